Background: an optimization exercise with open tools, aiming at small area. Do not read the settings as production practice. Only simulation tests tie the RTL to the original design; equivalence was not proved. Runs are listed by start time; runs that overlapped did not see each other's results, and the first one shown may already differ from the original design. Not every run is shown, and edits may drop behaviour that the tests do not exercise. Power figures rest on the tool's default switching activity, not on a simulated workload.

[design.v]
module Registrador (
    input  wire        Clk,
    input  wire        Reset,
    input  wire        Load,
    input  wire [31:0] Entrada,
    output reg  [31:0] Saida
);
    always @(posedge Clk) begin
        if (Reset)
            Saida <= 32'b0;
        else if (Load)
            Saida <= Entrada;
    end
endmodule
module Instr_Reg (
    input  wire        Clk,
    input  wire        Reset,
    input  wire        Load_ir,
    input  wire [31:0] Entrada,
    output reg  [5:0]  Instr31_26,
    output reg  [4:0]  Instr25_21,
    output reg  [4:0]  Instr20_16,
    output reg  [15:0] Instr15_0
);
    always @(posedge Clk) begin
        if (Reset) begin
            Instr31_26 <= 6'b0;
            Instr25_21 <= 5'b0;
            Instr20_16 <= 5'b0;
            Instr15_0  <= 16'b0;
        end
        else if (Load_ir) begin
            Instr31_26 <= Entrada[31:26];
            Instr25_21 <= Entrada[25:21];
            Instr20_16 <= Entrada[20:16];
            Instr15_0  <= Entrada[15:0];
        end
    end
endmodule
module Banco_reg (
    input  wire        Clk,
    input  wire        Reset,
    input  wire        RegWrite,
    input  wire [4:0]  ReadReg1,
    input  wire [4:0]  ReadReg2,
    input  wire [4:0]  WriteReg,
    input  wire [31:0] WriteData,
    output wire [31:0] ReadData1,
    output wire [31:0] ReadData2
);
    reg [31:0] Cluster [0:31];
    integer i;
    assign ReadData1 = Cluster[ReadReg1];
    assign ReadData2 = Cluster[ReadReg2];
    always @(posedge Clk) begin
        if (Reset) begin
            for (i = 0; i < 32; i = i + 1)
                Cluster[i] <= 32'b0;
        end
        else if (RegWrite) begin
            Cluster[WriteReg] <= WriteData;
        end
    end
endmodule
module RegDesloc (
    input  wire        Clk,
    input  wire        Reset,
    input  wire [2:0]  Shift,
    input  wire [4:0]  N,
    input  wire [31:0] Entrada,
    output wire [31:0] Saida
);
    reg [31:0] temp;
    reg [4:0]  n_shift;
    assign Saida = temp;
    always @(posedge Clk) begin
        if (Reset) begin
            temp    <= 32'b0;
            n_shift <= 5'b0;
        end
        else begin
            case (Shift)
                3'b001: begin
                    temp    <= Entrada;
                    n_shift <= N;
                end
                3'b010: temp <= temp << n_shift;
                3'b011: temp <= temp >> n_shift;
                3'b100: temp <= $signed(temp) >>> n_shift;
                3'b101: temp <= (temp >> n_shift) | (temp << (6'd32 - {1'b0, n_shift}));
                3'b110: temp <= (temp << n_shift) | (temp >> (6'd32 - {1'b0, n_shift}));
                default: temp <= temp;
            endcase
        end
    end
endmodule
module Ula32 (
    input  wire [31:0] A,
    input  wire [31:0] B,
    input  wire [2:0]  Seletor,
    output wire [31:0] S,
    output wire        Overflow,
    output wire        Negativo,
    output wire        z,
    output wire        Igual,
    output wire        Maior,
    output wire        Menor
);
    reg  [31:0] s_temp;
    wire [31:0] soma_temp;
    wire [31:0] carry_temp;
    wire [31:0] novo_B;
    wire        igual_temp;
    wire        overflow_temp;
    always @(*) begin
        case (Seletor)
            3'b000: s_temp = A;
            3'b001: s_temp = soma_temp;
            3'b010: s_temp = soma_temp;
            3'b011: s_temp = A & B;
            3'b110: s_temp = A ^ B;
            3'b101: s_temp = ~A;
            3'b100: s_temp = soma_temp;
            default: s_temp = 32'b0;
        endcase
    end
    assign S = s_temp;
    assign Negativo = s_temp[31];
    assign z = (s_temp == 32'b0);
    assign novo_B = (Seletor == 3'b001) ? B :
                    (Seletor == 3'b100) ? 32'd1 : ~B;
    assign soma_temp[0]  = A[0] ^ novo_B[0] ^ Seletor[1];
    assign carry_temp[0] = (Seletor[1] & (A[0] | novo_B[0])) | (A[0] & novo_B[0]);
    genvar k;
    generate
        for (k = 1; k < 32; k = k + 1) begin : rca
            assign soma_temp[k]  = A[k] ^ novo_B[k] ^ carry_temp[k-1];
            assign carry_temp[k] = (carry_temp[k-1] & (A[k] | novo_B[k])) | (A[k] & novo_B[k]);
        end
    endgenerate
    assign overflow_temp = carry_temp[31] ^ carry_temp[30];
    assign Overflow = overflow_temp;
    assign igual_temp = (soma_temp == 32'b0) ? ~overflow_temp : 1'b0;
    assign Igual = igual_temp;
    assign Maior = ((~soma_temp[31] & ~overflow_temp) | (overflow_temp & ~A[31])) & ~igual_temp;
    assign Menor = (soma_temp[31] & ~overflow_temp) | (overflow_temp & A[31]);
endmodule
module Control_Unit (
    input wire Clock,
    input wire Reset,
    input wire GT,
    input wire LT,
    input wire EQ,
    input wire Z,
    input wire [5:0] OP_Code,
    input wire [5:0] Funct,
    input wire Exception_Signal,
    output reg Reset_Signal,
    output reg Div_Control,
    output reg Mult_Control,
    output reg [2:0] Shift_Control,
    output reg [1:0] LS_Control,
    output reg [1:0] SS_Control,
    output reg [2:0] PC_Src,
    output reg [1:0] IorD,
    output reg [2:0] Reg_Dst,
    output reg [3:0] MemToReg,
    output reg ALU_SrcA,
    output reg [1:0] ALU_SrcB,
    output reg HI_Src,
    output reg LO_Src,
    output reg Shift_Src,
    output reg [1:0] Shift_Amt,
    output reg PC_Write,
    output reg PC_Write_Cond,
    output reg Mem_WR,
    output reg MDR_Write,
    output reg IR_Write,
    output reg Reg_Write,
    output reg A_Write,
    output reg B_Write,
    output reg HI_Write,
    output reg LO_Write,
    output reg ALUOut_Write,
    output reg EPC_Write,
    output reg [2:0] ALU_Op,
    output reg AllowException,
    output reg OPCode_Error
);
reg [5:0] State;
reg [5:0] Counter;
parameter State_Common = 6'b000000;
parameter State_Reset  = 6'b111111;
parameter State_Exception = 6'b111110;
parameter State_Add    = 6'b000001;
parameter State_And    = 6'b000010;
parameter State_Div    = 6'b000011;
parameter State_Mult   = 6'b000100;
parameter State_Jr     = 6'b000101;
parameter State_Mfhi   = 6'b000110;
parameter State_Mflo   = 6'b000111;
parameter State_Sll    = 6'b001000;
parameter State_Sllv   = 6'b001001;
parameter State_Slt    = 6'b001010;
parameter State_Sra    = 6'b001011;
parameter State_Srav   = 6'b001100;
parameter State_Srl    = 6'b001101;
parameter State_Sub    = 6'b001110;
parameter State_Break  = 6'b001111;
parameter State_Rte    = 6'b010000;
parameter State_Xchg   = 6'b010001;
parameter State_Addi   = 6'b010010;
parameter State_Addiu  = 6'b010011;
parameter State_Beq    = 6'b010100;
parameter State_Bne    = 6'b010101;
parameter State_Ble    = 6'b010110;
parameter State_Bgt    = 6'b010111;
parameter State_Sram   = 6'b011000;
parameter State_Lb     = 6'b011001;
parameter State_Lh     = 6'b011010;
parameter State_Lui    = 6'b011011;
parameter State_Lw     = 6'b011100;
parameter State_Sb     = 6'b011101;
parameter State_Sh     = 6'b011110;
parameter State_Slti   = 6'b011111;
parameter State_Sw     = 6'b100000;
parameter State_J      = 6'b100001;
parameter State_Jal    = 6'b100010;
parameter OPCode_R     = 6'b000000;
parameter R_Add        = 6'b100000;
parameter R_And        = 6'b100100;
parameter R_Div        = 6'b011010;
parameter R_Mult       = 6'b011000;
parameter R_Jr         = 6'b001000;
parameter R_Mfhi       = 6'b010000;
parameter R_Mflo       = 6'b010010;
parameter R_Sll        = 6'b000000;
parameter R_Sllv       = 6'b000100;
parameter R_Slt        = 6'b101010;
parameter R_Sra        = 6'b000011;
parameter R_Srav       = 6'b000111;
parameter R_Srl        = 6'b000010;
parameter R_Sub        = 6'b100010;
parameter R_Break      = 6'b001101;
parameter R_Rte        = 6'b010011;
parameter R_Xchg       = 6'b000101;
parameter OPCode_Addi  = 6'b001000;
parameter OPCode_Addiu = 6'b001001;
parameter OPCode_Beq   = 6'b000100;
parameter OPCode_Bne   = 6'b000101;
parameter OPCode_Ble   = 6'b000110;
parameter OPCode_Bgt   = 6'b000111;
parameter OPCode_Sram  = 6'b000001;
parameter OPCode_Lb    = 6'b100000;
parameter OPCode_Lh    = 6'b100001;
parameter OPCode_Lui   = 6'b001111;
parameter OPCode_Lw    = 6'b100011;
parameter OPCode_Sb    = 6'b101000;
parameter OPCode_Sh    = 6'b101001;
parameter OPCode_Slti  = 6'b001010;
parameter OPCode_Sw    = 6'b101011;
parameter OPCode_J     = 6'b000010;
parameter OPCode_Jal   = 6'b000011;
always @(posedge Clock) begin
    if (Reset) begin
        if (1'b1) begin   
            State <= State_Reset;
            Reset_Signal <= 1'b1;
            Counter <= 6'b0;
            Div_Control <= 1'b0;
            Mult_Control <= 1'b0;
            MDR_Write <= 1'b0;
            LS_Control <= 2'b0;
            SS_Control <= 2'b0;
            Shift_Control <= 3'b0;
            PC_Src <= 3'b001;
            IorD <= 2'b0;
            Reg_Dst <= 3'b0;
            MemToReg <= 4'b0;
            ALU_SrcA <= 1'b0;
            ALU_SrcB <= 2'b0;
            HI_Src <= 1'b0;
            LO_Src <= 1'b0;
            Shift_Src <= 1'b0;
            Shift_Amt <= 2'b0;
            PC_Write <= 1'b0;
            PC_Write_Cond <= 1'b0;
            Mem_WR <= 1'b0;
            IR_Write <= 1'b0;
            Reg_Write <= 1'b0;
            A_Write <= 1'b0;
            B_Write <= 1'b0;
            HI_Write <= 1'b0;
            LO_Write <= 1'b0;
            ALUOut_Write <= 1'b0;
            EPC_Write <= 1'b0;
            ALU_Op <= 3'b0;
            AllowException <= 1'b0;
            OPCode_Error <= 1'b0;
        end
        else begin
            State <= State_Common;
            Reset_Signal <= 1'b0;
            Counter <= 6'b0;
            Div_Control <= 1'b0;
            Mult_Control <= 1'b0;
            MDR_Write <= 1'b0;
            LS_Control <= 2'b0;
            SS_Control <= 2'b0;
            Shift_Control <= 3'b0;
            PC_Src <= 3'b001;
            IorD <= 2'b0;
            Reg_Dst <= 3'b0;
            MemToReg <= 4'b0;
            ALU_SrcA <= 1'b0;
            ALU_SrcB <= 2'b0;
            HI_Src <= 1'b0;
            LO_Src <= 1'b0;
            Shift_Src <= 1'b0;
            Shift_Amt <= 2'b0;
            PC_Write <= 1'b0;
            PC_Write_Cond <= 1'b0;
            Mem_WR <= 1'b0;
            IR_Write <= 1'b0;
            Reg_Write <= 1'b0;
            A_Write <= 1'b0;
            B_Write <= 1'b0;
            HI_Write <= 1'b0;
            LO_Write <= 1'b0;
            ALUOut_Write <= 1'b0;
            EPC_Write <= 1'b0;
            ALU_Op <= 3'b0;
            AllowException <= 1'b0;
            OPCode_Error <= 1'b0;
        end
    end
    else begin
        case (State)
            State_Common: begin
                if (Counter == 6'b000000 || Counter == 6'b000001) begin
                    State <= State_Common;
                    MemToReg <= 4'b0;
                    ALU_SrcA <= 1'b0;
                    ALU_SrcB <= 2'b01;
                    ALU_Op <= 3'b001;
                    Reg_Write <= 1'b0;
                    Mem_WR <= 1'b0;
                    IorD <= 2'b00;
                    MDR_Write <= 1'b0;
                    PC_Src <= 3'b000;
                    PC_Write <= 1'b0;
                    AllowException <= 1'b0;
                    Counter <= Counter + 1;
                end
                else if (Counter == 6'b000010) begin
                    State <= State_Common;
                    MemToReg <= 4'b0;        
                    ALU_SrcA <= 1'b0;        
                    ALU_SrcB <= 2'b01;       
                    PC_Write <= 1'b1;         
                    Mem_WR <= 1'b0;          
                    IR_Write <= 1'b1;         
                    ALU_Op <= 3'b001;        
                    Counter <= Counter + 1;
                end
                else if (Counter == 6'b000011) begin
                    State <= State_Common;
                    MemToReg <= 4'b0;        
                    ALU_SrcA <= 1'b0;        
                    ALU_SrcB <= 2'b00;        
                    PC_Write <= 1'b0;         
                    Mem_WR <= 1'b0;          
                    IR_Write <= 1'b0;         
                    Reg_Write <= 1'b0;
                    A_Write <= 1'b1;          
                    B_Write <= 1'b1;          
                    ALU_Op <= 3'b000;        
                    AllowException <= 1'b0;
                    OPCode_Error <= 1'b0;
                    Counter <= Counter + 1;
                end
                else if (Counter == 6'b000100) begin
                    case (OP_Code)
                        OPCode_R:  begin
                            case (Funct)
                                R_Add: begin
                                    State <= State_Add;
                                    OPCode_Error <= 1'b0;
                                end
                                R_And: begin
                                    State <= State_And;
                                    OPCode_Error <= 1'b0;
                                end
                                R_Div: begin
                                    State <= State_Div;
                                    OPCode_Error <= 1'b0;
                                end
                                R_Mult: begin
                                    State <= State_Mult;
                                    OPCode_Error <= 1'b0;
                                end
                                R_Jr: begin
                                    State <= State_Jr;
                                    OPCode_Error <= 1'b0;
                                end
                                R_Mfhi: begin
                                    State <= State_Mfhi;
                                    OPCode_Error <= 1'b0;
                                end
                                R_Mflo: begin
                                    State <= State_Mflo;
                                    OPCode_Error <= 1'b0;
                                end
                                R_Sll: begin
                                    State <= State_Sll;
                                    OPCode_Error <= 1'b0;
                                end
                                R_Sllv: begin
                                    State <= State_Sllv;
                                    OPCode_Error <= 1'b0;
                                end
                                R_Slt: begin
                                    State <= State_Slt;
                                    OPCode_Error <= 1'b0;
                                end
                                R_Sra: begin
                                    State <= State_Sra;
                                    OPCode_Error <= 1'b0;
                                end
                                R_Srav: begin
                                    State <= State_Srav;
                                    OPCode_Error <= 1'b0;
                                end
                                R_Srl: begin
                                    State <= State_Srl;
                                    OPCode_Error <= 1'b0;
                                end
                                R_Sub: begin
                                    State <= State_Sub;
                                    OPCode_Error <= 1'b0;
                                end
                                R_Break: begin
                                    State <= State_Break;
                                    OPCode_Error <= 1'b0;
                                end
                                R_Rte: begin
                                    State <= State_Rte;
                                    OPCode_Error <= 1'b0;
                                end
                                R_Xchg: begin
                                    State <= State_Xchg;
                                    OPCode_Error <= 1'b0;
                                end
                                default: begin
                                    State <= State_Exception;
                                    OPCode_Error <= 1'b1;
                                    Counter <=  6'b000000;
                                end
                            endcase
                        end
                        OPCode_Addi: begin
                            State <= State_Addi;
                            OPCode_Error <= 1'b0;
                        end
                        OPCode_Addiu: begin
                            State <= State_Addiu;
                            OPCode_Error <= 1'b0;
                        end
                        OPCode_Beq: begin
                            State <= State_Beq;
                            OPCode_Error <= 1'b0;
                        end
                        OPCode_Bne: begin
                            State <= State_Bne;
                            OPCode_Error <= 1'b0;
                        end
                        OPCode_Ble: begin
                            State <= State_Ble;
                            OPCode_Error <= 1'b0;
                        end
                        OPCode_Bgt: begin
                            State <= State_Bgt;
                            OPCode_Error <= 1'b0;
                        end
                        OPCode_Sram: begin
                            State <= State_Sram;
                            OPCode_Error <= 1'b0;
                        end
                        OPCode_Lb: begin
                            State <= State_Lb;
                            OPCode_Error <= 1'b0;
                        end
                        OPCode_Lh: begin
                            State <= State_Lh;
                            OPCode_Error <= 1'b0;
                        end
                        OPCode_Lui: begin
                            State <= State_Lui;
                            OPCode_Error <= 1'b0;
                        end
                        OPCode_Lw: begin
                            State <= State_Lw;
                            OPCode_Error <= 1'b0;
                        end
                        OPCode_Sb: begin
                            State <= State_Sb;
                            OPCode_Error <= 1'b0;
                        end
                        OPCode_Sh: begin
                            State <= State_Sh;
                            OPCode_Error <= 1'b0;
                        end
                        OPCode_Slti: begin
                            State <= State_Slti;
                            OPCode_Error <= 1'b0;
                        end
                        OPCode_Sw: begin
                            State <= State_Sw;
                            OPCode_Error <= 1'b0;
                        end
                        OPCode_J: begin
                            State <= State_J;
                            OPCode_Error <= 1'b0;
                        end
                        OPCode_Jal: begin
                            State <= State_Jal;
                            OPCode_Error <= 1'b0;
                        end
                        default: begin
                            State <= State_Exception;
                            OPCode_Error <= 1'b1;
                            Counter <=  6'b000000;
                        end
                    endcase
                    Reset_Signal <= 1'b0;
                    Shift_Control <= 2'b0;
                    LS_Control <= 2'b0;
                    SS_Control <= 2'b0;
                    PC_Src <= 3'b000;
                    IorD <= 2'b0;
                    Reg_Dst <= 3'b0;
                    MemToReg <= 4'b0;        
                    ALU_SrcA <= 1'b0;        
                    ALU_SrcB <= 2'b01;        
                    HI_Src <= 1'b0;
                    LO_Src <= 1'b0;
                    Shift_Src <= 2'b0;
                    Shift_Amt <= 3'b0;
                    PC_Write <= 1'b0;
                    PC_Write_Cond <= 1'b0;
                    Mem_WR <= 1'b0;
                    IR_Write <= 1'b0;
                    Reg_Write <= 1'b0;
                    A_Write <= 1'b0;          
                    B_Write <= 1'b0;          
                    HI_Write <= 1'b0;
                    LO_Write <= 1'b0;
                    ALUOut_Write <= 1'b0;
                    EPC_Write <= 1'b0;
                    ALU_Op <= 3'b001;         
                    Counter <=  6'b000000;
                end
            end
            State_Reset: begin
                State <= State_Common;
                Reset_Signal <= 1'b1;
                Counter <= 6'b0;
                Shift_Control <= 3'b0;
                PC_Src <= 3'b000;
                IorD <= 2'b0;
                Reg_Dst <= 3'b010;
                MemToReg <= 4'b0101;
                ALU_SrcA <= 1'b0;
                ALU_SrcB <= 2'b0;
                HI_Src <= 1'b0;
                LO_Src <= 1'b0;
                Shift_Src <= 2'b0;
                Shift_Amt <= 3'b0;
                PC_Write <= 1'b0;
                PC_Write_Cond <= 1'b0;
                Mem_WR <= 1'b0;
                IR_Write <= 1'b0;
                Reg_Write <= 1'b1;
                A_Write <= 1'b0;
                B_Write <= 1'b0;
                HI_Write <= 1'b0;
                LO_Write <= 1'b0;
                ALUOut_Write <= 1'b0;
                EPC_Write <= 1'b0;
                ALU_Op <= 3'b0;
                AllowException <= 1'b0;
                OPCode_Error <= 1'b0;
            end
            State_Add: begin
                if (Counter == 6'b000000) begin
                    State <= State_Add;
                    Reg_Dst <= 3'b100;       
                    MemToReg <= 4'b0000;     
                    ALU_SrcA <= 1'b1;         
                    ALU_SrcB <= 2'b00;        
                    Reg_Write <= 1'b0;       
                    ALUOut_Write <= 1'b1;    
                    ALU_Op <= 3'b001;         
                    AllowException <= 1'b0;
                    Counter <= Counter + 1;
                end
                else if (Counter == 6'b000001) begin
                    ALU_SrcA <= 1'b0;        
                    ALU_SrcB <= 2'b00;       
                    ALUOut_Write <= 1'b0;    
                    ALU_Op <= 3'b001;        
                    AllowException <= 1'b0;
                    if (Exception_Signal) begin
                        State <= State_Exception;
                        Reg_Write <= 1'b0;        
                    end
                    else begin
                        State <= State_Common;
                        Reg_Write <= 1'b1;        
                    end
                    Counter <= 6'b000000;
                end
            end
            State_And: begin
                if (Counter == 6'b000000) begin
                    State <= State_And;
                    Reg_Dst <= 3'b100;       
                    MemToReg <= 4'b0000;     
                    ALU_SrcA <= 1'b1;         
                    ALU_SrcB <= 2'b00;        
                    Reg_Write <= 1'b0;       
                    ALUOut_Write <= 1'b1;    
                    ALU_Op <= 3'b011;         
                    AllowException <= 1'b0;
                    Counter <= Counter + 1;
                end
                else if (Counter == 6'b000001) begin
                    State <= State_Common;
                    ALU_SrcA <= 1'b0;        
                    ALU_SrcB <= 2'b00;       
                    Reg_Write <= 1'b1;        
                    ALUOut_Write <= 1'b0;    
                    ALU_Op <= 3'b011;        
                    AllowException <= 1'b0;
                    Counter <= 6'b000000;
                end
            end
            State_Div: begin
                if (Counter <= 6'b100001) begin
                    AllowException <= 1'b0;
                    if (Exception_Signal) begin
                        State <= State_Exception;
                        Div_Control <= 1'b0;
                        Counter <= 6'b000000;
                    end
                    else begin
                        State <= State_Div;
                        Div_Control <= 1'b1;
                        Counter <= Counter + 1;
                    end
                end
                else if (Counter == 6'b100010) begin
                    State <= State_Common;
                    Div_Control <= 1'b0;
                    HI_Src <= 1'b1;
                    LO_Src <= 1'b1;
                    HI_Write <= 1'b1;
                    LO_Write <= 1'b1;
                    AllowException <= 1'b0;
                    Counter <= 6'b000000;
                end
            end
            State_Mult: begin
                if (Counter <= 6'b100000) begin
                    State <= State_Mult;
                    Mult_Control <= 1'b1;
                    AllowException <= 1'b0;
                    Counter <= Counter + 1;
                end
                else if (Counter == 6'b100001) begin
                    State <= State_Common;
                    Mult_Control <= 1'b0;
                    HI_Src <= 1'b0;
                    LO_Src <= 1'b0;
                    HI_Write <= 1'b1;
                    LO_Write <= 1'b1;
                    AllowException <= 1'b0;
                    Counter <= 6'b000000;
                end
            end
            State_Jr: begin
                if (Counter == 6'b000000) begin
                    State <= State_Jr;
                    ALU_SrcA <= 1'b1;
                    ALU_Op <= 3'b000;
                    PC_Src <= 3'b000;
                    PC_Write <= 1'b1;
                    AllowException <= 1'b0;
                    Counter <= Counter + 1;
                end
                else if (Counter == 6'b000001) begin
                    State <= State_Common;
                    ALU_SrcA <= 1'b0;       
                    ALU_Op <= 3'b000;     
                    PC_Src <= 3'b000;       
                    PC_Write <= 1'b0;
                    AllowException <= 1'b0;
                    Counter <= 6'b000000;
                end
            end
            State_Mfhi: begin
                if (Counter == 6'b000000) begin
                    State <= State_Mfhi;
                    Reg_Dst <= 3'b100;       
                    MemToReg <= 4'b0011;     
                    Reg_Write <= 1'b1;       
                    AllowException <= 1'b0;
                    Counter <= Counter + 1;
                end
                else if (Counter == 6'b000001) begin
                    State <= State_Common;
                    Reg_Dst <= 3'b100;       
                    MemToReg <= 4'b0011;     
                    Reg_Write <= 1'b0;       
                    AllowException <= 1'b0;
                    Counter <= 6'b000000;
                end
            end
            State_Mflo: begin
                if (Counter == 6'b000000) begin
                    State <= State_Mflo;
                    Reg_Dst <= 3'b100;       
                    MemToReg <= 4'b0100;     
                    Reg_Write <= 1'b1;       
                    AllowException <= 1'b0;
                    Counter <= Counter + 1;
                end
                else if (Counter == 6'b000001) begin
                    State <= State_Common;
                    Reg_Dst <= 3'b100;       
                    MemToReg <= 4'b0100;     
                    Reg_Write <= 1'b0;       
                    AllowException <= 1'b0;
                    Counter <= 6'b000000;
                end
            end
            State_Sll: begin
                 if (Counter == 6'b000000) begin
                    State <= State_Sll;
                    Shift_Control  <= 3'b001;
                    Shift_Src <= 2'b00;
                    Shift_Amt <= 3'b000;
                    AllowException <= 1'b0;
                    Counter <= Counter + 1;
                end
                else if (Counter == 6'b000001) begin
                    State <= State_Sll;
                    Shift_Src <= 2'b00;
                    Shift_Amt <= 3'b000;
                    Shift_Control <= 3'b010;
                    MemToReg <= 4'b0111;
                    Reg_Dst <= 3'b100;
                    Reg_Write <= 1'b0;
                    AllowException <= 1'b0;
                    Counter <= Counter + 1;
                end
                else if (Counter == 6'b000010) begin
                    State <= State_Sll;
                    Shift_Amt <= 3'b000;
                    Shift_Control <= 3'b010;
                    MemToReg <= 4'b0111;
                    Reg_Dst <= 3'b100;
                    Reg_Write <= 1'b1;
                    AllowException <= 1'b0;
                     Counter <= Counter + 1;
                end
                else if (Counter == 6'b000011) begin
                    State <= State_Common;
                    Reg_Write <= 1'b0;
                    AllowException <= 1'b0;
                    Counter <= 6'b000000;
                end
            end
            State_Sllv: begin
                if (Counter == 6'b000000) begin
                    State <= State_Sllv;
                    Shift_Control  <= 3'b001;
                    Shift_Src <= 2'b01;
                    Shift_Amt <= 3'b010;
                    AllowException <= 1'b0;
                    Counter <= Counter + 1;
                end
                else if (Counter == 6'b000001) begin
                    State <= State_Sllv;
                    Shift_Src <= 2'b01;
                    Shift_Amt <= 3'b010;
                    Shift_Control <= 3'b110;
                    MemToReg <= 4'b0111;
                    Reg_Dst <= 3'b100;
                    Reg_Write <= 1'b0;
                    AllowException <= 1'b0;
                    Counter <= Counter + 1;
                end
                else if (Counter == 6'b000010) begin
                    State <= State_Sllv;
                    Shift_Amt <= 3'b010;
                    Shift_Control <= 3'b110;
                    MemToReg <= 4'b0111;
                    Reg_Dst <= 3'b100;
                    Reg_Write <= 1'b1;
                    AllowException <= 1'b0;
                    Counter <= Counter + 1;
                end
                else if (Counter == 6'b000011) begin
                    State <= State_Common;
                    Reg_Write <= 1'b0;
                    AllowException <= 1'b0;
                    Counter <= 6'b000000;
                end
            end
            State_Slt: begin
                if (Counter == 6'b000000) begin
                    State <= State_Slt;
                    ALU_SrcA  <= 1'b1;
                    ALU_SrcB <= 2'b00;
                    ALU_Op <= 3'b111;
                    MemToReg <= 4'b1010;
                    Reg_Dst <= 3'b100;
                    Reg_Write <= 1'b1;
                    AllowException <= 1'b0;
                    Counter <= Counter + 1;
                end
                else if (Counter == 6'b000001) begin
                    State <= State_Common;
                    Reg_Write <= 1'b0;
                    AllowException <= 1'b0;
                    Counter <= 6'b000000;
                end
            end
            State_Sra: begin
                if (Counter == 6'b000000) begin
                    State <= State_Sra;
                    Shift_Control  <= 3'b001;
                    Shift_Src <= 2'b00;
                    Shift_Amt <= 3'b000;
                    AllowException <= 1'b0;
                    Counter <= Counter + 1;
                end
                else if (Counter == 6'b000001) begin
                    State <= State_Sra;
                    Shift_Src <= 2'b00;
                    Shift_Amt <= 3'b000;
                    Shift_Control <= 3'b100;
                    MemToReg <= 4'b0111;
                    Reg_Dst <= 3'b100;
                    Reg_Write <= 1'b0;
                    AllowException <= 1'b0;
                    Counter <= Counter + 1;
                end
                else if (Counter == 6'b000010) begin
                    State <= State_Sra;
                    Shift_Amt <= 3'b000;
                    Shift_Control <= 3'b100;
                    MemToReg <= 4'b0111;
                    Reg_Dst <= 3'b100;
                    Reg_Write <= 1'b1;
                    AllowException <= 1'b0;
                    Counter <= Counter + 1;
                end
                else if (Counter == 6'b000011) begin
                    State <= State_Common;
                    Reg_Write <= 1'b0;
                    AllowException <= 1'b0;
                    Counter <= 6'b000000;
                end
            end
            State_Srav: begin
                if (Counter == 6'b000000) begin
                    State <= State_Srav;
                    Shift_Control  <= 3'b001;
                    Shift_Src <= 2'b01;
                    Shift_Amt <= 3'b010;
                    AllowException <= 1'b0;
                    Counter <= Counter + 1;
                end
                else if (Counter == 6'b000001) begin
                    State <= State_Srav;
                    Shift_Src <= 2'b01;
                    Shift_Amt <= 3'b010;
                    Shift_Control <= 3'b100;
                    MemToReg <= 4'b0111;
                    Reg_Dst <= 3'b100;
                    Reg_Write <= 1'b0;
                    AllowException <= 1'b0;
                    Counter <= Counter + 1;
                end
                else if (Counter == 6'b000010) begin
                    State <= State_Srav;
                    Shift_Amt <= 3'b010;
                    Shift_Control <= 3'b100;
                    MemToReg <= 4'b0111;
                    Reg_Dst <= 3'b100;
                    Reg_Write <= 1'b1;
                    AllowException <= 1'b0;
                    Counter <= Counter + 1;
                end
                else if (Counter == 6'b000011) begin
                    State <= State_Common;
                    Reg_Write <= 1'b0;
                    AllowException <= 1'b0;
                    Counter <= 6'b000000;
                end
            end
            State_Srl: begin
                if (Counter == 6'b000000) begin
                    State <= State_Srl;
                    Shift_Control  <= 3'b001;
                    Shift_Src <= 2'b00;
                    Shift_Amt <= 3'b000;
                    AllowException <= 1'b0;
                    Counter <= Counter + 1;
                end
                else if (Counter == 6'b000001) begin
                    State <= State_Srl;
                    Shift_Src <= 2'b00;
                    Shift_Amt <= 3'b000;
                    Shift_Control <= 3'b011;
                    MemToReg <= 4'b0111;
                    Reg_Dst <= 3'b100;
                    Reg_Write <= 1'b0;
                    AllowException <= 1'b0;
                    Counter <= Counter + 1;
                end
                else if (Counter == 6'b000010) begin
                    State <= State_Srl;
                    Shift_Amt <= 3'b000;
                    Shift_Control <= 3'b011;
                    MemToReg <= 4'b0111;
                    Reg_Dst <= 3'b100;
                    Reg_Write <= 1'b1;
                    AllowException <= 1'b0;
                    Counter <= Counter + 1;
                end
                else if (Counter == 6'b000011) begin
                    State <= State_Common;
                    Reg_Write <= 1'b0;
                    AllowException <= 1'b0;
                    Counter <= 6'b000000;
                end
            end
            State_Sub: begin
                if (Counter == 6'b000000) begin
                    State <= State_Sub;
                    Reg_Dst <= 3'b100;       
                    MemToReg <= 4'b0000;     
                    ALU_SrcA <= 1'b1;         
                    ALU_SrcB <= 2'b00;        
                    Reg_Write <= 1'b0;       
                    ALUOut_Write <= 1'b1;    
                    ALU_Op <= 3'b010;         
                    AllowException <= 1'b0;
                    Counter <= Counter + 1;
                end
                else if (Counter == 6'b000001) begin
                    ALU_SrcA <= 1'b0;        
                    ALU_SrcB <= 2'b00;       
                    ALUOut_Write <= 1'b0;    
                    ALU_Op <= 3'b010;        
                    AllowException <= 1'b0;
                    if (Exception_Signal) begin
                        State <= State_Exception;
                        Reg_Write <= 1'b0;        
                    end
                    else begin
                        State <= State_Common;
                        Reg_Write <= 1'b1;        
                    end
                    Counter <= 6'b000000;
                end
            end
            State_Break: begin
                if (Counter == 6'b000000) begin
                    State <= State_Break;
                    ALU_SrcA <= 1'b0;         
                    ALU_SrcB <= 2'b01;        
                    ALU_Op <= 3'b010;         
                    PC_Src <= 3'b000;         
                    PC_Write <= 1'b1;
                    AllowException <= 1'b0;
                    Counter <= Counter + 1;
                end
                else if (Counter == 6'b000001) begin
                    State <= State_Common;
                    ALU_SrcA <= 1'b0;         
                    ALU_SrcB <= 2'b01;        
                    ALU_Op <= 3'b010;         
                    PC_Src <= 3'b000;         
                    PC_Write <= 1'b0;
                    AllowException <= 1'b0;
                    Counter <= 6'b000000;
                end
            end
            State_Rte: begin
                if (Counter == 6'b000000) begin
                    State <= State_Rte;
                    EPC_Write <= 1'b0;
                    PC_Src <= 3'b011;
                    PC_Write <= 1'b1;
                    AllowException <= 1'b0;
                    Counter <= Counter + 1;
                end
                else if (Counter == 6'b000001) begin
                    State <= State_Common;
                    EPC_Write <= 1'b0;      
                    PC_Src <= 3'b000;       
                    PC_Write <= 1'b0;       
                    AllowException <= 1'b0;
                    Counter <= 6'b000000;
                end 
            end
            State_Xchg: begin
                if (Counter == 6'b000000) begin
                    State <= State_Xchg;
                    Reg_Dst <= 3'b000;
                    MemToReg <= 4'b1001;
                    Reg_Write <= 1'b1;
                    AllowException <= 1'b0;
                    Counter <= Counter + 1;
                end
                else if (Counter == 6'b000001) begin
                    State <= State_Xchg;
                    Reg_Dst <= 3'b001;
                    MemToReg <= 4'b1000;
                    Reg_Write <= 1'b1;
                    AllowException <= 1'b0;
                    Counter <= Counter + 1;
                end
                else if (Counter == 6'b000010) begin
                    State <= State_Common;
                    Reg_Write <= 1'b0;
                    AllowException <= 1'b0;
                    Counter <= 6'b000000;
                end
            end
            State_Addi: begin
                if (Counter == 6'b000000) begin
                    State <= State_Addi;
                    Reg_Dst <= 3'b000;       
                    MemToReg <= 4'b0000;     
                    ALU_SrcA <= 1'b1;         
                    ALU_SrcB <= 2'b10;        
                    Reg_Write <= 1'b0;       
                    ALUOut_Write <= 1'b1;    
                    ALU_Op <= 3'b001;         
                    AllowException <= 1'b0;
                    Counter <= Counter + 1;
                end
                else if (Counter == 6'b000001) begin
                    ALU_SrcA <= 1'b0;        
                    ALU_SrcB <= 2'b00;       
                    ALUOut_Write <= 1'b0;    
                    ALU_Op <= 3'b001;        
                    AllowException <= 1'b0;
                    if (Exception_Signal) begin
                        State <= State_Exception;
                        Reg_Write <= 1'b0;        
                    end
                    else begin
                        Reg_Write <= 1'b1;        
                        State <= State_Common;
                    end
                    Counter <= 6'b000000;
                end
            end
            State_Addiu: begin
                if (Counter == 6'b000000) begin
                    State <= State_Addiu;
                    Reg_Dst <= 3'b000;       
                    MemToReg <= 4'b0000;     
                    ALU_SrcA <= 1'b1;         
                    ALU_SrcB <= 2'b10;        
                    Reg_Write <= 1'b0;       
                    ALUOut_Write <= 1'b1;    
                    ALU_Op <= 3'b001;         
                    AllowException <= 1'b1;
                    Counter <= Counter + 1;
                end
                else if (Counter == 6'b000001) begin
                    State <= State_Common;
                    ALU_SrcA <= 1'b0;        
                    ALU_SrcB <= 2'b00;       
                    Reg_Write <= 1'b1;        
                    ALUOut_Write <= 1'b0;    
                    ALU_Op <= 3'b001;        
                    AllowException <= 1'b1;
                    Counter <= 6'b000000;
                end
            end
            State_Beq: begin
                if (Counter == 6'b000000) begin
                    State <= State_Beq;
                    ALU_SrcA <= 1'b0;
                    ALU_SrcB <= 2'b11;
                    ALU_Op <= 3'b001;
                    ALUOut_Write <= 1'b1;
                    AllowException <= 1'b0;
                    Counter <= Counter + 1;
                end
                else if (Counter == 6'b000001) begin
                    State <= State_Beq;
                    ALU_SrcA <= 1'b1;
                    ALU_SrcB <= 2'b00;
                    ALU_Op <= 3'b111;
                    AllowException <= 1'b0;
                    ALUOut_Write <= 1'b0;
                    Counter <= Counter + 1;
                end
                else if (Counter == 6'b000010) begin
                    if (EQ) begin
                        PC_Src <= 3'b001;
                        PC_Write <= 1'b1;
                    end
                    else begin
                        PC_Src <= 3'b000;
                        PC_Write <= 1'b0;
                    end
                    Counter <= Counter + 1;
                end
                else if (Counter == 6'b000011) begin
                    State <= State_Common;
                    ALU_SrcA <= 1'b0;
                    ALU_SrcB <= 2'b00;
                    ALU_Op <= 3'b000;
                    PC_Src <= 3'b000;
                    PC_Write <= 1'b0;
                    AllowException <= 1'b0;
                    Counter <= 6'b000000;
                end
            end
            State_Bne: begin
                if (Counter == 6'b000000) begin
                    State <= State_Bne;
                    ALU_SrcA <= 1'b0;
                    ALU_SrcB <= 2'b11;
                    ALU_Op <= 3'b001;
                    ALUOut_Write <= 1'b1;
                    AllowException <= 1'b0;
                    Counter <= Counter + 1;
                end
                else if (Counter == 6'b000001) begin
                    State <= State_Bne;
                    ALU_SrcA <= 1'b1;
                    ALU_SrcB <= 2'b00;
                    ALU_Op <= 3'b111;
                    AllowException <= 1'b0;
                    ALUOut_Write <= 1'b0;
                    Counter <= Counter + 1;
                end
                else if (Counter == 6'b000010) begin
                    if (!EQ) begin
                        PC_Src <= 3'b001;
                        PC_Write <= 1'b1;
                    end
                    else begin
                        PC_Src <= 3'b000;
                        PC_Write <= 1'b0;
                    end
                    Counter <= Counter + 1;
                end
                else if (Counter == 6'b000011) begin
                    State <= State_Common;
                    ALU_SrcA <= 1'b0;
                    ALU_SrcB <= 2'b00;
                    ALU_Op <= 3'b000;
                    PC_Src <= 3'b000;
                    PC_Write <= 1'b0;
                    AllowException <= 1'b0;
                    Counter <= 6'b000000;
                end
            end
            State_Ble: begin
                if (Counter == 6'b000000) begin
                    State <= State_Ble;
                    ALU_SrcA <= 1'b0;
                    ALU_SrcB <= 2'b11;
                    ALU_Op <= 3'b001;
                    ALUOut_Write <= 1'b1;
                    AllowException <= 1'b0;
                    Counter <= Counter + 1;
                end
                else if (Counter == 6'b000001) begin
                    State <= State_Ble;
                    ALU_SrcA <= 1'b1;
                    ALU_SrcB <= 2'b00;
                    ALU_Op <= 3'b111;
                    AllowException <= 1'b0;
                    ALUOut_Write <= 1'b0;
                    Counter <= Counter + 1;
                end
                else if (Counter == 6'b000010) begin
                    if (!GT) begin
                        PC_Src <= 3'b001;
                        PC_Write <= 1'b1;
                    end
                    else begin
                        PC_Src <= 3'b000;
                        PC_Write <= 1'b0;
                    end
                    Counter <= Counter + 1;
                end
                else if (Counter == 6'b000011) begin
                    State <= State_Common;
                    ALU_SrcA <= 1'b0;
                    ALU_SrcB <= 2'b00;
                    ALU_Op <= 3'b000;
                    PC_Src <= 3'b000;
                    PC_Write <= 1'b0;
                    AllowException <= 1'b0;
                    Counter <= 6'b000000;
                end
            end
            State_Bgt: begin
                if (Counter == 6'b000000) begin
                    State <= State_Bgt;
                    ALU_SrcA <= 1'b0;
                    ALU_SrcB <= 2'b11;
                    ALU_Op <= 3'b001;
                    ALUOut_Write <= 1'b1;
                    AllowException <= 1'b0;
                    Counter <= Counter + 1;
                end
                else if (Counter == 6'b000001) begin
                    State <= State_Bgt;
                    ALU_SrcA <= 1'b1;
                    ALU_SrcB <= 2'b00;
                    ALU_Op <= 3'b111;
                    ALUOut_Write <= 1'b0;
                    AllowException <= 1'b0;
                    Counter <= Counter + 1;
                end
                else if (Counter == 6'b000010) begin
                    if (GT) begin
                        PC_Src <= 3'b001;
                        PC_Write <= 1'b1;
                    end
                    else begin
                        PC_Src <= 3'b000;
                        PC_Write <= 1'b0;
                    end
                    Counter <= Counter + 1;
                end
                else if (Counter == 6'b000011) begin
                    State <= State_Common;
                    ALU_SrcA <= 1'b0;
                    ALU_SrcB <= 2'b00;
                    ALU_Op <= 3'b000;
                    PC_Src <= 3'b000;
                    PC_Write <= 1'b0;
                    AllowException <= 1'b0;
                    Counter <= 6'b000000;
                end
            end
            State_Sram: begin
                if (Counter == 6'b000000 || Counter == 6'b000001) begin
                    State <= State_Sram;
                    ALU_SrcA <= 1'b1;
                    ALU_SrcB <= 2'b10;
                    ALU_Op <= 3'b001;
                    IorD <= 2'b10;
                    Mem_WR <= 1'b0;
                    MDR_Write <= 1'b0;
                    AllowException <= 1'b0;
                    Counter <= Counter + 1;
                end
                else if (Counter == 6'b000010) begin
                    State <= State_Sram;
                    Mem_WR <= 1'b0;
                    MDR_Write <= 1'b1;
                    LS_Control <= 2'b00;
                    Counter <= Counter + 1;
                end
                else if (Counter == 6'b000011) begin
                    State <= State_Sram;
                    LS_Control <= 2'b00;
                    MDR_Write <= 1'b0;
                    Shift_Src <= 2'b00;
                    Shift_Amt <= 2'b01;
                    Shift_Control <= 3'b001;
                    Reg_Dst <= 3'b000;
                    MemToReg <= 4'b0111;
                    Reg_Write <= 1'b0;
                    AllowException <= 1'b0;
                    Counter <= Counter + 1;
                end
                else if (Counter == 6'b000100) begin
                    State <= State_Sram;
                    LS_Control <= 2'b00;
                    MDR_Write <= 1'b0;
                    Shift_Amt <= 2'b01;
                    Shift_Control <= 3'b100;
                    Reg_Dst <= 3'b000;
                    MemToReg <= 4'b0111;
                    Reg_Write <= 1'b0;
                    AllowException <= 1'b0;
                    Counter <= Counter + 1;
                end
                else if (Counter == 6'b000101) begin
                    State <= State_Common;
                    LS_Control <= 2'b00;
                    MDR_Write <= 1'b0;
                    Shift_Amt <= 2'b01;
                    Shift_Control <= 3'b100;
                    Reg_Dst <= 3'b000;
                    MemToReg <= 4'b0111;
                    Reg_Write <= 1'b1;
                    AllowException <= 1'b0;
                    Counter <= 6'b000000;
                end
            end
            State_Lb: begin
                if (Counter == 6'b000000 || Counter == 6'b000001) begin
                    State <= State_Lb;
                    ALU_SrcA <= 1'b1;
                    ALU_SrcB <= 2'b10;
                    ALU_Op <= 3'b001;
                    MDR_Write <= 1'b0;
                    IorD <= 2'b10;
                    Mem_WR <= 1'b0;
                    AllowException <= 1'b0;
                    Counter <= Counter + 1;
                end
                else if (Counter == 6'b000010) begin
                    State <= State_Lb;
                    Mem_WR <= 1'b0;
                    MDR_Write <= 1'b1;
                    LS_Control <= 2'b10;
                    Counter <= Counter + 1;
                end
                else if (Counter == 6'b000011) begin
                    State <= State_Common;
                    LS_Control <= 2'b10;
                    MDR_Write <= 1'b1;
                    Reg_Dst <= 3'b000;
                    MemToReg <= 4'b0001;
                    Reg_Write <= 1'b1;
                    AllowException <= 1'b0;
                    Counter <= 6'b000000;
                end
            end
            State_Lh: begin
                if (Counter == 6'b000000 || Counter == 6'b000001) begin
                    State <= State_Lh;
                    ALU_SrcA <= 1'b1;
                    ALU_SrcB <= 2'b10;
                    ALU_Op <= 3'b001;
                    MDR_Write <= 1'b0;
                    IorD <= 2'b10;
                    Mem_WR <= 1'b0;
                    AllowException <= 1'b0;
                    Counter <= Counter + 1;
                end
                else if (Counter == 6'b000010) begin
                    State <= State_Lh;
                    Mem_WR <= 1'b0;
                    MDR_Write <= 1'b1;
                    LS_Control <= 2'b01;
                    Counter <= Counter + 1;
                end
                else if (Counter == 6'b000011) begin
                    State <= State_Common;
                    LS_Control <= 2'b01;
                    MDR_Write <= 1'b1;
                    Reg_Dst <= 3'b000;
                    MemToReg <= 4'b0001;
                    Reg_Write <= 1'b1;
                    AllowException <= 1'b0;
                    Counter <= 6'b000000;
                end
            end
            State_Lui: begin
                if (Counter == 6'b000000) begin
                    State <= State_Lui;
                    Reg_Dst <= 3'b000;
                    MemToReg <= 4'b0010;
                    Reg_Write <= 1'b1;
                    AllowException <= 1'b0;
                    Counter <= Counter + 1;
                end
                else if (Counter == 6'b000001) begin
                    State <= State_Common;
                    Reg_Dst <= 3'b000;
                    MemToReg <= 4'b0000;
                    Reg_Write <= 1'b0;
                    AllowException <= 1'b0;
                    Counter <= 6'b000000;
                end
            end
            State_Lw: begin
                if (Counter == 6'b000000 || Counter == 6'b000001) begin
                    State <= State_Lw;
                    ALU_SrcA <= 1'b1;
                    ALU_SrcB <= 2'b10;
                    ALU_Op <= 3'b001;
                    MDR_Write <= 1'b0;
                    IorD <= 2'b10;
                    Mem_WR <= 1'b0;
                    AllowException <= 1'b0;
                    Counter <= Counter + 1;
                end
                else if (Counter == 6'b000010) begin
                    State <= State_Lw;
                    Mem_WR <= 1'b0;
                    MDR_Write <= 1'b1;
                    LS_Control <= 2'b00;
                    Counter <= Counter + 1;
                end
                else if (Counter == 6'b000011) begin
                    State <= State_Common;
                    LS_Control <= 2'b00;
                    MDR_Write <= 1'b1;
                    Reg_Dst <= 3'b000;
                    MemToReg <= 4'b0001;
                    Reg_Write <= 1'b1;
                    AllowException <= 1'b0;
                    Counter <= 6'b000000;
                end
            end
            State_Sb: begin
                  if (Counter == 6'b000000) begin
                    State <= State_Sb;
                    ALU_SrcA <= 1'b1;
                    ALU_SrcB <= 2'b10;
                    ALU_Op <= 3'b001;
                    MDR_Write <= 1'b0;
                    IorD <= 2'b10;
                    Mem_WR <= 1'b0;
                    AllowException <= 1'b0;
                    Counter <= Counter + 1;
                end
                else if (Counter == 6'b000001 || Counter == 6'b000010) begin
                    State <= State_Sb;
                    MDR_Write <= 1'b1;
                    SS_Control <= 2'b10;
                    Counter <= Counter + 1;
                end
                else if (Counter == 6'b000011) begin
                    State <= State_Common;
                    SS_Control <= 2'b10;
                    Mem_WR <= 1'b1;
                    MDR_Write <= 1'b0;
                    AllowException <= 1'b0;
                    Counter <= 6'b000000;
                end
            end
            State_Sh: begin
                  if (Counter == 6'b000000) begin
                    State <= State_Sh;
                    ALU_SrcA <= 1'b1;
                    ALU_SrcB <= 2'b10;
                    ALU_Op <= 3'b001;
                    MDR_Write <= 1'b0;
                    IorD <= 2'b10;
                    Mem_WR <= 1'b0;
                    AllowException <= 1'b0;
                    Counter <= Counter + 1;
                end
                else if (Counter == 6'b000001 || Counter == 6'b000010) begin
                    State <= State_Sh;
                    MDR_Write <= 1'b1;
                    SS_Control <= 2'b01;
                    Counter <= Counter + 1;
                end
                else if (Counter == 6'b000011) begin
                    State <= State_Common;
                    SS_Control <= 2'b01;
                    Mem_WR <= 1'b1;
                    MDR_Write <= 1'b0;
                    AllowException <= 1'b0;
                    Counter <= 6'b000000;
                end
            end
            State_Slti: begin
                if (Counter == 6'b000000) begin
                    State <= State_Slti;
                    ALU_SrcA <= 1'b1;
                    ALU_SrcB <= 2'b10;
                    ALU_Op <= 3'b111;
                    MemToReg <= 4'b1010;
                    Reg_Dst <= 3'b000;
                    Reg_Write <= 1'b1;
                    AllowException <= 1'b0;
                    Counter <= Counter + 1;
                end
                else if (Counter == 6'b000001) begin
                    State <= State_Common;
                    Reg_Write <= 1'b0;
                    AllowException <= 1'b0;
                    Counter <= 6'b000000;
                end
            end
            State_Sw: begin
                 if (Counter == 6'b000000) begin
                    State <= State_Sw;
                    ALU_SrcA <= 1'b1;
                    ALU_SrcB <= 2'b10;
                    ALU_Op <= 3'b001;
                    MDR_Write <= 1'b0;
                    AllowException <= 1'b0;
                    Counter <= Counter + 1;
                end
                else if (Counter == 6'b000001) begin
                    State <= State_Sw;
                    IorD <= 2'b10;
                    Mem_WR <= 1'b0;
                    MDR_Write <= 1'b1;
                    SS_Control <= 2'b00;
                    Counter <= Counter + 1;
                end
                else if (Counter == 6'b000010) begin
                    State <= State_Common;
                    SS_Control <= 2'b00;
                    Mem_WR <= 1'b1;
                    MDR_Write <= 1'b0;
                    AllowException <= 1'b0;
                    Counter <= 6'b000000;
                end
            end
            State_J: begin
                if (Counter == 6'b000000) begin
                    State <= State_J;
                    PC_Src <= 3'b010;
                    PC_Write <= 1'b1;
                    ALU_SrcA <= 1'b0;
                    ALU_SrcB <= 2'b01;
                    ALU_Op <= 3'b001;
                    AllowException <= 1'b0;
                    Counter <= Counter + 1;
                end
                else if (Counter == 6'b000001) begin
                    State <= State_Common;
                    PC_Src <= 3'b010;
                    PC_Write <= 1'b0;
                    AllowException <= 1'b0;
                    Counter <= 6'b000000;
                end
            end
            State_Jal: begin
                 if (Counter == 6'b000000) begin
                    State <= State_Jal;
                    ALU_SrcA <= 1'b0;
                    ALU_SrcB <= 2'b01;
                    ALU_Op <= 3'b000;
                    Reg_Dst <= 3'b011;
                    ALUOut_Write <= 1'b1;
                    PC_Src <= 3'b010;
                    PC_Write <= 1'b1;
                    AllowException <= 1'b0;
                    Counter <= Counter + 1;
                end
                else if (Counter == 6'b000001) begin
                    State <= State_Common;
                    PC_Src <= 3'b000;
                    PC_Write <= 1'b0;
                    Reg_Write <= 1'b1;
                    Reg_Dst <= 3'b011;
                    MemToReg <= 4'b0000;
                    Counter <= 6'b000000;
                end
            end
            State_Exception: begin
                if (Counter == 6'b000000) begin
                    State <= State_Exception;
                    IorD <= 2'b11;
                    Mem_WR <= 1'b0;
                    ALU_SrcA <= 1'b0;
                    ALU_SrcB <= 2'b01;
                    ALU_Op <= 3'b010;
                    EPC_Write <= 1'b1;
                    Counter <= Counter + 1;
                end
                else if (Counter == 6'b000001 || Counter == 6'b000010) begin
                    State <= State_Exception;
                    IorD <= 2'b11;
                    Mem_WR <= 1'b0;
                    MDR_Write <= 1'b1;
                    LS_Control <= 2'b10;
                    PC_Src <= 3'b100;
                    EPC_Write <= 1'b0;
                    Counter <= Counter + 1;
                end
                else if (Counter == 6'b000011) begin
                    State <= State_Common;
                    IorD <= 2'b11;
                    Mem_WR <= 1'b0;
                    MDR_Write <= 1'b0;
                    LS_Control <= 2'b10;
                    PC_Src <= 3'b100;
                    PC_Write <= 1'b1;
                    OPCode_Error <= 1'b0;
                    Counter <= 6'b000000;
                end
            end
        endcase
    end
    Reset_Signal <= Reset;
end
endmodule
module Div (
    input wire Clock,
    input wire Reset,
    input wire Div_Control,
    input wire [31:0] A,
    input wire [31:0] B,
    output wire Div_Zero,
    output reg [31:0] HI_Out,
    output reg [31:0] LO_Out
);
reg Controle;
reg Div_Zero_Reg;
reg [1:0] Signal_Combination;
reg [31:0] Quociente;
reg [63:0] Divisor;
reg [63:0] Resto;
reg [5:0] Contador;
reg [31:0] HI_Out_t;
reg [31:0] LO_Out_t;
reg Div_Zero_Reg_t;
always @(posedge Clock) begin
    HI_Out_t = HI_Out;
    LO_Out_t = LO_Out;
    Div_Zero_Reg_t = Div_Zero_Reg;
    if (Reset) begin
        Signal_Combination = 2'b00;
        Divisor = 64'b00000000000000000000000000000000;
        Resto = 64'b00000000000000000000000000000000;
        Quociente = 32'b00000000000000000000000000000000;
        Contador = 6'b000000;
        Controle = 1'b0;
        Div_Zero_Reg_t = 1'b0;
        HI_Out_t = 32'b00000000000000000000000000000000;
        LO_Out_t = 32'b00000000000000000000000000000000;
    end
    else begin
        if (Div_Zero_Reg_t) begin
            Div_Zero_Reg_t = 1'b0;
        end
        if (Controle) begin
            if (A == 32'b0000000 || B == 32'b0000000) begin
                Div_Zero_Reg_t = 1'b1;
                Controle = 1'b0;
            end
            Resto = Resto - Divisor;
            if (Resto[63]) begin
                Resto = Resto + Divisor;
                Quociente[31:1] = Quociente[30:0];
                Quociente[0] = 1'b0;
            end
            else begin
                Quociente[31:1] = Quociente[30:0];
                Quociente[0] = 1'b1;
            end
            Divisor = Divisor >> 1;
            Contador = Contador + 1;
            if (Contador == 6'b100001) begin     
                if (Signal_Combination[1] != Signal_Combination[0]) begin
                    LO_Out_t = ~Quociente + 1;
                    HI_Out_t = Signal_Combination[1] ? ~Resto[31:0] : Resto[31:0];
                end
                else begin
                    LO_Out_t = Quociente;
                    HI_Out_t = Resto[31:0];
                end
                Controle = 1'b0;
                Contador = 6'b000000;
            end
        end
        if ((Div_Control != Controle) && (!Div_Zero_Reg_t)) begin
            Controle = Div_Control;
            if (Controle) begin
                Signal_Combination[1] = A[31];
                Signal_Combination[0] = B[31];
                Divisor[63:32] = B[31] ? ~B + 1 : B;
                Divisor[31:0] = 32'b00000000000000000000000000000000;
                Resto[31:0] = A[31] ? ~A + 1 : A;
                Resto[63:32] = 32'b00000000000000000000000000000000;
                Contador = 6'b000000;
                Quociente = 32'b00000000000000000000000000000000;
            end
        end
    end
    HI_Out <= HI_Out_t;
    LO_Out <= LO_Out_t;
    Div_Zero_Reg <= Div_Zero_Reg_t;
end
assign Div_Zero = Div_Zero_Reg;
endmodule
module Mult (
    input wire Clock,
    input wire Reset,
    input wire Mult_Control,
    input wire [31:0] A,
    input wire [31:0] B,
    output reg [31:0] HI_Out,
    output reg [31:0] LO_Out
);
reg Controle;
reg [1:0] Signal_Combination;
reg [31:0] Multiplicador;
reg [63:0] Multiplicando;
reg [63:0] Produto;
reg [5:0] Contador;
reg [31:0] HI_Out_t;
reg [31:0] LO_Out_t;
always @(posedge Clock) begin
    HI_Out_t = HI_Out;
    LO_Out_t = LO_Out;
    if (Reset) begin
        Signal_Combination = 2'b00;
        Multiplicando = 64'b00000;
        Multiplicador = 32'b00000;
        Produto = 64'b00000;
        Contador = 6'b000000;
        Controle = 1'b0;
        HI_Out_t = 32'b000;
        LO_Out_t = 32'b000;
    end
    else begin
        if (Controle) begin
            if (Multiplicador[0]) begin
                Produto = Produto + Multiplicando;
            end
            Multiplicando = Multiplicando <<< 1;
            Multiplicador = Multiplicador >>> 1;
            Contador = Contador + 1;
            if (Contador == 6'b100000) begin     
                HI_Out_t = Produto[63:32];
                LO_Out_t = Produto[31:0];
                Produto = 64'b00000;
                Controle = 1'b0;
                Contador = 6'b000000;
            end
        end
        if (Mult_Control != Controle) begin
            Controle = Mult_Control;
            if (Controle) begin
                Signal_Combination[1] = A[31];
                Signal_Combination[0] = B[31];
                Multiplicando[31:0] = A;
                Multiplicando[63:32] = 32'b00000000000;
                Multiplicador = B;
                Contador = 6'b000000;
            end
        end
    end
    HI_Out <= HI_Out_t;
    LO_Out <= LO_Out_t;
end
endmodule
module Exception_Control(
    input  wire AllowException,
    input  wire OPCodeError,
    input  wire OverflowError,
    input  wire DivisionByZeroError,
    output wire Exception_Signal,
    output wire [31:0] MemPosition
);
    assign MemPosition = (OPCodeError) ? 32'b00000000000000000000000011111101 : 
                         (OverflowError) ? 32'b00000000000000000000000011111110 : 
                         (DivisionByZeroError) ? 32'b00000000000000000000000011111111 : 
                         32'b00000000000000000000000000000000;
    assign Exception_Signal = (!AllowException && (OPCodeError || OverflowError || DivisionByZeroError));
endmodule
module load_size_control(
    input wire [1:0] LS_control,
    input wire [31:0] mdr_input,
    output wire [31:0] LS_out
);
    wire [31:0] LWH;
    assign LWH = (LS_control[0]) ? {{16'd0}, mdr_input[15:0]} : mdr_input;
    assign LS_out = (LS_control[1]) ? {{24'd0}, mdr_input[7:0]} : LWH;
endmodule
module store_size_control(
    input wire [1:0] SS_control,
    input wire [31:0] B,
    input wire [31:0] mdr_input,
    output wire [31:0] SS_out
);
    wire [31:0] SWH;
    assign SWH = (SS_control[0]) ? {mdr_input[31:16], B[15:0]} : B;
    assign SS_out = (SS_control[1]) ? {mdr_input[31:8], B[7:0]} : SWH;
endmodule
module mux_01_32b (
    input  wire        signal,
    input  wire [31:0] data_1,
    input  wire [31:0] data_2,
    output wire [31:0] data_out
);
    assign data_out = (signal) ? data_2 : data_1;
endmodule
module mux_ALUSrcB (
    input  wire [1:0]  ALUSrcB,
    input  wire [31:0] B,
    input  wire [31:0] Immediate,
    input  wire [31:0] ImmShifted,
    output wire [31:0] ALUSrcB_Out
);
    wire [31:0] aux1;
    wire [31:0] aux2;
    assign aux1 = (ALUSrcB[0]) ? 32'b00000000000000000000000000000100 : B;
    assign aux2 = (ALUSrcB[0]) ? ImmShifted : Immediate;
    assign ALUSrcB_Out = (ALUSrcB[1]) ? aux2 : aux1;
endmodule
module mux_IorD (
    input  wire [1:0]  IorD,
    input  wire [31:0] PC,
    input  wire [31:0] ALUOut,
    input  wire [31:0] ALU_Result,
    input  wire [31:0] Excpt_Out,
    output wire [31:0] IorD_Out
);
    wire [31:0] aux1;
    wire [31:0] aux2;
    assign aux1 = (IorD[0]) ? ALUOut : PC;
    assign aux2 = (IorD[0]) ? Excpt_Out : ALU_Result;
    assign IorD_Out = (IorD[1]) ? aux2 : aux1;
endmodule
module mux_MemToReg (
    input  wire [3:0]  MemToReg,
    input  wire [31:0] ALUOut,
    input  wire [31:0] LSControl_Out,
    input  wire [31:0] Imm_SL16,
    input  wire [31:0] HI_Out,
    input  wire [31:0] LO_Out,
    input  wire [31:0] Imm_SignExt,
    input  wire [31:0] ShiftReg_Out,
    input  wire [31:0] B_Out,
    input  wire [31:0] A_Out,
    input  wire [31:0] LT_extended,
    output wire [31:0] MemToReg_Out
);
    wire [31:0] w1xxx;
    wire [31:0] w0xxx;
    wire [31:0] w100x;
    wire [31:0] w01xx;
    wire [31:0] w00xx;
    wire [31:0] w011x;
    wire [31:0] w010x;
    wire [31:0] w001x;
    wire [31:0] w000x;
    assign w000x = (MemToReg[0]) ? LSControl_Out : ALUOut;
    assign w001x = (MemToReg[0]) ? HI_Out : Imm_SL16;
    assign w00xx = (MemToReg[1]) ? w001x : w000x;
    assign w010x = (MemToReg[0]) ? 32'b00000000000000000000000011100011 : LO_Out;
    assign w011x = (MemToReg[0]) ? ShiftReg_Out : Imm_SignExt;
    assign w01xx = (MemToReg[1]) ? w011x : w010x;
    assign w0xxx = (MemToReg[2]) ? w01xx : w00xx;
    assign w100x = (MemToReg[0]) ? A_Out : B_Out;
    assign w1xxx = (MemToReg[1]) ? LT_extended : w100x;
    assign MemToReg_Out = (MemToReg[3]) ? w1xxx : w0xxx;
endmodule
module mux_PCSrc (
    input  wire [2:0]  PCSource,
    input  wire [31:0] ALU_Result,
    input  wire [31:0] ALUOut,
    input  wire [31:0] Shift_28,
    input  wire [31:0] EPC_Out,
    input  wire [31:0] Sign_8_32,
    output wire [31:0] PCSource_Out
);
    wire [31:0] aux1;
    wire [31:0] aux2;
    wire [31:0] aux3;
    assign aux1 = (PCSource[0]) ? ALUOut : ALU_Result;
    assign aux2 = (PCSource[0]) ? EPC_Out : Shift_28;
    assign aux3 = (PCSource[1]) ? aux2 : aux1;
    assign PCSource_Out = (PCSource[2]) ? Sign_8_32 : aux3;
endmodule
module mux_RegDest (
    input  wire [2:0] RegDest,
    input  wire [4:0] rt,
    input  wire [4:0] rs,
    input  wire [4:0] rd,
    output wire [4:0] RegDest_Out
);
    wire [4:0] aux1;
    wire [4:0] aux2;
    wire [4:0] aux3;
    assign aux1 = (RegDest[0]) ? rs : rt;
    assign aux2 = (RegDest[0]) ? 5'b11111 : 5'b11101;
    assign aux3 = (RegDest[1]) ? aux2 : aux1;
    assign RegDest_Out = (RegDest[2]) ? rd : aux3;
endmodule
module mux_ShiftAmt (
    input wire [1:0] ShiftAmt,
    input wire [4:0] Shamt,
    input wire [4:0] MDR_Out,
    input wire [4:0] B_Out,
    output wire [4:0] ShiftAMt_Out
);
    wire [4:0] aux1;
    assign aux1 = (ShiftAmt[0]) ? MDR_Out : Shamt;
    assign ShiftAMt_Out = (ShiftAmt[1]) ? B_Out : aux1;
endmodule
module extend_1_32(
    input wire extend_in,
    output wire [31:0] extend_out
);
    assign extend_out = {{31{1'b0}},extend_in};
endmodule
module extend_28_32(
    input wire [31:0] pc,
    input wire [27:0] extend_26_28,
    output wire [31:0] extend_28_32_out
);
    assign extend_28_32_out = {pc[31:28], extend_26_28};
endmodule
module shift_left_16(
    input wire [15:0] sign_in,
    output wire [31:0] sign_out 
);
    wire [31:0] aux = {16'b0, sign_in};
    assign sign_out = aux << 16;
endmodule
module shift_left_2(
    input wire [31:0] sign_in,
    output wire [31:0] sign_out 
);
    assign sign_out = sign_in << 2;
endmodule
module shift_left_26_28(
    input wire [4:0] rs,
    input wire [4:0] rt,
    input wire [15:0] immediate,
    output wire [27:0] shift_left_26_28_out
);
    assign shift_left_26_28_out = {rs, rt, immediate, 2'b00};
endmodule
module extend_16_32(
    input wire [15:0] immediate,
    output wire [31:0] extend_out
);
    assign extend_out = (immediate[15]) ? {{16{1'b1}}, immediate} : {{16{1'b0}}, immediate};
endmodule
module cpu (
    input wire Clock,
    input wire Reset,
    output wire [31:0] mem_addr,
    output wire        mem_wr,
    output wire [31:0] mem_wdata,
    input  wire [31:0] mem_rdata
);
    wire [5:0] Instr_31_26;
    wire [4:0] Instr_25_21;
    wire [4:0] Instr_20_16;
    wire [15:0] Instr_15_0;
    wire Reset_Signal;
    wire Div_Control;
    wire Mult_Control;
    wire [2:0] Shift_Control;
    wire [1:0] LS_Control;
    wire [1:0] SS_Control;
    wire [2:0] PC_Src;
    wire [1:0] IorD;
    wire [2:0] Reg_Dst;
    wire [3:0] MemToReg;
    wire ALU_SrcA;
    wire [1:0] ALU_SrcB;
    wire HI_Src;
    wire LO_Src;
    wire Shift_Src;
    wire [1:0] Shift_Amt;
    wire PC_Write;
    wire PC_Write_Cond;
    wire Mem_WR;
    wire MDR_Write;
    wire IR_Write;
    wire Reg_Write;
    wire A_Write;
    wire B_Write;
    wire HI_Write;
    wire LO_Write;
    wire ALUOut_Write;
    wire EPC_Write;
    wire [2:0] ALU_Op;
    wire AllowException;
    wire Neg;
    wire Zero;
    wire Eq;
    wire Gt;
    wire Lt;
    wire [31:0] ALU_A;
    wire [31:0] ALU_B;
    wire [31:0] ALU_Result;
    wire OPCode_Error;
    wire Overflow;
    wire Div_Zero;
    wire Exception_Signal;
    wire [31:0] Exception_MemPosition;
    wire [4:0] ShiftReg_Amt;
    wire [31:0] ShiftReg_In;
    wire [31:0] ShiftReg_Out;
    wire [31:0] PC_In;               
    wire [31:0] PC_Out;              
    wire [31:0] A_In;                
    wire [31:0] A_Out;               
    wire [31:0] B_In;                
    wire [31:0] B_Out;               
    wire [31:0] ALUOut_Result;       
    wire [31:0] HI_In;               
    wire [31:0] HI_Out;              
    wire [31:0] LO_In;               
    wire [31:0] LO_Out;              
    wire [31:0] EPC_Out;             
    wire [31:0] ETR_Out;             
    wire [31:0] Mem_Address;         
    wire [31:0] Mem_Data;            
    wire [31:0] MDR_Out;             
    wire [31:0] SSControl_Out;       
    wire [31:0] LSControl_Out;       
    wire [4:0] Reg_WriteIn;          
    wire [31:0] Reg_WriteData;       
    wire [31:0] Div_HIOut;           
    wire [31:0] Div_LOOut;           
    wire [31:0] Mult_HIOut;          
    wire [31:0] Mult_LOOut;          
    wire [31:0] Imm_SL16;            
    wire [31:0] Imm_SignExt;         
    wire [31:0] Imm_SignExtSL2;      
    wire [31:0] SignExt_1_32_Out;
    wire [27:0] ShiftL_26_28_Out;    
    wire [31:0] Jump_Address;        
    Control_Unit Control_Unit(
        Clock,
        Reset,
        Gt,
        Lt,
        Eq,
        Zero,
        Instr_31_26,
        Instr_15_0[5:0],
        Exception_Signal,
        Reset_Signal,
        Div_Control,
        Mult_Control,
        Shift_Control,
        LS_Control,
        SS_Control,
        PC_Src,
        IorD,
        Reg_Dst,
        MemToReg,
        ALU_SrcA,
        ALU_SrcB,
        HI_Src,
        LO_Src,
        Shift_Src,
        Shift_Amt,
        PC_Write,
        PC_Write_Cond,
        Mem_WR,
        MDR_Write,
        IR_Write,
        Reg_Write,
        A_Write,
        B_Write,
        HI_Write,
        LO_Write,
        ALUOut_Write,
        EPC_Write,
        ALU_Op,
        AllowException,
        OPCode_Error
    );
    Ula32 ALU(
        ALU_A,
        ALU_B,
        ALU_Op,
        ALU_Result,
        Overflow,
        Neg,
        Zero,
        Eq,
        Gt,
        Lt
    );
    assign mem_addr  = Mem_Address;
    assign mem_wr    = Mem_WR;
    assign mem_wdata = SSControl_Out;
    assign Mem_Data  = mem_rdata;
    Div Div(
        Clock,
        Reset_Signal,
        Div_Control,
        A_Out,
        B_Out,
        Div_Zero,
        Div_HIOut,
        Div_LOOut
    );
    Mult Mult(
        Clock,
        Reset_Signal,
        Mult_Control,
        A_Out,
        B_Out,
        Mult_HIOut,
        Mult_LOOut
    );
    Instr_Reg IR(
        Clock,
        Reset_Signal,
        IR_Write,
        Mem_Data,
        Instr_31_26,
        Instr_25_21,
        Instr_20_16,
        Instr_15_0
    );
    Banco_reg Regs(
        Clock,
        Reset_Signal,
        Reg_Write,
        Instr_25_21,
        Instr_20_16,
        Reg_WriteIn,
        Reg_WriteData,
        A_In,
        B_In
    );
    RegDesloc ShiftReg(
        Clock,
        Reset_Signal,
        Shift_Control,
        ShiftReg_Amt,
        ShiftReg_In,
        ShiftReg_Out
    );
    Registrador PC(
        Clock,
        Reset_Signal,
        PC_Write || PC_Write_Cond,
        PC_In,
        PC_Out
    );
    Registrador A(
        Clock,
        Reset_Signal,
        A_Write,
        A_In,
        A_Out
    );
    Registrador B(
        Clock,
        Reset_Signal,
        B_Write,
        B_In,
        B_Out
    );
    Registrador ALUOut(
        Clock,
        Reset_Signal,
        ALUOut_Write,
        ALU_Result,
        ALUOut_Result
    );
    Registrador HI(
        Clock,
        Reset_Signal,
        HI_Write,
        HI_In,
        HI_Out
    );
    Registrador LO(
        Clock,
        Reset_Signal,
        LO_Write,
        LO_In,
        LO_Out
    );
    Registrador EPC(
        Clock,
        Reset_Signal,
        EPC_Write,
        ALU_Result,
        EPC_Out
    );
    Registrador ETR(
        Clock,
        Reset_Signal,
        Exception_Signal,
        Exception_MemPosition,
        ETR_Out
    );
    Registrador MDR(
        Clock,
        Reset_Signal,
        MDR_Write,
        Mem_Data,
        MDR_Out
    );
    load_size_control LSControl(
        LS_Control,
        MDR_Out,
        LSControl_Out
    );
    store_size_control SSControl(
        SS_Control,
        B_Out,
        MDR_Out,
        SSControl_Out
    );
    Exception_Control Exception_Control(
        AllowException,
        OPCode_Error,
        Overflow,
        Div_Zero,
        Exception_Signal,
        Exception_MemPosition
    );
    mux_PCSrc Mux_PCSrc(
        PC_Src,
        ALU_Result,
        ALUOut_Result,
        Jump_Address,
        EPC_Out,
        LSControl_Out,
        PC_In
    );
    mux_IorD Mux_IorD(
        IorD,
        PC_Out,
        ALUOut_Result,
        ALU_Result,
        ETR_Out,
        Mem_Address
    );
    mux_RegDest Mux_Reg_Dst(
        Reg_Dst,
        Instr_20_16,
        Instr_25_21,
        Instr_15_0[15:11],
        Reg_WriteIn
    );
    mux_MemToReg Mux_MemToReg(
        MemToReg,
        ALUOut_Result,
        LSControl_Out,
        Imm_SL16,
        HI_Out,
        LO_Out,
        Imm_SignExt,
        ShiftReg_Out,
        B_Out,
        A_Out,
        SignExt_1_32_Out,
        Reg_WriteData
    );
    mux_01_32b Mux_ALUSrcA(
        ALU_SrcA,
        PC_Out,
        A_Out,
        ALU_A
    );
    mux_ALUSrcB Mux_ALUSrcB(
        ALU_SrcB,
        B_Out,
        Imm_SignExt,
        Imm_SignExtSL2,
        ALU_B
    );
    mux_01_32b Mux_HI(
        HI_Src,
        Mult_HIOut,
        Div_HIOut,
        HI_In
    );
    mux_01_32b Mux_LO(
        LO_Src,
        Mult_LOOut,
        Div_LOOut,
        LO_In
    );
    mux_01_32b Mux_Shift_Src(
        Shift_Src,
        B_Out,
        A_Out,
        ShiftReg_In
    );
    mux_ShiftAmt Mux_Shift_Amt(
        Shift_Amt,
        Instr_15_0[10:6],
        MDR_Out[4:0],
        B_Out[4:0],
        ShiftReg_Amt
    );
    shift_left_2 ShiftL_2(
        Imm_SignExt,
        Imm_SignExtSL2
    );
    shift_left_16 ShiftL_16(
        Instr_15_0,
        Imm_SL16
    );
    shift_left_26_28 ShiftL_26_28(
        Instr_25_21,
        Instr_20_16,
        Instr_15_0,
        ShiftL_26_28_Out
    );
    extend_1_32 SignExt_1_32(
        Lt,
        SignExt_1_32_Out
    );
    extend_16_32 SignExt_16_32(
        Instr_15_0,
        Imm_SignExt
    );
    extend_28_32 SignExt_28_32(
        PC_Out,
        ShiftL_26_28_Out,
        Jump_Address
    );
endmodule
[constraint.sdc]
create_clock -name core_clock -period 25.0 [get_ports {Clock}]
set_input_delay 5.0000 -clock core_clock [delete_from_list [all_inputs] [get_ports {Clock}]]
set_output_delay 5.0000 -clock core_clock [all_outputs]
set_load 0.01 [all_outputs]
[config.mk]
export PLATFORM = sky130hd
export DESIGN_NAME = cpu
export DESIGN_NICKNAME = cpu
export VERILOG_FILES = /design/flow/design.v
export SDC_FILE = /design/flow/constraint.sdc
export NUM_CORES = 4
export LEC_CHECK = 0
export CAP_MARGIN = 20
export CORE_MARGIN = 2
export CORE_UTILIZATION = 40
export MAX_ROUTING_LAYER = met4
export PLACE_DENSITY = 0.6
export SLEW_MARGIN = 20
[run.sh]
#!/bin/bash
# synth_recipe.tcl (not shown) runs the flow's synth.tcl, then flattens the netlist and writes it again
# the make line also repeats each setting of config.mk as NAME=value (left out here)
make -C /OpenROAD-flow-scripts/flow DESIGN_CONFIG=/design/flow/config.mk WORK_HOME=/design/flow/orfs CLKGATE_MAP_FILE= SYNTH_SCRIPT=/design/flow/synth_recipe.tcl finish
==> impl_summary.txt, run 1 <==
----------------------------------------------------
[Pwr]
  Part of the total power dissipated in sequential elements ... 34.1%
  Power share of the combinational group ... 35.1%
  Lkg Pwr ... 43.50 nW
  Clock share of power ... 30.7%
  Internal power ... 6.701 mW
  Worst VDD drop ... 63.68 uV
  Net load switching power ... 4.116 mW
  Total power per unit cell area ... 83.95 nW/um^2
  Switching part of the total power ... 38.05%

[Yosys]
  Most frequent cells after synthesis ... 2288 x sky130_fd_sc_hd__nor2_1, 1024 x sky130_fd_sc_hd__edfxtp_1, 886 x sky130_fd_sc_hd__clkbuf_1
  Dominant register cell in the synthesized netlist ... sky130_fd_sc_hd__edfxtp_1
  Cell with the most instances after synthesis ... sky130_fd_sc_hd__nor2_1
  Cell count after synthesis ... 11780
  Distinct cell type count after synthesis ... 92
  Sequential-to-total area share from yosys stat ... 41.00%
  Yosys top cell by area ... sky130_fd_sc_hd__edfxtp_1
  Post-synthesis net count ... 12090
  Area fraction of the dominant cell type after synthesis ... 26.36%
  Netlist Area Pre-Place ... 116600 um^2
  Yosys synthesis warning count ... 8
  Average size of a mapped cell ... 9.906 um^2
  Largest cells by area after synthesis ... sky130_fd_sc_hd__edfxtp_1 26%, sky130_fd_sc_hd__dfxtp_1 15%, sky130_fd_sc_hd__mux4_2 14%
  Number of synthesized flops with an enable pin ... 1024
  Async set or reset register ratio after synthesis ... 0%
  Number of register bits inferred by synthesis ... 1877

[CTS]
  CTS Sinks ... 1877
  Quantity of hold-fixing buffers added after cts ... 0
  CTS Root Buffer Type ... sky130_fd_sc_hd__clkbuf_16
  TritonCTS buffer count ... 214
  CTS Buffer Depth ... 4
  CTS resizes ... 0
  Clock-pin slew of the registers on the worst-case setup and hold paths ... 60 ps
  Clock insertion delay at the later pin of the skew report ... 960 ps
  CTS tree ... yes
  Setup fix buffers added after clock tree synthesis ... 0
  H-tree levels ... 4

[Worst setup path]
  Top cell family by delay on the critical path ... adder cells
  Slowest Stage Delay on Critical Path ... 770 ps
  Most frequent cell on the critical path ... sky130_fd_sc_hd__fa_1
  End of the worst register-to-register path ... Control_Unit.State[4]
  Crit path depth ... 47
  Required arrival time at the worst endpoint ... 20000 ps
  Number of cells on the worst reg-to-reg path ... 48
  CP Max Fanout ... 64
  Worst Setup Start Kind ... flip-flop
  Register-to-Register Setup Slack ... 8080 ps
  Sum of buffers and inverters on the critical path ... 6
  WS Path Type ... reg -> out
  Arrival time at the worst endpoint ... 17780 ps
  Worst Setup End Kind ... primary output
  Cell with the largest stage delay on the worst path ... sky130_fd_sc_hd__clkinv_1
  FF-to-FF Start ... Control_Unit.ALU_Op[0]

[Placement]
  Port Buffers ... 98
  Pre-CTS setup slack ... 3250 ps
  Area post-placement ... 121500 um^2
  Gpl congestion ... 1.026
  Placed insts ... 15020
  Placed wire-length estimate ... 345100 um

[Finish]
  Util after Layout ... 44.34%
  Design area ... 128900 um^2
  Seq. cell area ... 47930 um^2
  Number of nets in the final layout ... 11650
  Fraction of layout cells with a size suffix above 1 ... 15.11%
  Area occupied by multi-input gates ... 64350 um^2
  Area Growth Syn to Fin ... 10.48%
  Final instance count without filler cells ... 15440
  Layout fillers ... 27310

[GRT]
  Total overflow reported by the global router ... 0
  Largest net degree at the start of global routing ... 189
  Global-route usage over all layers ... 33.54%
  First-pass GRT wire length ... 700400 um
  Antenna violations before repair ... 32
  Via count of the first global-routing pass ... 95210

[Min path]
  Sink of the worst hold path ... Div.HI_Out[4]
  Number of cells on the worst hold path ... 2
  Type of the worst min-delay path ... reg -> reg
  Critical hold path startpoint ... Div.HI_Out[4]

[Die]
  Number of cell rows ... 198
  Initial Utilization ... 40.14%
  Full die area ... 295900 um^2
  Placeable core region ... 290600 um^2
  I/O pin count ... 99
  Horizontal die dimension ... 544.0 um
  Die Height ... 544.0 um

[Drt]
  Overall via count from detail_route ... 99220
  First-pass detailed-route iteration total ... 7
  Routed length per instance ... 32.03 um
  DRC violations left ... 0
  Routed vias/inst ... 6.426
  Total Wirelength ... 494500 um
  Antenna-violating nets left ... 0
  1st-iter DRT viols ... 13470

[Timing]
  Actual slew at the worst max-slew pin ... 1340 ps
  Number of max-slew violations in the final report ... 0
  Setup repair after global routing missed its margin ... no
  Final Hold Viols ... 0
  Share of the clock period used by the worst path after layout ... 91.12%
  Final setup violation count ... 0
  Setup tns final ... 0 ps
  Achievable Freq ... 43.90 MHz
  Setup skew after layout ... 139.1 ps
  Tmin final ... 22780 ps
  Relative max-transition margin ... 10.67%
  Final critical-path setup slack ... 2219 ps

[Flow run]
  Max_cap viols ... 0

[Outcome]
  Outcome ... complete, no violations

----------------------------------------------------
## how the worst max path moves through the flow
stage / end / slack, ps / from
6_report: mem_addr[31] / 2220 / Control_Unit.ALU_Op[0]
3_5_place_dp: mem_addr[31] / 3250 / Control_Unit.ALU_Op[0]
5_1_grt: mem_addr[31] / 1550 / Control_Unit.ALU_Op[0]
4_1_cts: mem_addr[31] / 2290 / Control_Unit.ALU_Op[0]
2_1_floorplan: mem_addr[31] / 5520 / Control_Unit.ALU_Op[2]
3_3_place_gp: mem_addr[31] / 3020 / Control_Unit.ALU_Op[0]
## worst min-delay path: cells and delay by family, from the launching register on
family           cells  cell delay, ps
flip-flops           1             310
AND/OR/NAND/NOR      1              50
AO/OA/AOI/OAI        1              50
## area by class of cell
class                           count  area share (%)
Sequential cell                  1877           37.19
Clock inverter                    105          0.9933
Antenna cell                       29         0.05631
Multi-Input combinational cell   8604           49.94
Clock buffer                      283           4.660
Timing Repair Buffer              434           2.766
Inverter                          208          0.6078
Tap cell                         3900           3.787
## metrics by stage
stage | hold WS [ps] | total power [mW]
final | 453.0 | 10.82
after global routing | 479.3 | 11.17
after CTS | 454.4 | 10.74
after detailed placement | 446.5 | 7.438
after global placement | 441.8 | 7.406
after floorplan | 431.5 | 6.103
## metal layers
layer	routed length (um)	part of all wire (%)	up-vias	GRT usage [%]
met5	0	0	-	-
met4	32960	6.7	0	19.49
met3	51120	10	1259	6.841
met2	220900	45	5895	50.32
met1	189500	38	49350	41.99
li1	-	-	42720	-
## power by group through the flow
| stage | sequential [mW] | clock [mW] | combinational [mW] |
|---|---|---|---|
| after global routing | 3.70 | 3.46 | 4.00 |
| after CTS | 3.68 | 3.35 | 3.70 |
| final | 3.69 | 3.33 | 3.80 |
| after floorplan | 3.56 | 0 | 2.54 |
| after detailed placement | 3.75 | 0 | 3.69 |
| after global placement | 3.74 | 0 | 3.67 |
## layout by cell type, fill, tap and decap left out, drive strengths merged, types with 36 or more instances in the layout
cell,n
and3,47
a221oi,58
clkinv,74
a211oi,465
o22ai,62
a31oi,95
inv,209
xnor2,193
and2,36
o211ai,59
a21oi,736
o21bai,50
ha,241
mux2,128
nor2,2289
edfxtp,1024
nor2b,70
nor4,39
o21ai,548
or3,36
nand4,71
clkbuf,283
fa,36
dfxtp,853
o31ai,47
nand2b,60
buf,337
clkdlybuf4s50,97
nand2,852
mux4,707
nor3,129
xor2,111
mux2i,740
a22oi,85
a21o,141
nand3,100
## cells by family after synthesis
| group | synth area share [%] |
|---|---|
| multiplexers | 21.24 |
| XOR/XNOR | 2.283 |
| flip-flops | 41.00 |
| adder cells (fa/ha/maj) | 3.203 |
| buffers and inverters | 4.255 |
| AND/OR/NAND/NOR | 13.59 |
| AO/OA/AOI/OAI | 14.43 |
## registers in the layout, summed over array words and instances (netlist names), 64 cells and up, named ones only
| register | flops |
|---|---|
| Div.Resto | 64 |
| Mult.Multiplicando | 64 |
| Div.Divisor | 64 |
| Mult.Produto | 64 |
| Regs.Cluster | 1024 |
==> inputs of run 2 (changes only) <==
--- a/design.v
+++ b/design.v
@@ -186,8 +186,12 @@
     output reg [2:0] ALU_Op,
     output reg AllowException,
-    output reg OPCode_Error
+    output reg OPCode_Error,
+    output wire [5:0] State_o,
+    output wire [5:0] Counter_o
 );
 reg [5:0] State;
 reg [5:0] Counter;
+assign State_o = State;
+assign Counter_o = Counter;
 parameter State_Common = 6'b000000;
 parameter State_Reset  = 6'b111111;
@@ -1950,14 +1954,8 @@
     input  wire [31:0] mem_rdata
 );
-    wire [5:0] Instr_31_26;
-    wire [4:0] Instr_25_21;
-    wire [4:0] Instr_20_16;
-    wire [15:0] Instr_15_0;
     wire Reset_Signal;
-    wire Div_Control;
-    wire Mult_Control;
+    wire Div_Control, Mult_Control;
     wire [2:0] Shift_Control;
-    wire [1:0] LS_Control;
-    wire [1:0] SS_Control;
+    wire [1:0] LS_Control, SS_Control;
     wire [2:0] PC_Src;
     wire [1:0] IorD;
@@ -1966,358 +1964,177 @@
     wire ALU_SrcA;
     wire [1:0] ALU_SrcB;
-    wire HI_Src;
-    wire LO_Src;
-    wire Shift_Src;
+    wire HI_Src, LO_Src, Shift_Src;
     wire [1:0] Shift_Amt;
-    wire PC_Write;
-    wire PC_Write_Cond;
-    wire Mem_WR;
-    wire MDR_Write;
-    wire IR_Write;
-    wire Reg_Write;
-    wire A_Write;
-    wire B_Write;
-    wire HI_Write;
-    wire LO_Write;
-    wire ALUOut_Write;
-    wire EPC_Write;
+    wire PC_Write, PC_Write_Cond, Mem_WR, MDR_Write, IR_Write, Reg_Write;
+    wire A_Write, B_Write, HI_Write, LO_Write, ALUOut_Write, EPC_Write;
     wire [2:0] ALU_Op;
-    wire AllowException;
-    wire Neg;
-    wire Zero;
-    wire Eq;
-    wire Gt;
-    wire Lt;
-    wire [31:0] ALU_A;
-    wire [31:0] ALU_B;
-    wire [31:0] ALU_Result;
-    wire OPCode_Error;
-    wire Overflow;
-    wire Div_Zero;
+    wire AllowException, OPCode_Error;
+    wire [5:0] State, Counter;
+    wire Neg, Zero, Eq, Gt, Lt, Overflow;
     wire Exception_Signal;
-    wire [31:0] Exception_MemPosition;
-    wire [4:0] ShiftReg_Amt;
-    wire [31:0] ShiftReg_In;
-    wire [31:0] ShiftReg_Out;
-    wire [31:0] PC_In;               
-    wire [31:0] PC_Out;              
-    wire [31:0] A_In;                
-    wire [31:0] A_Out;               
-    wire [31:0] B_In;                
-    wire [31:0] B_Out;               
-    wire [31:0] ALUOut_Result;       
-    wire [31:0] HI_In;               
-    wire [31:0] HI_Out;              
-    wire [31:0] LO_In;               
-    wire [31:0] LO_Out;              
-    wire [31:0] EPC_Out;             
-    wire [31:0] ETR_Out;             
-    wire [31:0] Mem_Address;         
-    wire [31:0] Mem_Data;            
-    wire [31:0] MDR_Out;             
-    wire [31:0] SSControl_Out;       
-    wire [31:0] LSControl_Out;       
-    wire [4:0] Reg_WriteIn;          
-    wire [31:0] Reg_WriteData;       
-    wire [31:0] Div_HIOut;           
-    wire [31:0] Div_LOOut;           
-    wire [31:0] Mult_HIOut;          
-    wire [31:0] Mult_LOOut;          
-    wire [31:0] Imm_SL16;            
-    wire [31:0] Imm_SignExt;         
-    wire [31:0] Imm_SignExtSL2;      
-    wire [31:0] SignExt_1_32_Out;
-    wire [27:0] ShiftL_26_28_Out;    
-    wire [31:0] Jump_Address;        
+    reg [5:0]  IR_op;
+    reg [4:0]  IR_rs, IR_rt;
+    reg [15:0] IR_imm;
     Control_Unit Control_Unit(
-        Clock,
-        Reset,
-        Gt,
-        Lt,
-        Eq,
-        Zero,
-        Instr_31_26,
-        Instr_15_0[5:0],
-        Exception_Signal,
-        Reset_Signal,
-        Div_Control,
-        Mult_Control,
-        Shift_Control,
-        LS_Control,
-        SS_Control,
-        PC_Src,
-        IorD,
-        Reg_Dst,
-        MemToReg,
-        ALU_SrcA,
-        ALU_SrcB,
-        HI_Src,
-        LO_Src,
-        Shift_Src,
-        Shift_Amt,
-        PC_Write,
-        PC_Write_Cond,
-        Mem_WR,
-        MDR_Write,
-        IR_Write,
-        Reg_Write,
-        A_Write,
-        B_Write,
-        HI_Write,
-        LO_Write,
-        ALUOut_Write,
-        EPC_Write,
-        ALU_Op,
-        AllowException,
-        OPCode_Error
-    );
-    Ula32 ALU(
-        ALU_A,
-        ALU_B,
-        ALU_Op,
-        ALU_Result,
-        Overflow,
-        Neg,
-        Zero,
-        Eq,
-        Gt,
-        Lt
-    );
+        Clock, Reset, Gt, Lt, Eq, Zero, IR_op, IR_imm[5:0], Exception_Signal,
+        Reset_Signal, Div_Control, Mult_Control, Shift_Control, LS_Control, SS_Control,
+        PC_Src, IorD, Reg_Dst, MemToReg, ALU_SrcA, ALU_SrcB, HI_Src, LO_Src,
+        Shift_Src, Shift_Amt, PC_Write, PC_Write_Cond, Mem_WR, MDR_Write, IR_Write,
+        Reg_Write, A_Write, B_Write, HI_Write, LO_Write, ALUOut_Write, EPC_Write,
+        ALU_Op, AllowException, OPCode_Error, State, Counter
+    );
+    reg [31:0] PC, A, B, ALUOut, EPC, MDR, HI, LO, P0;
+    reg [1:0]  ETR;       
+    wire [31:0] ALU_A, ALU_B, ALU_Result;
+    wire [31:0] Imm_SignExt = {{16{IR_imm[15]}}, IR_imm};
+    reg [31:0] rf [0:31];
+    reg [31:0] rf_valid;
+    wire [4:0]  rd_addr = IR_Write ? mem_rdata[25:21] : IR_rt;
+    wire [31:0] rd_data = rf_valid[rd_addr] ? rf[rd_addr] : 32'b0;
+    wire [4:0]  Reg_WriteIn = Reg_Dst[2] ? IR_imm[15:11] :
+                              Reg_Dst[1] ? (Reg_Dst[0] ? 5'd31 : 5'd29) :
+                              (Reg_Dst[0] ? IR_rs : IR_rt);
+    wire [31:0] Reg_WriteData;
+    always @(posedge Clock) begin
+        if (Reg_Write)
+            rf[Reg_WriteIn] <= Reg_WriteData;
+    end
+    always @(posedge Clock) begin
+        if (Reset_Signal)
+            rf_valid <= 32'b0;
+        else if (Reg_Write)
+            rf_valid[Reg_WriteIn] <= 1'b1;
+    end
+    always @(posedge Clock) begin
+        if (Reset_Signal) begin
+            IR_op <= 6'b0; IR_rs <= 5'b0; IR_rt <= 5'b0; IR_imm <= 16'b0;
+        end else if (IR_Write) begin
+            IR_op <= mem_rdata[31:26]; IR_rs <= mem_rdata[25:21];
+            IR_rt <= mem_rdata[20:16]; IR_imm <= mem_rdata[15:0];
+        end
+    end
+    always @(posedge Clock) begin
+        if (Reset_Signal) A <= 32'b0;
+        else if (IR_Write) A <= rd_data;
+    end
+    always @(posedge Clock) begin
+        if (Reset_Signal) B <= 32'b0;
+        else if (A_Write) B <= rd_data;
+    end
+    assign ALU_A = ALU_SrcA ? A : PC;
+    assign ALU_B = ALU_SrcB[1] ? (ALU_SrcB[0] ? {Imm_SignExt[29:0], 2'b00} : Imm_SignExt)
+                               : (ALU_SrcB[0] ? 32'd4 : B);
+    Ula32 ALU(ALU_A, ALU_B, ALU_Op, ALU_Result, Overflow, Neg, Zero, Eq, Gt, Lt);
+    reg dz1;
+    wire Div_Zero = dz1;
+    assign Exception_Signal = !AllowException && (OPCode_Error || Overflow || Div_Zero);
+    wire [1:0] exc_code = OPCode_Error ? 2'd1 : Overflow ? 2'd2 : 2'd3;
+    always @(posedge Clock) begin
+        if (Reset_Signal) ETR <= 2'b0;
+        else if (Exception_Signal) ETR <= exc_code;
+    end
+    wire [31:0] ETR_Out = {24'b0, {6{ETR != 2'b0}}, ETR};
+    always @(posedge Clock) begin
+        if (Reset_Signal) MDR <= 32'b0;
+        else if (MDR_Write) MDR <= mem_rdata;
+    end
+    wire [31:0] LSControl_Out = LS_Control[1] ? {24'b0, MDR[7:0]} :
+                                LS_Control[0] ? {16'b0, MDR[15:0]} : MDR;
+    wire [31:0] SSControl_Out = SS_Control[1] ? {MDR[31:8], B[7:0]} :
+                                SS_Control[0] ? {MDR[31:16], B[15:0]} : B;
+    wire [31:0] Jump_Address = {PC[31:28], IR_rs, IR_rt, IR_imm, 2'b00};
+    wire [31:0] PC_In = PC_Src[2] ? LSControl_Out :
+                        PC_Src[1] ? (PC_Src[0] ? EPC : Jump_Address) :
+                                    (PC_Src[0] ? ALUOut : ALU_Result);
+    always @(posedge Clock) begin
+        if (Reset_Signal) PC <= 32'b0;
+        else if (PC_Write || PC_Write_Cond) PC <= PC_In;
+    end
+    always @(posedge Clock) begin
+        if (Reset_Signal) ALUOut <= 32'b0;
+        else if (ALUOut_Write) ALUOut <= ALU_Result;
+    end
+    always @(posedge Clock) begin
+        if (Reset_Signal) EPC <= 32'b0;
+        else if (EPC_Write) EPC <= ALU_Result;
+    end
+    wire [31:0] Mem_Address = IorD[1] ? (IorD[0] ? ETR_Out : ALU_Result)
+                                      : (IorD[0] ? ALUOut : PC);
     assign mem_addr  = Mem_Address;
     assign mem_wr    = Mem_WR;
     assign mem_wdata = SSControl_Out;
-    assign Mem_Data  = mem_rdata;
-    Div Div(
-        Clock,
-        Reset_Signal,
-        Div_Control,
-        A_Out,
-        B_Out,
-        Div_Zero,
-        Div_HIOut,
-        Div_LOOut
-    );
-    Mult Mult(
-        Clock,
-        Reset_Signal,
-        Mult_Control,
-        A_Out,
-        B_Out,
-        Mult_HIOut,
-        Mult_LOOut
-    );
-    Instr_Reg IR(
-        Clock,
-        Reset_Signal,
-        IR_Write,
-        Mem_Data,
-        Instr_31_26,
-        Instr_25_21,
-        Instr_20_16,
-        Instr_15_0
-    );
-    Banco_reg Regs(
-        Clock,
-        Reset_Signal,
-        Reg_Write,
-        Instr_25_21,
-        Instr_20_16,
-        Reg_WriteIn,
-        Reg_WriteData,
-        A_In,
-        B_In
-    );
-    RegDesloc ShiftReg(
-        Clock,
-        Reset_Signal,
-        Shift_Control,
-        ShiftReg_Amt,
-        ShiftReg_In,
-        ShiftReg_Out
-    );
-    Registrador PC(
-        Clock,
-        Reset_Signal,
-        PC_Write || PC_Write_Cond,
-        PC_In,
-        PC_Out
-    );
-    Registrador A(
-        Clock,
-        Reset_Signal,
-        A_Write,
-        A_In,
-        A_Out
-    );
-    Registrador B(
-        Clock,
-        Reset_Signal,
-        B_Write,
-        B_In,
-        B_Out
-    );
-    Registrador ALUOut(
-        Clock,
-        Reset_Signal,
-        ALUOut_Write,
-        ALU_Result,
-        ALUOut_Result
-    );
-    Registrador HI(
-        Clock,
-        Reset_Signal,
-        HI_Write,
-        HI_In,
-        HI_Out
-    );
-    Registrador LO(
-        Clock,
-        Reset_Signal,
-        LO_Write,
-        LO_In,
-        LO_Out
-    );
-    Registrador EPC(
-        Clock,
-        Reset_Signal,
-        EPC_Write,
-        ALU_Result,
-        EPC_Out
-    );
-    Registrador ETR(
-        Clock,
-        Reset_Signal,
-        Exception_Signal,
-        Exception_MemPosition,
-        ETR_Out
-    );
-    Registrador MDR(
-        Clock,
-        Reset_Signal,
-        MDR_Write,
-        Mem_Data,
-        MDR_Out
-    );
-    load_size_control LSControl(
-        LS_Control,
-        MDR_Out,
-        LSControl_Out
-    );
-    store_size_control SSControl(
-        SS_Control,
-        B_Out,
-        MDR_Out,
-        SSControl_Out
-    );
-    Exception_Control Exception_Control(
-        AllowException,
-        OPCode_Error,
-        Overflow,
-        Div_Zero,
-        Exception_Signal,
-        Exception_MemPosition
-    );
-    mux_PCSrc Mux_PCSrc(
-        PC_Src,
-        ALU_Result,
-        ALUOut_Result,
-        Jump_Address,
-        EPC_Out,
-        LSControl_Out,
-        PC_In
-    );
-    mux_IorD Mux_IorD(
-        IorD,
-        PC_Out,
-        ALUOut_Result,
-        ALU_Result,
-        ETR_Out,
-        Mem_Address
-    );
-    mux_RegDest Mux_Reg_Dst(
-        Reg_Dst,
-        Instr_20_16,
-        Instr_25_21,
-        Instr_15_0[15:11],
-        Reg_WriteIn
-    );
-    mux_MemToReg Mux_MemToReg(
-        MemToReg,
-        ALUOut_Result,
-        LSControl_Out,
-        Imm_SL16,
-        HI_Out,
-        LO_Out,
-        Imm_SignExt,
-        ShiftReg_Out,
-        B_Out,
-        A_Out,
-        SignExt_1_32_Out,
-        Reg_WriteData
-    );
-    mux_01_32b Mux_ALUSrcA(
-        ALU_SrcA,
-        PC_Out,
-        A_Out,
-        ALU_A
-    );
-    mux_ALUSrcB Mux_ALUSrcB(
-        ALU_SrcB,
-        B_Out,
-        Imm_SignExt,
-        Imm_SignExtSL2,
-        ALU_B
-    );
-    mux_01_32b Mux_HI(
-        HI_Src,
-        Mult_HIOut,
-        Div_HIOut,
-        HI_In
-    );
-    mux_01_32b Mux_LO(
-        LO_Src,
-        Mult_LOOut,
-        Div_LOOut,
-        LO_In
-    );
-    mux_01_32b Mux_Shift_Src(
-        Shift_Src,
-        B_Out,
-        A_Out,
-        ShiftReg_In
-    );
-    mux_ShiftAmt Mux_Shift_Amt(
-        Shift_Amt,
-        Instr_15_0[10:6],
-        MDR_Out[4:0],
-        B_Out[4:0],
-        ShiftReg_Amt
-    );
-    shift_left_2 ShiftL_2(
-        Imm_SignExt,
-        Imm_SignExtSL2
-    );
-    shift_left_16 ShiftL_16(
-        Instr_15_0,
-        Imm_SL16
-    );
-    shift_left_26_28 ShiftL_26_28(
-        Instr_25_21,
-        Instr_20_16,
-        Instr_15_0,
-        ShiftL_26_28_Out
-    );
-    extend_1_32 SignExt_1_32(
-        Lt,
-        SignExt_1_32_Out
-    );
-    extend_16_32 SignExt_16_32(
-        Instr_15_0,
-        Imm_SignExt
-    );
-    extend_28_32 SignExt_28_32(
-        PC_Out,
-        ShiftL_26_28_Out,
-        Jump_Address
-    );
+    wire [31:0] sh_src = Shift_Src ? A : B;
+    wire [4:0]  sh_n   = Shift_Amt[1] ? B[4:0] : (Shift_Amt[0] ? MDR[4:0] : IR_imm[10:6]);
+    reg  [31:0] ShiftReg_Out;
+    always @(*) begin
+        case (Shift_Control)
+            3'b010:  ShiftReg_Out = sh_src << sh_n;
+            3'b011:  ShiftReg_Out = sh_src >> sh_n;
+            3'b100:  ShiftReg_Out = $signed(sh_src) >>> sh_n;
+            default: ShiftReg_Out = (sh_src << sh_n) | (sh_src >> (6'd32 - {1'b0, sh_n}));
+        endcase
+    end
+    wire st_mult = (State == 6'b000100);
+    wire st_div  = (State == 6'b000011);
+    wire m_start = st_mult && (Counter == 6'd1);
+    wire m_step  = st_mult && (Counter >= 6'd2) && (Counter <= 6'd33);
+    wire m_end   = st_mult && (Counter == 6'd33);
+    wire dv_ok   = (A != 32'b0) && (B != 32'b0);
+    wire d_load  = st_div && (Counter == 6'd0) && dv_ok && !Exception_Signal;
+    wire d_abs   = st_div && (Counter == 6'd1) && dv_ok;
+    wire d_step  = st_div && (Counter >= 6'd2) && (Counter <= 6'd33) && dv_ok;
+    wire d_fix   = st_div && (Counter == 6'd34) && dv_ok;
+    wire [31:0] add_x  = st_mult ? HI : {HI[30:0], LO[31]};
+    wire [31:0] add_y  = st_mult ? A : (B[31] ? B : ~B);
+    wire        add_ci = !st_mult && !B[31];
+    wire [32:0] add_s  = {1'b0, add_x} + {1'b0, add_y} + {32'b0, add_ci};
+    wire [32:0] m_t    = LO[0] ? add_s : {1'b0, HI};
+    wire [31:0] lo_neg = ~LO + 32'd1;
+    always @(posedge Clock) begin
+        if (Reset_Signal) begin
+            HI <= 32'b0;
+            LO <= 32'b0;
+        end else if (m_start) begin
+            HI <= P0;
+            LO <= B;
+        end else if (m_step) begin
+            HI <= m_t[32:1];
+            LO <= {m_t[0], LO[31:1]};
+        end else if (d_load) begin
+            HI <= 32'b0;
+            LO <= A;
+        end else if (d_abs) begin
+            if (LO[31]) LO <= lo_neg;
+        end else if (d_step) begin
+            if (add_s[32]) begin
+                HI <= add_s[31:0];
+                LO <= {LO[30:0], 1'b1};
+            end else begin
+                HI <= {HI[30:0], LO[31]};
+                LO <= {LO[30:0], 1'b0};
+            end
+        end else if (d_fix) begin
+            if (A[31] ^ B[31]) LO <= lo_neg;
+            if (A[31] && !B[31]) HI <= ~HI;
+        end
+    end
+    always @(posedge Clock) begin
+        if (Reset_Signal) P0 <= 32'b0;
+        else if (m_end) P0 <= B[0] ? A : 32'b0;
+    end
+    always @(posedge Clock) begin
+        if (Reset_Signal) dz1 <= 1'b0;
+        else dz1 <= st_div && (Counter == 6'd2) && !dv_ok;
+    end
+    wire [31:0] Imm_SL16 = {IR_imm, 16'b0};
+    wire [31:0] w000x = MemToReg[0] ? LSControl_Out : ALUOut;
+    wire [31:0] w001x = MemToReg[0] ? HI : Imm_SL16;
+    wire [31:0] w00xx = MemToReg[1] ? w001x : w000x;
+    wire [31:0] w010x = MemToReg[0] ? 32'd227 : LO;
+    wire [31:0] w011x = MemToReg[0] ? ShiftReg_Out : Imm_SignExt;
+    wire [31:0] w01xx = MemToReg[1] ? w011x : w010x;
+    wire [31:0] w0xxx = MemToReg[2] ? w01xx : w00xx;
+    wire [31:0] w100x = MemToReg[0] ? A : B;
+    wire [31:0] w1xxx = MemToReg[1] ? {31'b0, Lt} : w100x;
+    assign Reg_WriteData = MemToReg[3] ? w1xxx : w0xxx;
 endmodule
==> impl_summary.txt, run 2 <==
----------------------------------------------------
[Yosys]
  Number of synthesized flops with an enable pin ... 1024
  Yosys synthesis warning count ... 3
  Cell count after synthesis ... 7435
  Area fraction of the dominant cell type after synthesis ... 38.53%
  Arithmetic-cell share of the synthesized area counting full adders, half adders and majority gates ... 2.195%
  Average size of a mapped cell ... 10.73 um^2
  Most frequent cells after synthesis ... 1024 x sky130_fd_sc_hd__edfxtp_1, 843 x sky130_fd_sc_hd__nand2_1, 745 x sky130_fd_sc_hd__nor2_1
  Fraction of the mapped netlist area in compound gates ... 14.66%
  Sequential-to-total area share from yosys stat ... 48.87%
  Post-Synth XOR/XNOR Area ... 1.021%
  Dominant register cell in the synthesized netlist ... sky130_fd_sc_hd__edfxtp_1
  Fraction of the mapped netlist area in simple logic gates ... 12.55%
  Async set or reset register ratio after synthesis ... 0%
  Mux contribution to synthesized area ... 16.86%
  Netlist Area Pre-Place ... 79800 um^2
  Number of register bits inferred by synthesis ... 1436
  Cell with the most instances after synthesis ... sky130_fd_sc_hd__edfxtp_1
  Largest cells by area after synthesis ... sky130_fd_sc_hd__edfxtp_1 39%, sky130_fd_sc_hd__dfxtp_1 10%, sky130_fd_sc_hd__mux4_2 9.5%
  Yosys top cell by area ... sky130_fd_sc_hd__edfxtp_1
  Post-synthesis net count ... 7588
  Distinct cell type count after synthesis ... 95
  Main combinational cell family by area after synthesis ... multiplexers

[CTS]
  Setup fix buffers added after clock tree synthesis ... 0
  TritonCTS buffer count ... 158
  H-tree levels ... 4
  CTS Sinks ... 1436
  Clock-pin slew of the registers on the worst-case setup and hold paths ... 60 ps
  Quantity of hold-fixing buffers added after cts ... 0
  CTS Root Buffer Type ... sky130_fd_sc_hd__clkbuf_16
  CTS Buffer Depth ... 3
  CTS tree ... yes
  CTS resizes ... 0
  Clock insertion delay at the later pin of the skew report ... 850 ps

[Drt]
  Routed length per instance ... 34.24 um
  Total Wirelength ... 345500 um
  1st-iter DRT viols ... 9652
  Overall via count from detail_route ... 66250
  DRC violations left ... 0
  First-pass detailed-route iteration total ... 13
  Antenna-violating nets left ... 0
  Routed vias/inst ... 6.565

[GRT]
  Largest net degree at the start of global routing ... 125
  Antenna violations before repair ... 24
  Global-route usage over all layers ... 34.18%
  Total overflow reported by the global router ... 0
  First-pass GRT wire length ... 483100 um
  Via count of the first global-routing pass ... 62100

[Pwr]
  Total power per unit cell area ... 87.97 nW/um^2
  Worst VDD drop ... 72.90 uV
  Lkg Pwr ... 30.83 nW
  Power consumption ... 7.890 mW

[Timing]
  Actual slew at the worst max-slew pin ... 1192 ps
  Setup skew after layout ... 73.86 ps
  Final Hold Viols ... 0
  Relative max-transition margin ... 20.03%
  Share of the clock period used by the worst path after layout ... 88.32%
  Final setup violation count ... 0
  Tmin final ... 22080 ps
  Setup tns final ... 0 ps
  Number of max-slew violations in the final report ... 0
  Setup repair after global routing missed its margin ... no
  Achievable Freq ... 45.29 MHz
  Final worst hold slack ... 455.8 ps

[Finish]
  Final instance count without filler cells ... 10090
  Area Growth Syn to Fin ... 12.39%
  Register with the most flip-flops ... rf
  Number of flip-flops in the largest register ... 1024
  Layout fillers ... 18410
  Number of nets in the final layout ... 7448
  Top library cells by usage in the layout, fill and taps aside ... 1024 x sky130_fd_sc_hd__edfxtp_1, 839 x sky130_fd_sc_hd__nand2_1, 704 x sky130_fd_sc_hd__nor2_1
  Leading cell type in the layout, fill and taps excluded ... sky130_fd_sc_hd__edfxtp_1
  Fraction of layout cells with a size suffix above 1 ... 15.82%

[Die]
  Initial Utilization ... 40.34%
  Placeable core region ... 197800 um^2
  Die Height ... 450.6 um
  Number of cell rows ... 163
  Full die area ... 203100 um^2
  Horizontal die dimension ... 450.6 um
  I/O pin count ... 99

[Worst setup path]
  Slowest Stage Delay on Critical Path ... 730 ps
  Worst Setup End Kind ... primary output
  Most frequent cell on the critical path ... sky130_fd_sc_hd__fa_1
  Worst Setup Start Kind ... flip-flop
  Number of cells on the worst reg-to-reg path ... 52
  CP Max Fanout ... 50
  Arrival time at the worst endpoint ... 17080 ps
  WS Path Type ... reg -> out
  Cell with the largest stage delay on the worst path ... sky130_fd_sc_hd__clkdlybuf4s50_1
  Register-to-Register Setup Slack ... 7470 ps
  End of the worst register-to-register path ... HI[14]
  FF-to-FF Start ... Control_Unit.ALU_Op[0]
  Required arrival time at the worst endpoint ... 20000 ps

[Min path]
  Type of the worst min-delay path ... reg -> reg
  Critical hold path startpoint ... P0[30]
  Number of cells on the worst hold path ... 2
  Sink of the worst hold path ... P0[30]

[Placement]
  Port Buffers ... 98
  Placed wire-length estimate ... 233500 um
  Placed insts ... 9775
  Gpl congestion ... 1.080

[Flow run]
  Max_cap viols ... 0

[Outcome]
  Outcome ... complete, no violations

----------------------------------------------------
[run 2: cell count changes after synthesis, moves of 211 or more]
cell / delta
sky130_fd_sc_hd__a211oi_1: -349
sky130_fd_sc_hd__nor2_1: -1543
sky130_fd_sc_hd__clkbuf_1: -391
sky130_fd_sc_hd__nand3_1: +211
sky130_fd_sc_hd__mux2i_1: -308
sky130_fd_sc_hd__mux4_2: -369
sky130_fd_sc_hd__dfxtp_1: -441
[run 2: layout make-up]
cell class	count	area, um^2	area share [%]
Antenna cell	29	72.57	0.08091
Clock buffer	189	4183	4.664
Clock inverter	98	1231	1.373
Inverter	93	349.1	0.3892
Multi-Input combinational cell	5233	38440	42.86
Sequential cell	1436	39040	43.53
Tap cell	2640	3303	3.683
Timing Repair Buffer	373	3065	3.418
[run 2: how the worst max path moves through the flow]
stage	startpoint	end	slack, ps
after floorplan	Control_Unit.ALU_Op[2]	mem_addr[31]	5660
after global placement	Control_Unit.ALU_Op[0]	mem_addr[31]	3970
after detailed placement	Control_Unit.ALU_Op[0]	mem_addr[31]	3980
after CTS	Control_Unit.ALU_Op[0]	mem_addr[31]	2970
after global routing	Control_Unit.ALU_Op[0]	mem_addr[31]	2310
final	Control_Unit.ALU_Op[0]	mem_addr[31]	2920
[run 2: per-stage QoR]
step / utilization, % / setup WS [ps] / cell area (um^2)
global route: 45.32 / 2312 / 89660
CTS: 45.27 / 2974 / 89550
floorplan: - / 5658 / 79800
finish: 45.34 / 2920 / 89690
global placement: 42.52 / 3972 / 84120
detailed placement: 42.53 / 3977 / 84140
[run 2: per-layer routing]
layer,global-route usage (%),vias to the layer above,share of wire (%)
li1,-,27890,-
met1,42.32,33230,38
met2,50.99,4155,45
met3,6.876,973,9.4
met4,22.01,0,7.8
met5,-,-,0
[run 2: cell families (layout without fill, tap and decap cells)]
family / after synthesis / in the layout
buffers and inverters: 766 / 753
AO/OA/AOI/OAI: 1819 / 1819
other: 0 / 29
XOR/XNOR: 93 / 93
AND/OR/NAND/NOR: 2298 / 2298
multiplexers: 904 / 904
flip-flops: 1436 / 1436
adder cells (fa/ha/maj): 119 / 119
[run 2: worst max-delay path: cells and delay by family, from the launching register on]
kind | cells | cell delay, ps
adders and majority gates | 32 | 12280
buffers and inverters | 7 | 1670
DFF | 1 | 650
muxes | 1 | 320
AOI/OAI and AO/OA | 5 | 890
and+or+nand+nor | 3 | 420
[run 2: power by group]
group	total, mW	internal, mW	switching (mW)
logic	2.44	0.725	1.72
clock network	2.44	1.41	1.03
registers	3.01	2.90	0.116
total	7.89	5.03	2.86
==> inputs of run 3 (changes only) <==
--- a/design.v
+++ b/design.v
@@ -105,5 +105,6 @@
     output wire        Igual,
     output wire        Maior,
-    output wire        Menor
+    output wire        Menor,
+    output wire        Carry
 );
     reg  [31:0] s_temp;
@@ -141,4 +142,5 @@
     assign overflow_temp = carry_temp[31] ^ carry_temp[30];
     assign Overflow = overflow_temp;
+    assign Carry = carry_temp[31];
     assign igual_temp = (soma_temp == 32'b0) ? ~overflow_temp : 1'b0;
     assign Igual = igual_temp;
@@ -1991,5 +1993,12 @@
     reg [31:0] rf_valid;
     wire [4:0]  rd_addr = IR_Write ? mem_rdata[25:21] : IR_rt;
-    wire [31:0] rd_data = rf_valid[rd_addr] ? rf[rd_addr] : 32'b0;
+    wire [31:0] rd_sel = rf_valid & (32'b1 << rd_addr);
+    reg  [31:0] rd_data;
+    integer ri;
+    always @(*) begin
+        rd_data = 32'b0;
+        for (ri = 0; ri < 32; ri = ri + 1)
+            rd_data = rd_data | (rf[ri] & {32{rd_sel[ri]}});
+    end
     wire [4:0]  Reg_WriteIn = Reg_Dst[2] ? IR_imm[15:11] :
                               Reg_Dst[1] ? (Reg_Dst[0] ? 5'd31 : 5'd29) :
@@ -2007,7 +2016,5 @@
     end
     always @(posedge Clock) begin
-        if (Reset_Signal) begin
-            IR_op <= 6'b0; IR_rs <= 5'b0; IR_rt <= 5'b0; IR_imm <= 16'b0;
-        end else if (IR_Write) begin
+        if (IR_Write) begin
             IR_op <= mem_rdata[31:26]; IR_rs <= mem_rdata[25:21];
             IR_rt <= mem_rdata[20:16]; IR_imm <= mem_rdata[15:0];
@@ -2015,27 +2022,36 @@
     end
     always @(posedge Clock) begin
-        if (Reset_Signal) A <= 32'b0;
-        else if (IR_Write) A <= rd_data;
+        if (IR_Write) A <= rd_data;
     end
     always @(posedge Clock) begin
-        if (Reset_Signal) B <= 32'b0;
-        else if (A_Write) B <= rd_data;
+        if (A_Write) B <= rd_data;
     end
-    assign ALU_A = ALU_SrcA ? A : PC;
-    assign ALU_B = ALU_SrcB[1] ? (ALU_SrcB[0] ? {Imm_SignExt[29:0], 2'b00} : Imm_SignExt)
-                               : (ALU_SrcB[0] ? 32'd4 : B);
-    Ula32 ALU(ALU_A, ALU_B, ALU_Op, ALU_Result, Overflow, Neg, Zero, Eq, Gt, Lt);
+    wire st_mult = (State == 6'b000100);
+    wire st_div  = (State == 6'b000011);
+    wire md_busy = st_mult || (st_div && (Counter != 6'd0));
+    wire md_inc  = st_div && ((Counter == 6'd1) || (Counter == 6'd34));    
+    wire [31:0] ALU_A_std = ALU_SrcA ? A : PC;
+    wire [31:0] ALU_B_std = ALU_SrcB[1] ? (ALU_SrcB[0] ? {Imm_SignExt[29:0], 2'b00} : Imm_SignExt)
+                                        : (ALU_SrcB[0] ? 32'd4 : B);
+    assign ALU_A = !md_busy ? ALU_A_std :
+                   st_mult  ? A :
+                   md_inc   ? ~LO : {HI[30:0], LO[31]};
+    assign ALU_B = !md_busy ? ALU_B_std : (st_mult ? HI : B);
+    wire [2:0] ALU_Sel = !md_busy ? ALU_Op :
+                         md_inc   ? 3'b100 :
+                         (st_mult || B[31]) ? 3'b001 : 3'b010;
+    wire ALU_Carry;
+    Ula32 ALU(ALU_A, ALU_B, ALU_Sel, ALU_Result, Overflow, Neg, Zero, Eq, Gt, Lt, ALU_Carry);
     reg dz1;
     wire Div_Zero = dz1;
-    assign Exception_Signal = !AllowException && (OPCode_Error || Overflow || Div_Zero);
-    wire [1:0] exc_code = OPCode_Error ? 2'd1 : Overflow ? 2'd2 : 2'd3;
+    wire Ovf_Eff = Overflow && !md_busy;
+    assign Exception_Signal = !AllowException && (OPCode_Error || Ovf_Eff || Div_Zero);
+    wire [1:0] exc_code = OPCode_Error ? 2'd1 : Ovf_Eff ? 2'd2 : 2'd3;
     always @(posedge Clock) begin
-        if (Reset_Signal) ETR <= 2'b0;
-        else if (Exception_Signal) ETR <= exc_code;
+        if (Exception_Signal) ETR <= exc_code;
     end
     wire [31:0] ETR_Out = {24'b0, {6{ETR != 2'b0}}, ETR};
     always @(posedge Clock) begin
-        if (Reset_Signal) MDR <= 32'b0;
-        else if (MDR_Write) MDR <= mem_rdata;
+        if (MDR_Write) MDR <= mem_rdata;
     end
     wire [31:0] LSControl_Out = LS_Control[1] ? {24'b0, MDR[7:0]} :
@@ -2052,6 +2068,5 @@
     end
     always @(posedge Clock) begin
-        if (Reset_Signal) ALUOut <= 32'b0;
-        else if (ALUOut_Write) ALUOut <= ALU_Result;
+        if (ALUOut_Write) ALUOut <= ALU_Result;
     end
     always @(posedge Clock) begin
@@ -2066,15 +2081,24 @@
     wire [31:0] sh_src = Shift_Src ? A : B;
     wire [4:0]  sh_n   = Shift_Amt[1] ? B[4:0] : (Shift_Amt[0] ? MDR[4:0] : IR_imm[10:6]);
-    reg  [31:0] ShiftReg_Out;
-    always @(*) begin
-        case (Shift_Control)
-            3'b010:  ShiftReg_Out = sh_src << sh_n;
-            3'b011:  ShiftReg_Out = sh_src >> sh_n;
-            3'b100:  ShiftReg_Out = $signed(sh_src) >>> sh_n;
-            default: ShiftReg_Out = (sh_src << sh_n) | (sh_src >> (6'd32 - {1'b0, sh_n}));
-        endcase
-    end
-    wire st_mult = (State == 6'b000100);
-    wire st_div  = (State == 6'b000011);
+    wire        sh_left  = Shift_Control[1] && !Shift_Control[0];       
+    wire        sh_rot   = Shift_Control[2] && Shift_Control[1];        
+    wire        sh_arith = Shift_Control[2] && !Shift_Control[1];       
+    wire [4:0]  sh_r   = sh_left ? sh_n : (5'd0 - sh_n);
+    wire [31:0] rot1 = sh_r[0] ? {sh_src[30:0], sh_src[31]}    : sh_src;
+    wire [31:0] rot2 = sh_r[1] ? {rot1[29:0],   rot1[31:30]}   : rot1;
+    wire [31:0] rot4 = sh_r[2] ? {rot2[27:0],   rot2[31:28]}   : rot2;
+    wire [31:0] rot8 = sh_r[3] ? {rot4[23:0],   rot4[31:24]}   : rot4;
+    wire [31:0] rot  = sh_r[4] ? {rot8[15:0],   rot8[31:16]}   : rot8;
+    wire [31:0] low_mask = ~(32'hffffffff << sh_n);
+    wire [31:0] high_mask;
+    genvar gi;
+    generate
+        for (gi = 0; gi < 32; gi = gi + 1) begin : g_hm
+            assign high_mask[gi] = low_mask[31 - gi];
+        end
+    endgenerate
+    wire [31:0] sh_mask = sh_rot ? 32'b0 : (sh_left ? low_mask : high_mask);
+    wire        sh_fill = sh_arith && sh_src[31];
+    wire [31:0] ShiftReg_Out = (rot & ~sh_mask) | ({32{sh_fill}} & sh_mask);
     wire m_start = st_mult && (Counter == 6'd1);
     wire m_step  = st_mult && (Counter >= 6'd2) && (Counter <= 6'd33);
@@ -2085,10 +2109,7 @@
     wire d_step  = st_div && (Counter >= 6'd2) && (Counter <= 6'd33) && dv_ok;
     wire d_fix   = st_div && (Counter == 6'd34) && dv_ok;
-    wire [31:0] add_x  = st_mult ? HI : {HI[30:0], LO[31]};
-    wire [31:0] add_y  = st_mult ? A : (B[31] ? B : ~B);
-    wire        add_ci = !st_mult && !B[31];
-    wire [32:0] add_s  = {1'b0, add_x} + {1'b0, add_y} + {32'b0, add_ci};
+    wire [32:0] add_s  = {ALU_Carry, ALU_Result};
     wire [32:0] m_t    = LO[0] ? add_s : {1'b0, HI};
-    wire [31:0] lo_neg = ~LO + 32'd1;
+    wire [31:0] lo_neg = ALU_Result;
     always @(posedge Clock) begin
         if (Reset_Signal) begin
@@ -2124,6 +2145,5 @@
     end
     always @(posedge Clock) begin
-        if (Reset_Signal) dz1 <= 1'b0;
-        else dz1 <= st_div && (Counter == 6'd2) && !dv_ok;
+        dz1 <= st_div && (Counter == 6'd2) && !dv_ok;
     end
     wire [31:0] Imm_SL16 = {IR_imm, 16'b0};
==> impl_summary.txt, run 3 <==
----------------------------------------------------
[GRT]
  Via count of the first global-routing pass ... 54040
  Antenna violations before repair ... 15
  Global-route usage over all layers ... 37.03%
  First-pass GRT wire length ... 454400 um
  Largest net degree at the start of global routing ... 79
  Total overflow reported by the global router ... 0

[Drt]
  Top layer in use ... met4
  Total Wirelength ... 335600 um
  Routed length per instance ... 39.42 um
  Overall via count from detail_route ... 59730
  Total length of routed met3 wires ... 36970 um
  First-pass detailed-route iteration total ... 9
  1st-iter DRT viols ... 10100
  Detail Route met2 WL ... 148300 um
  Wl on met1 ... 124300 um
  DRC violations left ... 0
  Routed vias/inst ... 7.016
  Antenna-violating nets left ... 0

[Finish]
  Seq. cell area ... 40650 um^2
  Fraction of layout cells with a size suffix above 1 ... 13.58%
  Layout fillers ... 16000
  Area occupied by multi-input gates ... 28140 um^2
  Final instance count without filler cells ... 8514
  Register with the most flip-flops ... rf
  Number of flip-flops in the largest register ... 1024
  Leading cell type in the layout, fill and taps excluded ... sky130_fd_sc_hd__edfxtp_1
  Area Growth Syn to Fin ... 12.96%
  Number of nets in the final layout ... 6164
  Top library cells by usage in the layout, fill and taps aside ... 1186 x sky130_fd_sc_hd__edfxtp_1, 456 x sky130_fd_sc_hd__nor2_1, 383 x sky130_fd_sc_hd__nand2_1

[Timing]
  Setup skew after layout ... 55.07 ps
  Number of max-slew violations in the final report ... 0
  Setup tns final ... 0 ps
  Final setup violation count ... 0
  Achievable Freq ... 43.81 MHz
  Actual slew at the worst max-slew pin ... 1292 ps
  Setup repair after global routing missed its margin ... no
  Relative max-transition margin ... 13.88%
  Share of the clock period used by the worst path after layout ... 91.30%
  Final Hold Viols ... 0
  Tmin final ... 22830 ps

[Worst setup path]
  Arrival time at the worst endpoint ... 17830 ps
  Required arrival time at the worst endpoint ... 20000 ps
  WS Path Type ... reg -> out
  Worst Setup End Kind ... primary output
  Slowest Stage Delay on Critical Path ... 740 ps
  Worst Setup Start Kind ... flip-flop
  Most frequent cell on the critical path ... sky130_fd_sc_hd__fa_1
  Cell with the largest stage delay on the worst path ... sky130_fd_sc_hd__a211oi_4
  CP Max Fanout ... 20

[Die]
  I/O pin count ... 99
  Die Height ... 425.1 um
  Full die area ... 180700 um^2
  Horizontal die dimension ... 425.1 um
  Number of cell rows ... 154
  Placeable core region ... 176100 um^2
  Initial Utilization ... 40.28%

[Yosys]
  Distinct cell type count after synthesis ... 115
  Yosys synthesis warning count ... 3
  Average size of a mapped cell ... 11.66 um^2
  Post-synthesis net count ... 6205
  Number of register bits inferred by synthesis ... 1436
  Async set or reset register ratio after synthesis ... 0%
  Largest cells by area after synthesis ... sky130_fd_sc_hd__edfxtp_1 50%, sky130_fd_sc_hd__dfxtp_1 7.1%, sky130_fd_sc_hd__a22oi_1 3.8%
  Yosys top cell by area ... sky130_fd_sc_hd__edfxtp_1
  Number of synthesized flops with an enable pin ... 1186
  Netlist Area Pre-Place ... 70940 um^2
  Dominant register cell in the synthesized netlist ... sky130_fd_sc_hd__edfxtp_1
  Area fraction of the dominant cell type after synthesis ... 50.20%
  Cell count after synthesis ... 6085
  Most frequent cells after synthesis ... 1186 x sky130_fd_sc_hd__edfxtp_1, 492 x sky130_fd_sc_hd__nor2_1, 395 x sky130_fd_sc_hd__clkbuf_1
  Cell with the most instances after synthesis ... sky130_fd_sc_hd__edfxtp_1
  Sequential-to-total area share from yosys stat ... 57.26%

[Pwr]
  Lkg Pwr ... 26.40 nW
  Power share of the combinational group ... 33.6%
  Internal power ... 5.043 mW
  Part of the total power dissipated in sequential elements ... 38.3%
  Clock share of power ... 28.1%
  Total power per unit cell area ... 101.6 nW/um^2
  Net load switching power ... 3.098 mW
  Switching part of the total power ... 38.05%
  Worst VDD drop ... 70.95 uV

[CTS]
  CTS Root Buffer Type ... sky130_fd_sc_hd__clkbuf_16
  Clock-pin slew of the registers on the worst-case setup and hold paths ... 60 ps
  CTS tree ... yes
  TritonCTS buffer count ... 151
  Setup fix buffers added after clock tree synthesis ... 0
  Clock insertion delay at the later pin of the skew report ... 820 ps
  CTS Sinks ... 1436
  Quantity of hold-fixing buffers added after cts ... 0
  H-tree levels ... 4
  CTS resizes ... 0
  CTS Buffer Depth ... 3

[Placement]
  Gpl congestion ... 1.053
  Placed insts ... 8228
  Placed wire-length estimate ... 212100 um
  Port Buffers ... 98

[Flow run]
  Max_cap viols ... 0

[Outcome]
  Outcome ... complete, no violations

[Min path]
  Type of the worst min-delay path ... reg -> reg

----------------------------------------------------
run 3: cell count changes after synthesis, sizes merged, moves of 165 or more:
| cell | previous run | this run |
|---|---|---|
| nand3 | 311 | 140 |
| a22oi | 60 | 360 |
| a21oi | 572 | 298 |
| nand2 | 843 | 386 |
| mux4 | 338 | 27 |
| nor2 | 746 | 494 |
| mux2i | 433 | 268 |
run 3: through the flow:
| stage | area (um^2) | util (%) | setup WS, ps | hold WS, ps | power, mW |
|---|---|---|---|---|---|
| 2_1_floorplan | 70940 | - | 5368 | 428.6 | 4.792 |
| 3_3_place_gp | 74980 | 42.58 | 3324 | 438.6 | 5.769 |
| 3_5_place_dp | 75020 | 42.60 | 3320 | 446.6 | 5.764 |
| 4_1_cts | 80010 | 45.43 | 2387 | 454.2 | 8.023 |
| 5_1_grt | 80120 | 45.49 | 1640 | 474.7 | 8.332 |
| 6_report | 80130 | 45.50 | 2174 | 452.1 | 8.141 |
run 3: logic make-up after synthesis:
group / Yosys count / share of synthesized area, %
compound gates: 1895 / 19.51
fa+ha+maj: 87 / 1.880
mux: 421 / 6.678
xor+xnor: 29 / 0.3792
buf+inv: 664 / 3.861
simple gates: 1553 / 10.43
flops: 1436 / 57.26
run 3: final timing paths:
kind / cells after the start / slack, ps / endpoint / from
worst max-delay path: 48 / 2170 / mem_addr[31] / Control_Unit.Counter[0]
worst min-delay path: 2 / 450 / P0[10] / P0[10]
worst max register to register: 48 / 6520 / LO[15] / Control_Unit.Counter[0]
worst min register to register: 2 / 450 / P0[10] / P0[10]
run 3: area by class of cell:
type	instances	share of cell area, %
Antenna cell	18	0.05621
Clock buffer	191	5.020
Clock inverter	74	1.209
Inverter	115	0.5387
Multi-Input combinational cell	3985	35.12
Sequential cell	1436	50.73
Tap cell	2340	3.654
Timing Repair Buffer	355	3.679
run 3: metal layers:
layer  track usage, %  vias to the layer above
met1            46.65                    30120
met3            7.020                     1092
met4            22.56                        0
li1                 -                    23940
met2            55.29                     4581
met5                -                        -
run 3: power by group through the flow:
stage | Clock, mW | Sequential [mW] | Combinational [mW]
6_report | 2.29 | 3.12 | 2.74
5_1_grt | 2.38 | 3.12 | 2.83
4_1_cts | 2.30 | 3.11 | 2.61
3_5_place_dp | 0 | 3.16 | 2.60
3_3_place_gp | 0 | 3.16 | 2.61
2_1_floorplan | 0 | 3.09 | 1.70
run 3: critical path, delay by kind of cell (launching register included):
kind                     cells  cell delay (ps)
buffers and inverters        6             1250
AND/OR/NAND/NOR              3              680
multiplexers                 1              230
adder cells (fa/ha/maj)     32            12650
flip-flops                   1              450
AO/OA/AOI/OAI                6             1760
==> inputs of run 4 (changes only) <==
--- a/design.v
+++ b/design.v
@@ -120,6 +120,4 @@
             3'b010: s_temp = soma_temp;
             3'b011: s_temp = A & B;
-            3'b110: s_temp = A ^ B;
-            3'b101: s_temp = ~A;
             3'b100: s_temp = soma_temp;
             default: s_temp = 32'b0;
@@ -1975,9 +1973,8 @@
     wire Neg, Zero, Eq, Gt, Lt, Overflow;
     wire Exception_Signal;
-    reg [5:0]  IR_op;
     reg [4:0]  IR_rs, IR_rt;
     reg [15:0] IR_imm;
     Control_Unit Control_Unit(
-        Clock, Reset, Gt, Lt, Eq, Zero, IR_op, IR_imm[5:0], Exception_Signal,
+        Clock, Reset, Gt, Lt, Eq, Zero, mem_rdata[31:26], IR_imm[5:0], Exception_Signal,
         Reset_Signal, Div_Control, Mult_Control, Shift_Control, LS_Control, SS_Control,
         PC_Src, IorD, Reg_Dst, MemToReg, ALU_SrcA, ALU_SrcB, HI_Src, LO_Src,
@@ -1986,11 +1983,17 @@
         ALU_Op, AllowException, OPCode_Error, State, Counter
     );
-    reg [31:0] PC, A, B, ALUOut, EPC, MDR, HI, LO, P0;
+    reg [31:0] PC, A, ALUOut, EPC, HI, LO, P0;
+    wire [31:0] B;
+    reg [7:0]  MDR_lo;
     reg [1:0]  ETR;       
     wire [31:0] ALU_A, ALU_B, ALU_Result;
+    wire xchg0 = (State == 6'b010001) && (Counter == 6'd0);
     wire [31:0] Imm_SignExt = {{16{IR_imm[15]}}, IR_imm};
     reg [31:0] rf [0:31];
     reg [31:0] rf_valid;
-    wire [4:0]  rd_addr = IR_Write ? mem_rdata[25:21] : IR_rt;
+    reg  [4:0]  rd_addr;
+    always @(posedge Clock) begin
+        rd_addr <= IR_Write ? mem_rdata[25:21] : IR_rt;
+    end
     wire [31:0] rd_sel = rf_valid & (32'b1 << rd_addr);
     reg  [31:0] rd_data;
@@ -2017,14 +2020,12 @@
     always @(posedge Clock) begin
         if (IR_Write) begin
-            IR_op <= mem_rdata[31:26]; IR_rs <= mem_rdata[25:21];
+            IR_rs <= mem_rdata[25:21];
             IR_rt <= mem_rdata[20:16]; IR_imm <= mem_rdata[15:0];
         end
     end
     always @(posedge Clock) begin
-        if (IR_Write) A <= rd_data;
-    end
-    always @(posedge Clock) begin
-        if (A_Write) B <= rd_data;
+        if (A_Write) A <= rd_data;
     end
+    assign B = rd_data;
     wire st_mult = (State == 6'b000100);
     wire st_div  = (State == 6'b000011);
@@ -2035,5 +2036,5 @@
                                         : (ALU_SrcB[0] ? 32'd4 : B);
     assign ALU_A = !md_busy ? ALU_A_std :
-                   st_mult  ? A :
+                   st_mult  ? (A & {32{LO[0]}}) :
                    md_inc   ? ~LO : {HI[30:0], LO[31]};
     assign ALU_B = !md_busy ? ALU_B_std : (st_mult ? HI : B);
@@ -2053,6 +2054,7 @@
     wire [31:0] ETR_Out = {24'b0, {6{ETR != 2'b0}}, ETR};
     always @(posedge Clock) begin
-        if (MDR_Write) MDR <= mem_rdata;
+        if (MDR_Write) MDR_lo <= mem_rdata[7:0];
     end
+    wire [31:0] MDR = {mem_rdata[31:8], MDR_lo};
     wire [31:0] LSControl_Out = LS_Control[1] ? {24'b0, MDR[7:0]} :
                                 LS_Control[0] ? {16'b0, MDR[15:0]} : MDR;
@@ -2069,4 +2071,5 @@
     always @(posedge Clock) begin
         if (ALUOut_Write) ALUOut <= ALU_Result;
+        else if (xchg0) ALUOut <= rd_data;
     end
     always @(posedge Clock) begin
@@ -2110,5 +2113,4 @@
     wire d_fix   = st_div && (Counter == 6'd34) && dv_ok;
     wire [32:0] add_s  = {ALU_Carry, ALU_Result};
-    wire [32:0] m_t    = LO[0] ? add_s : {1'b0, HI};
     wire [31:0] lo_neg = ALU_Result;
     always @(posedge Clock) begin
@@ -2120,6 +2122,6 @@
             LO <= B;
         end else if (m_step) begin
-            HI <= m_t[32:1];
-            LO <= {m_t[0], LO[31:1]};
+            HI <= add_s[32:1];
+            LO <= {add_s[0], LO[31:1]};
         end else if (d_load) begin
             HI <= 32'b0;
@@ -2155,5 +2157,5 @@
     wire [31:0] w01xx = MemToReg[1] ? w011x : w010x;
     wire [31:0] w0xxx = MemToReg[2] ? w01xx : w00xx;
-    wire [31:0] w100x = MemToReg[0] ? A : B;
+    wire [31:0] w100x = MemToReg[0] ? A : ALUOut;    
     wire [31:0] w1xxx = MemToReg[1] ? {31'b0, Lt} : w100x;
     assign Reg_WriteData = MemToReg[3] ? w1xxx : w0xxx;
--- a/config.mk
+++ b/config.mk
@@ -8,6 +8,8 @@
 export CAP_MARGIN = 20
 export CORE_MARGIN = 2
-export CORE_UTILIZATION = 40
+export CORE_UTILIZATION = 45
+export CTS_CLUSTER_DIAMETER = 120
+export CTS_CLUSTER_SIZE = 20
 export MAX_ROUTING_LAYER = met4
-export PLACE_DENSITY = 0.6
+export PLACE_DENSITY = 0.65
 export SLEW_MARGIN = 20
==> impl_summary.txt, run 4 <==
----------------------------------------------------
[Yosys]
  Async set or reset register ratio after synthesis ... 0%
  Cell with the most instances after synthesis ... sky130_fd_sc_hd__edfxtp_1
  Distinct cell type count after synthesis ... 104
  Netlist Area Pre-Place ... 69860 um^2
  Largest cells by area after synthesis ... sky130_fd_sc_hd__edfxtp_1 48%, sky130_fd_sc_hd__dfxtp_1 7.3%, sky130_fd_sc_hd__nand3_1 6.8%
  Post-Synth XOR/XNOR Area ... 0.1863%
  Mux contribution to synthesized area ... 5.067%
  Arithmetic-cell share of the synthesized area counting full adders, half adders and majority gates ... 1.322%
  Number of register bits inferred by synthesis ... 1379
  Fraction of the mapped netlist area in compound gates ... 14.75%
  Post-synthesis net count ... 6796
  Yosys synthesis warning count ... 3
  Sequential-to-total area share from yosys stat ... 55.63%
  Fraction of the mapped netlist area in simple logic gates ... 19.07%
  Most frequent cells after synthesis ... 1124 x sky130_fd_sc_hd__edfxtp_1, 949 x sky130_fd_sc_hd__nand3_1, 574 x sky130_fd_sc_hd__nor2_1
  Main combinational cell family by area after synthesis ... simple AND/OR/NAND/NOR gates
  Average size of a mapped cell ... 10.41 um^2
  Cell count after synthesis ... 6708
  Dominant register cell in the synthesized netlist ... sky130_fd_sc_hd__edfxtp_1
  Yosys top cell by area ... sky130_fd_sc_hd__edfxtp_1
  Number of synthesized flops with an enable pin ... 1124
  Area fraction of the dominant cell type after synthesis ... 48.32%

[Drt]
  Routed vias/inst ... 7.383
  Routed length per instance ... 40.34 um
  1st-iter DRT viols ... 12130
  DRC violations left ... 0
  Overall via count from detail_route ... 64630
  First-pass detailed-route iteration total ... 12
  Antenna-violating nets left ... 0
  Total Wirelength ... 353100 um

[GRT]
  Largest net degree at the start of global routing ... 87
  First-pass GRT wire length ... 483200 um
  Total overflow reported by the global router ... 0
  Global-route usage over all layers ... 44.83%
  Via count of the first global-routing pass ... 59110
  Antenna violations before repair ... 38

[Pwr]
  Switching part of the total power ... 41.40%
  Net load switching power ... 3.036 mW
  Power consumption ... 7.333 mW
  Power share of the combinational group ... 40.4%
  Total power per unit cell area ... 95.55 nW/um^2
  Part of the total power dissipated in sequential elements ... 39.7%
  Internal power ... 4.298 mW
  Worst VDD drop ... 101.1 uV
  Lkg Pwr ... 25.71 nW
  Clock share of power ... 19.9%

[Timing]
  Setup skew after layout ... 59.16 ps
  Share of the clock period used by the worst path after layout ... 97.31%
  Actual slew at the worst max-slew pin ... 1298 ps
  Final setup violation count ... 0
  Setup tns final ... 0 ps
  Final worst hold slack ... 457.5 ps
  Achievable Freq ... 41.10 MHz
  Setup repair after global routing missed its margin ... no
  Number of max-slew violations in the final report ... 0
  Tmin final ... 24330 ps
  Final Hold Viols ... 0
  Relative max-transition margin ... 13.44%

[Die]
  I/O pin count ... 99
  Initial Utilization ... 45.35%
  Full die area ... 158400 um^2
  Placeable core region ... 154000 um^2
  Number of cell rows ... 144
  Die Height ... 398 um
  Horizontal die dimension ... 398 um

[Worst setup path]
  Slowest Stage Delay on Critical Path ... 910 ps
  WS Path Type ... reg -> out
  Most frequent cell on the critical path ... sky130_fd_sc_hd__fa_1
  Required arrival time at the worst endpoint ... 20000 ps
  Arrival time at the worst endpoint ... 19330 ps
  Register-to-Register Setup Slack ... 4190 ps
  Cell with the largest stage delay on the worst path ... sky130_fd_sc_hd__a2111oi_0
  Worst Setup End Kind ... primary output
  Number of cells on the worst reg-to-reg path ... 51
  End of the worst register-to-register path ... HI[17]
  FF-to-FF Start ... rd_addr[2]
  CP Max Fanout ... 19
  Worst Setup Start Kind ... flip-flop

[Placement]
  Placed wire-length estimate ... 231800 um
  Gpl congestion ... 1.116
  Area post-placement ... 74180 um^2
  Port Buffers ... 98
  Placed insts ... 8594

[CTS]
  CTS Buffer Depth ... 3
  H-tree levels ... 3
  CTS resizes ... 0
  CTS Root Buffer Type ... sky130_fd_sc_hd__clkbuf_16
  CTS Sinks ... 1379
  Setup fix buffers added after clock tree synthesis ... 0
  Clock insertion delay at the later pin of the skew report ... 780 ps
  CTS tree ... yes
  Clock-pin slew of the registers on the worst-case setup and hold paths ... 90 ps
  TritonCTS buffer count ... 82
  Quantity of hold-fixing buffers added after cts ... 0

[Finish]
  Leading cell type in the layout, fill and taps excluded ... sky130_fd_sc_hd__edfxtp_1
  Number of flip-flops in the largest register ... 1024
  Number of nets in the final layout ... 6723
  Final instance count without filler cells ... 8753
  Design area ... 76750 um^2
  Register with the most flip-flops ... rf
  Seq. cell area ... 38880 um^2
  Top library cells by usage in the layout, fill and taps aside ... 1124 x sky130_fd_sc_hd__edfxtp_1, 946 x sky130_fd_sc_hd__nand3_1, 538 x sky130_fd_sc_hd__nor2_1
  Fraction of layout cells with a size suffix above 1 ... 10.49%
  Area Growth Syn to Fin ... 9.866%
  Layout fillers ... 13920
  Area occupied by multi-input gates ... 28970 um^2

[Min path]
  Sink of the worst hold path ... P0[6]
  Number of cells on the worst hold path ... 2
  Critical hold path startpoint ... P0[6]
  Type of the worst min-delay path ... reg -> reg

[Flow run]
  Max_cap viols ... 0

[Outcome]
  Outcome ... complete, no violations

----------------------------------------------------
## run 4: worst max path at each step
| stage | startpoint | end | slack (ps) | cells after the start |
|---|---|---|---|---|
| floorplan | Control_Unit.Counter[2] | mem_addr[31] | 4540 | 50 |
| global placement | rd_addr[2] | mem_addr[31] | 2190 | 47 |
| detailed placement | rd_addr[2] | mem_addr[31] | 2030 | 47 |
| CTS | rd_addr[2] | mem_addr[31] | 1100 | 47 |
| global route | rd_addr[2] | mem_addr[31] | 500 | 47 |
| finish | rd_addr[2] | mem_addr[31] | 670 | 47 |
## run 4: final cells by class
| type | instances | share of cell area (%) |
|---|---|---|
| diodes | 36 | 0.1174 |
| clock buffers | 107 | 2.824 |
| clock inverters | 15 | 0.3587 |
| inverters | 95 | 0.4712 |
| multi-input cells | 4658 | 37.75 |
| flip-flops and latches | 1379 | 50.65 |
| well taps | 2044 | 3.332 |
| repair buffers | 419 | 4.493 |
## run 4: stage by stage
| step | setup slack (ps) | utilization [%] |
|---|---|---|
| floorplan | 4539 | - |
| global route | 501.0 | 49.81 |
| detailed placement | 2029 | 48.15 |
| CTS | 1103 | 49.74 |
| global placement | 2187 | 48.15 |
| finish | 671.9 | 49.82 |
## run 4: kinds of logic after synthesis
group / count (synthesis)
AOI/OAI and AO/OA: 1569
xor gates and xnor gates: 14
adders and majority gates: 54
buffers and inverters: 671
DFF: 1379
muxes: 311
and+or+nand+nor: 2710
## run 4: power groups by stage
stage                     Combinational (mW)  Sequential [mW]  Clock [mW]
after global routing                    3.06             2.92        1.52
after detailed placement                2.81             2.96           0
final                                   2.97             2.91        1.46
after floorplan                         1.66             2.91           0
after global placement                  2.81             2.95           0
after CTS                               2.82             2.90        1.45
## run 4: per-layer routing
metal,up-vias,track usage (%),part of all wire [%]
met2,6055,62.15,41
met5,-,-,0
met1,31380,54.95,35
met3,1584,14.84,15
li1,25610,-,-
met4,0,31.20,8.8
## run 4: worst max-delay path, delay by kind of cell (launching register included)
| kind | cells | cell delay [ps] |
|---|---|---|
| mux | 1 | 240 |
| fa+ha+maj | 31 | 12250 |
| simple gates | 4 | 1180 |
| buf+inv | 7 | 1690 |
| flops | 1 | 810 |
| compound gates | 4 | 2330 |
==> inputs of run 5 (changes only) <==
==> flow/run.sh (new file) <==
#!/bin/bash
# Layout flow: the standard layout (standard.sh) with two changes to
# how the layout is made:
#  - the port buffers use the smallest buffer cell (buf_1) instead of
#    buffer_ports' default choice;
#  - after global routing, power recovery (RECOVER_POWER=100) downsizes
#    gates on paths that keep positive slack.
# Synthesis is the standard one, run unchanged. Each step's full output is
# in synth.log and layout.log here, and ORFS's per-step logs in orfs/logs.
set -euo pipefail
bash standard.sh synth > synth.log 2>&1
bash standard.sh "BUFFER_PORTS_ARGS=-buffer_cell sky130_fd_sc_hd__buf_1" RECOVER_POWER=100 finish > layout.log 2>&1
==> standard.sh (new file) <==
#!/bin/bash
# synth_recipe.tcl (not shown) runs the flow's synth.tcl, then flattens the netlist and writes it again
# the make line also repeats each setting of config.mk as NAME=value (left out here)
make -C /OpenROAD-flow-scripts/flow DESIGN_CONFIG=/design/flow/config.mk WORK_HOME=/design/flow/orfs CLKGATE_MAP_FILE= SYNTH_SCRIPT=/design/flow/synth_recipe.tcl "${@:-finish}"
removed: run.sh
==> impl_summary.txt, run 5 <==
----------------------------------------------------
[Outcome]
  Outcome ... finished with violations
  Layout violations ..... max-capacitance violations, max-slew violations

[CTS]
  CTS Sinks ... 1379
  Clock insertion delay at the later pin of the skew report ... 770 ps
  CTS resizes ... 0
  CTS tree ... yes
  Clock-pin slew of the registers on the worst-case setup and hold paths ... 100 ps
  TritonCTS buffer count ... 82
  Setup fix buffers added after clock tree synthesis ... 0
  Quantity of hold-fixing buffers added after cts ... 0
  CTS Buffer Depth ... 3
  H-tree levels ... 3
  CTS Root Buffer Type ... sky130_fd_sc_hd__clkbuf_16

[Timing]
  Setup skew after layout ... 51.64 ps
  Relative max-transition margin ... -222.9%
  Number of max-slew violations in the final report ... 2431
  Share of the clock period used by the worst path after layout ... 95.62%
  Setup repair after global routing missed its margin ... no
  Final Hold Viols ... 0
  Actual slew at the worst max-slew pin ... 4792 ps
  Tmin final ... 23910 ps
  Final critical-path setup slack ... 1095 ps
  Achievable Freq ... 41.83 MHz
  Final setup violation count ... 0
  Setup tns final ... 0 ps

[Finish]
  Layout fillers ... 14190
  Fraction of layout cells with a size suffix above 1 ... 8.497%
  Register with the most flip-flops ... rf
  Leading cell type in the layout, fill and taps excluded ... sky130_fd_sc_hd__edfxtp_1
  Number of nets in the final layout ... 6734
  Top library cells by usage in the layout, fill and taps aside ... 1124 x sky130_fd_sc_hd__edfxtp_1, 947 x sky130_fd_sc_hd__nand3_1, 537 x sky130_fd_sc_hd__nor2_1
  Area Growth Syn to Fin ... 8.252%
  Number of flip-flops in the largest register ... 1024
  Design area ... 75620 um^2

[Yosys]
  Cell count after synthesis ... 6708
  Dominant register cell in the synthesized netlist ... sky130_fd_sc_hd__edfxtp_1
  Distinct cell type count after synthesis ... 104
  Number of register bits inferred by synthesis ... 1379
  Sequential-to-total area share from yosys stat ... 55.63%
  Yosys synthesis warning count ... 3
  Number of synthesized flops with an enable pin ... 1124
  Netlist Area Pre-Place ... 69860 um^2
  Area fraction of the dominant cell type after synthesis ... 48.32%
  Largest cells by area after synthesis ... sky130_fd_sc_hd__edfxtp_1 48%, sky130_fd_sc_hd__dfxtp_1 7.3%, sky130_fd_sc_hd__nand3_1 6.8%
  Most frequent cells after synthesis ... 1124 x sky130_fd_sc_hd__edfxtp_1, 949 x sky130_fd_sc_hd__nand3_1, 574 x sky130_fd_sc_hd__nor2_1
  Yosys top cell by area ... sky130_fd_sc_hd__edfxtp_1
  Post-synthesis net count ... 6796
  Cell with the most instances after synthesis ... sky130_fd_sc_hd__edfxtp_1
  Average size of a mapped cell ... 10.41 um^2
  Async set or reset register ratio after synthesis ... 0%

[Drt]
  First-pass detailed-route iteration total ... 10
  DRC violations left ... 0
  Total Wirelength ... 374800 um
  1st-iter DRT viols ... 11490
  Overall via count from detail_route ... 64830
  Routed vias/inst ... 7.402
  Routed length per instance ... 42.79 um
  Antenna-violating nets left ... 0

[Placement]
  Area post-placement ... 73680 um^2
  Placed wire-length estimate ... 246100 um
  Pre-CTS setup slack ... 2789 ps
  Port Buffers ... 98
  Gpl congestion ... 1.094

[Die]
  Placeable core region ... 154000 um^2
  Horizontal die dimension ... 398 um
  Number of cell rows ... 144
  Full die area ... 158400 um^2
  I/O pin count ... 99
  Initial Utilization ... 45.35%
  Die Height ... 398 um

[Flow run]
  Max_cap viols ... 79

[Worst setup path]
  Slowest Stage Delay on Critical Path ... 890 ps
  Worst Setup End Kind ... primary output
  FF-to-FF Start ... rd_addr[3]
  WS Path Type ... reg -> out
  Most frequent cell on the critical path ... sky130_fd_sc_hd__fa_1
  Cell with the largest stage delay on the worst path ... sky130_fd_sc_hd__clkbuf_1
  Required arrival time at the worst endpoint ... 20000 ps
  Worst Setup Start Kind ... flip-flop
  Register-to-Register Setup Slack ... 3110 ps
  Critical Path Source ... rd_addr[3]
  Arrival time at the worst endpoint ... 18900 ps
  CP Max Fanout ... 30

[GRT]
  Global-route usage over all layers ... 47.55%
  Total overflow reported by the global router ... 0
  Via count of the first global-routing pass ... 59360
  Largest net degree at the start of global routing ... 99
  First-pass GRT wire length ... 504900 um
  Antenna violations before repair ... 32

[Pwr]
  Total power per unit cell area ... 97.46 nW/um^2
  Lkg Pwr ... 25.07 nW
  Worst VDD drop ... 148.9 uV

[Min path]
  Type of the worst min-delay path ... reg -> reg
  Critical hold path startpoint ... P0[4]

----------------------------------------------------
[run 5: critical path, delay by kind of cell, from the launching register on]
family / cells / cell delay (ps)
mux: 1 / 290
compound gates: 3 / 530
fa+ha+maj: 32 / 12640
simple gates: 6 / 2010
buf+inv: 8 / 1960
flops: 1 / 730
[run 5: where the power goes]
group | switching, mW | total, mW | leakage [nW] | internal (mW)
Combinational | 2.16 | 2.95 | 11.7 | 0.787
Sequential | 0.114 | 2.96 | 12.2 | 2.85
Clock | 0.837 | 1.46 | 1.16 | 0.622
Total | 3.11 | 7.37 | 25.1 | 4.26
[run 5: final cells by class]
class	count	area (um^2)	area share [%]
multi-input cells	4658	28800	38.09
well taps	2044	2557	3.382
inverters	95	361.6	0.4782
diodes	29	72.57	0.09597
flip-flops and latches	1379	38880	51.41
clock buffers	107	2146	2.838
clock inverters	16	276.5	0.3657
repair buffers	430	2525	3.339
[run 5: kinds of logic after synthesis]
group,after synthesis,share of synthesized area (%)
simple gates,2710,19.07
flops,1379,55.63
fa+ha+maj,54,1.322
xor+xnor,14,0.1863
compound gates,1569,14.75
mux,311,5.067
buf+inv,671,3.976
[run 5: layer usage]
metal / part of all wire, % / up-vias / global-route usage (%) / wire length, um
li1: - / 25600 / - / -
met1: 35 / 31900 / 58.71 / 132500
met2: 42 / 5809 / 66.69 / 156800
met3: 13 / 1517 / 13.51 / 50590
met4: 9.3 / 0 / 34.04 / 34930
met5: 0 / - / - / 0
[run 5: path summary, 6_finish.rpt]
path                                      to  cells after the start
worst min-delay path                   P0[4]                      2
worst max-delay path            mem_addr[31]                     50
worst max register to register        HI[18]                     53
worst min register to register         P0[4]                      2
[run 5: metrics by stage]
| stage | utilization, % | power (mW) | instances | hold slack (ps) |
|---|---|---|---|---|
| 5_1_grt | 49.08 | 7.525 | 8754 | 475.8 |
| 6_report | 49.09 | 7.370 | 8758 | 462.7 |
| 2_1_floorplan | - | 4.562 | 6708 | 428.6 |
| 3_5_place_dp | 47.83 | 5.817 | 8603 | 445.7 |
| 3_3_place_gp | 47.82 | 5.831 | 8603 | 439.0 |
| 4_1_cts | 49.40 | 7.234 | 8726 | 459.4 |
==> inputs of run 6 (changes only) <==
==> flow/run.sh (replaced) <==
#!/bin/bash
# Layout flow: the standard layout (standard.sh) with one change to how
# the layout is made: the port buffers use the smallest buffer cell (buf_1)
# instead of buffer_ports' default choice. Every port still gets its own
# buffer, and repair_design still resizes them where slew or load needs it.
# Synthesis is the standard one, run unchanged. Each step's full output is
# in synth.log and layout.log here, and ORFS's per-step logs in orfs/logs.
set -euo pipefail
bash standard.sh synth > synth.log 2>&1
bash standard.sh "BUFFER_PORTS_ARGS=-buffer_cell sky130_fd_sc_hd__buf_1" finish > layout.log 2>&1
==> impl_summary.txt, run 6 <==
----------------------------------------------------
[Timing]
  Setup repair after global routing missed its margin ... no
  Share of the clock period used by the worst path after layout ... 93.61%
  Setup skew after layout ... 53.66 ps
  Tmin final ... 23400 ps
  Setup tns final ... 0 ps
  Relative max-transition margin ... 17.65%
  Final Hold Viols ... 0
  Number of max-slew violations in the final report ... 0
  Achievable Freq ... 42.73 MHz
  Actual slew at the worst max-slew pin ... 1224 ps
  Final setup violation count ... 0

[Worst setup path]
  Cell with the largest stage delay on the worst path ... sky130_fd_sc_hd__dfxtp_1
  Required arrival time at the worst endpoint ... 20000 ps
  Slowest Stage Delay on Critical Path ... 730 ps
  CP Max Fanout ... 30
  Most frequent cell on the critical path ... sky130_fd_sc_hd__fa_1
  Worst Setup Start Kind ... flip-flop
  Worst Setup End Kind ... primary output
  WS Path Type ... reg -> out
  Arrival time at the worst endpoint ... 18400 ps

[CTS]
  TritonCTS buffer count ... 82
  H-tree levels ... 3
  Clock-pin slew of the registers on the worst-case setup and hold paths ... 100 ps
  CTS Sinks ... 1379
  CTS tree ... yes
  CTS resizes ... 0
  Quantity of hold-fixing buffers added after cts ... 0
  CTS Buffer Depth ... 3
  CTS Root Buffer Type ... sky130_fd_sc_hd__clkbuf_16
  Clock insertion delay at the later pin of the skew report ... 770 ps
  Setup fix buffers added after clock tree synthesis ... 0

[Pwr]
  Part of the total power dissipated in sequential elements ... 39.6%
  Switching part of the total power ... 42.07%
  Worst VDD drop ... 152.1 uV
  Internal power ... 4.287 mW
  Lkg Pwr ... 25.57 nW
  Net load switching power ... 3.113 mW
  Power share of the combinational group ... 40.7%
  Total power per unit cell area ... 96.99 nW/um^2
  Clock share of power ... 19.7%

[Yosys]
  Number of register bits inferred by synthesis ... 1379
  Distinct cell type count after synthesis ... 104
  Mux contribution to synthesized area ... 5.067%
  Post-Synth XOR/XNOR Area ... 0.1863%
  Main combinational cell family by area after synthesis ... simple AND/OR/NAND/NOR gates
  Most frequent cells after synthesis ... 1124 x sky130_fd_sc_hd__edfxtp_1, 949 x sky130_fd_sc_hd__nand3_1, 574 x sky130_fd_sc_hd__nor2_1
  Area fraction of the dominant cell type after synthesis ... 48.32%
  Fraction of the mapped netlist area in compound gates ... 14.75%
  Cell count after synthesis ... 6708
  Sequential-to-total area share from yosys stat ... 55.63%
  Netlist Area Pre-Place ... 69860 um^2
  Yosys top cell by area ... sky130_fd_sc_hd__edfxtp_1
  Largest cells by area after synthesis ... sky130_fd_sc_hd__edfxtp_1 48%, sky130_fd_sc_hd__dfxtp_1 7.3%, sky130_fd_sc_hd__nand3_1 6.8%
  Cell with the most instances after synthesis ... sky130_fd_sc_hd__edfxtp_1
  Arithmetic-cell share of the synthesized area counting full adders, half adders and majority gates ... 1.322%
  Async set or reset register ratio after synthesis ... 0%
  Yosys synthesis warning count ... 3
  Average size of a mapped cell ... 10.41 um^2
  Dominant register cell in the synthesized netlist ... sky130_fd_sc_hd__edfxtp_1
  Post-synthesis net count ... 6796
  Number of synthesized flops with an enable pin ... 1124
  Fraction of the mapped netlist area in simple logic gates ... 19.07%

[Drt]
  DRC violations left ... 0
  Routed length per instance ... 42.78 um
  Antenna-violating nets left ... 0
  1st-iter DRT viols ... 11730
  Total Wirelength ... 374700 um
  Overall via count from detail_route ... 64830
  First-pass detailed-route iteration total ... 9
  Routed vias/inst ... 7.403

[Die]
  Initial Utilization ... 45.35%
  Placeable core region ... 154000 um^2
  I/O pin count ... 99
  Horizontal die dimension ... 398 um
  Number of cell rows ... 144
  Full die area ... 158400 um^2
  Die Height ... 398 um

[Placement]
  Placed insts ... 8603
  Area post-placement ... 73680 um^2
  Gpl congestion ... 1.094
  Port Buffers ... 98
  Placed wire-length estimate ... 246100 um

[Finish]
  Leading cell type in the layout, fill and taps excluded ... sky130_fd_sc_hd__edfxtp_1
  Number of flip-flops in the largest register ... 1024
  Top library cells by usage in the layout, fill and taps aside ... 1124 x sky130_fd_sc_hd__edfxtp_1, 946 x sky130_fd_sc_hd__nand3_1, 537 x sky130_fd_sc_hd__nor2_1
  Final instance count without filler cells ... 8758
  Design area ... 76300 um^2
  Register with the most flip-flops ... rf
  Number of nets in the final layout ... 6734
  Area Growth Syn to Fin ... 9.221%
  Fraction of layout cells with a size suffix above 1 ... 10.67%

[GRT]
  Total overflow reported by the global router ... 0
  Largest net degree at the start of global routing ... 99
  Via count of the first global-routing pass ... 59360
  First-pass GRT wire length ... 504900 um
  Global-route usage over all layers ... 47.55%
  Antenna violations before repair ... 32

[Min path]
  Type of the worst min-delay path ... reg -> reg

[Flow run]
  Max_cap viols ... 0

[Outcome]
  Outcome ... complete, no violations

----------------------------------------------------
==> run 6: cells by family after synthesis <==
kind of cell / Yosys count
compound gates: 1569
xor+xnor: 14
fa+ha+maj: 54
buf+inv: 671
flops: 1379
mux: 311
simple gates: 2710
==> run 6: power groups by stage <==
stage	logic (mW)	registers [mW]	clock network, mW
after floorplan	1.66	2.91	0
after global placement	2.86	2.97	0
after detailed placement	2.84	2.98	0
after CTS	2.85	2.92	1.46
after global routing	3.11	2.93	1.52
final	3.01	2.93	1.46
==> run 6: metal layers <==
metal,vias up,GRT usage [%],share of wire [%]
met3,1515,13.51,13
met4,0,34.04,9.0
met5,-,-,0
li1,25620,-,-
met2,5930,66.69,42
met1,31770,58.71,36
==> run 6: path summary, 6_finish.rpt <==
path | start | endpoint | slack, ps | cells after the start
max | rd_addr[3] | mem_addr[31] | 1600 | 50
min | P0[30] | P0[30] | 460 | 2
max reg2reg | rd_addr[3] | HI[16] | 4280 | 53
min reg2reg | P0[30] | P0[30] | 460 | 2
==> run 6: cell type report <==
type / count / area [um^2]
Multi-Input combinational cell: 4658 / 29040
Clock inverter: 16 / 276.5
Antenna cell: 29 / 72.57
Inverter: 95 / 361.6
Timing Repair Buffer: 430 / 2964
Fill cell: 14050 / 77750
Sequential cell: 1379 / 38880
Clock buffer: 107 / 2146
Tap cell: 2044 / 2557
==> run 6: worst max-delay path: cells and delay by family (launching register included) <==
| kind | cells | cell delay [ps] |
|---|---|---|
| compound gates | 3 | 520 |
| fa+ha+maj | 32 | 12650 |
| buf+inv | 8 | 1480 |
| flops | 1 | 730 |
| mux | 1 | 290 |
| simple gates | 6 | 1970 |
==> run 6: metrics by stage <==
stage	power, mW	util [%]	setup slack, ps	hold WS (ps)
floorplan	4.562	-	4539	428.6
global placement	5.831	47.82	2793	439.0
detailed placement	5.817	47.83	2789	445.7
CTS	7.234	49.40	1909	459.4
global route	7.564	49.52	1136	475.8
finish	7.400	49.53	1598	459.9

[separate check: timing with driven ports]
No port has a modelled driver above. Below, the same layouts with a new extraction and two added sets of constraints. Step 1 (the two cells are an assumption about what drives the block):
set clk [get_ports {Clock}]
set_driving_cell -lib_cell sky130_fd_sc_hd__clkbuf_16 $clk
set_driving_cell -lib_cell sky130_fd_sc_hd__buf_2 [delete_from_list [all_inputs] $clk]
Step 2 moves the port delays by t, midway between the first and last clock arrival at a register: inputs arrive t later, outputs are due t later. That takes back most of the time a late clock gives input paths. a / b / c = ideal / step 1 / step 2; a / b = the first two.
run	shift t [ns]	setup slack, ns	hold slack, ns	slew at the worst register clock pin (ns)	worst data-port slew with drivers (ns)
run 1	0.987	2.219 / 2.126 / 3.112	0.453 / 0.453 / 0.453	0.08 / 0.08	0.27
run 2	0.913	2.920 / 2.824 / 3.737	0.456 / 0.456 / 0.456	0.07 / 0.07	0.10
run 3	0.880	2.174 / 2.087 / 2.967	0.452 / 0.452 / 0.452	0.07 / 0.07	0.08
run 4	0.845	0.672 / 0.578 / 1.423	0.457 / 0.457 / 0.457	0.11 / 0.11	0.10
run 5	0.833	1.095 / 1.009 / 1.842	0.463 / 0.463 / 0.463	0.11 / 0.11	0.10
run 6	0.829	1.598 / 1.513 / 2.342	0.460 / 0.460 / 0.460	0.11 / 0.11	0.10
